What follows belongs to an exercise in optimizing a design on an open flow for small area and a short achievable clock period; a production flow would make more cautious choices.
In this exercise RTL edits were held to simulation tests only and were not proved equivalent to the original.
Order is by start time. A run may have started before the one above it ended, and the first run may already hold edits.
Some runs may be left out. An edit can pass the tests and still lose a function that they never use.

===== flow/constraint.sdc =====
create_clock -name core_clock -period 80.0 [get_ports {clk}]
set_input_delay 16.0000 -clock core_clock [delete_from_list [all_inputs] [get_ports {clk}]]
set_output_delay 16.0000 -clock core_clock [all_outputs]
set_load 0.01 [all_outputs]

===== flow/config.mk =====
export PLATFORM = sky130hd
export DESIGN_NAME = CHIP
export DESIGN_NICKNAME = CHIP
export VERILOG_FILES = /design/flow/design.v
export SDC_FILE = /design/flow/constraint.sdc
export NUM_CORES = 4
export LEC_CHECK = 0
export CAP_MARGIN = 20
export CORE_MARGIN = 2
export CORE_UTILIZATION = 40
export SETUP_SLACK_MARGIN = 5
export SLEW_MARGIN = 20

===== flow/design.v =====
module CHIP(clk,
            rst_n,
            mem_wen_D,
            mem_addr_D,
            mem_wdata_D,
            mem_rdata_D,
            mem_addr_I,
            mem_rdata_I);
    input         clk, rst_n ;
    output        mem_wen_D  ;
    output [31:0] mem_addr_D ;
    output [31:0] mem_wdata_D;
    input  [31:0] mem_rdata_D;
    output [31:0] mem_addr_I ;
    input  [31:0] mem_rdata_I;
    reg    [31:0] PC          ;              
    wire   [31:0] PC_nxt      ;              
    wire          regWrite    ;              
    wire   [ 4:0] rs1, rs2, rd;              
    wire   [31:0] rs1_data    ;              
    wire   [31:0] rs2_data    ;              
    wire   [31:0] rd_data     ;              
    wire          branchWire  ;
    wire          memReadWriteWire;
    wire   [1:0]  memtoRegWire;
    wire   [2:0]  aluOpWire   ;
    wire          jalOpWire   ;
    wire          aluSrcWire  ;
    wire          auipcOp0Wire;
    wire          auipcOp1Wire;
    wire   [2:0]  immGenOpWire;
    wire          jalrOpWire  ;
    wire          regWriteWire;
    wire   [31:0] immGenWire  ;   
    wire          zeroWire    ;   
    wire   [31:0] aluIn1      ;   
    wire   [31:0] aluIn2      ;   
    wire   [31:0] aluOut      ;   
    assign mem_wdata_D = rs2_data;
    assign mem_addr_I = PC ;
    assign mem_addr_D = aluOut;
    assign rs1 = mem_rdata_I[19:15];
    assign rs2 = mem_rdata_I[24:20];
    assign rd = mem_rdata_I[11:7];
    Control_unit control0(
        .opcode(mem_rdata_I[6:0]),
        .funct7(mem_rdata_I[31:25]),
        .funct3(mem_rdata_I[14:12]),
        .Branch(branchWire),
        .MemReadWrite(mem_wen_D),
        .MemtoReg(memtoRegWire),
        .ALUOp(aluOpWire),
        .JALOp(jalOpWire),
        .ALUSrc(aluSrcWire),
        .AUIPCOp0(auipcOp0Wire),
        .AUIPCOp1(auipcOp1Wire),
        .ImmGenOp(immGenOpWire),
        .JALROp(jalrOpWire),
        .RegWrite(regWrite));
    Program_counter counter0(
    	.address(PC),
    	.immGen(immGenWire),
    	.aluResult(aluOut),
    	.address_nxt(PC_nxt),
    	.BranchPC(branchWire),
    	.ZeroPC(zeroWire),
    	.JALOpPC(jalOpWire),
    	.JALROpPC(jalrOpWire));
    Imm_gen imm0(
    	.instruction(mem_rdata_I),
    	.ImmGenOpIG(immGenOpWire),
    	.ImmGenOut(immGenWire));
    Middle_stage middle0(
    	.pc(PC),
    	.rd1(rs1_data),
    	.rd2(rs2_data),
    	.imm(immGenWire),
    	.asrc(aluSrcWire),
    	.auipc0(auipcOp0Wire),
    	.auipc1(auipcOp1Wire),
    	.o1(aluIn1),
    	.o2(aluIn2));
    MemtoReg_mux memtoReg0(
    	.i0(mem_rdata_D),
    	.i1(PC),
    	.i2(aluOut),
    	.memtoReg(memtoRegWire),
    	.writeData(rd_data));
    ALU alu(
        .mode(aluOpWire), 
        .in_A(aluIn1), 
        .in_B(aluIn2), 
        .out(aluOut),
        .zeroALU(zeroWire));
    reg_file reg0(                           
        .clk(clk),                           
        .rst_n(rst_n),                       
        .wen(regWrite),                      
        .a1(rs1),                            
        .a2(rs2),                            
        .aw(rd),                             
        .d(rd_data),                         
        .q1(rs1_data),                       
        .q2(rs2_data));                      
    always @(posedge clk or negedge rst_n) begin
        if (!rst_n) begin
            PC <= 32'h00010000;  
        end
        else begin
            PC <= PC_nxt;
        end
    end
endmodule
module Control_unit(opcode,
                    funct7,
                    funct3,
                    Branch,
                    MemReadWrite,
                    MemtoReg,
                    ALUOp,
                    JALOp,
                    ALUSrc,
                    AUIPCOp0,
                    AUIPCOp1,
                    ImmGenOp,
                    JALROp,
                    RegWrite);
    input [6:0] opcode;
    input [6:0] funct7;
    input [2:0] funct3;
    output reg  Branch;
    output reg  MemReadWrite;
    output reg [1:0] MemtoReg;
    output reg [2:0] ALUOp;
    output reg  JALOp;
    output reg  ALUSrc;
    output reg  AUIPCOp0;
    output reg  AUIPCOp1;
    output reg [2:0] ImmGenOp;
    output reg  JALROp;
    output reg  RegWrite;
    always @(*) begin
        if(!opcode[6]&&opcode[5]&&opcode[4]&&!opcode[3]&&!opcode[2]&&opcode[1]&&opcode[0])begin  
            if(funct7[5])begin  
                Branch <= 1'b0;
                MemReadWrite <= 1'b0;
                MemtoReg <= 2'b10;
                ALUOp <= 3'b001;
                JALOp <= 1'b0;
                ALUSrc <= 1'b0;
                AUIPCOp0 <= 1'b0;
                AUIPCOp1 <= 1'b0;
                ImmGenOp <= 3'b000;
                JALROp <= 1'b0;
                RegWrite <= 1'b1;
            end
            else begin  
                if(funct7[0])begin  
                    Branch <= 1'b0;
	                MemReadWrite <= 1'b0;
	                MemtoReg <= 2'b10;
                    ALUOp <= 3'b010;
	                JALOp <= 1'b0;
	                ALUSrc <= 1'b0;
	                AUIPCOp0 <= 1'b0;
	                AUIPCOp1 <= 1'b0;
	                ImmGenOp <= 3'b000;
	                JALROp <= 1'b0;
	                RegWrite <= 1'b1;
                end
                else begin  
                    Branch <= 1'b0;
	                MemReadWrite <= 1'b0;
	                MemtoReg <= 2'b10;
	                ALUOp <= 3'b000;
	                JALOp <= 1'b0;
	                ALUSrc <= 1'b0;
	                AUIPCOp0 <= 1'b0;
	                AUIPCOp1 <= 1'b0;
	                ImmGenOp <= 3'b000;
	                JALROp <= 1'b0;
	                RegWrite <= 1'b1;
                end
            end
        end
        else if(!opcode[6]&&!opcode[5]&&!opcode[4]&&!opcode[3]&&!opcode[2]&&opcode[1]&&opcode[0])begin  
            Branch <= 1'b0;
            MemReadWrite <= 1'b0;
            MemtoReg <= 2'b00;
            ALUOp <= 3'b000;
            JALOp <= 1'b0;
            ALUSrc <= 1'b1;
            AUIPCOp0 <= 1'b0;
            AUIPCOp1 <= 1'b0;
            ImmGenOp <= 3'b000;
            JALROp <= 1'b0;
            RegWrite <= 1'b1;
        end
        else if(!opcode[6]&&opcode[5]&&!opcode[4]&&!opcode[3]&&!opcode[2]&&opcode[1]&&opcode[0])begin  
            Branch <= 1'b0;
            MemReadWrite <= 1'b1;
            MemtoReg <= 2'b00;
            ALUOp <= 3'b000;
            JALOp <= 1'b0;
            ALUSrc <= 1'b1;
            AUIPCOp0 <= 1'b0;
            AUIPCOp1 <= 1'b0;
            ImmGenOp <= 3'b001;
            JALROp <= 1'b0;
            RegWrite <= 1'b0;
        end
        else if(opcode[6]&&opcode[5]&&!opcode[4]&&!opcode[3]&&!opcode[2]&&opcode[1]&&opcode[0])begin  
            if (!funct3[0]) begin   
                Branch <= 1'b1;
                MemReadWrite <= 1'b0;
                MemtoReg <= 2'b00;
                ALUOp <= 3'b001;
                JALOp <= 1'b0;
                ALUSrc <= 1'b0;
                AUIPCOp0 <= 1'b0;
                AUIPCOp1 <= 1'b0;
                ImmGenOp <= 3'b010;
                JALROp <= 1'b0;
                RegWrite <= 1'b0;
            end
            else begin   
                Branch <= 1'b1;
                MemReadWrite <= 1'b0;
                MemtoReg <= 2'b00;
                ALUOp <= 3'b100;
                JALOp <= 1'b0;
                ALUSrc <= 1'b0;
                AUIPCOp0 <= 1'b0;
                AUIPCOp1 <= 1'b0;
                ImmGenOp <= 3'b010;
                JALROp <= 1'b0;
                RegWrite <= 1'b0;
            end
        end
        else if(!opcode[6]&&!opcode[5]&&opcode[4]&&!opcode[3]&&opcode[2]&&opcode[1]&&opcode[0])begin  
            Branch <= 1'b0;
            MemReadWrite <= 1'b0;
            MemtoReg <= 2'b10;
            ALUOp <= 3'b000;
            JALOp <= 1'b0;
            ALUSrc <= 1'b1;
            AUIPCOp0 <= 1'b1;
            AUIPCOp1 <= 1'b1;
            ImmGenOp <= 3'b011;
            JALROp <= 1'b0;
            RegWrite <= 1'b1;
        end
        else if(opcode[6]&&opcode[5]&&!opcode[4]&&opcode[3]&&opcode[2]&&opcode[1]&&opcode[0])begin  
            Branch <= 1'b0;
            MemReadWrite <= 1'b0;
            MemtoReg <= 2'b01;
            ALUOp <= 3'b000;
            JALOp <= 1'b1;
            ALUSrc <= 1'b0;
            AUIPCOp0 <= 1'b0;
            AUIPCOp1 <= 1'b0;
            ImmGenOp <= 3'b100;
            JALROp <= 1'b0;
            RegWrite <= 1'b1;
        end
        else if(opcode[6]&&opcode[5]&&!opcode[4]&&!opcode[3]&&opcode[2]&&opcode[1]&&opcode[0])begin  
            Branch <= 1'b0;
            MemReadWrite <= 1'b0;
            MemtoReg <= 2'b00;
            ALUOp <= 3'b000;
            JALOp <= 1'b0;
            ALUSrc <= 1'b1;
            AUIPCOp0 <= 1'b0;
            AUIPCOp1 <= 1'b0;
            ImmGenOp <= 3'b000;
            JALROp <= 1'b1;
            RegWrite <= 1'b0;
        end
        else begin  
            if (funct3[2]) begin  
                Branch <= 1'b0;
                MemReadWrite <= 1'b0;
                MemtoReg <= 2'b10;
                ALUOp <= 3'b101;
                JALOp <= 1'b0;
                ALUSrc <= 1'b1;
                AUIPCOp0 <= 1'b0;
                AUIPCOp1 <= 1'b0;
                ImmGenOp <= 3'b000;
                JALROp <= 1'b0;
                RegWrite <= 1'b1;
            end
            else if(funct3[1])begin  
                Branch <= 1'b0;
	            MemReadWrite <= 1'b0;
	            MemtoReg <= 2'b10;
	            ALUOp <= 3'b011;
	            JALOp <= 1'b0;
	            ALUSrc <= 1'b1;
	            AUIPCOp0 <= 1'b0;
	            AUIPCOp1 <= 1'b0;
	            ImmGenOp <= 3'b000;
	            JALROp <= 1'b0;
	            RegWrite <= 1'b1;
            end
            else begin  
                Branch <= 1'b0;
	            MemReadWrite <= 1'b0;
	            MemtoReg <= 2'b10;
	            ALUOp <= 3'b000;
	            JALOp <= 1'b0;
	            ALUSrc <= 1'b1;
	            AUIPCOp0 <= 1'b0;
	            AUIPCOp1 <= 1'b0;
	            ImmGenOp <= 3'b000;
	            JALROp <= 1'b0;
	            RegWrite <= 1'b1;
            end
        end
    end
endmodule
module Program_counter(address, immGen, aluResult, address_nxt, BranchPC, ZeroPC, JALOpPC, JALROpPC);
    input [31:0] address;
    input [31:0] immGen;
    input [31:0] aluResult;
    input BranchPC;
    input ZeroPC;
    input JALOpPC;
    input JALROpPC;
    output reg [31:0] address_nxt;
    always @(*) begin
    	if (!JALROpPC) begin
    		if ((BranchPC && ZeroPC) || JALOpPC)begin
	            address_nxt = address + (immGen << 1);
	        end
	        else begin
	            address_nxt = address + 4;
	        end
    	end
    	else begin
    		address_nxt = aluResult;
    	end
    end
endmodule
module Imm_gen(instruction,ImmGenOpIG,ImmGenOut);
    input [31:0] instruction;
    input [2:0] ImmGenOpIG;
    output reg [31:0] ImmGenOut;
    always @(*) begin
        case(ImmGenOpIG)
            3'b000 : begin   
                if(instruction[31]==1'b0)begin
                    ImmGenOut[31:12] <= 20'b0000_0000_0000_0000_0000;
                    ImmGenOut[11:0] <= instruction[31:20];
                end
                else begin
                    ImmGenOut[31:12] <= 20'b1111_1111_1111_1111_1111;
                    ImmGenOut[11:0] <= instruction[31:20];
                end
            end
            3'b001 : begin   
                if(instruction[31]==1'b0)begin
                    ImmGenOut[31:12] <= 20'b0000_0000_0000_0000_0000;
                    ImmGenOut[11:5] <= instruction[31:25];
                    ImmGenOut[4:0] <= instruction[11:7];
                end
                else begin
                    ImmGenOut[31:12] <= 20'b1111_1111_1111_1111_1111;
                    ImmGenOut[11:5] <= instruction[31:25];
                    ImmGenOut[4:0] <= instruction[11:7];
                end
            end
            3'b010 : begin   
                if(instruction[31]==1'b0)begin
                    ImmGenOut[31:12] <= 20'b0000_0000_0000_0000_0000;
                    ImmGenOut[11] <= instruction[31];
                    ImmGenOut[10] <= instruction[7];
                    ImmGenOut[9:4] <= instruction[30:25];
                    ImmGenOut[3:0] <= instruction[11:8];
                end
                else begin
                    ImmGenOut[31:12] <= 20'b1111_1111_1111_1111_1111;
                    ImmGenOut[11] <= instruction[31];
                    ImmGenOut[10] <= instruction[7];
                    ImmGenOut[9:4] <= instruction[30:25];
                    ImmGenOut[3:0] <= instruction[11:8];
                end
            end
            3'b011 : begin   
                if(instruction[31]==1'b0)begin
                    ImmGenOut[31:20] <= 12'b0000_0000_0000;
                    ImmGenOut[19:0] <= instruction[31:12];
                end
                else begin
                    ImmGenOut[31:20] <= 12'b1111_1111_1111;
                    ImmGenOut[19:0] <= instruction[31:12];
                end
            end
            3'b100 : begin   
                if(instruction[31]==1'b0)begin
                    ImmGenOut[31:20] <= 12'b0000_0000_0000;
                    ImmGenOut[19] <= instruction[31];
                    ImmGenOut[18:11] <= instruction[19:12];
                    ImmGenOut[10] <= instruction[20];
                    ImmGenOut[9:0] <= instruction[30:21];
                end
                else begin
                    ImmGenOut[31:20] <= 12'b1111_1111_1111;
                    ImmGenOut[19] <= instruction[31];
                    ImmGenOut[18:11] <= instruction[19:12];
                    ImmGenOut[10] <= instruction[20];
                    ImmGenOut[9:0] <= instruction[30:21];
                end
            end
            default: begin
                ImmGenOut[31:0] <= 32'b00;
            end
        endcase
    end
endmodule
module Middle_stage(pc,rd1,rd2,imm,asrc,auipc0,auipc1,o1,o2);
	input [31:0] pc, rd1, rd2, imm;
	input asrc,auipc0, auipc1;
	output reg [31:0] o1, o2;
	always @(*) begin
		if (auipc0==1'b1) begin
			o1 = pc;
		end
		else begin
			o1 = rd1;
		end
		if (auipc1==1'b0) begin
			if (asrc==1'b0) begin
				o2 = rd2;
			end
			else begin
				o2 = imm;
			end
		end
		else begin
			o2 = imm << 12;
		end
	end
endmodule
module MemtoReg_mux(i0, i1, i2, memtoReg, writeData);
	input [31:0] i0;
	input [31:0] i1;
	input [31:0] i2;
	input [1:0] memtoReg;
	output reg [31:0] writeData;
	always @(*) begin
		case (memtoReg)
			2'b00 : writeData <= i0;
			2'b01 : writeData <= i1 + 4;
			2'b10 : writeData <= i2;
			default : writeData <= 31'b0;
		endcase
	end
endmodule
module reg_file(clk, rst_n, wen, a1, a2, aw, d, q1, q2);
    parameter BITS = 32;
    parameter word_depth = 32;
    parameter addr_width = 5;  
    input clk, rst_n, wen;  
    input [BITS-1:0] d;
    input [addr_width-1:0] a1, a2, aw;
    output [BITS-1:0] q1, q2;
    reg [BITS-1:0] mem [0:word_depth-1];
    reg [BITS-1:0] mem_nxt [0:word_depth-1];
    integer i;
    assign q1 = mem[a1];
    assign q2 = mem[a2];
    always @(*) begin
        for (i=0; i<word_depth; i=i+1)
            mem_nxt[i] = (wen && (aw == i)) ? d : mem[i];
    end
    always @(posedge clk or negedge rst_n) begin
        if (!rst_n) begin
            mem[0] <= 0;
            for (i=1; i<word_depth; i=i+1) begin
                case(i)
                    32'd2: mem[i] <= 32'hbffffff0;
                    32'd3: mem[i] <= 32'h10008000;
                    default: mem[i] <= 32'h0;
                endcase
            end
        end
        else begin
            mem[0] <= 0;
            for (i=1; i<word_depth; i=i+1)
                mem[i] <= mem_nxt[i];
        end       
    end
endmodule
module ALU(mode, in_A, in_B, out, zeroALU);
    input  [2:0]  mode;
    input  [31:0] in_A, in_B;
    output [31:0] out;
    output reg zeroALU;
    reg  [63:0] shreg [0:32];
    reg  [32:0] alu_out;
    parameter ADD = 3'b000;
    parameter SUB = 3'b001;
    parameter MULT = 3'b010;
    parameter COMPARE = 3'b011;
    parameter BNE = 3'b100;
    parameter SRLI = 3'b101;
    integer i;
    assign out = shreg[32][31:0]; 
    always @(*) begin
        for (i=0; i<32; i=i+1)
            shreg[i] = {64{1'b0}};
        alu_out = {33{1'b0}};
        case(mode)
            ADD:begin
                shreg[32] =  in_A + in_B;
                zeroALU = 1'b0;
            end
            SUB:begin
                shreg[32] =  in_A - in_B;
                if (shreg[32]==64'b0) begin
                    zeroALU = 1'b1;
                end
                else begin
                    zeroALU = 1'b0;
                end
            end
            COMPARE:begin
                shreg[32] =  (in_A<in_B) ? {{63{1'b0}},1'b1} : {64{1'b0}};
                zeroALU = 1'b0;
            end
            MULT:begin
                shreg[0] = in_A;
                for (i=0; i<32; i=i+1) begin
                    if (shreg[i][0]) begin
                        alu_out = shreg[i][63:32] + in_B;
                        shreg[i+1] = {alu_out, shreg[i][31:1]};
                    end
                    else
                        shreg[i+1] = {1'b0, shreg[i][63:1]};
                end
                zeroALU = 1'b0;
            end
            BNE:begin
                shreg[32] =  in_A - in_B;
                if (shreg[32]==64'b0) begin
                    zeroALU = 1'b0;
                end
                else begin
                    zeroALU = 1'b1;
                end
            end
            SRLI:begin
                shreg[32] = in_A >> in_B;
                zeroALU = 1'b0;
            end
            default:begin
            	shreg[32] = {64{1'b0}};
            	zeroALU = 1'b0;
            end
        endcase
    end
endmodule

===== flow/run.sh =====
#!/bin/bash
# synth_recipe.tcl (not shown) runs the flow's synth.tcl, then flattens the netlist and writes it again
# the make line also repeats each setting of config.mk as NAME=value (left out here)
make -C /OpenROAD-flow-scripts/flow DESIGN_CONFIG=/design/flow/config.mk WORK_HOME=/design/flow/orfs CLKGATE_MAP_FILE= SYNTH_SCRIPT=/design/flow/synth_recipe.tcl finish

==> results of run 1 <==
state kept, by name, summed over array words and instances (netlist names):
name / flops
PC: 32
reg0.mem: 992
final cells by class:
cell class	count	area, µm²
antenna	46	115.1
clock buffer	148	3012
clock inverter	50	709.4
fill	21480	117800
inverter	409	1562
multi-input combinational	8824	59560
sequential	1024	25660
tap	2854	3571
timing repair buffer	602	5370
metal layers:
| layer | vias to the layer above | GRT usage |
|---|---|---|
| li1 | 40400 | - |
| met1 | 46430 | 0.4885 |
| met2 | 7624 | 0.6138 |
| met3 | 2487 | 0.1502 |
| met4 | 34 | 0.3470 |
| met5 | - | 0.008003 |
cell families (layout without fill, tap and decap cells):
family                   after synthesis  in the layout  share of synthesized area
adder cells (fa/ha/maj)              590            590                    0.08701
AND/OR/NAND/NOR                     3705           3707                     0.1965
AO/OA/AOI/OAI                       3689           3689                     0.2756
buffers and inverters               1162           1209                    0.05295
XOR/XNOR                             436            436                    0.04501
other                                  0             46                          0
multiplexers                         402            402                    0.04999
flip-flops                          1024           1024                     0.2930
how the worst max path moves through the flow:
stage	start	end	cells after the start
CTS	mem_rdata_I[22]	mem_addr_D[31]	203
floorplan	mem_rdata_I[22]	mem_addr_D[31]	202
global route	mem_rdata_I[19]	mem_addr_D[31]	203
finish	mem_rdata_I[21]	mem_addr_D[31]	188
detailed placement	mem_rdata_I[23]	mem_addr_D[31]	191
global placement	mem_rdata_I[24]	mem_addr_D[31]	192
layout by cell type (no fill, tap or decap), types with 57 or more instances in the layout:
cell	Yosys	routed
nand2_1	1362	1341
dfrtp_1	994	994
o21ai_0	1016	984
nor2_1	854	778
a21oi_1	721	670
a22oi_1	605	598
ha_1	558	552
nand3_1	427	413
inv_1	395	394
buf_4	11	379
xnor2_1	312	309
and3_1	293	292
mux2_2	244	244
a21o_1	218	218
nand4_1	165	165
clkdlybuf4s50_1	0	150
mux2i_1	148	145
nor3_1	154	138
xor2_1	115	114
clkbuf_16	0	112
o21bai_1	96	96
o31ai_1	102	92
nor2b_1	88	84
a31oi_1	92	77
o21a_1	74	72
a22o_1	70	70
nand2b_1	67	63
o211ai_1	57	57
timing repair:
| item | in CTS | in global routing |
|---|---|---|
| resized for setup | 55 | 345 |
| setup endpoints to repair | 2 | 2 |
| cloned | 0 | 7 |
| hold buffers | 0 | 0 |
| pin swaps | 1 | 33 |
| buffers inserted | 3 | 65 |
per-stage QoR:
step / hold slack, ps / setup WS (ps) / cell area, µm² / util / cells
3_3_place_gp: 479.7 / 1512 / 93580 / 0.4305 / 13640
6_report: 502.3 / 6511 / 99570 / 0.4580 / 13960
5_1_grt: 523.4 / 4744 / 99470 / 0.4576 / 13920
3_5_place_dp: 483.9 / 1965 / 93610 / 0.4306 / 13640
2_1_floorplan: 455.3 / 8456 / 87600 / - / 11010
4_1_cts: 498.6 / 5010 / 97550 / 0.4488 / 13840
worst reg2reg max path, delay by kind of cell (launching register included):
family | cells | cell delay (ps)
compound gates | 58 | 12120
fa+ha+maj | 30 | 10110
simple gates | 42 | 7320
xor+xnor | 33 | 6330
mux | 11 | 2440
buf+inv | 15 | 2230
flops | 1 | 440
==> results by group, run 1 <==
Min path
  – Min-delay worst type: flop to flop
  – Endpoint, Worst Hold: reg0.mem[2][25]$_DFFE_PN1P_
  – Hold Path Depth: 2
  – Min-delay src: reg0.mem[2][25]$_DFFE_PN1P_

Die
  – Num rows: 171
  – Full die area: 222800 µm²
  – I/O pin count: roughly 160
  – Die height: 472.0 µm
  – Die Span X: between 400 and 500 µm
  – Core Area: 217400 µm²
  – Initial Utilization: 0.4030

Setup path
  – Startpoint Class: input pin
  – R2R depth: 189
  – Most frequent CP cell: ha_1
  – Worst reg2reg path endpoint: reg0.mem[4][31]$_DFFE_PN0P_
  – CP required: 64000 ps
  – Slowest cell on the critical path: or4b_2
  – Worst path buffer plus inverter count: 18
  – Crit path max-delay family: compound AO/OA/AOI/OAI gates
  – WP data arrival: 57490 ps
  – Crit. End Element: primary output
  – Crit Path Class: input pin to primary output
  – RR Startpoint: reg0.mem[12][10]$_DFFE_PN0P_
  – Worst R2R Setup Slack: 38830 ps
  – CP max stage delay: 630 ps
  – CP max FO: 37

Outcome
  – Run status: complete, no violations

Route
  – WL/cell: roughly 35 µm
  – DRT iter0 DRCs: approximately 16000
  – Max Used Layer: met5
  – DR pass1 iterations: 9
  – Vias per cell: 6.948
  – Met2 wire length: 202900 µm
  – Routed length on met1: 172500 µm
  – DR vias: 96970
  – Antenna-violating nets left: 0
  – Met3 wire length: 62160 µm
  – DRC viols: 0
  – Total wire length: 489200 µm

Clock network
  – CTS tree: yes
  – Total CTS buffers: 105
  – CTS max path bufs: 3
  – Clk slew on worst S/H paths: 60 ps
  – CTS H-tree depth: 3
  – Clk Tree Root Cell: clkbuf_16
  – Clk latency of the worst-skew pair: 770 ps
  – Clock sink total: approximately 1000

Synth
  – EDFF count, synth: 0
  – FFs w/ async S/R, synth: 1.000
  – Sequential area share after synthesis: 0.2930
  – Mapped Cells: 11010
  – Cell taking the most area after synthesis: dfrtp_1
  – Synth cell types: between 100 and 150
  – Ys flop type: dfrtp_1
  – Synth top area share: 0.2840
  – Most frequent cells after synthesis: nand2_1, o21ai_0, dfrtp_1
  – Cells taking the most area after synthesis: dfrtp_1, ha_1, nand2_1, o21ai_0, a22oi_1
  – Most frequent cell after synthesis: nand2_1
  – Avg Inst Size Synth: 7.958 µm²
  – Mapped Area: 87600 µm²
  – Synth Register Bits: roughly 1000
  – Syn. warnings: 11

Place
  – Detailed Place HPWL: 326800 µm
  – Gpl congestion: 1.023
  – Port Buffer Count: 162

Job
  – Max-cap viol count: 0

Timing
  – Max Slew Vio Count: 0
  – Max Fclk: 13.61 MHz
  – Crit share post-route: 0.9186
  – RSZ-0062 raised after global routing: false
  – Hold Vio Cnt, Final: 0
  – Worst-Margin Slew: 1398 ps
  – Final setup vio count: 0
  – Final TNS setup: 0 ps
  – Crit path time final: 73490 ps
  – Clk_skew: 40.71 ps
  – Relative slew slack: 0.06809

Global route
  – First-pass GRT wire length: about 680000 µm
  – Largest net degree at the start of global routing: between 100 and 150
  – Initial antenna violation count: 44
  – Total track usage: 0.4188
  – Total grt overflow: 0
  – Number of global-route vias before repair: 90190

Final layout
  – Final nets: roughly 12000
  – Area grow syn2layout: 13.66%
  – Share of layout cells above drive strength 1: 0.1245
Power of run 1 is not shown: default switching activity piles up to over one toggle a cycle in this logic, so the estimate is an artifact.
==> run 2, diff against run 1 <==
==> flow/design.v (replaced) <==
module CHIP(clk,
            rst_n,
            mem_wen_D,
            mem_addr_D,
            mem_wdata_D,
            mem_rdata_D,
            mem_addr_I,
            mem_rdata_I);
    input         clk, rst_n ;
    output        mem_wen_D  ;
    output [31:0] mem_addr_D ;
    output [31:0] mem_wdata_D;
    input  [31:0] mem_rdata_D;
    output [31:0] mem_addr_I ;
    input  [31:0] mem_rdata_I;
    wire [31:0] ins = mem_rdata_I;
    reg  [31:0] PC;
    wire b6 = ins[6], b5 = ins[5], b4 = ins[4], b3 = ins[3], b2 = ins[2];
    wire isR     = b5 & b4;
    wire isI     = b4 & ~b5 & ~b2;
    wire isAUIPC = b4 & b2;
    wire isLW    = ~b5 & ~b4;
    wire isBR    = b6 & ~b2;
    wire isJAL   = b3;
    wire isJALR  = b6 & b2 & ~b3;
    wire regWrite = b4 | ~b5 | b3;
    assign mem_wen_D = ~b6 & b5 & ~b4;
    wire isMul = isR & ins[25];
    wire isSrl = isI & ins[14];
    wire isSlt = isI & ins[13];
    wire isAdd = (isR & ~ins[25]) | (isI & ~ins[14] & ~ins[13]);
    wire [4:0] ra = ins[19:15];
    wire [4:0] rb = ins[24:20];
    wire [4:0] rd = ins[11:7];
    wire [31:0] wd;
    wire [31:0] rq [0:31];
    assign rq[0] = 32'b0;
    genvar g;
    generate
        for (g = 1; g < 32; g = g + 1) begin : R
            reg [31:0] q;
            always @(posedge clk or negedge rst_n) begin
                if (!rst_n)
                    q <= (g == 2) ? 32'hbffffff0 : (g == 3) ? 32'h10008000 : 32'h0;
                else if (regWrite && rd == g)
                    q <= wd;
            end
            assign rq[g] = q;
        end
    endgenerate
    reg [31:0] rs1, rs2;
    integer i;
    always @(*) begin
        rs1 = 32'b0;
        rs2 = 32'b0;
        for (i = 1; i < 32; i = i + 1) begin
            rs1 = rs1 | (rq[i] & {32{ra == i}});
            rs2 = rs2 | (rq[i] & {32{rb == i}});
        end
    end
    wire        selS  = b5 & ~b6;
    wire [31:0] immI  = {{20{ins[31]}}, ins[31:20]};
    wire [31:0] immIS = {{20{ins[31]}}, ins[31:25], selS ? ins[11:7] : ins[24:20]};
    wire [31:0] immB  = {{20{ins[31]}}, ins[7], ins[30:25], ins[11:8], 1'b0};
    wire [31:0] immJ  = {{12{ins[31]}}, ins[19:12], ins[20], ins[30:21], 1'b0};
    wire [31:0] immU  = {ins[31:12], 12'b0};
    wire [31:0] immT  = isJAL ? immJ : (b6 ? immB : immU);
    wire [31:0] addr  = rs1 + immIS;            
    assign mem_addr_D  = addr;
    assign mem_wdata_D = rs2;
    assign mem_addr_I  = PC;
    wire [31:0] aluB  = b5 ? rs2 : immI;
    wire        inv   = b5 ? ins[30] : ins[13];
    wire [32:0] asum  = {1'b0, rs1} + {1'b0, aluB ^ {32{inv}}} + {32'b0, inv};
    wire        lt    = ~asum[32];
    wire [31:0] prod  = rs1 * rs2;
    wire [31:0] shr   = rs1 >> rb;
    wire [31:0] tgt   = PC + immT;
    wire [31:0] pc4   = PC + 32'd4;
    assign wd = ({32{isLW}}    & mem_rdata_D)
              | ({32{isJAL}}   & pc4)
              | ({32{isAUIPC}} & tgt)
              | ({32{isMul}}   & prod)
              | ({32{isSrl}}   & shr)
              | ({32{isSlt}}   & {31'b0, lt})
              | ({32{isAdd}}   & asum[31:0]);
    wire eq    = (rs1 == rs2);
    wire taken = isJAL | (isBR & (eq ^ ins[12]));
    wire [31:0] PC_nxt = isJALR ? addr : (taken ? tgt : pc4);
    always @(posedge clk or negedge rst_n) begin
        if (!rst_n)
            PC <= 32'h00010000;
        else
            PC <= PC_nxt;
    end
endmodule
==> results by group, run 2 <==
Final layout
  – Area grow syn2layout: 12.09%
  – Largest reg by FF count: R.q
  – Most frequent cells in the layout: dfrtp_1, nand2_1, nor2_1
  – Most common cell after layout, fill and taps aside: dfrtp_1
  – Biggest regs: R.q x992, PC x32
  – Fin util: 0.4504 (-0.007648)
  – Max reg flops: 992 (unchanged)
  – Final nets: 8985 (-23%)
  – Share of layout cells above drive strength 1: 0.09999 (-0.02455)

Setup path
  – R2R depth: 31 (-84%)
  – Worst Setup SP: mem_rdata_I[18]
  – Startpoint Class: input pin
  – Crit. End Element: primary output
  – Crit Path Class: input pin to primary output
  – Worst reg2reg path endpoint: R[19].q[23]$_DFFE_PN0P_
  – Worst R2R Setup Slack: 68910 ps (+30080 ps)
  – RR Startpoint: R[15].q[11]$_DFFE_PN0P_
  – WP data arrival: 24840 ps (-32650 ps)
  – CP endpoint: mem_addr_D[24]
  – CP required: 64000 ps (about the same)
  – CP max FO: 22 (-41%)

Synth
  – Ys flop type: dfrtp_1
  – Synth top area share: 0.3342 (+0.05024)
  – Synth Register Bits: 1024 (unchanged)
  – EDFF count, synth: 0 (unchanged)
  – Mapped Area: 74430 µm² (-15%)
  – FFs w/ async S/R, synth: 1.000 (unchanged)
  – Avg Inst Size Synth: 8.817 µm² (+11%)
  – Sequential area share after synthesis: 0.3448 (+0.05183)
  – Syn. warnings: 1 (-10)
  – Most frequent cell after synthesis: dfrtp_1
  – Synth cell types: 96 (-13%)
  – Most frequent cells after synthesis: dfrtp_1, nand2_1, nor2_1
  – Cell taking the most area after synthesis: dfrtp_1
  – Cells taking the most area after synthesis: dfrtp_1, fa_1, a22oi_1, nand2_1, a21oi_1
  – Mapped Cells: 8442 (-23%)

Global route
  – First-pass GRT wire length: 543000 µm (-20%)
  – Number of global-route vias before repair: 70090 (-22%)
  – GRT Max-Usage Layer: met2
  – Total grt overflow: 0 (unchanged)
  – Total track usage: 0.4018 (-0.01702)
  – Largest net degree at the start of global routing: 91 (-20%)
  – Met1 Usage GRT: 0.4914 (+0.002860)
  – Met3 Use GR: 0.1764 (+0.02619)
  – Met2 Track Usage GR: 0.5544 (-0.05938)
  – Initial antenna violation count: 58 (+32%)

Route
  – Vias per cell: 6.870 (-1.1%)
  – WL/cell: 35.88 µm (+2.4%)
  – DRC viols: 0 (unchanged)
  – DRT iter0 DRCs: 14420 (-7.1%)
  – DR vias: 75030 (-23%)
  – Antenna-violating nets left: 0 (unchanged)
  – Total wire length: 391900 µm (-20%)
  – DR pass1 iterations: 7 (-2)

Timing
  – Final TNS setup: 0 ps (unchanged)
  – Max Fclk: 24.48 MHz (+80%)
  – Max Slew Vio Count: 0 (unchanged)
  – Final hold slack: 500.9 ps (-1.465 ps)
  – Clk_skew: 121.9 ps (+81.20 ps)
  – Relative slew slack: 0.1707 (+0.1026)
  – Final setup vio count: 0 (unchanged)
  – RSZ-0062 raised after global routing: false
  – Crit share post-route: 0.5105 (-0.4081)
  – Worst-Margin Slew: 1241 ps (-156.9 ps)
  – Hold Vio Cnt, Final: 0 (unchanged)
  – Crit path time final: 40840 ps (-32650 ps)

Clock network
  – Post-CTS setup buffer count: 0 (-3)
  – Post-cts resize count: 0 (-100%)
  – CTS max path bufs: 3 (unchanged)
  – Clk latency of the worst-skew pair: 810 ps (+40 ps)
  – Cts hold-fix bufs: 0 (unchanged)
  – CTS H-tree depth: 3 (unchanged)
  – Clk slew on worst S/H paths: 60 ps (about the same)
  – Clock sink total: 1024 (unchanged)
  – Clk Tree Root Cell: clkbuf_16
  – CTS tree: yes
  – Total CTS buffers: 111 (+5.7%)

Die
  – Num rows: 158 (-7.6%)
  – Core Area: 185200 µm² (-15%)
  – Die Span X: 435.4 µm (-7.8%)
  – Die height: 435.4 µm (-7.8%)
  – Full die area: 189500 µm² (-15%)
  – Initial Utilization: 0.4018 (-0.001159)
  – I/O pin count: 163 (unchanged)

Job
  – Max-cap viol count: 0 (unchanged)

Min path
  – Min-delay worst type: flop to flop
  – Hold Path Depth: 2 (unchanged)

Place
  – Port Buffer Count: 160 (-1.2%)
  – Detailed Place HPWL: 247800 µm (-24%)
  – Gpl congestion: 1.032 (+0.86%)

Outcome
  – Run status: complete, no violations
-- run 2: area by class of cell --
type                       count  area (µm²)
multi-input combinational   6178       44920
inverter                     522        1959
tap                         2480        3103
clock buffer                 152        3182
timing repair buffer         439        3687
clock inverter                56       738.2
sequential                  1024       25660
fill                       17970      101800
antenna                       71       177.7
-- run 2: through the flow --
step	setup WS, ps	std cells	area (µm²)
2_1_floorplan	42570	8442	74430
3_3_place_gp	39560	10640	79290
3_5_place_dp	39590	10640	79310
4_1_cts	39580	10850	83230
5_1_grt	39210	10850	83260
6_report	39160	10920	83430
-- run 2: worst min-delay path by stage --
stage,startpoint,endpoint
2_1_floorplan,R[16].q[11]$_DFFE_PN0P_,R[16].q[11]$_DFFE_PN0P_
3_3_place_gp,R[26].q[6]$_DFFE_PN0P_,R[26].q[6]$_DFFE_PN0P_
3_5_place_dp,R[26].q[6]$_DFFE_PN0P_,R[26].q[6]$_DFFE_PN0P_
4_1_cts,R[29].q[17]$_DFFE_PN0P_,R[29].q[17]$_DFFE_PN0P_
5_1_grt,R[31].q[23]$_DFFE_PN0P_,R[31].q[23]$_DFFE_PN0P_
6_report,R[31].q[15]$_DFFE_PN0P_,R[31].q[15]$_DFFE_PN0P_
-- run 2: per-layer routing --
metal	share of wire	vias up
li1	-	29360
met1	0.35	36110
met2	0.40	7211
met3	0.16	2327
met4	0.099	30
met5	0.00076	-
-- run 2: critical path: stages --
cell	delay [ps]
clkdlybuf4s50_1	460
buf_4	490
nand2b_1	760
nor2_4	810
buf_4	650
nand2_1	90
nor4b_1	190
nand4_1	150
buf_4	390
ha_1	260
inv_1	70
fa_1	500
nor2b_1	130
o21ai_0	110
a21bo_2	260
a221oi_1	500
o31ai_1	200
o21ai_0	380
a31oi_1	220
o21a_1	290
o211ai_1	350
a31o_2	210
a21o_1	120
xor2_1	470
clkdlybuf4s50_1	640
-- run 2: kinds of logic (layout without fill, tap and decap cells) --
family | Yosys count | after routing | synth area share
fa+ha+maj | 643 | 643 | 0.1495
xor+xnor | 236 | 236 | 0.02861
mux | 215 | 215 | 0.03418
other cells | 0 | 71 | 0
compound gates | 2199 | 2199 | 0.1894
flops | 1024 | 1024 | 0.3448
simple gates | 2885 | 2885 | 0.1870
buf+inv | 1240 | 1169 | 0.06645
Power of run 2 is left out for the same reason.
==> run 3, diff against run 2 <==
==> flow/design.v (replaced) <==
module CHIP(clk,
            rst_n,
            mem_wen_D,
            mem_addr_D,
            mem_wdata_D,
            mem_rdata_D,
            mem_addr_I,
            mem_rdata_I);
    input         clk, rst_n ;
    output        mem_wen_D  ;
    output [31:0] mem_addr_D ;
    output [31:0] mem_wdata_D;
    input  [31:0] mem_rdata_D;
    output [31:0] mem_addr_I ;
    input  [31:0] mem_rdata_I;
    wire [31:0] ins = mem_rdata_I;
    reg  [31:0] PC;
    genvar g;
    wire b6 = ins[6], b5 = ins[5], b4 = ins[4], b3 = ins[3], b2 = ins[2];
    wire isR     = b5 & b4;
    wire isI     = b4 & ~b5 & ~b2;
    wire isAUIPC = b4 & b2;
    wire isLW    = ~b5 & ~b4;
    wire isBR    = b6 & ~b2;
    wire isJAL   = b3;
    wire isJALR  = b6 & b2 & ~b3;
    wire regWrite = b4 | ~b5 | b3;
    assign mem_wen_D = ~b6 & b5 & ~b4;
    wire isMul = isR & ins[25];
    wire isSlt = isI & ins[13];
    wire isAdd = (isR & ~ins[25]) | (isI & ~ins[14] & ~ins[13]);
    wire isSrl, nSrl;                
    srldec dsr(.ins(ins), .srl(isSrl), .nsrl(nSrl));
    wire [4:0] ra = ins[19:15];
    wire [4:0] rb = ins[24:20];
    wire [4:0] rd = ins[11:7];
    wire [31:0] wd;
    wire [31:1] wen, hold, sel1, sel2;
    wdec  dw(.we(regWrite), .a(rd), .wen(wen), .hold(hold));
    rdec  d1(.a(ra), .sel(sel1));
    rdec  d2(.a(rb), .sel(sel2));
    wire [32*32-1:0] rq;
    assign rq[31:0] = 32'b0;
    generate
        for (g = 1; g < 32; g = g + 1) begin : R
            reg  [31:0] q;
            wire [31:0] d;
            ao22 m[31:0] (.a1(wen[g]), .a2(wd), .b1(hold[g]), .b2(q), .x(d));
            always @(posedge clk or negedge rst_n) begin
                if (!rst_n)
                    q <= (g == 2) ? 32'hbffffff0 : (g == 3) ? 32'h10008000 : 32'h0;
                else
                    q <= d;
            end
            assign rq[32*g+31:32*g] = q;
        end
    endgenerate
    wire [31:0] rs1, rs2;
    generate
        for (g = 0; g < 32; g = g + 1) begin : P
            wire [30:0] col;
            genvar k;
            for (k = 0; k < 31; k = k + 1) begin : C
                assign col[k] = rq[32*(k+1)+g];
            end
            rmux m1(.sel(sel1), .d(col), .y(rs1[g]));
            rmux m2(.sel(sel2), .d(col), .y(rs2[g]));
        end
    endgenerate
    wire        selS  = b5 & ~b6;
    wire [31:0] immI  = {{20{ins[31]}}, ins[31:20]};
    wire [31:0] immIS = {{20{ins[31]}}, ins[31:25], selS ? ins[11:7] : ins[24:20]};
    wire [31:0] immB  = {{20{ins[31]}}, ins[7], ins[30:25], ins[11:8], 1'b0};
    wire [31:0] immJ  = {{12{ins[31]}}, ins[19:12], ins[20], ins[30:21], 1'b0};
    wire [31:0] immU  = {ins[31:12], 12'b0};
    wire [31:0] immT  = isJAL ? immJ : (b6 ? immB : immU);
    wire [31:0] addr;
    addfast af(.a(rs1), .b(immIS), .s(addr));
    assign mem_addr_D  = addr;
    assign mem_wdata_D = rs2;
    assign mem_addr_I  = PC;
    wire [31:0] aluB  = b5 ? rs2 : immI;
    wire        inv   = b5 ? ins[30] : ins[13];
    wire [31:0] aluBx = aluB ^ {32{inv}};
    wire [32:0] ac;
    wire [31:0] asum;
    assign ac[0] = inv;
    generate
        for (g = 0; g < 32; g = g + 1) begin : AA
            fa u(.a(rs1[g]), .b(aluBx[g]), .c(ac[g]), .s(asum[g]), .co(ac[g+1]));
        end
    endgenerate
    wire        lt    = ~ac[32];
    wire [31:0] rs1r, man, mb, prod;
    generate
        for (g = 0; g < 32; g = g + 1) begin : M
            assign rs1r[g] = rs1[31-g];
            assign mb[g]   = (nSrl & rs2[g]) | (isSrl & (rb == g));
        end
    endgenerate
    o22ai mam[31:0] (.a1(nSrl), .a2(rs1r), .b1(isSrl), .b2(rs1), .y(man));
    mul32 mul(.an(man), .b(mb), .p(prod));
    wire [31:0] prodr;
    generate
        for (g = 0; g < 32; g = g + 1) begin : MR
            assign prodr[g] = prod[31-g];
        end
    endgenerate
    wire [31:0] tgt;
    wire [31:0] tc;
    assign tgt[0] = PC[0];
    assign tgt[1] = PC[1] ^ immT[1];
    assign tc[2]  = PC[1] & immT[1];
    generate
        for (g = 2; g < 32; g = g + 1) begin : TA
            if (g < 31) begin : F
                fa u(.a(PC[g]), .b(immT[g]), .c(tc[g]), .s(tgt[g]), .co(tc[g+1]));
            end else begin : L
                assign tgt[g] = PC[g] ^ immT[g] ^ tc[g];
            end
        end
    endgenerate
    wire [31:0] pc4   = {PC[31:2] + 30'd1, PC[1:0]};
    wire [31:0] wn0, wn1;
    aoi222 wm0[31:0] (.a1(isLW), .a2(mem_rdata_D), .b1(isJAL), .b2(pc4),
                      .c1(isAUIPC), .c2(tgt), .y(wn0));
    aoi222 wm1[31:0] (.a1(isMul), .a2(prod), .b1(isSrl), .b2(prodr),
                      .c1(isAdd), .c2(asum), .y(wn1));
    assign wd = ~(wn0 & wn1) | {31'b0, isSlt & lt};
    wire eq    = (rs1 == rs2);
    wire taken = isJAL | (isBR & (eq ^ ins[12]));
    wire [31:0] PC_nxt = isJALR ? addr : (taken ? tgt : pc4);
    always @(posedge clk or negedge rst_n) begin
        if (!rst_n)
            PC <= 32'h00010000;
        else
            PC <= PC_nxt;
    end
endmodule
module srldec(ins, srl, nsrl);
    input  [31:0] ins;
    output srl, nsrl;
    assign srl  = ins[4] & ~ins[5] & ~ins[2] & ins[14];
    assign nsrl = ~srl;
endmodule
module wdec(we, a, wen, hold);
    input        we;
    input  [4:0] a;
    output [31:1] wen, hold;
    genvar g;
    generate
        for (g = 1; g < 32; g = g + 1) begin : D
            assign wen[g]  = we & (a == g);
            assign hold[g] = ~wen[g];
        end
    endgenerate
endmodule
module rdec(a, sel);
    input  [4:0] a;
    output [31:1] sel;
    wire [3:0] lo = 4'b1 << a[1:0];
    wire [7:0] hi = 8'b1 << a[4:2];
    genvar g;
    generate
        for (g = 1; g < 32; g = g + 1) begin : D
            assign sel[g] = lo[g % 4] & hi[g / 4];
        end
    endgenerate
endmodule
module rmux(sel, d, y);
    input  [31:1] sel;
    input  [30:0] d;
    output y;
    wire [10:0] n;
    genvar k;
    generate
        for (k = 0; k < 10; k = k + 1) begin : G
            aoi222 u(.a1(sel[3*k+1]), .a2(d[3*k]), .b1(sel[3*k+2]), .b2(d[3*k+1]),
                     .c1(sel[3*k+3]), .c2(d[3*k+2]), .y(n[k]));
        end
    endgenerate
    assign n[10] = ~(sel[31] & d[30]);
    wire z0 = ~(n[0] & n[1] & n[2] & n[3]);
    wire z1 = ~(n[4] & n[5] & n[6] & n[7]);
    wire z2 = ~(n[8] & n[9] & n[10]);
    assign y = z0 | z1 | z2;
endmodule
module addfast(a, b, s);
    input  [31:0] a, b;
    output [31:0] s;
    wire [31:0] G [0:5];
    wire [31:0] P [0:5];
    assign G[0] = a & b;
    assign P[0] = a ^ b;
    genvar l, i;
    generate
        for (l = 0; l < 5; l = l + 1) begin : L
            for (i = 0; i < 32; i = i + 1) begin : B
                if ((i >> l) & 1) begin : C
                    localparam integer j = ((i >> l) << l) - 1;
                    assign G[l+1][i] = G[l][i] | (P[l][i] & G[l][j]);
                    assign P[l+1][i] = P[l][i] & P[l][j];
                end else begin : T
                    assign G[l+1][i] = G[l][i];
                    assign P[l+1][i] = P[l][i];
                end
            end
        end
    endgenerate
    assign s = P[0] ^ {G[5][30:0], 1'b0};
endmodule
module aoi222(a1, a2, b1, b2, c1, c2, y);
    input  a1, a2, b1, b2, c1, c2;
    output y;
    assign y = ~((a1 & a2) | (b1 & b2) | (c1 & c2));
endmodule
module ao22(a1, a2, b1, b2, x);
    input  a1, a2, b1, b2;
    output x;
    assign x = (a1 & a2) | (b1 & b2);
endmodule
module fa(a, b, c, s, co);
    input  a, b, c;
    output s, co;
    assign s  = a ^ b ^ c;
    assign co = (a & b) | (a & c) | (b & c);
endmodule
module mul32(an, b, p);
    input  [31:0] an, b;
    output [31:0] p;
    wire none0, ntwo0, neg0;
    benc e0(.b2(b[1]), .b1(b[0]), .b0(1'b0), .none(none0), .ntwo(ntwo0), .neg(neg0));
    wire none1, ntwo1, neg1;
    benc e1(.b2(b[3]), .b1(b[2]), .b0(b[1]), .none(none1), .ntwo(ntwo1), .neg(neg1));
    wire none2, ntwo2, neg2;
    benc e2(.b2(b[5]), .b1(b[4]), .b0(b[3]), .none(none2), .ntwo(ntwo2), .neg(neg2));
    wire none3, ntwo3, neg3;
    benc e3(.b2(b[7]), .b1(b[6]), .b0(b[5]), .none(none3), .ntwo(ntwo3), .neg(neg3));
    wire none4, ntwo4, neg4;
    benc e4(.b2(b[9]), .b1(b[8]), .b0(b[7]), .none(none4), .ntwo(ntwo4), .neg(neg4));
    wire none5, ntwo5, neg5;
    benc e5(.b2(b[11]), .b1(b[10]), .b0(b[9]), .none(none5), .ntwo(ntwo5), .neg(neg5));
    wire none6, ntwo6, neg6;
    benc e6(.b2(b[13]), .b1(b[12]), .b0(b[11]), .none(none6), .ntwo(ntwo6), .neg(neg6));
    wire none7, ntwo7, neg7;
    benc e7(.b2(b[15]), .b1(b[14]), .b0(b[13]), .none(none7), .ntwo(ntwo7), .neg(neg7));
    wire none8, ntwo8, neg8;
    benc e8(.b2(b[17]), .b1(b[16]), .b0(b[15]), .none(none8), .ntwo(ntwo8), .neg(neg8));
    wire none9, ntwo9, neg9;
    benc e9(.b2(b[19]), .b1(b[18]), .b0(b[17]), .none(none9), .ntwo(ntwo9), .neg(neg9));
    wire none10, ntwo10, neg10;
    benc e10(.b2(b[21]), .b1(b[20]), .b0(b[19]), .none(none10), .ntwo(ntwo10), .neg(neg10));
    wire none11, ntwo11, neg11;
    benc e11(.b2(b[23]), .b1(b[22]), .b0(b[21]), .none(none11), .ntwo(ntwo11), .neg(neg11));
    wire none12, ntwo12, neg12;
    benc e12(.b2(b[25]), .b1(b[24]), .b0(b[23]), .none(none12), .ntwo(ntwo12), .neg(neg12));
    wire none13, ntwo13, neg13;
    benc e13(.b2(b[27]), .b1(b[26]), .b0(b[25]), .none(none13), .ntwo(ntwo13), .neg(neg13));
    wire none14, ntwo14, neg14;
    benc e14(.b2(b[29]), .b1(b[28]), .b0(b[27]), .none(none14), .ntwo(ntwo14), .neg(neg14));
    wire none15, ntwo15, neg15;
    benc e15(.b2(b[31]), .b1(b[30]), .b0(b[29]), .none(none15), .ntwo(ntwo15), .neg(neg15));
    wire m1, m1_s;
    nor2 s0_0(.a(none0), .b(an[0]), .y(m1_s));
    xor2 x0_0(.a(m1_s), .b(neg0), .y(m1));
    wire m2, m2_s;
    o22ai s0_1(.a1(none0), .a2(an[1]), .b1(ntwo0), .b2(an[0]), .y(m2_s));
    xor2 x0_1(.a(m2_s), .b(neg0), .y(m2));
    wire m3, m3_s;
    o22ai s0_2(.a1(none0), .a2(an[2]), .b1(ntwo0), .b2(an[1]), .y(m3_s));
    xor2 x0_2(.a(m3_s), .b(neg0), .y(m3));
    wire m4, m4_s;
    o22ai s0_3(.a1(none0), .a2(an[3]), .b1(ntwo0), .b2(an[2]), .y(m4_s));
    xor2 x0_3(.a(m4_s), .b(neg0), .y(m4));
    wire m5, m5_s;
    o22ai s0_4(.a1(none0), .a2(an[4]), .b1(ntwo0), .b2(an[3]), .y(m5_s));
    xor2 x0_4(.a(m5_s), .b(neg0), .y(m5));
    wire m6, m6_s;
    o22ai s0_5(.a1(none0), .a2(an[5]), .b1(ntwo0), .b2(an[4]), .y(m6_s));
    xor2 x0_5(.a(m6_s), .b(neg0), .y(m6));
    wire m7, m7_s;
    o22ai s0_6(.a1(none0), .a2(an[6]), .b1(ntwo0), .b2(an[5]), .y(m7_s));
    xor2 x0_6(.a(m7_s), .b(neg0), .y(m7));
    wire m8, m8_s;
    o22ai s0_7(.a1(none0), .a2(an[7]), .b1(ntwo0), .b2(an[6]), .y(m8_s));
    xor2 x0_7(.a(m8_s), .b(neg0), .y(m8));
    wire m9, m9_s;
    o22ai s0_8(.a1(none0), .a2(an[8]), .b1(ntwo0), .b2(an[7]), .y(m9_s));
    xor2 x0_8(.a(m9_s), .b(neg0), .y(m9));
    wire m10, m10_s;
    o22ai s0_9(.a1(none0), .a2(an[9]), .b1(ntwo0), .b2(an[8]), .y(m10_s));
    xor2 x0_9(.a(m10_s), .b(neg0), .y(m10));
    wire m11, m11_s;
    o22ai s0_10(.a1(none0), .a2(an[10]), .b1(ntwo0), .b2(an[9]), .y(m11_s));
    xor2 x0_10(.a(m11_s), .b(neg0), .y(m11));
    wire m12, m12_s;
    o22ai s0_11(.a1(none0), .a2(an[11]), .b1(ntwo0), .b2(an[10]), .y(m12_s));
    xor2 x0_11(.a(m12_s), .b(neg0), .y(m12));
    wire m13, m13_s;
    o22ai s0_12(.a1(none0), .a2(an[12]), .b1(ntwo0), .b2(an[11]), .y(m13_s));
    xor2 x0_12(.a(m13_s), .b(neg0), .y(m13));
    wire m14, m14_s;
    o22ai s0_13(.a1(none0), .a2(an[13]), .b1(ntwo0), .b2(an[12]), .y(m14_s));
    xor2 x0_13(.a(m14_s), .b(neg0), .y(m14));
    wire m15, m15_s;
    o22ai s0_14(.a1(none0), .a2(an[14]), .b1(ntwo0), .b2(an[13]), .y(m15_s));
    xor2 x0_14(.a(m15_s), .b(neg0), .y(m15));
    wire m16, m16_s;
    o22ai s0_15(.a1(none0), .a2(an[15]), .b1(ntwo0), .b2(an[14]), .y(m16_s));
    xor2 x0_15(.a(m16_s), .b(neg0), .y(m16));
    wire m17, m17_s;
    o22ai s0_16(.a1(none0), .a2(an[16]), .b1(ntwo0), .b2(an[15]), .y(m17_s));
    xor2 x0_16(.a(m17_s), .b(neg0), .y(m17));
    wire m18, m18_s;
    o22ai s0_17(.a1(none0), .a2(an[17]), .b1(ntwo0), .b2(an[16]), .y(m18_s));
    xor2 x0_17(.a(m18_s), .b(neg0), .y(m18));
    wire m19, m19_s;
    o22ai s0_18(.a1(none0), .a2(an[18]), .b1(ntwo0), .b2(an[17]), .y(m19_s));
    xor2 x0_18(.a(m19_s), .b(neg0), .y(m19));
    wire m20, m20_s;
    o22ai s0_19(.a1(none0), .a2(an[19]), .b1(ntwo0), .b2(an[18]), .y(m20_s));
    xor2 x0_19(.a(m20_s), .b(neg0), .y(m20));
    wire m21, m21_s;
    o22ai s0_20(.a1(none0), .a2(an[20]), .b1(ntwo0), .b2(an[19]), .y(m21_s));
    xor2 x0_20(.a(m21_s), .b(neg0), .y(m21));
    wire m22, m22_s;
    o22ai s0_21(.a1(none0), .a2(an[21]), .b1(ntwo0), .b2(an[20]), .y(m22_s));
    xor2 x0_21(.a(m22_s), .b(neg0), .y(m22));
    wire m23, m23_s;
    o22ai s0_22(.a1(none0), .a2(an[22]), .b1(ntwo0), .b2(an[21]), .y(m23_s));
    xor2 x0_22(.a(m23_s), .b(neg0), .y(m23));
    wire m24, m24_s;
    o22ai s0_23(.a1(none0), .a2(an[23]), .b1(ntwo0), .b2(an[22]), .y(m24_s));
    xor2 x0_23(.a(m24_s), .b(neg0), .y(m24));
    wire m25, m25_s;
    o22ai s0_24(.a1(none0), .a2(an[24]), .b1(ntwo0), .b2(an[23]), .y(m25_s));
    xor2 x0_24(.a(m25_s), .b(neg0), .y(m25));
    wire m26, m26_s;
    o22ai s0_25(.a1(none0), .a2(an[25]), .b1(ntwo0), .b2(an[24]), .y(m26_s));
    xor2 x0_25(.a(m26_s), .b(neg0), .y(m26));
    wire m27, m27_s;
    o22ai s0_26(.a1(none0), .a2(an[26]), .b1(ntwo0), .b2(an[25]), .y(m27_s));
    xor2 x0_26(.a(m27_s), .b(neg0), .y(m27));
    wire m28, m28_s;
    o22ai s0_27(.a1(none0), .a2(an[27]), .b1(ntwo0), .b2(an[26]), .y(m28_s));
    xor2 x0_27(.a(m28_s), .b(neg0), .y(m28));
    wire m29, m29_s;
    o22ai s0_28(.a1(none0), .a2(an[28]), .b1(ntwo0), .b2(an[27]), .y(m29_s));
    xor2 x0_28(.a(m29_s), .b(neg0), .y(m29));
    wire m30, m30_s;
    o22ai s0_29(.a1(none0), .a2(an[29]), .b1(ntwo0), .b2(an[28]), .y(m30_s));
    xor2 x0_29(.a(m30_s), .b(neg0), .y(m30));
    wire m31, m31_s;
    o22ai s0_30(.a1(none0), .a2(an[30]), .b1(ntwo0), .b2(an[29]), .y(m31_s));
    xor2 x0_30(.a(m31_s), .b(neg0), .y(m31));
    wire m32, m32_s;
    o22ai s0_31(.a1(none0), .a2(an[31]), .b1(ntwo0), .b2(an[30]), .y(m32_s));
    xor2 x0_31(.a(m32_s), .b(neg0), .y(m32));
    wire m33, m33_s;
    nor2 s1_0(.a(none1), .b(an[0]), .y(m33_s));
    xor2 x1_0(.a(m33_s), .b(neg1), .y(m33));
    wire m34, m34_s;
    o22ai s1_1(.a1(none1), .a2(an[1]), .b1(ntwo1), .b2(an[0]), .y(m34_s));
    xor2 x1_1(.a(m34_s), .b(neg1), .y(m34));
    wire m35, m35_s;
    o22ai s1_2(.a1(none1), .a2(an[2]), .b1(ntwo1), .b2(an[1]), .y(m35_s));
    xor2 x1_2(.a(m35_s), .b(neg1), .y(m35));
    wire m36, m36_s;
    o22ai s1_3(.a1(none1), .a2(an[3]), .b1(ntwo1), .b2(an[2]), .y(m36_s));
    xor2 x1_3(.a(m36_s), .b(neg1), .y(m36));
    wire m37, m37_s;
    o22ai s1_4(.a1(none1), .a2(an[4]), .b1(ntwo1), .b2(an[3]), .y(m37_s));
    xor2 x1_4(.a(m37_s), .b(neg1), .y(m37));
    wire m38, m38_s;
    o22ai s1_5(.a1(none1), .a2(an[5]), .b1(ntwo1), .b2(an[4]), .y(m38_s));
    xor2 x1_5(.a(m38_s), .b(neg1), .y(m38));
    wire m39, m39_s;
    o22ai s1_6(.a1(none1), .a2(an[6]), .b1(ntwo1), .b2(an[5]), .y(m39_s));
    xor2 x1_6(.a(m39_s), .b(neg1), .y(m39));
    wire m40, m40_s;
    o22ai s1_7(.a1(none1), .a2(an[7]), .b1(ntwo1), .b2(an[6]), .y(m40_s));
    xor2 x1_7(.a(m40_s), .b(neg1), .y(m40));
    wire m41, m41_s;
    o22ai s1_8(.a1(none1), .a2(an[8]), .b1(ntwo1), .b2(an[7]), .y(m41_s));
    xor2 x1_8(.a(m41_s), .b(neg1), .y(m41));
    wire m42, m42_s;
    o22ai s1_9(.a1(none1), .a2(an[9]), .b1(ntwo1), .b2(an[8]), .y(m42_s));
    xor2 x1_9(.a(m42_s), .b(neg1), .y(m42));
    wire m43, m43_s;
    o22ai s1_10(.a1(none1), .a2(an[10]), .b1(ntwo1), .b2(an[9]), .y(m43_s));
    xor2 x1_10(.a(m43_s), .b(neg1), .y(m43));
    wire m44, m44_s;
    o22ai s1_11(.a1(none1), .a2(an[11]), .b1(ntwo1), .b2(an[10]), .y(m44_s));
    xor2 x1_11(.a(m44_s), .b(neg1), .y(m44));
    wire m45, m45_s;
    o22ai s1_12(.a1(none1), .a2(an[12]), .b1(ntwo1), .b2(an[11]), .y(m45_s));
    xor2 x1_12(.a(m45_s), .b(neg1), .y(m45));
    wire m46, m46_s;
    o22ai s1_13(.a1(none1), .a2(an[13]), .b1(ntwo1), .b2(an[12]), .y(m46_s));
    xor2 x1_13(.a(m46_s), .b(neg1), .y(m46));
    wire m47, m47_s;
    o22ai s1_14(.a1(none1), .a2(an[14]), .b1(ntwo1), .b2(an[13]), .y(m47_s));
    xor2 x1_14(.a(m47_s), .b(neg1), .y(m47));
    wire m48, m48_s;
    o22ai s1_15(.a1(none1), .a2(an[15]), .b1(ntwo1), .b2(an[14]), .y(m48_s));
    xor2 x1_15(.a(m48_s), .b(neg1), .y(m48));
    wire m49, m49_s;
    o22ai s1_16(.a1(none1), .a2(an[16]), .b1(ntwo1), .b2(an[15]), .y(m49_s));
    xor2 x1_16(.a(m49_s), .b(neg1), .y(m49));
    wire m50, m50_s;
    o22ai s1_17(.a1(none1), .a2(an[17]), .b1(ntwo1), .b2(an[16]), .y(m50_s));
    xor2 x1_17(.a(m50_s), .b(neg1), .y(m50));
    wire m51, m51_s;
    o22ai s1_18(.a1(none1), .a2(an[18]), .b1(ntwo1), .b2(an[17]), .y(m51_s));
    xor2 x1_18(.a(m51_s), .b(neg1), .y(m51));
    wire m52, m52_s;
    o22ai s1_19(.a1(none1), .a2(an[19]), .b1(ntwo1), .b2(an[18]), .y(m52_s));
    xor2 x1_19(.a(m52_s), .b(neg1), .y(m52));
    wire m53, m53_s;
    o22ai s1_20(.a1(none1), .a2(an[20]), .b1(ntwo1), .b2(an[19]), .y(m53_s));
    xor2 x1_20(.a(m53_s), .b(neg1), .y(m53));
    wire m54, m54_s;
    o22ai s1_21(.a1(none1), .a2(an[21]), .b1(ntwo1), .b2(an[20]), .y(m54_s));
    xor2 x1_21(.a(m54_s), .b(neg1), .y(m54));
    wire m55, m55_s;
    o22ai s1_22(.a1(none1), .a2(an[22]), .b1(ntwo1), .b2(an[21]), .y(m55_s));
    xor2 x1_22(.a(m55_s), .b(neg1), .y(m55));
    wire m56, m56_s;
    o22ai s1_23(.a1(none1), .a2(an[23]), .b1(ntwo1), .b2(an[22]), .y(m56_s));
    xor2 x1_23(.a(m56_s), .b(neg1), .y(m56));
    wire m57, m57_s;
    o22ai s1_24(.a1(none1), .a2(an[24]), .b1(ntwo1), .b2(an[23]), .y(m57_s));
    xor2 x1_24(.a(m57_s), .b(neg1), .y(m57));
    wire m58, m58_s;
    o22ai s1_25(.a1(none1), .a2(an[25]), .b1(ntwo1), .b2(an[24]), .y(m58_s));
    xor2 x1_25(.a(m58_s), .b(neg1), .y(m58));
    wire m59, m59_s;
    o22ai s1_26(.a1(none1), .a2(an[26]), .b1(ntwo1), .b2(an[25]), .y(m59_s));
    xor2 x1_26(.a(m59_s), .b(neg1), .y(m59));
    wire m60, m60_s;
    o22ai s1_27(.a1(none1), .a2(an[27]), .b1(ntwo1), .b2(an[26]), .y(m60_s));
    xor2 x1_27(.a(m60_s), .b(neg1), .y(m60));
    wire m61, m61_s;
    o22ai s1_28(.a1(none1), .a2(an[28]), .b1(ntwo1), .b2(an[27]), .y(m61_s));
    xor2 x1_28(.a(m61_s), .b(neg1), .y(m61));
    wire m62, m62_s;
    o22ai s1_29(.a1(none1), .a2(an[29]), .b1(ntwo1), .b2(an[28]), .y(m62_s));
    xor2 x1_29(.a(m62_s), .b(neg1), .y(m62));
    wire m63, m63_s;
    nor2 s2_0(.a(none2), .b(an[0]), .y(m63_s));
    xor2 x2_0(.a(m63_s), .b(neg2), .y(m63));
    wire m64, m64_s;
    o22ai s2_1(.a1(none2), .a2(an[1]), .b1(ntwo2), .b2(an[0]), .y(m64_s));
    xor2 x2_1(.a(m64_s), .b(neg2), .y(m64));
    wire m65, m65_s;
    o22ai s2_2(.a1(none2), .a2(an[2]), .b1(ntwo2), .b2(an[1]), .y(m65_s));
    xor2 x2_2(.a(m65_s), .b(neg2), .y(m65));
    wire m66, m66_s;
    o22ai s2_3(.a1(none2), .a2(an[3]), .b1(ntwo2), .b2(an[2]), .y(m66_s));
    xor2 x2_3(.a(m66_s), .b(neg2), .y(m66));
    wire m67, m67_s;
    o22ai s2_4(.a1(none2), .a2(an[4]), .b1(ntwo2), .b2(an[3]), .y(m67_s));
    xor2 x2_4(.a(m67_s), .b(neg2), .y(m67));
    wire m68, m68_s;
    o22ai s2_5(.a1(none2), .a2(an[5]), .b1(ntwo2), .b2(an[4]), .y(m68_s));
    xor2 x2_5(.a(m68_s), .b(neg2), .y(m68));
    wire m69, m69_s;
    o22ai s2_6(.a1(none2), .a2(an[6]), .b1(ntwo2), .b2(an[5]), .y(m69_s));
    xor2 x2_6(.a(m69_s), .b(neg2), .y(m69));
    wire m70, m70_s;
    o22ai s2_7(.a1(none2), .a2(an[7]), .b1(ntwo2), .b2(an[6]), .y(m70_s));
    xor2 x2_7(.a(m70_s), .b(neg2), .y(m70));
    wire m71, m71_s;
    o22ai s2_8(.a1(none2), .a2(an[8]), .b1(ntwo2), .b2(an[7]), .y(m71_s));
    xor2 x2_8(.a(m71_s), .b(neg2), .y(m71));
    wire m72, m72_s;
    o22ai s2_9(.a1(none2), .a2(an[9]), .b1(ntwo2), .b2(an[8]), .y(m72_s));
    xor2 x2_9(.a(m72_s), .b(neg2), .y(m72));
    wire m73, m73_s;
    o22ai s2_10(.a1(none2), .a2(an[10]), .b1(ntwo2), .b2(an[9]), .y(m73_s));
    xor2 x2_10(.a(m73_s), .b(neg2), .y(m73));
    wire m74, m74_s;
    o22ai s2_11(.a1(none2), .a2(an[11]), .b1(ntwo2), .b2(an[10]), .y(m74_s));
    xor2 x2_11(.a(m74_s), .b(neg2), .y(m74));
    wire m75, m75_s;
    o22ai s2_12(.a1(none2), .a2(an[12]), .b1(ntwo2), .b2(an[11]), .y(m75_s));
    xor2 x2_12(.a(m75_s), .b(neg2), .y(m75));
    wire m76, m76_s;
    o22ai s2_13(.a1(none2), .a2(an[13]), .b1(ntwo2), .b2(an[12]), .y(m76_s));
    xor2 x2_13(.a(m76_s), .b(neg2), .y(m76));
    wire m77, m77_s;
    o22ai s2_14(.a1(none2), .a2(an[14]), .b1(ntwo2), .b2(an[13]), .y(m77_s));
    xor2 x2_14(.a(m77_s), .b(neg2), .y(m77));
    wire m78, m78_s;
    o22ai s2_15(.a1(none2), .a2(an[15]), .b1(ntwo2), .b2(an[14]), .y(m78_s));
    xor2 x2_15(.a(m78_s), .b(neg2), .y(m78));
    wire m79, m79_s;
    o22ai s2_16(.a1(none2), .a2(an[16]), .b1(ntwo2), .b2(an[15]), .y(m79_s));
    xor2 x2_16(.a(m79_s), .b(neg2), .y(m79));
    wire m80, m80_s;
    o22ai s2_17(.a1(none2), .a2(an[17]), .b1(ntwo2), .b2(an[16]), .y(m80_s));
    xor2 x2_17(.a(m80_s), .b(neg2), .y(m80));
    wire m81, m81_s;
    o22ai s2_18(.a1(none2), .a2(an[18]), .b1(ntwo2), .b2(an[17]), .y(m81_s));
    xor2 x2_18(.a(m81_s), .b(neg2), .y(m81));
    wire m82, m82_s;
    o22ai s2_19(.a1(none2), .a2(an[19]), .b1(ntwo2), .b2(an[18]), .y(m82_s));
    xor2 x2_19(.a(m82_s), .b(neg2), .y(m82));
    wire m83, m83_s;
    o22ai s2_20(.a1(none2), .a2(an[20]), .b1(ntwo2), .b2(an[19]), .y(m83_s));
    xor2 x2_20(.a(m83_s), .b(neg2), .y(m83));
    wire m84, m84_s;
    o22ai s2_21(.a1(none2), .a2(an[21]), .b1(ntwo2), .b2(an[20]), .y(m84_s));
    xor2 x2_21(.a(m84_s), .b(neg2), .y(m84));
    wire m85, m85_s;
    o22ai s2_22(.a1(none2), .a2(an[22]), .b1(ntwo2), .b2(an[21]), .y(m85_s));
    xor2 x2_22(.a(m85_s), .b(neg2), .y(m85));
    wire m86, m86_s;
    o22ai s2_23(.a1(none2), .a2(an[23]), .b1(ntwo2), .b2(an[22]), .y(m86_s));
    xor2 x2_23(.a(m86_s), .b(neg2), .y(m86));
    wire m87, m87_s;
    o22ai s2_24(.a1(none2), .a2(an[24]), .b1(ntwo2), .b2(an[23]), .y(m87_s));
    xor2 x2_24(.a(m87_s), .b(neg2), .y(m87));
    wire m88, m88_s;
    o22ai s2_25(.a1(none2), .a2(an[25]), .b1(ntwo2), .b2(an[24]), .y(m88_s));
    xor2 x2_25(.a(m88_s), .b(neg2), .y(m88));
    wire m89, m89_s;
    o22ai s2_26(.a1(none2), .a2(an[26]), .b1(ntwo2), .b2(an[25]), .y(m89_s));
    xor2 x2_26(.a(m89_s), .b(neg2), .y(m89));
    wire m90, m90_s;
    o22ai s2_27(.a1(none2), .a2(an[27]), .b1(ntwo2), .b2(an[26]), .y(m90_s));
    xor2 x2_27(.a(m90_s), .b(neg2), .y(m90));
    wire m91, m91_s;
    nor2 s3_0(.a(none3), .b(an[0]), .y(m91_s));
    xor2 x3_0(.a(m91_s), .b(neg3), .y(m91));
    wire m92, m92_s;
    o22ai s3_1(.a1(none3), .a2(an[1]), .b1(ntwo3), .b2(an[0]), .y(m92_s));
    xor2 x3_1(.a(m92_s), .b(neg3), .y(m92));
    wire m93, m93_s;
    o22ai s3_2(.a1(none3), .a2(an[2]), .b1(ntwo3), .b2(an[1]), .y(m93_s));
    xor2 x3_2(.a(m93_s), .b(neg3), .y(m93));
    wire m94, m94_s;
    o22ai s3_3(.a1(none3), .a2(an[3]), .b1(ntwo3), .b2(an[2]), .y(m94_s));
    xor2 x3_3(.a(m94_s), .b(neg3), .y(m94));
    wire m95, m95_s;
    o22ai s3_4(.a1(none3), .a2(an[4]), .b1(ntwo3), .b2(an[3]), .y(m95_s));
    xor2 x3_4(.a(m95_s), .b(neg3), .y(m95));
    wire m96, m96_s;
    o22ai s3_5(.a1(none3), .a2(an[5]), .b1(ntwo3), .b2(an[4]), .y(m96_s));
    xor2 x3_5(.a(m96_s), .b(neg3), .y(m96));
    wire m97, m97_s;
    o22ai s3_6(.a1(none3), .a2(an[6]), .b1(ntwo3), .b2(an[5]), .y(m97_s));
    xor2 x3_6(.a(m97_s), .b(neg3), .y(m97));
    wire m98, m98_s;
    o22ai s3_7(.a1(none3), .a2(an[7]), .b1(ntwo3), .b2(an[6]), .y(m98_s));
    xor2 x3_7(.a(m98_s), .b(neg3), .y(m98));
    wire m99, m99_s;
    o22ai s3_8(.a1(none3), .a2(an[8]), .b1(ntwo3), .b2(an[7]), .y(m99_s));
    xor2 x3_8(.a(m99_s), .b(neg3), .y(m99));
    wire m100, m100_s;
    o22ai s3_9(.a1(none3), .a2(an[9]), .b1(ntwo3), .b2(an[8]), .y(m100_s));
    xor2 x3_9(.a(m100_s), .b(neg3), .y(m100));
    wire m101, m101_s;
    o22ai s3_10(.a1(none3), .a2(an[10]), .b1(ntwo3), .b2(an[9]), .y(m101_s));
    xor2 x3_10(.a(m101_s), .b(neg3), .y(m101));
    wire m102, m102_s;
    o22ai s3_11(.a1(none3), .a2(an[11]), .b1(ntwo3), .b2(an[10]), .y(m102_s));
    xor2 x3_11(.a(m102_s), .b(neg3), .y(m102));
    wire m103, m103_s;
    o22ai s3_12(.a1(none3), .a2(an[12]), .b1(ntwo3), .b2(an[11]), .y(m103_s));
    xor2 x3_12(.a(m103_s), .b(neg3), .y(m103));
    wire m104, m104_s;
    o22ai s3_13(.a1(none3), .a2(an[13]), .b1(ntwo3), .b2(an[12]), .y(m104_s));
    xor2 x3_13(.a(m104_s), .b(neg3), .y(m104));
    wire m105, m105_s;
    o22ai s3_14(.a1(none3), .a2(an[14]), .b1(ntwo3), .b2(an[13]), .y(m105_s));
    xor2 x3_14(.a(m105_s), .b(neg3), .y(m105));
    wire m106, m106_s;
    o22ai s3_15(.a1(none3), .a2(an[15]), .b1(ntwo3), .b2(an[14]), .y(m106_s));
    xor2 x3_15(.a(m106_s), .b(neg3), .y(m106));
    wire m107, m107_s;
    o22ai s3_16(.a1(none3), .a2(an[16]), .b1(ntwo3), .b2(an[15]), .y(m107_s));
    xor2 x3_16(.a(m107_s), .b(neg3), .y(m107));
    wire m108, m108_s;
    o22ai s3_17(.a1(none3), .a2(an[17]), .b1(ntwo3), .b2(an[16]), .y(m108_s));
    xor2 x3_17(.a(m108_s), .b(neg3), .y(m108));
    wire m109, m109_s;
    o22ai s3_18(.a1(none3), .a2(an[18]), .b1(ntwo3), .b2(an[17]), .y(m109_s));
    xor2 x3_18(.a(m109_s), .b(neg3), .y(m109));
    wire m110, m110_s;
    o22ai s3_19(.a1(none3), .a2(an[19]), .b1(ntwo3), .b2(an[18]), .y(m110_s));
    xor2 x3_19(.a(m110_s), .b(neg3), .y(m110));
    wire m111, m111_s;
    o22ai s3_20(.a1(none3), .a2(an[20]), .b1(ntwo3), .b2(an[19]), .y(m111_s));
    xor2 x3_20(.a(m111_s), .b(neg3), .y(m111));
    wire m112, m112_s;
    o22ai s3_21(.a1(none3), .a2(an[21]), .b1(ntwo3), .b2(an[20]), .y(m112_s));
    xor2 x3_21(.a(m112_s), .b(neg3), .y(m112));
    wire m113, m113_s;
    o22ai s3_22(.a1(none3), .a2(an[22]), .b1(ntwo3), .b2(an[21]), .y(m113_s));
    xor2 x3_22(.a(m113_s), .b(neg3), .y(m113));
    wire m114, m114_s;
    o22ai s3_23(.a1(none3), .a2(an[23]), .b1(ntwo3), .b2(an[22]), .y(m114_s));
    xor2 x3_23(.a(m114_s), .b(neg3), .y(m114));
    wire m115, m115_s;
    o22ai s3_24(.a1(none3), .a2(an[24]), .b1(ntwo3), .b2(an[23]), .y(m115_s));
    xor2 x3_24(.a(m115_s), .b(neg3), .y(m115));
    wire m116, m116_s;
    o22ai s3_25(.a1(none3), .a2(an[25]), .b1(ntwo3), .b2(an[24]), .y(m116_s));
    xor2 x3_25(.a(m116_s), .b(neg3), .y(m116));
    wire m117, m117_s;
    nor2 s4_0(.a(none4), .b(an[0]), .y(m117_s));
    xor2 x4_0(.a(m117_s), .b(neg4), .y(m117));
    wire m118, m118_s;
    o22ai s4_1(.a1(none4), .a2(an[1]), .b1(ntwo4), .b2(an[0]), .y(m118_s));
    xor2 x4_1(.a(m118_s), .b(neg4), .y(m118));
    wire m119, m119_s;
    o22ai s4_2(.a1(none4), .a2(an[2]), .b1(ntwo4), .b2(an[1]), .y(m119_s));
    xor2 x4_2(.a(m119_s), .b(neg4), .y(m119));
    wire m120, m120_s;
    o22ai s4_3(.a1(none4), .a2(an[3]), .b1(ntwo4), .b2(an[2]), .y(m120_s));
    xor2 x4_3(.a(m120_s), .b(neg4), .y(m120));
    wire m121, m121_s;
    o22ai s4_4(.a1(none4), .a2(an[4]), .b1(ntwo4), .b2(an[3]), .y(m121_s));
    xor2 x4_4(.a(m121_s), .b(neg4), .y(m121));
    wire m122, m122_s;
    o22ai s4_5(.a1(none4), .a2(an[5]), .b1(ntwo4), .b2(an[4]), .y(m122_s));
    xor2 x4_5(.a(m122_s), .b(neg4), .y(m122));
    wire m123, m123_s;
    o22ai s4_6(.a1(none4), .a2(an[6]), .b1(ntwo4), .b2(an[5]), .y(m123_s));
    xor2 x4_6(.a(m123_s), .b(neg4), .y(m123));
    wire m124, m124_s;
    o22ai s4_7(.a1(none4), .a2(an[7]), .b1(ntwo4), .b2(an[6]), .y(m124_s));
    xor2 x4_7(.a(m124_s), .b(neg4), .y(m124));
    wire m125, m125_s;
    o22ai s4_8(.a1(none4), .a2(an[8]), .b1(ntwo4), .b2(an[7]), .y(m125_s));
    xor2 x4_8(.a(m125_s), .b(neg4), .y(m125));
    wire m126, m126_s;
    o22ai s4_9(.a1(none4), .a2(an[9]), .b1(ntwo4), .b2(an[8]), .y(m126_s));
    xor2 x4_9(.a(m126_s), .b(neg4), .y(m126));
    wire m127, m127_s;
    o22ai s4_10(.a1(none4), .a2(an[10]), .b1(ntwo4), .b2(an[9]), .y(m127_s));
    xor2 x4_10(.a(m127_s), .b(neg4), .y(m127));
    wire m128, m128_s;
    o22ai s4_11(.a1(none4), .a2(an[11]), .b1(ntwo4), .b2(an[10]), .y(m128_s));
    xor2 x4_11(.a(m128_s), .b(neg4), .y(m128));
    wire m129, m129_s;
    o22ai s4_12(.a1(none4), .a2(an[12]), .b1(ntwo4), .b2(an[11]), .y(m129_s));
    xor2 x4_12(.a(m129_s), .b(neg4), .y(m129));
    wire m130, m130_s;
    o22ai s4_13(.a1(none4), .a2(an[13]), .b1(ntwo4), .b2(an[12]), .y(m130_s));
    xor2 x4_13(.a(m130_s), .b(neg4), .y(m130));
    wire m131, m131_s;
    o22ai s4_14(.a1(none4), .a2(an[14]), .b1(ntwo4), .b2(an[13]), .y(m131_s));
    xor2 x4_14(.a(m131_s), .b(neg4), .y(m131));
    wire m132, m132_s;
    o22ai s4_15(.a1(none4), .a2(an[15]), .b1(ntwo4), .b2(an[14]), .y(m132_s));
    xor2 x4_15(.a(m132_s), .b(neg4), .y(m132));
    wire m133, m133_s;
    o22ai s4_16(.a1(none4), .a2(an[16]), .b1(ntwo4), .b2(an[15]), .y(m133_s));
    xor2 x4_16(.a(m133_s), .b(neg4), .y(m133));
    wire m134, m134_s;
    o22ai s4_17(.a1(none4), .a2(an[17]), .b1(ntwo4), .b2(an[16]), .y(m134_s));
    xor2 x4_17(.a(m134_s), .b(neg4), .y(m134));
    wire m135, m135_s;
    o22ai s4_18(.a1(none4), .a2(an[18]), .b1(ntwo4), .b2(an[17]), .y(m135_s));
    xor2 x4_18(.a(m135_s), .b(neg4), .y(m135));
    wire m136, m136_s;
    o22ai s4_19(.a1(none4), .a2(an[19]), .b1(ntwo4), .b2(an[18]), .y(m136_s));
    xor2 x4_19(.a(m136_s), .b(neg4), .y(m136));
    wire m137, m137_s;
    o22ai s4_20(.a1(none4), .a2(an[20]), .b1(ntwo4), .b2(an[19]), .y(m137_s));
    xor2 x4_20(.a(m137_s), .b(neg4), .y(m137));
    wire m138, m138_s;
    o22ai s4_21(.a1(none4), .a2(an[21]), .b1(ntwo4), .b2(an[20]), .y(m138_s));
    xor2 x4_21(.a(m138_s), .b(neg4), .y(m138));
    wire m139, m139_s;
    o22ai s4_22(.a1(none4), .a2(an[22]), .b1(ntwo4), .b2(an[21]), .y(m139_s));
    xor2 x4_22(.a(m139_s), .b(neg4), .y(m139));
    wire m140, m140_s;
    o22ai s4_23(.a1(none4), .a2(an[23]), .b1(ntwo4), .b2(an[22]), .y(m140_s));
    xor2 x4_23(.a(m140_s), .b(neg4), .y(m140));
    wire m141, m141_s;
    nor2 s5_0(.a(none5), .b(an[0]), .y(m141_s));
    xor2 x5_0(.a(m141_s), .b(neg5), .y(m141));
    wire m142, m142_s;
    o22ai s5_1(.a1(none5), .a2(an[1]), .b1(ntwo5), .b2(an[0]), .y(m142_s));
    xor2 x5_1(.a(m142_s), .b(neg5), .y(m142));
    wire m143, m143_s;
    o22ai s5_2(.a1(none5), .a2(an[2]), .b1(ntwo5), .b2(an[1]), .y(m143_s));
    xor2 x5_2(.a(m143_s), .b(neg5), .y(m143));
    wire m144, m144_s;
    o22ai s5_3(.a1(none5), .a2(an[3]), .b1(ntwo5), .b2(an[2]), .y(m144_s));
    xor2 x5_3(.a(m144_s), .b(neg5), .y(m144));
    wire m145, m145_s;
    o22ai s5_4(.a1(none5), .a2(an[4]), .b1(ntwo5), .b2(an[3]), .y(m145_s));
    xor2 x5_4(.a(m145_s), .b(neg5), .y(m145));
    wire m146, m146_s;
    o22ai s5_5(.a1(none5), .a2(an[5]), .b1(ntwo5), .b2(an[4]), .y(m146_s));
    xor2 x5_5(.a(m146_s), .b(neg5), .y(m146));
    wire m147, m147_s;
    o22ai s5_6(.a1(none5), .a2(an[6]), .b1(ntwo5), .b2(an[5]), .y(m147_s));
    xor2 x5_6(.a(m147_s), .b(neg5), .y(m147));
    wire m148, m148_s;
    o22ai s5_7(.a1(none5), .a2(an[7]), .b1(ntwo5), .b2(an[6]), .y(m148_s));
    xor2 x5_7(.a(m148_s), .b(neg5), .y(m148));
    wire m149, m149_s;
    o22ai s5_8(.a1(none5), .a2(an[8]), .b1(ntwo5), .b2(an[7]), .y(m149_s));
    xor2 x5_8(.a(m149_s), .b(neg5), .y(m149));
    wire m150, m150_s;
    o22ai s5_9(.a1(none5), .a2(an[9]), .b1(ntwo5), .b2(an[8]), .y(m150_s));
    xor2 x5_9(.a(m150_s), .b(neg5), .y(m150));
    wire m151, m151_s;
    o22ai s5_10(.a1(none5), .a2(an[10]), .b1(ntwo5), .b2(an[9]), .y(m151_s));
    xor2 x5_10(.a(m151_s), .b(neg5), .y(m151));
    wire m152, m152_s;
    o22ai s5_11(.a1(none5), .a2(an[11]), .b1(ntwo5), .b2(an[10]), .y(m152_s));
    xor2 x5_11(.a(m152_s), .b(neg5), .y(m152));
    wire m153, m153_s;
    o22ai s5_12(.a1(none5), .a2(an[12]), .b1(ntwo5), .b2(an[11]), .y(m153_s));
    xor2 x5_12(.a(m153_s), .b(neg5), .y(m153));
    wire m154, m154_s;
    o22ai s5_13(.a1(none5), .a2(an[13]), .b1(ntwo5), .b2(an[12]), .y(m154_s));
    xor2 x5_13(.a(m154_s), .b(neg5), .y(m154));
    wire m155, m155_s;
    o22ai s5_14(.a1(none5), .a2(an[14]), .b1(ntwo5), .b2(an[13]), .y(m155_s));
    xor2 x5_14(.a(m155_s), .b(neg5), .y(m155));
    wire m156, m156_s;
    o22ai s5_15(.a1(none5), .a2(an[15]), .b1(ntwo5), .b2(an[14]), .y(m156_s));
    xor2 x5_15(.a(m156_s), .b(neg5), .y(m156));
    wire m157, m157_s;
    o22ai s5_16(.a1(none5), .a2(an[16]), .b1(ntwo5), .b2(an[15]), .y(m157_s));
    xor2 x5_16(.a(m157_s), .b(neg5), .y(m157));
    wire m158, m158_s;
    o22ai s5_17(.a1(none5), .a2(an[17]), .b1(ntwo5), .b2(an[16]), .y(m158_s));
    xor2 x5_17(.a(m158_s), .b(neg5), .y(m158));
    wire m159, m159_s;
    o22ai s5_18(.a1(none5), .a2(an[18]), .b1(ntwo5), .b2(an[17]), .y(m159_s));
    xor2 x5_18(.a(m159_s), .b(neg5), .y(m159));
    wire m160, m160_s;
    o22ai s5_19(.a1(none5), .a2(an[19]), .b1(ntwo5), .b2(an[18]), .y(m160_s));
    xor2 x5_19(.a(m160_s), .b(neg5), .y(m160));
    wire m161, m161_s;
    o22ai s5_20(.a1(none5), .a2(an[20]), .b1(ntwo5), .b2(an[19]), .y(m161_s));
    xor2 x5_20(.a(m161_s), .b(neg5), .y(m161));
    wire m162, m162_s;
    o22ai s5_21(.a1(none5), .a2(an[21]), .b1(ntwo5), .b2(an[20]), .y(m162_s));
    xor2 x5_21(.a(m162_s), .b(neg5), .y(m162));
    wire m163, m163_s;
    nor2 s6_0(.a(none6), .b(an[0]), .y(m163_s));
    xor2 x6_0(.a(m163_s), .b(neg6), .y(m163));
    wire m164, m164_s;
    o22ai s6_1(.a1(none6), .a2(an[1]), .b1(ntwo6), .b2(an[0]), .y(m164_s));
    xor2 x6_1(.a(m164_s), .b(neg6), .y(m164));
    wire m165, m165_s;
    o22ai s6_2(.a1(none6), .a2(an[2]), .b1(ntwo6), .b2(an[1]), .y(m165_s));
    xor2 x6_2(.a(m165_s), .b(neg6), .y(m165));
    wire m166, m166_s;
    o22ai s6_3(.a1(none6), .a2(an[3]), .b1(ntwo6), .b2(an[2]), .y(m166_s));
    xor2 x6_3(.a(m166_s), .b(neg6), .y(m166));
    wire m167, m167_s;
    o22ai s6_4(.a1(none6), .a2(an[4]), .b1(ntwo6), .b2(an[3]), .y(m167_s));
    xor2 x6_4(.a(m167_s), .b(neg6), .y(m167));
    wire m168, m168_s;
    o22ai s6_5(.a1(none6), .a2(an[5]), .b1(ntwo6), .b2(an[4]), .y(m168_s));
    xor2 x6_5(.a(m168_s), .b(neg6), .y(m168));
    wire m169, m169_s;
    o22ai s6_6(.a1(none6), .a2(an[6]), .b1(ntwo6), .b2(an[5]), .y(m169_s));
    xor2 x6_6(.a(m169_s), .b(neg6), .y(m169));
    wire m170, m170_s;
    o22ai s6_7(.a1(none6), .a2(an[7]), .b1(ntwo6), .b2(an[6]), .y(m170_s));
    xor2 x6_7(.a(m170_s), .b(neg6), .y(m170));
    wire m171, m171_s;
    o22ai s6_8(.a1(none6), .a2(an[8]), .b1(ntwo6), .b2(an[7]), .y(m171_s));
    xor2 x6_8(.a(m171_s), .b(neg6), .y(m171));
    wire m172, m172_s;
    o22ai s6_9(.a1(none6), .a2(an[9]), .b1(ntwo6), .b2(an[8]), .y(m172_s));
    xor2 x6_9(.a(m172_s), .b(neg6), .y(m172));
    wire m173, m173_s;
    o22ai s6_10(.a1(none6), .a2(an[10]), .b1(ntwo6), .b2(an[9]), .y(m173_s));
    xor2 x6_10(.a(m173_s), .b(neg6), .y(m173));
    wire m174, m174_s;
    o22ai s6_11(.a1(none6), .a2(an[11]), .b1(ntwo6), .b2(an[10]), .y(m174_s));
    xor2 x6_11(.a(m174_s), .b(neg6), .y(m174));
    wire m175, m175_s;
    o22ai s6_12(.a1(none6), .a2(an[12]), .b1(ntwo6), .b2(an[11]), .y(m175_s));
    xor2 x6_12(.a(m175_s), .b(neg6), .y(m175));
    wire m176, m176_s;
    o22ai s6_13(.a1(none6), .a2(an[13]), .b1(ntwo6), .b2(an[12]), .y(m176_s));
    xor2 x6_13(.a(m176_s), .b(neg6), .y(m176));
    wire m177, m177_s;
    o22ai s6_14(.a1(none6), .a2(an[14]), .b1(ntwo6), .b2(an[13]), .y(m177_s));
    xor2 x6_14(.a(m177_s), .b(neg6), .y(m177));
    wire m178, m178_s;
    o22ai s6_15(.a1(none6), .a2(an[15]), .b1(ntwo6), .b2(an[14]), .y(m178_s));
    xor2 x6_15(.a(m178_s), .b(neg6), .y(m178));
    wire m179, m179_s;
    o22ai s6_16(.a1(none6), .a2(an[16]), .b1(ntwo6), .b2(an[15]), .y(m179_s));
    xor2 x6_16(.a(m179_s), .b(neg6), .y(m179));
    wire m180, m180_s;
    o22ai s6_17(.a1(none6), .a2(an[17]), .b1(ntwo6), .b2(an[16]), .y(m180_s));
    xor2 x6_17(.a(m180_s), .b(neg6), .y(m180));
    wire m181, m181_s;
    o22ai s6_18(.a1(none6), .a2(an[18]), .b1(ntwo6), .b2(an[17]), .y(m181_s));
    xor2 x6_18(.a(m181_s), .b(neg6), .y(m181));
    wire m182, m182_s;
    o22ai s6_19(.a1(none6), .a2(an[19]), .b1(ntwo6), .b2(an[18]), .y(m182_s));
    xor2 x6_19(.a(m182_s), .b(neg6), .y(m182));
    wire m183, m183_s;
    nor2 s7_0(.a(none7), .b(an[0]), .y(m183_s));
    xor2 x7_0(.a(m183_s), .b(neg7), .y(m183));
    wire m184, m184_s;
    o22ai s7_1(.a1(none7), .a2(an[1]), .b1(ntwo7), .b2(an[0]), .y(m184_s));
    xor2 x7_1(.a(m184_s), .b(neg7), .y(m184));
    wire m185, m185_s;
    o22ai s7_2(.a1(none7), .a2(an[2]), .b1(ntwo7), .b2(an[1]), .y(m185_s));
    xor2 x7_2(.a(m185_s), .b(neg7), .y(m185));
    wire m186, m186_s;
    o22ai s7_3(.a1(none7), .a2(an[3]), .b1(ntwo7), .b2(an[2]), .y(m186_s));
    xor2 x7_3(.a(m186_s), .b(neg7), .y(m186));
    wire m187, m187_s;
    o22ai s7_4(.a1(none7), .a2(an[4]), .b1(ntwo7), .b2(an[3]), .y(m187_s));
    xor2 x7_4(.a(m187_s), .b(neg7), .y(m187));
    wire m188, m188_s;
    o22ai s7_5(.a1(none7), .a2(an[5]), .b1(ntwo7), .b2(an[4]), .y(m188_s));
    xor2 x7_5(.a(m188_s), .b(neg7), .y(m188));
    wire m189, m189_s;
    o22ai s7_6(.a1(none7), .a2(an[6]), .b1(ntwo7), .b2(an[5]), .y(m189_s));
    xor2 x7_6(.a(m189_s), .b(neg7), .y(m189));
    wire m190, m190_s;
    o22ai s7_7(.a1(none7), .a2(an[7]), .b1(ntwo7), .b2(an[6]), .y(m190_s));
    xor2 x7_7(.a(m190_s), .b(neg7), .y(m190));
    wire m191, m191_s;
    o22ai s7_8(.a1(none7), .a2(an[8]), .b1(ntwo7), .b2(an[7]), .y(m191_s));
    xor2 x7_8(.a(m191_s), .b(neg7), .y(m191));
    wire m192, m192_s;
    o22ai s7_9(.a1(none7), .a2(an[9]), .b1(ntwo7), .b2(an[8]), .y(m192_s));
    xor2 x7_9(.a(m192_s), .b(neg7), .y(m192));
    wire m193, m193_s;
    o22ai s7_10(.a1(none7), .a2(an[10]), .b1(ntwo7), .b2(an[9]), .y(m193_s));
    xor2 x7_10(.a(m193_s), .b(neg7), .y(m193));
    wire m194, m194_s;
    o22ai s7_11(.a1(none7), .a2(an[11]), .b1(ntwo7), .b2(an[10]), .y(m194_s));
    xor2 x7_11(.a(m194_s), .b(neg7), .y(m194));
    wire m195, m195_s;
    o22ai s7_12(.a1(none7), .a2(an[12]), .b1(ntwo7), .b2(an[11]), .y(m195_s));
    xor2 x7_12(.a(m195_s), .b(neg7), .y(m195));
    wire m196, m196_s;
    o22ai s7_13(.a1(none7), .a2(an[13]), .b1(ntwo7), .b2(an[12]), .y(m196_s));
    xor2 x7_13(.a(m196_s), .b(neg7), .y(m196));
    wire m197, m197_s;
    o22ai s7_14(.a1(none7), .a2(an[14]), .b1(ntwo7), .b2(an[13]), .y(m197_s));
    xor2 x7_14(.a(m197_s), .b(neg7), .y(m197));
    wire m198, m198_s;
    o22ai s7_15(.a1(none7), .a2(an[15]), .b1(ntwo7), .b2(an[14]), .y(m198_s));
    xor2 x7_15(.a(m198_s), .b(neg7), .y(m198));
    wire m199, m199_s;
    o22ai s7_16(.a1(none7), .a2(an[16]), .b1(ntwo7), .b2(an[15]), .y(m199_s));
    xor2 x7_16(.a(m199_s), .b(neg7), .y(m199));
    wire m200, m200_s;
    o22ai s7_17(.a1(none7), .a2(an[17]), .b1(ntwo7), .b2(an[16]), .y(m200_s));
    xor2 x7_17(.a(m200_s), .b(neg7), .y(m200));
    wire m201, m201_s;
    nor2 s8_0(.a(none8), .b(an[0]), .y(m201_s));
    xor2 x8_0(.a(m201_s), .b(neg8), .y(m201));
    wire m202, m202_s;
    o22ai s8_1(.a1(none8), .a2(an[1]), .b1(ntwo8), .b2(an[0]), .y(m202_s));
    xor2 x8_1(.a(m202_s), .b(neg8), .y(m202));
    wire m203, m203_s;
    o22ai s8_2(.a1(none8), .a2(an[2]), .b1(ntwo8), .b2(an[1]), .y(m203_s));
    xor2 x8_2(.a(m203_s), .b(neg8), .y(m203));
    wire m204, m204_s;
    o22ai s8_3(.a1(none8), .a2(an[3]), .b1(ntwo8), .b2(an[2]), .y(m204_s));
    xor2 x8_3(.a(m204_s), .b(neg8), .y(m204));
    wire m205, m205_s;
    o22ai s8_4(.a1(none8), .a2(an[4]), .b1(ntwo8), .b2(an[3]), .y(m205_s));
    xor2 x8_4(.a(m205_s), .b(neg8), .y(m205));
    wire m206, m206_s;
    o22ai s8_5(.a1(none8), .a2(an[5]), .b1(ntwo8), .b2(an[4]), .y(m206_s));
    xor2 x8_5(.a(m206_s), .b(neg8), .y(m206));
    wire m207, m207_s;
    o22ai s8_6(.a1(none8), .a2(an[6]), .b1(ntwo8), .b2(an[5]), .y(m207_s));
    xor2 x8_6(.a(m207_s), .b(neg8), .y(m207));
    wire m208, m208_s;
    o22ai s8_7(.a1(none8), .a2(an[7]), .b1(ntwo8), .b2(an[6]), .y(m208_s));
    xor2 x8_7(.a(m208_s), .b(neg8), .y(m208));
    wire m209, m209_s;
    o22ai s8_8(.a1(none8), .a2(an[8]), .b1(ntwo8), .b2(an[7]), .y(m209_s));
    xor2 x8_8(.a(m209_s), .b(neg8), .y(m209));
    wire m210, m210_s;
    o22ai s8_9(.a1(none8), .a2(an[9]), .b1(ntwo8), .b2(an[8]), .y(m210_s));
    xor2 x8_9(.a(m210_s), .b(neg8), .y(m210));
    wire m211, m211_s;
    o22ai s8_10(.a1(none8), .a2(an[10]), .b1(ntwo8), .b2(an[9]), .y(m211_s));
    xor2 x8_10(.a(m211_s), .b(neg8), .y(m211));
    wire m212, m212_s;
    o22ai s8_11(.a1(none8), .a2(an[11]), .b1(ntwo8), .b2(an[10]), .y(m212_s));
    xor2 x8_11(.a(m212_s), .b(neg8), .y(m212));
    wire m213, m213_s;
    o22ai s8_12(.a1(none8), .a2(an[12]), .b1(ntwo8), .b2(an[11]), .y(m213_s));
    xor2 x8_12(.a(m213_s), .b(neg8), .y(m213));
    wire m214, m214_s;
    o22ai s8_13(.a1(none8), .a2(an[13]), .b1(ntwo8), .b2(an[12]), .y(m214_s));
    xor2 x8_13(.a(m214_s), .b(neg8), .y(m214));
    wire m215, m215_s;
    o22ai s8_14(.a1(none8), .a2(an[14]), .b1(ntwo8), .b2(an[13]), .y(m215_s));
    xor2 x8_14(.a(m215_s), .b(neg8), .y(m215));
    wire m216, m216_s;
    o22ai s8_15(.a1(none8), .a2(an[15]), .b1(ntwo8), .b2(an[14]), .y(m216_s));
    xor2 x8_15(.a(m216_s), .b(neg8), .y(m216));
    wire m217, m217_s;
    nor2 s9_0(.a(none9), .b(an[0]), .y(m217_s));
    xor2 x9_0(.a(m217_s), .b(neg9), .y(m217));
    wire m218, m218_s;
    o22ai s9_1(.a1(none9), .a2(an[1]), .b1(ntwo9), .b2(an[0]), .y(m218_s));
    xor2 x9_1(.a(m218_s), .b(neg9), .y(m218));
    wire m219, m219_s;
    o22ai s9_2(.a1(none9), .a2(an[2]), .b1(ntwo9), .b2(an[1]), .y(m219_s));
    xor2 x9_2(.a(m219_s), .b(neg9), .y(m219));
    wire m220, m220_s;
    o22ai s9_3(.a1(none9), .a2(an[3]), .b1(ntwo9), .b2(an[2]), .y(m220_s));
    xor2 x9_3(.a(m220_s), .b(neg9), .y(m220));
    wire m221, m221_s;
    o22ai s9_4(.a1(none9), .a2(an[4]), .b1(ntwo9), .b2(an[3]), .y(m221_s));
    xor2 x9_4(.a(m221_s), .b(neg9), .y(m221));
    wire m222, m222_s;
    o22ai s9_5(.a1(none9), .a2(an[5]), .b1(ntwo9), .b2(an[4]), .y(m222_s));
    xor2 x9_5(.a(m222_s), .b(neg9), .y(m222));
    wire m223, m223_s;
    o22ai s9_6(.a1(none9), .a2(an[6]), .b1(ntwo9), .b2(an[5]), .y(m223_s));
    xor2 x9_6(.a(m223_s), .b(neg9), .y(m223));
    wire m224, m224_s;
    o22ai s9_7(.a1(none9), .a2(an[7]), .b1(ntwo9), .b2(an[6]), .y(m224_s));
    xor2 x9_7(.a(m224_s), .b(neg9), .y(m224));
    wire m225, m225_s;
    o22ai s9_8(.a1(none9), .a2(an[8]), .b1(ntwo9), .b2(an[7]), .y(m225_s));
    xor2 x9_8(.a(m225_s), .b(neg9), .y(m225));
    wire m226, m226_s;
    o22ai s9_9(.a1(none9), .a2(an[9]), .b1(ntwo9), .b2(an[8]), .y(m226_s));
    xor2 x9_9(.a(m226_s), .b(neg9), .y(m226));
    wire m227, m227_s;
    o22ai s9_10(.a1(none9), .a2(an[10]), .b1(ntwo9), .b2(an[9]), .y(m227_s));
    xor2 x9_10(.a(m227_s), .b(neg9), .y(m227));
    wire m228, m228_s;
    o22ai s9_11(.a1(none9), .a2(an[11]), .b1(ntwo9), .b2(an[10]), .y(m228_s));
    xor2 x9_11(.a(m228_s), .b(neg9), .y(m228));
    wire m229, m229_s;
    o22ai s9_12(.a1(none9), .a2(an[12]), .b1(ntwo9), .b2(an[11]), .y(m229_s));
    xor2 x9_12(.a(m229_s), .b(neg9), .y(m229));
    wire m230, m230_s;
    o22ai s9_13(.a1(none9), .a2(an[13]), .b1(ntwo9), .b2(an[12]), .y(m230_s));
    xor2 x9_13(.a(m230_s), .b(neg9), .y(m230));
    wire m231, m231_s;
    nor2 s10_0(.a(none10), .b(an[0]), .y(m231_s));
    xor2 x10_0(.a(m231_s), .b(neg10), .y(m231));
    wire m232, m232_s;
    o22ai s10_1(.a1(none10), .a2(an[1]), .b1(ntwo10), .b2(an[0]), .y(m232_s));
    xor2 x10_1(.a(m232_s), .b(neg10), .y(m232));
    wire m233, m233_s;
    o22ai s10_2(.a1(none10), .a2(an[2]), .b1(ntwo10), .b2(an[1]), .y(m233_s));
    xor2 x10_2(.a(m233_s), .b(neg10), .y(m233));
    wire m234, m234_s;
    o22ai s10_3(.a1(none10), .a2(an[3]), .b1(ntwo10), .b2(an[2]), .y(m234_s));
    xor2 x10_3(.a(m234_s), .b(neg10), .y(m234));
    wire m235, m235_s;
    o22ai s10_4(.a1(none10), .a2(an[4]), .b1(ntwo10), .b2(an[3]), .y(m235_s));
    xor2 x10_4(.a(m235_s), .b(neg10), .y(m235));
    wire m236, m236_s;
    o22ai s10_5(.a1(none10), .a2(an[5]), .b1(ntwo10), .b2(an[4]), .y(m236_s));
    xor2 x10_5(.a(m236_s), .b(neg10), .y(m236));
    wire m237, m237_s;
    o22ai s10_6(.a1(none10), .a2(an[6]), .b1(ntwo10), .b2(an[5]), .y(m237_s));
    xor2 x10_6(.a(m237_s), .b(neg10), .y(m237));
    wire m238, m238_s;
    o22ai s10_7(.a1(none10), .a2(an[7]), .b1(ntwo10), .b2(an[6]), .y(m238_s));
    xor2 x10_7(.a(m238_s), .b(neg10), .y(m238));
    wire m239, m239_s;
    o22ai s10_8(.a1(none10), .a2(an[8]), .b1(ntwo10), .b2(an[7]), .y(m239_s));
    xor2 x10_8(.a(m239_s), .b(neg10), .y(m239));
    wire m240, m240_s;
    o22ai s10_9(.a1(none10), .a2(an[9]), .b1(ntwo10), .b2(an[8]), .y(m240_s));
    xor2 x10_9(.a(m240_s), .b(neg10), .y(m240));
    wire m241, m241_s;
    o22ai s10_10(.a1(none10), .a2(an[10]), .b1(ntwo10), .b2(an[9]), .y(m241_s));
    xor2 x10_10(.a(m241_s), .b(neg10), .y(m241));
    wire m242, m242_s;
    o22ai s10_11(.a1(none10), .a2(an[11]), .b1(ntwo10), .b2(an[10]), .y(m242_s));
    xor2 x10_11(.a(m242_s), .b(neg10), .y(m242));
    wire m243, m243_s;
    nor2 s11_0(.a(none11), .b(an[0]), .y(m243_s));
    xor2 x11_0(.a(m243_s), .b(neg11), .y(m243));
    wire m244, m244_s;
    o22ai s11_1(.a1(none11), .a2(an[1]), .b1(ntwo11), .b2(an[0]), .y(m244_s));
    xor2 x11_1(.a(m244_s), .b(neg11), .y(m244));
    wire m245, m245_s;
    o22ai s11_2(.a1(none11), .a2(an[2]), .b1(ntwo11), .b2(an[1]), .y(m245_s));
    xor2 x11_2(.a(m245_s), .b(neg11), .y(m245));
    wire m246, m246_s;
    o22ai s11_3(.a1(none11), .a2(an[3]), .b1(ntwo11), .b2(an[2]), .y(m246_s));
    xor2 x11_3(.a(m246_s), .b(neg11), .y(m246));
    wire m247, m247_s;
    o22ai s11_4(.a1(none11), .a2(an[4]), .b1(ntwo11), .b2(an[3]), .y(m247_s));
    xor2 x11_4(.a(m247_s), .b(neg11), .y(m247));
    wire m248, m248_s;
    o22ai s11_5(.a1(none11), .a2(an[5]), .b1(ntwo11), .b2(an[4]), .y(m248_s));
    xor2 x11_5(.a(m248_s), .b(neg11), .y(m248));
    wire m249, m249_s;
    o22ai s11_6(.a1(none11), .a2(an[6]), .b1(ntwo11), .b2(an[5]), .y(m249_s));
    xor2 x11_6(.a(m249_s), .b(neg11), .y(m249));
    wire m250, m250_s;
    o22ai s11_7(.a1(none11), .a2(an[7]), .b1(ntwo11), .b2(an[6]), .y(m250_s));
    xor2 x11_7(.a(m250_s), .b(neg11), .y(m250));
    wire m251, m251_s;
    o22ai s11_8(.a1(none11), .a2(an[8]), .b1(ntwo11), .b2(an[7]), .y(m251_s));
    xor2 x11_8(.a(m251_s), .b(neg11), .y(m251));
    wire m252, m252_s;
    o22ai s11_9(.a1(none11), .a2(an[9]), .b1(ntwo11), .b2(an[8]), .y(m252_s));
    xor2 x11_9(.a(m252_s), .b(neg11), .y(m252));
    wire m253, m253_s;
    nor2 s12_0(.a(none12), .b(an[0]), .y(m253_s));
    xor2 x12_0(.a(m253_s), .b(neg12), .y(m253));
    wire m254, m254_s;
    o22ai s12_1(.a1(none12), .a2(an[1]), .b1(ntwo12), .b2(an[0]), .y(m254_s));
    xor2 x12_1(.a(m254_s), .b(neg12), .y(m254));
    wire m255, m255_s;
    o22ai s12_2(.a1(none12), .a2(an[2]), .b1(ntwo12), .b2(an[1]), .y(m255_s));
    xor2 x12_2(.a(m255_s), .b(neg12), .y(m255));
    wire m256, m256_s;
    o22ai s12_3(.a1(none12), .a2(an[3]), .b1(ntwo12), .b2(an[2]), .y(m256_s));
    xor2 x12_3(.a(m256_s), .b(neg12), .y(m256));
    wire m257, m257_s;
    o22ai s12_4(.a1(none12), .a2(an[4]), .b1(ntwo12), .b2(an[3]), .y(m257_s));
    xor2 x12_4(.a(m257_s), .b(neg12), .y(m257));
    wire m258, m258_s;
    o22ai s12_5(.a1(none12), .a2(an[5]), .b1(ntwo12), .b2(an[4]), .y(m258_s));
    xor2 x12_5(.a(m258_s), .b(neg12), .y(m258));
    wire m259, m259_s;
    o22ai s12_6(.a1(none12), .a2(an[6]), .b1(ntwo12), .b2(an[5]), .y(m259_s));
    xor2 x12_6(.a(m259_s), .b(neg12), .y(m259));
    wire m260, m260_s;
    o22ai s12_7(.a1(none12), .a2(an[7]), .b1(ntwo12), .b2(an[6]), .y(m260_s));
    xor2 x12_7(.a(m260_s), .b(neg12), .y(m260));
    wire m261, m261_s;
    nor2 s13_0(.a(none13), .b(an[0]), .y(m261_s));
    xor2 x13_0(.a(m261_s), .b(neg13), .y(m261));
    wire m262, m262_s;
    o22ai s13_1(.a1(none13), .a2(an[1]), .b1(ntwo13), .b2(an[0]), .y(m262_s));
    xor2 x13_1(.a(m262_s), .b(neg13), .y(m262));
    wire m263, m263_s;
    o22ai s13_2(.a1(none13), .a2(an[2]), .b1(ntwo13), .b2(an[1]), .y(m263_s));
    xor2 x13_2(.a(m263_s), .b(neg13), .y(m263));
    wire m264, m264_s;
    o22ai s13_3(.a1(none13), .a2(an[3]), .b1(ntwo13), .b2(an[2]), .y(m264_s));
    xor2 x13_3(.a(m264_s), .b(neg13), .y(m264));
    wire m265, m265_s;
    o22ai s13_4(.a1(none13), .a2(an[4]), .b1(ntwo13), .b2(an[3]), .y(m265_s));
    xor2 x13_4(.a(m265_s), .b(neg13), .y(m265));
    wire m266, m266_s;
    o22ai s13_5(.a1(none13), .a2(an[5]), .b1(ntwo13), .b2(an[4]), .y(m266_s));
    xor2 x13_5(.a(m266_s), .b(neg13), .y(m266));
    wire m267, m267_s;
    nor2 s14_0(.a(none14), .b(an[0]), .y(m267_s));
    xor2 x14_0(.a(m267_s), .b(neg14), .y(m267));
    wire m268, m268_s;
    o22ai s14_1(.a1(none14), .a2(an[1]), .b1(ntwo14), .b2(an[0]), .y(m268_s));
    xor2 x14_1(.a(m268_s), .b(neg14), .y(m268));
    wire m269, m269_s;
    o22ai s14_2(.a1(none14), .a2(an[2]), .b1(ntwo14), .b2(an[1]), .y(m269_s));
    xor2 x14_2(.a(m269_s), .b(neg14), .y(m269));
    wire m270, m270_s;
    o22ai s14_3(.a1(none14), .a2(an[3]), .b1(ntwo14), .b2(an[2]), .y(m270_s));
    xor2 x14_3(.a(m270_s), .b(neg14), .y(m270));
    wire m271, m271_s;
    nor2 s15_0(.a(none15), .b(an[0]), .y(m271_s));
    xor2 x15_0(.a(m271_s), .b(neg15), .y(m271));
    wire m272, m272_s;
    o22ai s15_1(.a1(none15), .a2(an[1]), .b1(ntwo15), .b2(an[0]), .y(m272_s));
    xor2 x15_1(.a(m272_s), .b(neg15), .y(m272));
    wire m273 = neg0 ^ m1;
    wire m274 = neg0 & m1;
    wire m275 = m2 ^ m274;
    wire m276 = m2 & m274;
    wire m277, m278;
    fa f0(.a(neg1), .b(m3), .c(m33), .s(m277), .co(m278));
    wire m279 = m276 ^ m277;
    wire m280 = m276 & m277;
    wire m281, m282;
    fa f1(.a(m34), .b(m4), .c(m278), .s(m281), .co(m282));
    wire m283 = m280 ^ m281;
    wire m284 = m280 & m281;
    wire m285, m286;
    fa f2(.a(neg2), .b(m35), .c(m5), .s(m285), .co(m286));
    wire m287, m288;
    fa f3(.a(m63), .b(m285), .c(m282), .s(m287), .co(m288));
    wire m289 = m284 ^ m287;
    wire m290 = m284 & m287;
    wire m291, m292;
    fa f4(.a(m36), .b(m6), .c(m64), .s(m291), .co(m292));
    wire m293, m294;
    fa f5(.a(m286), .b(m291), .c(m288), .s(m293), .co(m294));
    wire m295 = m290 ^ m293;
    wire m296 = m290 & m293;
    wire m297, m298;
    fa f6(.a(neg3), .b(m37), .c(m65), .s(m297), .co(m298));
    wire m299, m300;
    fa f7(.a(m7), .b(m91), .c(m292), .s(m299), .co(m300));
    wire m301, m302;
    fa f8(.a(m297), .b(m299), .c(m294), .s(m301), .co(m302));
    wire m303 = m296 ^ m301;
    wire m304 = m296 & m301;
    wire m305, m306;
    fa f9(.a(m38), .b(m66), .c(m8), .s(m305), .co(m306));
    wire m307, m308;
    fa f10(.a(m92), .b(m298), .c(m305), .s(m307), .co(m308));
    wire m309, m310;
    fa f11(.a(m300), .b(m307), .c(m302), .s(m309), .co(m310));
    wire m311 = m304 ^ m309;
    wire m312 = m304 & m309;
    wire m313, m314;
    fa f12(.a(neg4), .b(m117), .c(m39), .s(m313), .co(m314));
    wire m315, m316;
    fa f13(.a(m67), .b(m9), .c(m93), .s(m315), .co(m316));
    wire m317, m318;
    fa f14(.a(m306), .b(m313), .c(m315), .s(m317), .co(m318));
    wire m319, m320;
    fa f15(.a(m308), .b(m317), .c(m310), .s(m319), .co(m320));
    wire m321 = m312 ^ m319;
    wire m322 = m312 & m319;
    wire m323, m324;
    fa f16(.a(m10), .b(m118), .c(m40), .s(m323), .co(m324));
    wire m325, m326;
    fa f17(.a(m68), .b(m94), .c(m314), .s(m325), .co(m326));
    wire m327, m328;
    fa f18(.a(m316), .b(m323), .c(m318), .s(m327), .co(m328));
    wire m329, m330;
    fa f19(.a(m325), .b(m327), .c(m320), .s(m329), .co(m330));
    wire m331 = m322 ^ m329;
    wire m332 = m322 & m329;
    wire m333, m334;
    fa f20(.a(neg5), .b(m11), .c(m119), .s(m333), .co(m334));
    wire m335, m336;
    fa f21(.a(m141), .b(m41), .c(m69), .s(m335), .co(m336));
    wire m337, m338;
    fa f22(.a(m95), .b(m324), .c(m333), .s(m337), .co(m338));
    wire m339, m340;
    fa f23(.a(m335), .b(m326), .c(m337), .s(m339), .co(m340));
    wire m341, m342;
    fa f24(.a(m328), .b(m339), .c(m330), .s(m341), .co(m342));
    wire m343 = m332 ^ m341;
    wire m344 = m332 & m341;
    wire m345, m346;
    fa f25(.a(m12), .b(m120), .c(m142), .s(m345), .co(m346));
    wire m347, m348;
    fa f26(.a(m42), .b(m70), .c(m96), .s(m347), .co(m348));
    wire m349, m350;
    fa f27(.a(m334), .b(m336), .c(m345), .s(m349), .co(m350));
    wire m351, m352;
    fa f28(.a(m347), .b(m338), .c(m349), .s(m351), .co(m352));
    wire m353, m354;
    fa f29(.a(m340), .b(m351), .c(m342), .s(m353), .co(m354));
    wire m355 = m344 ^ m353;
    wire m356 = m344 & m353;
    wire m357, m358;
    fa f30(.a(neg6), .b(m121), .c(m13), .s(m357), .co(m358));
    wire m359, m360;
    fa f31(.a(m143), .b(m163), .c(m43), .s(m359), .co(m360));
    wire m361, m362;
    fa f32(.a(m71), .b(m97), .c(m346), .s(m361), .co(m362));
    wire m363, m364;
    fa f33(.a(m348), .b(m357), .c(m359), .s(m363), .co(m364));
    wire m365, m366;
    fa f34(.a(m350), .b(m361), .c(m363), .s(m365), .co(m366));
    wire m367, m368;
    fa f35(.a(m352), .b(m365), .c(m354), .s(m367), .co(m368));
    wire m369 = m356 ^ m367;
    wire m370 = m356 & m367;
    wire m371, m372;
    fa f36(.a(m122), .b(m14), .c(m144), .s(m371), .co(m372));
    wire m373, m374;
    fa f37(.a(m164), .b(m44), .c(m72), .s(m373), .co(m374));
    wire m375, m376;
    fa f38(.a(m98), .b(m358), .c(m360), .s(m375), .co(m376));
    wire m377, m378;
    fa f39(.a(m371), .b(m373), .c(m362), .s(m377), .co(m378));
    wire m379, m380;
    fa f40(.a(m364), .b(m375), .c(m377), .s(m379), .co(m380));
    wire m381, m382;
    fa f41(.a(m366), .b(m379), .c(m368), .s(m381), .co(m382));
    wire m383 = m370 ^ m381;
    wire m384 = m370 & m381;
    wire m385, m386;
    fa f42(.a(neg7), .b(m123), .c(m145), .s(m385), .co(m386));
    wire m387, m388;
    fa f43(.a(m15), .b(m165), .c(m183), .s(m387), .co(m388));
    wire m389, m390;
    fa f44(.a(m45), .b(m73), .c(m99), .s(m389), .co(m390));
    wire m391, m392;
    fa f45(.a(m372), .b(m374), .c(m385), .s(m391), .co(m392));
    wire m393, m394;
    fa f46(.a(m387), .b(m389), .c(m376), .s(m393), .co(m394));
    wire m395, m396;
    fa f47(.a(m391), .b(m378), .c(m393), .s(m395), .co(m396));
    wire m397, m398;
    fa f48(.a(m380), .b(m395), .c(m382), .s(m397), .co(m398));
    wire m399 = m384 ^ m397;
    wire m400 = m384 & m397;
    wire m401, m402;
    fa f49(.a(m100), .b(m124), .c(m146), .s(m401), .co(m402));
    wire m403, m404;
    fa f50(.a(m16), .b(m166), .c(m184), .s(m403), .co(m404));
    wire m405, m406;
    fa f51(.a(m46), .b(m74), .c(m386), .s(m405), .co(m406));
    wire m407, m408;
    fa f52(.a(m388), .b(m390), .c(m401), .s(m407), .co(m408));
    wire m409, m410;
    fa f53(.a(m403), .b(m392), .c(m405), .s(m409), .co(m410));
    wire m411, m412;
    fa f54(.a(m407), .b(m394), .c(m409), .s(m411), .co(m412));
    wire m413, m414;
    fa f55(.a(m396), .b(m411), .c(m398), .s(m413), .co(m414));
    wire m415 = m400 ^ m413;
    wire m416 = m400 & m413;
    wire m417, m418;
    fa f56(.a(neg8), .b(m101), .c(m125), .s(m417), .co(m418));
    wire m419, m420;
    fa f57(.a(m147), .b(m167), .c(m17), .s(m419), .co(m420));
    wire m421, m422;
    fa f58(.a(m185), .b(m201), .c(m47), .s(m421), .co(m422));
    wire m423, m424;
    fa f59(.a(m75), .b(m402), .c(m404), .s(m423), .co(m424));
    wire m425, m426;
    fa f60(.a(m417), .b(m419), .c(m421), .s(m425), .co(m426));
    wire m427, m428;
    fa f61(.a(m406), .b(m408), .c(m423), .s(m427), .co(m428));
    wire m429, m430;
    fa f62(.a(m425), .b(m410), .c(m427), .s(m429), .co(m430));
    wire m431, m432;
    fa f63(.a(m412), .b(m429), .c(m414), .s(m431), .co(m432));
    wire m433 = m416 ^ m431;
    wire m434 = m416 & m431;
    wire m435, m436;
    fa f64(.a(m102), .b(m126), .c(m148), .s(m435), .co(m436));
    wire m437, m438;
    fa f65(.a(m168), .b(m18), .c(m186), .s(m437), .co(m438));
    wire m439, m440;
    fa f66(.a(m202), .b(m48), .c(m76), .s(m439), .co(m440));
    wire m441, m442;
    fa f67(.a(m418), .b(m420), .c(m422), .s(m441), .co(m442));
    wire m443, m444;
    fa f68(.a(m435), .b(m437), .c(m439), .s(m443), .co(m444));
    wire m445, m446;
    fa f69(.a(m424), .b(m426), .c(m441), .s(m445), .co(m446));
    wire m447, m448;
    fa f70(.a(m443), .b(m428), .c(m445), .s(m447), .co(m448));
    wire m449, m450;
    fa f71(.a(m430), .b(m447), .c(m432), .s(m449), .co(m450));
    wire m451 = m434 ^ m449;
    wire m452 = m434 & m449;
    wire m453, m454;
    fa f72(.a(neg9), .b(m103), .c(m127), .s(m453), .co(m454));
    wire m455, m456;
    fa f73(.a(m149), .b(m169), .c(m187), .s(m455), .co(m456));
    wire m457, m458;
    fa f74(.a(m19), .b(m203), .c(m217), .s(m457), .co(m458));
    wire m459, m460;
    fa f75(.a(m49), .b(m77), .c(m436), .s(m459), .co(m460));
    wire m461, m462;
    fa f76(.a(m438), .b(m440), .c(m453), .s(m461), .co(m462));
    wire m463, m464;
    fa f77(.a(m455), .b(m457), .c(m442), .s(m463), .co(m464));
    wire m465, m466;
    fa f78(.a(m444), .b(m459), .c(m461), .s(m465), .co(m466));
    wire m467, m468;
    fa f79(.a(m446), .b(m463), .c(m465), .s(m467), .co(m468));
    wire m469, m470;
    fa f80(.a(m448), .b(m467), .c(m450), .s(m469), .co(m470));
    wire m471 = m452 ^ m469;
    wire m472 = m452 & m469;
    wire m473, m474;
    fa f81(.a(m104), .b(m128), .c(m150), .s(m473), .co(m474));
    wire m475, m476;
    fa f82(.a(m170), .b(m188), .c(m20), .s(m475), .co(m476));
    wire m477, m478;
    fa f83(.a(m204), .b(m218), .c(m50), .s(m477), .co(m478));
    wire m479, m480;
    fa f84(.a(m78), .b(m454), .c(m456), .s(m479), .co(m480));
    wire m481, m482;
    fa f85(.a(m458), .b(m473), .c(m475), .s(m481), .co(m482));
    wire m483, m484;
    fa f86(.a(m477), .b(m460), .c(m462), .s(m483), .co(m484));
    wire m485, m486;
    fa f87(.a(m479), .b(m481), .c(m464), .s(m485), .co(m486));
    wire m487, m488;
    fa f88(.a(m483), .b(m466), .c(m485), .s(m487), .co(m488));
    wire m489, m490;
    fa f89(.a(m468), .b(m487), .c(m470), .s(m489), .co(m490));
    wire m491 = m472 ^ m489;
    wire m492 = m472 & m489;
    wire m493, m494;
    fa f90(.a(neg10), .b(m105), .c(m129), .s(m493), .co(m494));
    wire m495, m496;
    fa f91(.a(m151), .b(m171), .c(m189), .s(m495), .co(m496));
    wire m497, m498;
    fa f92(.a(m205), .b(m21), .c(m219), .s(m497), .co(m498));
    wire m499, m500;
    fa f93(.a(m231), .b(m51), .c(m79), .s(m499), .co(m500));
    wire m501, m502;
    fa f94(.a(m474), .b(m476), .c(m478), .s(m501), .co(m502));
    wire m503, m504;
    fa f95(.a(m493), .b(m495), .c(m497), .s(m503), .co(m504));
    wire m505, m506;
    fa f96(.a(m499), .b(m480), .c(m482), .s(m505), .co(m506));
    wire m507, m508;
    fa f97(.a(m501), .b(m503), .c(m484), .s(m507), .co(m508));
    wire m509, m510;
    fa f98(.a(m505), .b(m486), .c(m507), .s(m509), .co(m510));
    wire m511, m512;
    fa f99(.a(m488), .b(m509), .c(m490), .s(m511), .co(m512));
    wire m513 = m492 ^ m511;
    wire m514 = m492 & m511;
    wire m515, m516;
    fa f100(.a(m106), .b(m130), .c(m152), .s(m515), .co(m516));
    wire m517, m518;
    fa f101(.a(m172), .b(m190), .c(m206), .s(m517), .co(m518));
    wire m519, m520;
    fa f102(.a(m22), .b(m220), .c(m232), .s(m519), .co(m520));
    wire m521, m522;
    fa f103(.a(m52), .b(m80), .c(m494), .s(m521), .co(m522));
    wire m523, m524;
    fa f104(.a(m496), .b(m498), .c(m500), .s(m523), .co(m524));
    wire m525, m526;
    fa f105(.a(m515), .b(m517), .c(m519), .s(m525), .co(m526));
    wire m527, m528;
    fa f106(.a(m502), .b(m504), .c(m521), .s(m527), .co(m528));
    wire m529, m530;
    fa f107(.a(m523), .b(m525), .c(m506), .s(m529), .co(m530));
    wire m531, m532;
    fa f108(.a(m527), .b(m508), .c(m529), .s(m531), .co(m532));
    wire m533, m534;
    fa f109(.a(m510), .b(m531), .c(m512), .s(m533), .co(m534));
    wire m535 = m514 ^ m533;
    wire m536 = m514 & m533;
    wire m537, m538;
    fa f110(.a(neg11), .b(m107), .c(m131), .s(m537), .co(m538));
    wire m539, m540;
    fa f111(.a(m153), .b(m173), .c(m191), .s(m539), .co(m540));
    wire m541, m542;
    fa f112(.a(m207), .b(m221), .c(m23), .s(m541), .co(m542));
    wire m543, m544;
    fa f113(.a(m233), .b(m243), .c(m53), .s(m543), .co(m544));
    wire m545, m546;
    fa f114(.a(m81), .b(m516), .c(m518), .s(m545), .co(m546));
    wire m547, m548;
    fa f115(.a(m520), .b(m537), .c(m539), .s(m547), .co(m548));
    wire m549, m550;
    fa f116(.a(m541), .b(m543), .c(m522), .s(m549), .co(m550));
    wire m551, m552;
    fa f117(.a(m524), .b(m526), .c(m545), .s(m551), .co(m552));
    wire m553, m554;
    fa f118(.a(m547), .b(m528), .c(m549), .s(m553), .co(m554));
    wire m555, m556;
    fa f119(.a(m551), .b(m530), .c(m553), .s(m555), .co(m556));
    wire m557, m558;
    fa f120(.a(m532), .b(m555), .c(m534), .s(m557), .co(m558));
    wire m559 = m536 ^ m557;
    wire m560 = m536 & m557;
    wire m561, m562;
    fa f121(.a(m108), .b(m132), .c(m154), .s(m561), .co(m562));
    wire m563, m564;
    fa f122(.a(m174), .b(m192), .c(m208), .s(m563), .co(m564));
    wire m565, m566;
    fa f123(.a(m222), .b(m234), .c(m24), .s(m565), .co(m566));
    wire m567, m568;
    fa f124(.a(m244), .b(m54), .c(m82), .s(m567), .co(m568));
    wire m569, m570;
    fa f125(.a(m538), .b(m540), .c(m542), .s(m569), .co(m570));
    wire m571, m572;
    fa f126(.a(m544), .b(m561), .c(m563), .s(m571), .co(m572));
    wire m573, m574;
    fa f127(.a(m565), .b(m567), .c(m546), .s(m573), .co(m574));
    wire m575, m576;
    fa f128(.a(m548), .b(m569), .c(m571), .s(m575), .co(m576));
    wire m577, m578;
    fa f129(.a(m550), .b(m552), .c(m573), .s(m577), .co(m578));
    wire m579, m580;
    fa f130(.a(m575), .b(m554), .c(m577), .s(m579), .co(m580));
    wire m581, m582;
    fa f131(.a(m556), .b(m579), .c(m558), .s(m581), .co(m582));
    wire m583 = m560 ^ m581;
    wire m584 = m560 & m581;
    wire m585, m586;
    fa f132(.a(neg12), .b(m109), .c(m133), .s(m585), .co(m586));
    wire m587, m588;
    fa f133(.a(m155), .b(m175), .c(m193), .s(m587), .co(m588));
    wire m589, m590;
    fa f134(.a(m209), .b(m223), .c(m235), .s(m589), .co(m590));
    wire m591, m592;
    fa f135(.a(m245), .b(m25), .c(m253), .s(m591), .co(m592));
    wire m593, m594;
    fa f136(.a(m55), .b(m83), .c(m562), .s(m593), .co(m594));
    wire m595, m596;
    fa f137(.a(m564), .b(m566), .c(m568), .s(m595), .co(m596));
    wire m597, m598;
    fa f138(.a(m585), .b(m587), .c(m589), .s(m597), .co(m598));
    wire m599, m600;
    fa f139(.a(m591), .b(m570), .c(m572), .s(m599), .co(m600));
    wire m601, m602;
    fa f140(.a(m593), .b(m595), .c(m597), .s(m601), .co(m602));
    wire m603, m604;
    fa f141(.a(m574), .b(m599), .c(m576), .s(m603), .co(m604));
    wire m605, m606;
    fa f142(.a(m601), .b(m578), .c(m603), .s(m605), .co(m606));
    wire m607, m608;
    fa f143(.a(m580), .b(m605), .c(m582), .s(m607), .co(m608));
    wire m609 = m584 ^ m607;
    wire m610 = m584 & m607;
    wire m611, m612;
    fa f144(.a(m110), .b(m134), .c(m156), .s(m611), .co(m612));
    wire m613, m614;
    fa f145(.a(m176), .b(m194), .c(m210), .s(m613), .co(m614));
    wire m615, m616;
    fa f146(.a(m224), .b(m236), .c(m246), .s(m615), .co(m616));
    wire m617, m618;
    fa f147(.a(m254), .b(m26), .c(m56), .s(m617), .co(m618));
    wire m619, m620;
    fa f148(.a(m84), .b(m586), .c(m588), .s(m619), .co(m620));
    wire m621, m622;
    fa f149(.a(m590), .b(m592), .c(m611), .s(m621), .co(m622));
    wire m623, m624;
    fa f150(.a(m613), .b(m615), .c(m617), .s(m623), .co(m624));
    wire m625, m626;
    fa f151(.a(m594), .b(m596), .c(m598), .s(m625), .co(m626));
    wire m627, m628;
    fa f152(.a(m619), .b(m621), .c(m623), .s(m627), .co(m628));
    wire m629, m630;
    fa f153(.a(m600), .b(m625), .c(m602), .s(m629), .co(m630));
    wire m631, m632;
    fa f154(.a(m627), .b(m604), .c(m629), .s(m631), .co(m632));
    wire m633, m634;
    fa f155(.a(m606), .b(m631), .c(m608), .s(m633), .co(m634));
    wire m635 = m610 ^ m633;
    wire m636 = m610 & m633;
    wire m637, m638;
    fa f156(.a(neg13), .b(m111), .c(m135), .s(m637), .co(m638));
    wire m639, m640;
    fa f157(.a(m157), .b(m177), .c(m195), .s(m639), .co(m640));
    wire m641, m642;
    fa f158(.a(m211), .b(m225), .c(m237), .s(m641), .co(m642));
    wire m643, m644;
    fa f159(.a(m247), .b(m255), .c(m261), .s(m643), .co(m644));
    wire m645, m646;
    fa f160(.a(m27), .b(m57), .c(m85), .s(m645), .co(m646));
    wire m647, m648;
    fa f161(.a(m612), .b(m614), .c(m616), .s(m647), .co(m648));
    wire m649, m650;
    fa f162(.a(m618), .b(m637), .c(m639), .s(m649), .co(m650));
    wire m651, m652;
    fa f163(.a(m641), .b(m643), .c(m645), .s(m651), .co(m652));
    wire m653, m654;
    fa f164(.a(m620), .b(m622), .c(m624), .s(m653), .co(m654));
    wire m655, m656;
    fa f165(.a(m647), .b(m649), .c(m651), .s(m655), .co(m656));
    wire m657, m658;
    fa f166(.a(m626), .b(m653), .c(m628), .s(m657), .co(m658));
    wire m659, m660;
    fa f167(.a(m655), .b(m630), .c(m657), .s(m659), .co(m660));
    wire m661, m662;
    fa f168(.a(m632), .b(m659), .c(m634), .s(m661), .co(m662));
    wire m663 = m636 ^ m661;
    wire m664 = m636 & m661;
    wire m665, m666;
    fa f169(.a(m112), .b(m136), .c(m158), .s(m665), .co(m666));
    wire m667, m668;
    fa f170(.a(m178), .b(m196), .c(m212), .s(m667), .co(m668));
    wire m669, m670;
    fa f171(.a(m226), .b(m238), .c(m248), .s(m669), .co(m670));
    wire m671, m672;
    fa f172(.a(m256), .b(m262), .c(m28), .s(m671), .co(m672));
    wire m673, m674;
    fa f173(.a(m58), .b(m86), .c(m638), .s(m673), .co(m674));
    wire m675, m676;
    fa f174(.a(m640), .b(m642), .c(m644), .s(m675), .co(m676));
    wire m677, m678;
    fa f175(.a(m646), .b(m665), .c(m667), .s(m677), .co(m678));
    wire m679, m680;
    fa f176(.a(m669), .b(m671), .c(m648), .s(m679), .co(m680));
    wire m681, m682;
    fa f177(.a(m650), .b(m652), .c(m673), .s(m681), .co(m682));
    wire m683, m684;
    fa f178(.a(m675), .b(m677), .c(m654), .s(m683), .co(m684));
    wire m685, m686;
    fa f179(.a(m679), .b(m681), .c(m656), .s(m685), .co(m686));
    wire m687, m688;
    fa f180(.a(m683), .b(m658), .c(m685), .s(m687), .co(m688));
    wire m689, m690;
    fa f181(.a(m660), .b(m687), .c(m662), .s(m689), .co(m690));
    wire m691 = m664 ^ m689;
    wire m692 = m664 & m689;
    wire m693, m694;
    fa f182(.a(neg14), .b(m113), .c(m137), .s(m693), .co(m694));
    wire m695, m696;
    fa f183(.a(m159), .b(m179), .c(m197), .s(m695), .co(m696));
    wire m697, m698;
    fa f184(.a(m213), .b(m227), .c(m239), .s(m697), .co(m698));
    wire m699, m700;
    fa f185(.a(m249), .b(m257), .c(m263), .s(m699), .co(m700));
    wire m701, m702;
    fa f186(.a(m267), .b(m29), .c(m59), .s(m701), .co(m702));
    wire m703, m704;
    fa f187(.a(m87), .b(m666), .c(m668), .s(m703), .co(m704));
    wire m705, m706;
    fa f188(.a(m670), .b(m672), .c(m693), .s(m705), .co(m706));
    wire m707, m708;
    fa f189(.a(m695), .b(m697), .c(m699), .s(m707), .co(m708));
    wire m709, m710;
    fa f190(.a(m701), .b(m674), .c(m676), .s(m709), .co(m710));
    wire m711, m712;
    fa f191(.a(m678), .b(m703), .c(m705), .s(m711), .co(m712));
    wire m713, m714;
    fa f192(.a(m707), .b(m680), .c(m682), .s(m713), .co(m714));
    wire m715, m716;
    fa f193(.a(m709), .b(m711), .c(m684), .s(m715), .co(m716));
    wire m717, m718;
    fa f194(.a(m713), .b(m686), .c(m715), .s(m717), .co(m718));
    wire m719, m720;
    fa f195(.a(m688), .b(m717), .c(m690), .s(m719), .co(m720));
    wire m721 = m692 ^ m719;
    wire m722 = m692 & m719;
    wire m723, m724;
    fa f196(.a(m114), .b(m138), .c(m160), .s(m723), .co(m724));
    wire m725, m726;
    fa f197(.a(m180), .b(m198), .c(m214), .s(m725), .co(m726));
    wire m727, m728;
    fa f198(.a(m228), .b(m240), .c(m250), .s(m727), .co(m728));
    wire m729, m730;
    fa f199(.a(m258), .b(m264), .c(m268), .s(m729), .co(m730));
    wire m731, m732;
    fa f200(.a(m30), .b(m60), .c(m88), .s(m731), .co(m732));
    wire m733, m734;
    fa f201(.a(m694), .b(m696), .c(m698), .s(m733), .co(m734));
    wire m735, m736;
    fa f202(.a(m700), .b(m702), .c(m723), .s(m735), .co(m736));
    wire m737, m738;
    fa f203(.a(m725), .b(m727), .c(m729), .s(m737), .co(m738));
    wire m739, m740;
    fa f204(.a(m731), .b(m704), .c(m706), .s(m739), .co(m740));
    wire m741, m742;
    fa f205(.a(m708), .b(m733), .c(m735), .s(m741), .co(m742));
    wire m743, m744;
    fa f206(.a(m737), .b(m710), .c(m739), .s(m743), .co(m744));
    wire m745, m746;
    fa f207(.a(m712), .b(m741), .c(m714), .s(m745), .co(m746));
    wire m747, m748;
    fa f208(.a(m743), .b(m716), .c(m745), .s(m747), .co(m748));
    wire m749, m750;
    fa f209(.a(m718), .b(m747), .c(m720), .s(m749), .co(m750));
    wire m751 = m722 ^ m749;
    wire m752 = m722 & m749;
    wire m753, m754;
    fa f210(.a(neg15), .b(m115), .c(m139), .s(m753), .co(m754));
    wire m755, m756;
    fa f211(.a(m161), .b(m181), .c(m199), .s(m755), .co(m756));
    wire m757, m758;
    fa f212(.a(m215), .b(m229), .c(m241), .s(m757), .co(m758));
    wire m759, m760;
    fa f213(.a(m251), .b(m259), .c(m265), .s(m759), .co(m760));
    wire m761, m762;
    fa f214(.a(m269), .b(m271), .c(m31), .s(m761), .co(m762));
    wire m763, m764;
    fa f215(.a(m61), .b(m89), .c(m724), .s(m763), .co(m764));
    wire m765, m766;
    fa f216(.a(m726), .b(m728), .c(m730), .s(m765), .co(m766));
    wire m767, m768;
    fa f217(.a(m732), .b(m753), .c(m755), .s(m767), .co(m768));
    wire m769, m770;
    fa f218(.a(m757), .b(m759), .c(m761), .s(m769), .co(m770));
    wire m771, m772;
    fa f219(.a(m734), .b(m736), .c(m738), .s(m771), .co(m772));
    wire m773, m774;
    fa f220(.a(m763), .b(m765), .c(m767), .s(m773), .co(m774));
    wire m775, m776;
    fa f221(.a(m769), .b(m740), .c(m771), .s(m775), .co(m776));
    wire m777, m778;
    fa f222(.a(m742), .b(m773), .c(m744), .s(m777), .co(m778));
    wire m779, m780;
    fa f223(.a(m775), .b(m746), .c(m777), .s(m779), .co(m780));
    wire m781, m782;
    fa f224(.a(m748), .b(m779), .c(m750), .s(m781), .co(m782));
    wire m783 = m752 ^ m781;
    wire m784 = m752 & m781;
    wire m785 = m116 ^ m140;
    wire m786 = m162 ^ m182;
    wire m787 = m200 ^ m216;
    wire m788 = m230 ^ m242;
    wire m789 = m252 ^ m260;
    wire m790 = m266 ^ m270;
    wire m791 = m272 ^ m32;
    wire m792 = m62 ^ m90;
    wire m793 = m785 ^ m786;
    wire m794 = m787 ^ m788;
    wire m795 = m789 ^ m790;
    wire m796 = m791 ^ m792;
    wire m797 = m754 ^ m756;
    wire m798 = m758 ^ m760;
    wire m799 = m762 ^ m793;
    wire m800 = m794 ^ m795;
    wire m801 = m796 ^ m797;
    wire m802 = m798 ^ m764;
    wire m803 = m766 ^ m799;
    wire m804 = m800 ^ m768;
    wire m805 = m770 ^ m801;
    wire m806 = m802 ^ m803;
    wire m807 = m804 ^ m805;
    wire m808 = m772 ^ m774;
    wire m809 = m806 ^ m807;
    wire m810 = m808 ^ m776;
    wire m811 = m809 ^ m810;
    wire m812 = m778 ^ m811;
    wire m813 = m812 ^ m780;
    wire m814 = m813 ^ m782;
    wire m815 = m784 ^ m814;
    assign p[0] = m273;
    assign p[1] = m275;
    assign p[2] = m279;
    assign p[3] = m283;
    assign p[4] = m289;
    assign p[5] = m295;
    assign p[6] = m303;
    assign p[7] = m311;
    assign p[8] = m321;
    assign p[9] = m331;
    assign p[10] = m343;
    assign p[11] = m355;
    assign p[12] = m369;
    assign p[13] = m383;
    assign p[14] = m399;
    assign p[15] = m415;
    assign p[16] = m433;
    assign p[17] = m451;
    assign p[18] = m471;
    assign p[19] = m491;
    assign p[20] = m513;
    assign p[21] = m535;
    assign p[22] = m559;
    assign p[23] = m583;
    assign p[24] = m609;
    assign p[25] = m635;
    assign p[26] = m663;
    assign p[27] = m691;
    assign p[28] = m721;
    assign p[29] = m751;
    assign p[30] = m783;
    assign p[31] = m815;
endmodule
module benc(b2, b1, b0, none, ntwo, neg);
    input  b2, b1, b0;
    output none, ntwo, neg;
    assign none = ~(b1 ^ b0);
    assign ntwo = ~((b2 & ~b1 & ~b0) | (~b2 & b1 & b0));
    assign neg  = b2;
endmodule
module o22ai(a1, a2, b1, b2, y);
    input  a1, a2, b1, b2;
    output y;
    assign y = ~((a1 | a2) & (b1 | b2));
endmodule
module nor2(a, b, y);
    input  a, b;
    output y;
    assign y = ~(a | b);
endmodule
module xor2(a, b, y);
    input  a, b;
    output y;
    assign y = a ^ b;
endmodule
--- a/flow/config.mk
+++ b/flow/config.mk
@@ -10,3 +10,4 @@
 export CORE_UTILIZATION = 40
 export SETUP_SLACK_MARGIN = 5
 export SLEW_MARGIN = 20
+export SYNTH_HIERARCHICAL = 1
==> results by group, run 3 <==
Final layout
  – FILL cells: 13410 (-25%)
  – Storage cell area: 25660 µm² (unchanged)
  – Fin util: 0.4697 (+0.01930)
  – Area grow syn2layout: 16.69%
  – Share of layout cells above drive strength 1: 0.1205 (+0.02053)
  – Largest reg by FF count: R.q
  – Most frequent cells in the layout: a22o_1, dfrtp_1, a222oi_1
  – Biggest regs: R.q x992, PC x32
  – Final nets: 5717 (-36%)
  – Area of the multi-input gates: 34650 µm² (-23%)
  – Max reg flops: 992 (unchanged)
  – Most common cell after layout, fill and taps aside: a22o_1

Route
  – Antenna-violating nets left: 0 (unchanged)
  – DRT iter0 DRCs: 12020 (-17%)
  – DRC viols: 0 (unchanged)
  – DR pass1 iterations: 17 (+10)
  – Vias per cell: 7.648 (+11%)
  – DR vias: 56610 (-25%)
  – Total wire length: 281100 µm (-28%)
  – WL/cell: 37.97 µm (+5.8%)

Setup path
  – Startpoint Class: input pin
  – CP required: 64000 ps (about the same)
  – Crit. End Element: primary output
  – WP data arrival: 22880 ps (-1960 ps)
  – CP max FO: 21 (-4.5%)
  – Crit Path Class: input pin to primary output
  – Worst Setup SP: mem_rdata_I[15]
  – RR Startpoint: R[22].q[1]$_DFF_PN0_

Synth
  – Sequential area share after synthesis: 0.4257 (+0.08090)
  – Cells taking the most area after synthesis: dfrtp_1, a22o_1, a222oi_1, fa_1, xor2_1
  – Cell taking the most area after synthesis: dfrtp_1
  – Synth cell types: 77 (-20%)
  – Avg Inst Size Synth: 12.34 µm² (+40%)
  – Synth Register Bits: 1024 (unchanged)
  – Mapped Cells: 4887 (-42%)
  – Synth top area share: 0.4126 (+0.07841)
  – Most frequent cell after synthesis: a22o_1
  – Most frequent cells after synthesis: a22o_1, dfrtp_1, a222oi_1
  – Syn. warnings: 8 (+7)
  – Mapped Area: 60290 µm² (-19%)
  – FFs w/ async S/R, synth: 1.000 (unchanged)
  – EDFF count, synth: 0 (unchanged)
  – Ys flop type: dfrtp_1

Min path
  – Min-delay worst type: flop to flop
  – Min-delay src: R[8].q[6]$_DFF_PN0_

Clock network
  – Clk Tree Root Cell: clkbuf_16
  – CTS H-tree depth: 3 (unchanged)
  – Total CTS buffers: 107 (-3.6%)
  – Cts hold-fix bufs: 0 (unchanged)
  – Clk slew on worst S/H paths: 60 ps (about the same)
  – Post-CTS setup buffer count: 0 (unchanged)
  – Post-cts resize count: 0 (unchanged)
  – Clock sink total: 1024 (unchanged)
  – CTS max path bufs: 3 (unchanged)
  – CTS tree: yes
  – Clk latency of the worst-skew pair: 790 ps (-20 ps)

Timing
  – Max Slew Vio Count: 0 (unchanged)
  – Final TNS setup: 0 ps (unchanged)
  – Hold Vio Cnt, Final: 0 (unchanged)
  – Crit path time final: 38880 ps (-1960 ps)
  – Clk_skew: 68.66 ps (-53.25 ps)
  – Crit share post-route: 0.4860 (-0.02449)
  – Final setup vio count: 0 (unchanged)
  – RSZ-0062 raised after global routing: false
  – Worst-Margin Slew: 1179 ps (-61.72 ps)
  – Relative slew slack: 0.2120 (+0.04125)
  – Max Fclk: 25.72 MHz (+5.0%)

Outcome
  – Run status: complete, no violations

Die
  – Core Area: 149800 µm² (-19%)
  – Die Span X: 392.2 µm (-9.9%)
  – Die height: 392.2 µm (-9.9%)
  – I/O pin count: 163 (unchanged)
  – Num rows: 142 (-10%)
  – Full die area: 153800 µm² (-19%)
  – Initial Utilization: 0.4025 (+0.0006885)

Global route
  – Total grt overflow: 0 (unchanged)
  – Number of global-route vias before repair: 55510 (-21%)
  – First-pass GRT wire length: 399600 µm (-26%)
  – Largest net degree at the start of global routing: 175 (+92%)
  – Initial antenna violation count: 4 (-93%)
  – Total track usage: 0.3547 (-0.04712)

Place
  – Port Buffer Count: 160 (unchanged)
  – Detailed Place HPWL: 168500 µm (-32%)
  – Gpl congestion: 0.9681 (-6.2%)

Job
  – Max-cap viol count: 0 (unchanged)
run 3: path summary, 6_finish.rpt:
path / endpoint / slack (ps) / cells past startpoint
worst min-delay path: R[8].q[6]$_DFF_PN0_ / 520 / 1
worst min register to register: R[8].q[6]$_DFF_PN0_ / 520 / 1
worst max-delay path: mem_addr_D[27] / 41120 / 17
max in group asynchronous: PC[25]$_DFF_PN0_ / 61480 / 5
min in group asynchronous: R[29].q[2]$_DFF_PN0_ / 15330 / 1
worst max register to register: R[24].q[31]$_DFF_PN0_ / 62150 / 48
run 3: final cells by class:
type                            instances  area share
Antenna cell                            1  0.00003557
Clock buffer                          164     0.04425
Sequential cell                      1024      0.3648
Multi-Input combinational cell       3712      0.4926
Tap cell                             2016     0.03586
Clock inverter                         33    0.006705
Timing Repair Buffer                  402     0.05313
Inverter                               50    0.002668
run 3: cells by family (layout without fill, tap and decap cells):
logic type,count (synthesis),count (layout),share of synthesized area
AOI/OAI and AO/OA,2236,2236,0.3268
xor gates and xnor gates,438,438,0.06363
adders and majority gates,354,354,0.1097
buffers and inverters,153,649,0.01328
DFF,1024,1024,0.4257
muxes,15,15,0.002594
other,1,4,0.00006220
and+or+nand+nor,666,666,0.05828
run 3: stage by stage:
stage / cells / cell area, µm² / worst slack [ps] / hold WS, ps
6_report: 7402 / 70350 / 41120 / 520.2
5_1_grt: 7401 / 70340 / 41070 / 533.3
4_1_cts: 7392 / 70120 / 41290 / 522.2
2_1_floorplan: 4889 / 60290 / 44190 / 483.4
3_5_place_dp: 7195 / 66540 / 41290 / 503.3
3_3_place_gp: 7187 / 66330 / 41320 / 498.6
run 3: metal layers:
layer  track usage  vias up  wire (µm)
met5      0.004147        -         65
met4        0.2292        6      21330
met3        0.1254     1093      41740
met2        0.5060     4866     117500
met1        0.4539    28660     100400
li1              -    21990          -
run 3: worst max-delay path, stage by stage:
cell and delay [ps]:
clkdlybuf4s50_1 710, nand2b_1 810, nor2_4 270, buf_4 350, a222oi_1 430, nand4_1 500
a2111o_1 810, fa_1 600, a211oi_2 230, o211ai_1 180, a32oi_1 250, o21ai_2 150
a21boi_2 270, inv_1 90, a41o_1 250, xor2_1 330, clkdlybuf4s50_1 620
run 3: per-module statistics from Yosys (local to each module, per instance), excerpt:
module	times used	cells	cell area, µm²	flops+latches
fa	286	1	20.02	0
benc	16	5	37.54	0
o22ai	288	1	6.256	0
aoi222	704	1	10.01	0
rdec	2	46	217.7	0
wdec	1	96	491.7	0
nor2	16	1	3.754	0
mul32	1	95	903.4	0
Power of run 3 is left out for the same reason.
==> run 4, diff against run 3 <==
==> flow/flow/run.sh (new file) <==
#!/bin/bash
# Standard layout, with timing repair aimed at a tighter setup slack margin
# (the clock period and constraints are unchanged).
set -euo pipefail
bash standard.sh SETUP_SLACK_MARGIN=43 finish > standard.log 2>&1
==> flow/standard.sh (new file) <==
#!/bin/bash
# synth_recipe.tcl (not shown) runs the flow's synth.tcl, then flattens the netlist and writes it again
# the make line also repeats each setting of config.mk as NAME=value (left out here)
make -C /OpenROAD-flow-scripts/flow DESIGN_CONFIG=/design/flow/config.mk WORK_HOME=/design/flow/orfs CLKGATE_MAP_FILE= SYNTH_SCRIPT=/design/flow/synth_recipe.tcl "${@:-finish}"
--- a/flow/config.mk
+++ b/flow/config.mk
@@ -8,6 +8,5 @@
 export CAP_MARGIN = 20
 export CORE_MARGIN = 2
 export CORE_UTILIZATION = 40
-export SETUP_SLACK_MARGIN = 5
 export SLEW_MARGIN = 20
 export SYNTH_HIERARCHICAL = 1
removed: flow/run.sh
==> results by group, run 4 <==
Final layout
  – Most common cell after layout, fill and taps aside: a22o_1
  – Max reg flops: 992 (unchanged)
  – Largest reg by FF count: R.q
  – Area grow syn2layout: 17.64%
  – Most frequent cells in the layout: a22o_1, dfrtp_1, a222oi_1
  – Storage cell area: 25660 µm² (unchanged)
  – Share of layout cells above drive strength 1: 0.1341 (+0.01358)
  – Final nets: 5746 (+0.51%)
  – FILL cells: 13380 (-0.23%)
  – Finished Cell Area: 70920 µm² (+0.82%)
  – Area of the multi-input gates: 34890 µm² (+0.71%)
  – Biggest regs: R.q x992, PC x32

Clock network
  – CTS max path bufs: 3 (unchanged)
  – Clk Tree Root Cell: clkbuf_16
  – Total CTS buffers: 107 (unchanged)
  – CTS H-tree depth: 3 (unchanged)
  – CTS tree: yes
  – Clock sink total: 1024 (unchanged)
  – Clk slew on worst S/H paths: 60 ps (about the same)
  – Clk latency of the worst-skew pair: 810 ps (+20 ps)

Die
  – Die Span X: 392.2 µm (unchanged)
  – Die height: 392.2 µm (unchanged)
  – Initial Utilization: 0.4025 (unchanged)
  – Core Area: 149800 µm² (unchanged)
  – Full die area: 153800 µm² (unchanged)
  – Num rows: 142 (unchanged)
  – I/O pin count: 163 (unchanged)

Synth
  – Synth top area share: 0.4126 (unchanged)
  – EDFF count, synth: 0 (unchanged)
  – Synth cell types: 77 (unchanged)
  – XOR/XNOR Fraction of Synth Area: 0.06363 (unchanged)
  – Post-synthesis mux area share: 0.002594 (unchanged)
  – Synth Register Bits: 1024 (unchanged)
  – FFs w/ async S/R, synth: 1.000 (unchanged)
  – Compound-gate portion of the synthesized area: 0.3268 (unchanged)
  – Post-Synth Simple-Gate Area: 0.05828 (unchanged)
  – Sequential area share after synthesis: 0.4257 (unchanged)
  – Syn. warnings: 8 (unchanged)
  – Post-synthesis adder-cell area fraction: 0.1097 (unchanged)
  – Cells taking the most area after synthesis: dfrtp_1, a22o_1, a222oi_1, fa_1, xor2_1
  – Avg Inst Size Synth: 12.34 µm² (unchanged)
  – Most frequent cell after synthesis: a22o_1
  – Cell taking the most area after synthesis: dfrtp_1
  – Most frequent cells after synthesis: a22o_1, dfrtp_1, a222oi_1
  – Mapped Cells: 4887 (unchanged)
  – Mapped Area: 60290 µm² (unchanged)
  – Ys flop type: dfrtp_1
  – Main combinational cell family by area after synthesis: compound AO/OA/AOI/OAI gates

Setup path
  – Crit Path Class: input pin to primary output
  – WP data arrival: 21130 ps (-1750 ps)
  – Startpoint Class: input pin
  – R2R depth: 48 (unchanged)
  – Worst reg2reg path endpoint: R[24].q[31]$_DFF_PN0_
  – Worst Setup SP: mem_rdata_I[16]
  – CP max FO: 32 (+52%)
  – Worst R2R Setup Slack: 62150 ps (about the same)
  – RR Startpoint: R[28].q[1]$_DFF_PN0_
  – CP required: 64000 ps (about the same)
  – Crit. End Element: primary output

Place
  – Detailed Place HPWL: 168500 µm (unchanged)
  – Area post-placement: 66540 µm² (unchanged)
  – Port Buffer Count: 160 (unchanged)
  – Gpl congestion: 0.9681 (unchanged)

Route
  – Antenna-violating nets left: 0 (unchanged)
  – DR vias: 56880 (+0.47%)
  – DRC viols: 0 (unchanged)
  – Vias per cell: 7.654 (about the same)
  – Total wire length: 282400 µm (+0.49%)
  – DR pass1 iterations: 15 (-2)
  – DRT iter0 DRCs: 12080 (+0.49%)
  – WL/cell: 38.01 µm (about the same)

Timing
  – Hold Vio Cnt, Final: 0 (unchanged)
  – Worst-Margin Slew: 1234 ps (+54.40 ps)
  – Crit path time final: 37130 ps (-1756 ps)
  – Max Slew Vio Count: 0 (unchanged)
  – Max Fclk: 26.93 MHz (+4.7%)
  – Final TNS setup: 0 ps (unchanged)
  – Relative slew slack: 0.1756 (-0.03635)
  – Clk_skew: 67.97 ps (-0.6873 ps)
  – Final setup vio count: 0 (unchanged)
  – RSZ-0062 raised after global routing: true
  – Crit share post-route: 0.4641 (-0.02195)

Outcome
  – Run status: complete, no violations

Min path
  – Min-delay src: R[14].q[22]$_DFF_PN0_
  – Endpoint, Worst Hold: R[14].q[22]$_DFF_PN0_
  – Hold Path Depth: 1 (unchanged)
  – Min-delay worst type: flop to flop

Global route
  – Initial antenna violation count: 9 (+5)
  – Total track usage: 0.3561 (+0.001442)
  – First-pass GRT wire length: 401000 µm (+0.35%)
  – Largest net degree at the start of global routing: 175 (unchanged)
  – Number of global-route vias before repair: 55740 (+0.41%)
  – GRT Max-Usage Layer: met2
  – Total grt overflow: 0 (unchanged)
  – Met1 Usage GRT: 0.4540 (about the same)
  – Met3 Use GR: 0.1303 (+0.004973)
  – Met2 Track Usage GR: 0.5083 (+0.002277)

Job
  – Max-cap viol count: 0 (unchanged)
-- run 4: cell counts after synthesis --
No cell type changed its count.
-- run 4: repair_timing --
| item | CTS | global route |
|---|---|---|
| gates resized for setup | 77 | 69 |
| endpoints found under the setup margin | 31 | 21 |
| pin swaps | 31 | 38 |
| gates cloned | 0 | 0 |
| endpoints found under the hold margin | 0 | 0 |
| hold buffers | 0 | 0 |
| setup buffers | 24 | 7 |
-- run 4: layer usage --
metal | vias up | share of wire
met5 | - | 0.00029
met4 | 14 | 0.076
met3 | 1103 | 0.15
met2 | 4914 | 0.42
met1 | 28810 | 0.36
li1 | 22040 | -
-- run 4: cells by family (layout without fill, tap and decap cells) --
logic type / Yosys count / after routing
AO/OA/AOI/OAI: 2236 / 2236
XOR/XNOR: 438 / 438
adder cells (fa/ha/maj): 354 / 354
buffers and inverters: 153 / 678
flip-flops: 1024 / 1024
multiplexers: 15 / 15
other: 1 / 4
AND/OR/NAND/NOR: 666 / 666
-- run 4: cell type report --
type | instances | area share
Antenna cell | 1 | 0.00003528
Clock buffer | 164 | 0.04389
Clock inverter | 33 | 0.006651
Inverter | 50 | 0.002646
Multi-Input combinational cell | 3712 | 0.4920
Sequential cell | 1024 | 0.3618
Tap cell | 2016 | 0.03557
Timing Repair Buffer | 431 | 0.05735
-- run 4: how the worst max path moves through the flow --
| stage | endpoint | depth (start not counted) |
|---|---|---|
| 4_1_cts | mem_addr_D[27] | 19 |
| 5_1_grt | mem_addr_D[31] | 20 |
| 3_5_place_dp | mem_addr_D[27] | 17 |
| 3_3_place_gp | mem_addr_D[27] | 17 |
| 6_report | mem_addr_D[31] | 19 |
| 2_1_floorplan | mem_addr_D[27] | 15 |
-- run 4: per-stage QoR --
| step | instances | util | setup slack, ps | hold slack, ps |
|---|---|---|---|---|
| after global routing | 7430 | 0.4735 | 42830 | 533.3 |
| final | 7431 | 0.4735 | 42870 | 519.9 |
| after global placement | 7187 | 0.4429 | 41320 | 498.6 |
| after floorplan | 4889 | - | 44190 | 483.4 |
| after CTS | 7416 | 0.4703 | 42880 | 522.2 |
| after detailed placement | 7195 | 0.4442 | 41290 | 503.3 |
-- run 4: per-module statistics from Yosys (local to each module, per instance), a selection --
module | times used | flip-flops and latches
fa | 286 | 0
xor2 | 272 | 0
CHIP | 1 | 1024
nor2 | 16 | 0
o22ai | 288 | 0
addfast | 1 | 0
rmux | 64 | 0
ao22 | 992 | 0
srldec | 1 | 0
rdec | 2 | 0
-- run 4: critical path, stage by stage --
cell and delay [ps]:
buf_4 190, nand2b_4 230, buf_4 140, nor2_4 40, buf_8 220, a222oi_1 410
nand4_1 550, a2111o_2 710, fa_2 460, a211oi_2 250, o211ai_1 240, a32oi_2 320
o21ai_4 130, a21boi_2 190, buf_4 150, o21ai_4 70, a211oi_1 260, xnor2_1 210
dlygate4sd2_1 320
Power of run 4 is left out for the same reason.
==> run 5, diff against run 4 <==
--- a/flow/design.v
+++ b/flow/design.v
@@ -34,7 +34,9 @@
     wire [4:0] ra = ins[19:15];
     wire [4:0] rb = ins[24:20];
     wire [4:0] rd = ins[11:7];
+    reg         ph;
     wire [31:0] wd;
+    wire [31:0] wdx = wd ^ {32{ph}};          
     wire [31:1] wen, hold, sel1, sel2;
     wdec  dw(.we(regWrite), .a(rd), .wen(wen), .hold(hold));
     rdec  d1(.a(ra), .sel(sel1));
@@ -45,7 +47,7 @@
         for (g = 1; g < 32; g = g + 1) begin : R
             reg  [31:0] q;
             wire [31:0] d;
-            ao22 m[31:0] (.a1(wen[g]), .a2(wd), .b1(hold[g]), .b2(q), .x(d));
+            o22ai m[31:0] (.a1(hold[g]), .a2(wdx), .b1(wen[g]), .b2(q), .y(d));
             always @(posedge clk or negedge rst_n) begin
                 if (!rst_n)
                     q <= (g == 2) ? 32'hbffffff0 : (g == 3) ? 32'h10008000 : 32'h0;
@@ -55,7 +57,13 @@
             assign rq[32*g+31:32*g] = q;
         end
     endgenerate
-    wire [31:0] rs1, rs2;
+    always @(posedge clk or negedge rst_n) begin
+        if (!rst_n)
+            ph <= 1'b0;
+        else
+            ph <= ~ph;
+    end
+    wire [31:0] yn1, yn2;                     
     generate
         for (g = 0; g < 32; g = g + 1) begin : P
             wire [30:0] col;
@@ -63,10 +71,14 @@
             for (k = 0; k < 31; k = k + 1) begin : C
                 assign col[k] = rq[32*(k+1)+g];
             end
-            rmux m1(.sel(sel1), .d(col), .y(rs1[g]));
-            rmux m2(.sel(sel2), .d(col), .y(rs2[g]));
+            rmux m1(.sel(sel1), .d(col), .yn(yn1[g]));
+            rmux m2(.sel(sel2), .d(col), .yn(yn2[g]));
         end
     endgenerate
+    wire ph1 = ph & (ra != 5'd0);
+    wire ph2 = ph & (rb != 5'd0);
+    wire [31:0] rs1 = ~(yn1 ^ {32{ph1}});
+    wire [31:0] rs2 = ~(yn2 ^ {32{ph2}});
     wire        selS  = b5 & ~b6;
     wire [31:0] immI  = {{20{ins[31]}}, ins[31:20]};
     wire [31:0] immIS = {{20{ins[31]}}, ins[31:25], selS ? ins[11:7] : ins[24:20]};
@@ -75,7 +87,7 @@
     wire [31:0] immU  = {ins[31:12], 12'b0};
     wire [31:0] immT  = isJAL ? immJ : (b6 ? immB : immU);
     wire [31:0] addr;
-    addfast af(.a(rs1), .b(immIS), .s(addr));
+    addx af(.yn(yn1), .bl(immIS[11:0]), .bs(ins[31]), .phi(ph1), .s(addr));
     assign mem_addr_D  = addr;
     assign mem_wdata_D = rs2;
     assign mem_addr_I  = PC;
@@ -167,11 +179,12 @@
         end
     endgenerate
 endmodule
-module rmux(sel, d, y);
+module rmux(sel, d, yn);
     input  [31:1] sel;
     input  [30:0] d;
-    output y;
+    output yn;
     wire [10:0] n;
+    wire [2:0] z;
     genvar k;
     generate
         for (k = 0; k < 10; k = k + 1) begin : G
@@ -179,35 +192,26 @@
                      .c1(sel[3*k+3]), .c2(d[3*k+2]), .y(n[k]));
         end
     endgenerate
-    assign n[10] = ~(sel[31] & d[30]);
-    wire z0 = ~(n[0] & n[1] & n[2] & n[3]);
-    wire z1 = ~(n[4] & n[5] & n[6] & n[7]);
-    wire z2 = ~(n[8] & n[9] & n[10]);
-    assign y = z0 | z1 | z2;
+    c_nand2 u10(.a(sel[31]), .b(d[30]), .y(n[10]));
+    c_nand4 z0(.a(n[0]), .b(n[1]), .c(n[2]), .d(n[3]), .y(z[0]));
+    c_nand4 z1(.a(n[4]), .b(n[5]), .c(n[6]), .d(n[7]), .y(z[1]));
+    c_nand3 z2(.a(n[8]), .b(n[9]), .c(n[10]), .y(z[2]));
+    c_nor3  o(.a(z[0]), .b(z[1]), .c(z[2]), .y(yn));
 endmodule
-module addfast(a, b, s);
-    input  [31:0] a, b;
-    output [31:0] s;
-    wire [31:0] G [0:5];
-    wire [31:0] P [0:5];
-    assign G[0] = a & b;
-    assign P[0] = a ^ b;
-    genvar l, i;
-    generate
-        for (l = 0; l < 5; l = l + 1) begin : L
-            for (i = 0; i < 32; i = i + 1) begin : B
-                if ((i >> l) & 1) begin : C
-                    localparam integer j = ((i >> l) << l) - 1;
-                    assign G[l+1][i] = G[l][i] | (P[l][i] & G[l][j]);
-                    assign P[l+1][i] = P[l][i] & P[l][j];
-                end else begin : T
-                    assign G[l+1][i] = G[l][i];
-                    assign P[l+1][i] = P[l][i];
-                end
-            end
-        end
-    endgenerate
-    assign s = P[0] ^ {G[5][30:0], 1'b0};
+module c_nand4(a, b, c, d, y);
+    input  a, b, c, d;
+    output y;
+    assign y = ~(a & b & c & d);
+endmodule
+module c_nand3(a, b, c, y);
+    input  a, b, c;
+    output y;
+    assign y = ~(a & b & c);
+endmodule
+module c_nor3(a, b, c, y);
+    input  a, b, c;
+    output y;
+    assign y = ~(a | b | c);
 endmodule
 module aoi222(a1, a2, b1, b2, c1, c2, y);
     input  a1, a2, b1, b2, c1, c2;
@@ -1674,3 +1678,625 @@
     output y;
     assign y = a ^ b;
 endmodule
+module addx(yn, bl, bs, phi, s);
+    input  [31:0] yn;
+    input  [11:0] bl;
+    input         bs, phi;
+    output [31:0] s;
+    wire [11:0] bxn = ~(bl ^ {12{phi}});
+    wire        sxn = ~(bs ^ phi);
+    wire        ne0 = ~(phi | ~bxn[0]);
+    wire        ne1 = ~(phi & ~bxn[0]);
+    wire w1;
+    c_nor2 uw1(.a(yn[1]), .b(bxn[1]), .y(w1));
+    wire w2;
+    c_nand2 uw2(.a(yn[1]), .b(bxn[1]), .y(w2));
+    wire w3;
+    c_nor2 uw3(.a(yn[2]), .b(bxn[2]), .y(w3));
+    wire w4;
+    c_nand2 uw4(.a(yn[2]), .b(bxn[2]), .y(w4));
+    wire w5;
+    c_nor2 uw5(.a(yn[3]), .b(bxn[3]), .y(w5));
+    wire w6;
+    c_nand2 uw6(.a(yn[3]), .b(bxn[3]), .y(w6));
+    wire w7;
+    c_nor2 uw7(.a(yn[4]), .b(bxn[4]), .y(w7));
+    wire w8;
+    c_nand2 uw8(.a(yn[4]), .b(bxn[4]), .y(w8));
+    wire w9;
+    c_nor2 uw9(.a(yn[5]), .b(bxn[5]), .y(w9));
+    wire w10;
+    c_nand2 uw10(.a(yn[5]), .b(bxn[5]), .y(w10));
+    wire w11;
+    c_nor2 uw11(.a(yn[6]), .b(bxn[6]), .y(w11));
+    wire w12;
+    c_nand2 uw12(.a(yn[6]), .b(bxn[6]), .y(w12));
+    wire w13;
+    c_nor2 uw13(.a(yn[7]), .b(bxn[7]), .y(w13));
+    wire w14;
+    c_nand2 uw14(.a(yn[7]), .b(bxn[7]), .y(w14));
+    wire w15;
+    c_nor2 uw15(.a(yn[8]), .b(bxn[8]), .y(w15));
+    wire w16;
+    c_nand2 uw16(.a(yn[8]), .b(bxn[8]), .y(w16));
+    wire w17;
+    c_nor2 uw17(.a(yn[9]), .b(bxn[9]), .y(w17));
+    wire w18;
+    c_nand2 uw18(.a(yn[9]), .b(bxn[9]), .y(w18));
+    wire w19;
+    c_nor2 uw19(.a(yn[10]), .b(bxn[10]), .y(w19));
+    wire w20;
+    c_nand2 uw20(.a(yn[10]), .b(bxn[10]), .y(w20));
+    wire w21;
+    c_nor2 uw21(.a(yn[11]), .b(bxn[11]), .y(w21));
+    wire w22;
+    c_nand2 uw22(.a(yn[11]), .b(bxn[11]), .y(w22));
+    wire w23;
+    c_nor2 uw23(.a(yn[12]), .b(sxn), .y(w23));
+    wire w24;
+    c_nand2 uw24(.a(yn[12]), .b(sxn), .y(w24));
+    wire w25;
+    c_nor2 uw25(.a(yn[13]), .b(sxn), .y(w25));
+    wire w26;
+    c_nand2 uw26(.a(yn[13]), .b(sxn), .y(w26));
+    wire w27;
+    c_nor2 uw27(.a(yn[14]), .b(sxn), .y(w27));
+    wire w28;
+    c_nand2 uw28(.a(yn[14]), .b(sxn), .y(w28));
+    wire w29;
+    c_nor2 uw29(.a(yn[15]), .b(sxn), .y(w29));
+    wire w30;
+    c_nand2 uw30(.a(yn[15]), .b(sxn), .y(w30));
+    wire w31;
+    c_nor2 uw31(.a(yn[16]), .b(sxn), .y(w31));
+    wire w32;
+    c_nand2 uw32(.a(yn[16]), .b(sxn), .y(w32));
+    wire w33;
+    c_nor2 uw33(.a(yn[17]), .b(sxn), .y(w33));
+    wire w34;
+    c_nand2 uw34(.a(yn[17]), .b(sxn), .y(w34));
+    wire w35;
+    c_nor2 uw35(.a(yn[18]), .b(sxn), .y(w35));
+    wire w36;
+    c_nand2 uw36(.a(yn[18]), .b(sxn), .y(w36));
+    wire w37;
+    c_nor2 uw37(.a(yn[19]), .b(sxn), .y(w37));
+    wire w38;
+    c_nand2 uw38(.a(yn[19]), .b(sxn), .y(w38));
+    wire w39;
+    c_nor2 uw39(.a(yn[20]), .b(sxn), .y(w39));
+    wire w40;
+    c_nand2 uw40(.a(yn[20]), .b(sxn), .y(w40));
+    wire w41;
+    c_nor2 uw41(.a(yn[21]), .b(sxn), .y(w41));
+    wire w42;
+    c_nand2 uw42(.a(yn[21]), .b(sxn), .y(w42));
+    wire w43;
+    c_nor2 uw43(.a(yn[22]), .b(sxn), .y(w43));
+    wire w44;
+    c_nand2 uw44(.a(yn[22]), .b(sxn), .y(w44));
+    wire w45;
+    c_nor2 uw45(.a(yn[23]), .b(sxn), .y(w45));
+    wire w46;
+    c_nand2 uw46(.a(yn[23]), .b(sxn), .y(w46));
+    wire w47;
+    c_nor2 uw47(.a(yn[24]), .b(sxn), .y(w47));
+    wire w48;
+    c_nand2 uw48(.a(yn[24]), .b(sxn), .y(w48));
+    wire w49;
+    c_nor2 uw49(.a(yn[25]), .b(sxn), .y(w49));
+    wire w50;
+    c_nand2 uw50(.a(yn[25]), .b(sxn), .y(w50));
+    wire w51;
+    c_nor2 uw51(.a(yn[26]), .b(sxn), .y(w51));
+    wire w52;
+    c_nand2 uw52(.a(yn[26]), .b(sxn), .y(w52));
+    wire w53;
+    c_nor2 uw53(.a(yn[27]), .b(sxn), .y(w53));
+    wire w54;
+    c_nand2 uw54(.a(yn[27]), .b(sxn), .y(w54));
+    wire w55;
+    c_nor2 uw55(.a(yn[28]), .b(sxn), .y(w55));
+    wire w56;
+    c_nand2 uw56(.a(yn[28]), .b(sxn), .y(w56));
+    wire w57;
+    c_nor2 uw57(.a(yn[29]), .b(sxn), .y(w57));
+    wire w58;
+    c_nand2 uw58(.a(yn[29]), .b(sxn), .y(w58));
+    wire w59;
+    c_nor2 uw59(.a(yn[30]), .b(sxn), .y(w59));
+    wire w60;
+    c_nand2 uw60(.a(yn[30]), .b(sxn), .y(w60));
+    wire w63;
+    c_mux2i uw63(.a0(ne0), .a1(ne1), .s(yn[0]), .y(w63));
+    wire w64;
+    c_aoi21 uw64(.a1(w2), .a2(w63), .b1(w1), .y(w64));
+    wire w65;
+    c_aoi21 uw65(.a1(w6), .a2(w3), .b1(w5), .y(w65));
+    wire w66;
+    c_nand2 uw66(.a(w6), .b(w4), .y(w66));
+    wire w67;
+    c_aoi21 uw67(.a1(w10), .a2(w7), .b1(w9), .y(w67));
+    wire w68;
+    c_nand2 uw68(.a(w10), .b(w8), .y(w68));
+    wire w69;
+    c_aoi21 uw69(.a1(w14), .a2(w11), .b1(w13), .y(w69));
+    wire w70;
+    c_nand2 uw70(.a(w14), .b(w12), .y(w70));
+    wire w71;
+    c_aoi21 uw71(.a1(w18), .a2(w15), .b1(w17), .y(w71));
+    wire w72;
+    c_nand2 uw72(.a(w18), .b(w16), .y(w72));
+    wire w73;
+    c_aoi21 uw73(.a1(w22), .a2(w19), .b1(w21), .y(w73));
+    wire w74;
+    c_nand2 uw74(.a(w22), .b(w20), .y(w74));
+    wire w75;
+    c_aoi21 uw75(.a1(w26), .a2(w23), .b1(w25), .y(w75));
+    wire w76;
+    c_nand2 uw76(.a(w26), .b(w24), .y(w76));
+    wire w77;
+    c_aoi21 uw77(.a1(w30), .a2(w27), .b1(w29), .y(w77));
+    wire w78;
+    c_nand2 uw78(.a(w30), .b(w28), .y(w78));
+    wire w79;
+    c_aoi21 uw79(.a1(w34), .a2(w31), .b1(w33), .y(w79));
+    wire w80;
+    c_nand2 uw80(.a(w34), .b(w32), .y(w80));
+    wire w81;
+    c_aoi21 uw81(.a1(w38), .a2(w35), .b1(w37), .y(w81));
+    wire w82;
+    c_nand2 uw82(.a(w38), .b(w36), .y(w82));
+    wire w83;
+    c_aoi21 uw83(.a1(w42), .a2(w39), .b1(w41), .y(w83));
+    wire w84;
+    c_nand2 uw84(.a(w42), .b(w40), .y(w84));
+    wire w85;
+    c_aoi21 uw85(.a1(w46), .a2(w43), .b1(w45), .y(w85));
+    wire w86;
+    c_nand2 uw86(.a(w46), .b(w44), .y(w86));
+    wire w87;
+    c_aoi21 uw87(.a1(w50), .a2(w47), .b1(w49), .y(w87));
+    wire w88;
+    c_nand2 uw88(.a(w50), .b(w48), .y(w88));
+    wire w89;
+    c_aoi21 uw89(.a1(w54), .a2(w51), .b1(w53), .y(w89));
+    wire w90;
+    c_nand2 uw90(.a(w54), .b(w52), .y(w90));
+    wire w91;
+    c_aoi21 uw91(.a1(w58), .a2(w55), .b1(w57), .y(w91));
+    wire w92;
+    c_nand2 uw92(.a(w58), .b(w56), .y(w92));
+    wire w95;
+    c_inv uw95(.a(w64), .y(w95));
+    wire w96;
+    c_aoi21 uw96(.a1(w4), .a2(w95), .b1(w3), .y(w96));
+    wire w97;
+    c_oai21 uw97(.a1(w66), .a2(w64), .b1(w65), .y(w97));
+    wire w98;
+    c_inv uw98(.a(w67), .y(w98));
+    wire w99;
+    c_aoi21 uw99(.a1(w12), .a2(w98), .b1(w11), .y(w99));
+    wire w100;
+    c_inv uw100(.a(w68), .y(w100));
+    wire w101;
+    c_nand2 uw101(.a(w12), .b(w100), .y(w101));
+    wire w102;
+    c_oai21 uw102(.a1(w70), .a2(w67), .b1(w69), .y(w102));
+    wire w103;
+    c_nor2 uw103(.a(w70), .b(w68), .y(w103));
+    wire w104;
+    c_inv uw104(.a(w71), .y(w104));
+    wire w105;
+    c_aoi21 uw105(.a1(w20), .a2(w104), .b1(w19), .y(w105));
+    wire w106;
+    c_inv uw106(.a(w72), .y(w106));
+    wire w107;
+    c_nand2 uw107(.a(w20), .b(w106), .y(w107));
+    wire w108;
+    c_oai21 uw108(.a1(w74), .a2(w71), .b1(w73), .y(w108));
+    wire w109;
+    c_nor2 uw109(.a(w74), .b(w72), .y(w109));
+    wire w110;
+    c_inv uw110(.a(w75), .y(w110));
+    wire w111;
+    c_aoi21 uw111(.a1(w28), .a2(w110), .b1(w27), .y(w111));
+    wire w112;
+    c_inv uw112(.a(w76), .y(w112));
+    wire w113;
+    c_nand2 uw113(.a(w28), .b(w112), .y(w113));
+    wire w114;
+    c_oai21 uw114(.a1(w78), .a2(w75), .b1(w77), .y(w114));
+    wire w115;
+    c_nor2 uw115(.a(w78), .b(w76), .y(w115));
+    wire w116;
+    c_inv uw116(.a(w79), .y(w116));
+    wire w117;
+    c_aoi21 uw117(.a1(w36), .a2(w116), .b1(w35), .y(w117));
+    wire w118;
+    c_inv uw118(.a(w80), .y(w118));
+    wire w119;
+    c_nand2 uw119(.a(w36), .b(w118), .y(w119));
+    wire w120;
+    c_oai21 uw120(.a1(w82), .a2(w79), .b1(w81), .y(w120));
+    wire w121;
+    c_nor2 uw121(.a(w82), .b(w80), .y(w121));
+    wire w122;
+    c_inv uw122(.a(w83), .y(w122));
+    wire w123;
+    c_aoi21 uw123(.a1(w44), .a2(w122), .b1(w43), .y(w123));
+    wire w124;
+    c_inv uw124(.a(w84), .y(w124));
+    wire w125;
+    c_nand2 uw125(.a(w44), .b(w124), .y(w125));
+    wire w126;
+    c_oai21 uw126(.a1(w86), .a2(w83), .b1(w85), .y(w126));
+    wire w127;
+    c_nor2 uw127(.a(w86), .b(w84), .y(w127));
+    wire w128;
+    c_inv uw128(.a(w87), .y(w128));
+    wire w129;
+    c_aoi21 uw129(.a1(w52), .a2(w128), .b1(w51), .y(w129));
+    wire w130;
+    c_inv uw130(.a(w88), .y(w130));
+    wire w131;
+    c_nand2 uw131(.a(w52), .b(w130), .y(w131));
+    wire w132;
+    c_oai21 uw132(.a1(w90), .a2(w87), .b1(w89), .y(w132));
+    wire w133;
+    c_nor2 uw133(.a(w90), .b(w88), .y(w133));
+    wire w134;
+    c_inv uw134(.a(w91), .y(w134));
+    wire w135;
+    c_aoi21 uw135(.a1(w60), .a2(w134), .b1(w59), .y(w135));
+    wire w136;
+    c_inv uw136(.a(w92), .y(w136));
+    wire w137;
+    c_nand2 uw137(.a(w60), .b(w136), .y(w137));
+    wire w140;
+    c_aoi21 uw140(.a1(w8), .a2(w97), .b1(w7), .y(w140));
+    wire w141;
+    c_inv uw141(.a(w97), .y(w141));
+    wire w142;
+    c_oai21 uw142(.a1(w68), .a2(w141), .b1(w67), .y(w142));
+    wire w143;
+    c_oai21 uw143(.a1(w101), .a2(w141), .b1(w99), .y(w143));
+    wire w144;
+    c_aoi21 uw144(.a1(w103), .a2(w97), .b1(w102), .y(w144));
+    wire w145;
+    c_aoi21 uw145(.a1(w24), .a2(w108), .b1(w23), .y(w145));
+    wire w146;
+    c_nand2 uw146(.a(w24), .b(w109), .y(w146));
+    wire w147;
+    c_inv uw147(.a(w108), .y(w147));
+    wire w148;
+    c_oai21 uw148(.a1(w76), .a2(w147), .b1(w75), .y(w148));
+    wire w149;
+    c_inv uw149(.a(w109), .y(w149));
+    wire w150;
+    c_nor2 uw150(.a(w76), .b(w149), .y(w150));
+    wire w151;
+    c_oai21 uw151(.a1(w113), .a2(w147), .b1(w111), .y(w151));
+    wire w152;
+    c_nor2 uw152(.a(w113), .b(w149), .y(w152));
+    wire w153;
+    c_aoi21 uw153(.a1(w115), .a2(w108), .b1(w114), .y(w153));
+    wire w154;
+    c_nand2 uw154(.a(w115), .b(w109), .y(w154));
+    wire w155;
+    c_aoi21 uw155(.a1(w40), .a2(w120), .b1(w39), .y(w155));
+    wire w156;
+    c_nand2 uw156(.a(w40), .b(w121), .y(w156));
+    wire w157;
+    c_inv uw157(.a(w120), .y(w157));
+    wire w158;
+    c_oai21 uw158(.a1(w84), .a2(w157), .b1(w83), .y(w158));
+    wire w159;
+    c_inv uw159(.a(w121), .y(w159));
+    wire w160;
+    c_nor2 uw160(.a(w84), .b(w159), .y(w160));
+    wire w161;
+    c_oai21 uw161(.a1(w125), .a2(w157), .b1(w123), .y(w161));
+    wire w162;
+    c_nor2 uw162(.a(w125), .b(w159), .y(w162));
+    wire w163;
+    c_aoi21 uw163(.a1(w127), .a2(w120), .b1(w126), .y(w163));
+    wire w164;
+    c_nand2 uw164(.a(w127), .b(w121), .y(w164));
+    wire w165;
+    c_aoi21 uw165(.a1(w56), .a2(w132), .b1(w55), .y(w165));
+    wire w166;
+    c_nand2 uw166(.a(w56), .b(w133), .y(w166));
+    wire w167;
+    c_inv uw167(.a(w132), .y(w167));
+    wire w168;
+    c_oai21 uw168(.a1(w92), .a2(w167), .b1(w91), .y(w168));
+    wire w169;
+    c_inv uw169(.a(w133), .y(w169));
+    wire w170;
+    c_nor2 uw170(.a(w92), .b(w169), .y(w170));
+    wire w171;
+    c_oai21 uw171(.a1(w137), .a2(w167), .b1(w135), .y(w171));
+    wire w172;
+    c_nor2 uw172(.a(w137), .b(w169), .y(w172));
+    wire w175;
+    c_inv uw175(.a(w144), .y(w175));
+    wire w176;
+    c_aoi21 uw176(.a1(w16), .a2(w175), .b1(w15), .y(w176));
+    wire w177;
+    c_oai21 uw177(.a1(w72), .a2(w144), .b1(w71), .y(w177));
+    wire w178;
+    c_oai21 uw178(.a1(w107), .a2(w144), .b1(w105), .y(w178));
+    wire w179;
+    c_aoi21 uw179(.a1(w109), .a2(w175), .b1(w108), .y(w179));
+    wire w180;
+    c_oai21 uw180(.a1(w146), .a2(w144), .b1(w145), .y(w180));
+    wire w181;
+    c_aoi21 uw181(.a1(w150), .a2(w175), .b1(w148), .y(w181));
+    wire w182;
+    c_aoi21 uw182(.a1(w152), .a2(w175), .b1(w151), .y(w182));
+    wire w183;
+    c_oai21 uw183(.a1(w154), .a2(w144), .b1(w153), .y(w183));
+    wire w184;
+    c_inv uw184(.a(w163), .y(w184));
+    wire w185;
+    c_aoi21 uw185(.a1(w48), .a2(w184), .b1(w47), .y(w185));
+    wire w186;
+    c_inv uw186(.a(w164), .y(w186));
+    wire w187;
+    c_nand2 uw187(.a(w48), .b(w186), .y(w187));
+    wire w188;
+    c_oai21 uw188(.a1(w88), .a2(w163), .b1(w87), .y(w188));
+    wire w189;
+    c_nor2 uw189(.a(w88), .b(w164), .y(w189));
+    wire w190;
+    c_oai21 uw190(.a1(w131), .a2(w163), .b1(w129), .y(w190));
+    wire w191;
+    c_nor2 uw191(.a(w131), .b(w164), .y(w191));
+    wire w192;
+    c_aoi21 uw192(.a1(w133), .a2(w184), .b1(w132), .y(w192));
+    wire w193;
+    c_nand2 uw193(.a(w133), .b(w186), .y(w193));
+    wire w194;
+    c_oai21 uw194(.a1(w166), .a2(w163), .b1(w165), .y(w194));
+    wire w195;
+    c_nor2 uw195(.a(w166), .b(w164), .y(w195));
+    wire w196;
+    c_aoi21 uw196(.a1(w170), .a2(w184), .b1(w168), .y(w196));
+    wire w197;
+    c_nand2 uw197(.a(w170), .b(w186), .y(w197));
+    wire w198;
+    c_aoi21 uw198(.a1(w172), .a2(w184), .b1(w171), .y(w198));
+    wire w199;
+    c_nand2 uw199(.a(w172), .b(w186), .y(w199));
+    wire w202;
+    c_aoi21 uw202(.a1(w32), .a2(w183), .b1(w31), .y(w202));
+    wire w203;
+    c_inv uw203(.a(w183), .y(w203));
+    wire w204;
+    c_oai21 uw204(.a1(w80), .a2(w203), .b1(w79), .y(w204));
+    wire w205;
+    c_oai21 uw205(.a1(w119), .a2(w203), .b1(w117), .y(w205));
+    wire w206;
+    c_aoi21 uw206(.a1(w121), .a2(w183), .b1(w120), .y(w206));
+    wire w207;
+    c_oai21 uw207(.a1(w156), .a2(w203), .b1(w155), .y(w207));
+    wire w208;
+    c_aoi21 uw208(.a1(w160), .a2(w183), .b1(w158), .y(w208));
+    wire w209;
+    c_aoi21 uw209(.a1(w162), .a2(w183), .b1(w161), .y(w209));
+    wire w210;
+    c_oai21 uw210(.a1(w164), .a2(w203), .b1(w163), .y(w210));
+    wire w211;
+    c_oai21 uw211(.a1(w187), .a2(w203), .b1(w185), .y(w211));
+    wire w212;
+    c_aoi21 uw212(.a1(w189), .a2(w183), .b1(w188), .y(w212));
+    wire w213;
+    c_aoi21 uw213(.a1(w191), .a2(w183), .b1(w190), .y(w213));
+    wire w214;
+    c_oai21 uw214(.a1(w193), .a2(w203), .b1(w192), .y(w214));
+    wire w215;
+    c_aoi21 uw215(.a1(w195), .a2(w183), .b1(w194), .y(w215));
+    wire w216;
+    c_oai21 uw216(.a1(w197), .a2(w203), .b1(w196), .y(w216));
+    wire w217;
+    c_oai21 uw217(.a1(w199), .a2(w203), .b1(w198), .y(w217));
+    wire w219;
+    c_xnor2 uw219(.a(yn[0]), .b(bl[0]), .y(w219));
+    wire w220;
+    c_xnor2 uw220(.a(yn[1]), .b(bl[1]), .y(w220));
+    wire w221;
+    c_xor2 uw221(.a(w220), .b(w63), .y(w221));
+    wire w222;
+    c_xnor2 uw222(.a(yn[2]), .b(bl[2]), .y(w222));
+    wire w223;
+    c_xnor2 uw223(.a(w222), .b(w64), .y(w223));
+    wire w224;
+    c_xnor2 uw224(.a(yn[3]), .b(bl[3]), .y(w224));
+    wire w225;
+    c_xnor2 uw225(.a(w224), .b(w96), .y(w225));
+    wire w226;
+    c_xnor2 uw226(.a(yn[4]), .b(bl[4]), .y(w226));
+    wire w227;
+    c_xor2 uw227(.a(w226), .b(w97), .y(w227));
+    wire w228;
+    c_xnor2 uw228(.a(yn[5]), .b(bl[5]), .y(w228));
+    wire w229;
+    c_xnor2 uw229(.a(w228), .b(w140), .y(w229));
+    wire w230;
+    c_xnor2 uw230(.a(yn[6]), .b(bl[6]), .y(w230));
+    wire w231;
+    c_xor2 uw231(.a(w230), .b(w142), .y(w231));
+    wire w232;
+    c_xnor2 uw232(.a(yn[7]), .b(bl[7]), .y(w232));
+    wire w233;
+    c_xor2 uw233(.a(w232), .b(w143), .y(w233));
+    wire w234;
+    c_xnor2 uw234(.a(yn[8]), .b(bl[8]), .y(w234));
+    wire w235;
+    c_xnor2 uw235(.a(w234), .b(w144), .y(w235));
+    wire w236;
+    c_xnor2 uw236(.a(yn[9]), .b(bl[9]), .y(w236));
+    wire w237;
+    c_xnor2 uw237(.a(w236), .b(w176), .y(w237));
+    wire w238;
+    c_xnor2 uw238(.a(yn[10]), .b(bl[10]), .y(w238));
+    wire w239;
+    c_xor2 uw239(.a(w238), .b(w177), .y(w239));
+    wire w240;
+    c_xnor2 uw240(.a(yn[11]), .b(bl[11]), .y(w240));
+    wire w241;
+    c_xor2 uw241(.a(w240), .b(w178), .y(w241));
+    wire w242;
+    c_xnor2 uw242(.a(yn[12]), .b(bs), .y(w242));
+    wire w243;
+    c_xnor2 uw243(.a(w242), .b(w179), .y(w243));
+    wire w244;
+    c_xnor2 uw244(.a(yn[13]), .b(bs), .y(w244));
+    wire w245;
+    c_xor2 uw245(.a(w244), .b(w180), .y(w245));
+    wire w246;
+    c_xnor2 uw246(.a(yn[14]), .b(bs), .y(w246));
+    wire w247;
+    c_xnor2 uw247(.a(w246), .b(w181), .y(w247));
+    wire w248;
+    c_xnor2 uw248(.a(yn[15]), .b(bs), .y(w248));
+    wire w249;
+    c_xnor2 uw249(.a(w248), .b(w182), .y(w249));
+    wire w250;
+    c_xnor2 uw250(.a(yn[16]), .b(bs), .y(w250));
+    wire w251;
+    c_xor2 uw251(.a(w250), .b(w183), .y(w251));
+    wire w252;
+    c_xnor2 uw252(.a(yn[17]), .b(bs), .y(w252));
+    wire w253;
+    c_xnor2 uw253(.a(w252), .b(w202), .y(w253));
+    wire w254;
+    c_xnor2 uw254(.a(yn[18]), .b(bs), .y(w254));
+    wire w255;
+    c_xor2 uw255(.a(w254), .b(w204), .y(w255));
+    wire w256;
+    c_xnor2 uw256(.a(yn[19]), .b(bs), .y(w256));
+    wire w257;
+    c_xor2 uw257(.a(w256), .b(w205), .y(w257));
+    wire w258;
+    c_xnor2 uw258(.a(yn[20]), .b(bs), .y(w258));
+    wire w259;
+    c_xnor2 uw259(.a(w258), .b(w206), .y(w259));
+    wire w260;
+    c_xnor2 uw260(.a(yn[21]), .b(bs), .y(w260));
+    wire w261;
+    c_xor2 uw261(.a(w260), .b(w207), .y(w261));
+    wire w262;
+    c_xnor2 uw262(.a(yn[22]), .b(bs), .y(w262));
+    wire w263;
+    c_xnor2 uw263(.a(w262), .b(w208), .y(w263));
+    wire w264;
+    c_xnor2 uw264(.a(yn[23]), .b(bs), .y(w264));
+    wire w265;
+    c_xnor2 uw265(.a(w264), .b(w209), .y(w265));
+    wire w266;
+    c_xnor2 uw266(.a(yn[24]), .b(bs), .y(w266));
+    wire w267;
+    c_xor2 uw267(.a(w266), .b(w210), .y(w267));
+    wire w268;
+    c_xnor2 uw268(.a(yn[25]), .b(bs), .y(w268));
+    wire w269;
+    c_xor2 uw269(.a(w268), .b(w211), .y(w269));
+    wire w270;
+    c_xnor2 uw270(.a(yn[26]), .b(bs), .y(w270));
+    wire w271;
+    c_xnor2 uw271(.a(w270), .b(w212), .y(w271));
+    wire w272;
+    c_xnor2 uw272(.a(yn[27]), .b(bs), .y(w272));
+    wire w273;
+    c_xnor2 uw273(.a(w272), .b(w213), .y(w273));
+    wire w274;
+    c_xnor2 uw274(.a(yn[28]), .b(bs), .y(w274));
+    wire w275;
+    c_xor2 uw275(.a(w274), .b(w214), .y(w275));
+    wire w276;
+    c_xnor2 uw276(.a(yn[29]), .b(bs), .y(w276));
+    wire w277;
+    c_xnor2 uw277(.a(w276), .b(w215), .y(w277));
+    wire w278;
+    c_xnor2 uw278(.a(yn[30]), .b(bs), .y(w278));
+    wire w279;
+    c_xor2 uw279(.a(w278), .b(w216), .y(w279));
+    wire w280;
+    c_xnor2 uw280(.a(yn[31]), .b(bs), .y(w280));
+    wire w281;
+    c_xor2 uw281(.a(w280), .b(w217), .y(w281));
+    assign s[0] = w219 ^ phi;
+    assign s[1] = w221;
+    assign s[2] = w223;
+    assign s[3] = w225;
+    assign s[4] = w227;
+    assign s[5] = w229;
+    assign s[6] = w231;
+    assign s[7] = w233;
+    assign s[8] = w235;
+    assign s[9] = w237;
+    assign s[10] = w239;
+    assign s[11] = w241;
+    assign s[12] = w243;
+    assign s[13] = w245;
+    assign s[14] = w247;
+    assign s[15] = w249;
+    assign s[16] = w251;
+    assign s[17] = w253;
+    assign s[18] = w255;
+    assign s[19] = w257;
+    assign s[20] = w259;
+    assign s[21] = w261;
+    assign s[22] = w263;
+    assign s[23] = w265;
+    assign s[24] = w267;
+    assign s[25] = w269;
+    assign s[26] = w271;
+    assign s[27] = w273;
+    assign s[28] = w275;
+    assign s[29] = w277;
+    assign s[30] = w279;
+    assign s[31] = w281;
+endmodule
+module c_inv(a, y);
+    input  a;
+    output y;
+    assign y = ~a;
+endmodule
+module c_nand2(a, b, y);
+    input  a, b;
+    output y;
+    assign y = ~(a & b);
+endmodule
+module c_nor2(a, b, y);
+    input  a, b;
+    output y;
+    assign y = ~(a | b);
+endmodule
+module c_aoi21(a1, a2, b1, y);
+    input  a1, a2, b1;
+    output y;
+    assign y = ~((a1 & a2) | b1);
+endmodule
+module c_oai21(a1, a2, b1, y);
+    input  a1, a2, b1;
+    output y;
+    assign y = ~((a1 | a2) & b1);
+endmodule
+module c_mux2i(a0, a1, s, y);
+    input  a0, a1, s;
+    output y;
+    assign y = ~(s ? a1 : a0);
+endmodule
+module c_xor2(a, b, y);
+    input  a, b;
+    output y;
+    assign y = a ^ b;
+endmodule
+module c_xnor2(a, b, y);
+    input  a, b;
+    output y;
+    assign y = ~(a ^ b);
+endmodule
==> flow/flow/run.sh (replaced) <==
#!/bin/bash
# Standard layout (standard.sh), with timing repair aimed at a larger
# setup slack margin, free gate sizing, and buf_4 port buffers.  The clock
# period and constraints are unchanged.
set -euo pipefail
bash standard.sh SETUP_SLACK_MARGIN=45 MATCH_CELL_FOOTPRINT=0 \
    "BUFFER_PORTS_ARGS=-buffer_cell sky130_fd_sc_hd__buf_4" finish > standard.log 2>&1
==> results by group, run 5 <==
Synth
  – Most frequent cells after synthesis: o22ai_1, dfrtp_1, a222oi_1
  – Avg Inst Size Synth: 11.47 µm² (-7.0%)
  – Cells taking the most area after synthesis: dfrtp_1, o22ai_1, a222oi_1, fa_1, xor2_1
  – Cell taking the most area after synthesis: dfrtp_1
  – Most frequent cell after synthesis: o22ai_1
  – Ys flop type: dfrtp_1
  – Synth Register Bits: 1025 (+0.098%)
  – Synth cell types: 63 (-18%)
  – Sequential area share after synthesis: 0.4319 (+0.006242)
  – Synth top area share: 0.4187 (+0.006063)
  – Syn. warnings: 7 (-1)
  – Mapped Cells: 5184 (+6.1%)
  – FFs w/ async S/R, synth: 1.000 (unchanged)
  – EDFF count, synth: 0 (unchanged)
  – Mapped Area: 59470 µm² (-1.3%)

Route
  – WL/cell: 37.51 µm (-1.3%)
  – Vias per cell: 7.634 (-0.26%)
  – DR pass1 iterations: 14 (-1)
  – DRT iter0 DRCs: 11840 (-2.0%)
  – Total wire length: 293300 µm (+3.8%)
  – DR vias: 59690 (+4.9%)
  – Antenna-violating nets left: 0 (unchanged)
  – DRC viols: 0 (unchanged)

Clock network
  – Clk slew on worst S/H paths: 60 ps (about the same)
  – Clk Tree Root Cell: clkbuf_16
  – CTS H-tree depth: 3 (unchanged)
  – Total CTS buffers: 106 (-0.93%)
  – Clock sink total: 1025 (+0.098%)
  – Cts hold-fix bufs: 0 (unchanged)
  – Clk latency of the worst-skew pair: 770 ps (-40 ps)
  – CTS tree: yes
  – CTS max path bufs: 3 (unchanged)

Timing
  – Clk_skew: 62.77 ps (-5.201 ps)
  – Hold Vio Cnt, Final: 0 (unchanged)
  – Final TNS setup: 0 ps (unchanged)
  – Worst-Margin Slew: 1265 ps (+31.31 ps)
  – Max Fclk: 27.88 MHz (+3.5%)
  – Relative slew slack: 0.1547 (-0.02092)
  – Max Slew Vio Count: 0 (unchanged)
  – Final setup vio count: 0 (unchanged)
  – Crit path time final: 35860 ps (-1263 ps)
  – Crit share post-route: 0.4483 (-0.01579)
  – RSZ-0062 raised after global routing: true

Die
  – Initial Utilization: 0.4028 (about the same)
  – Full die area: 151800 µm² (-1.3%)
  – Num rows: 141 (-0.70%)
  – I/O pin count: 163 (unchanged)
  – Die height: 389.6 µm (-0.67%)
  – Core Area: 147700 µm² (-1.4%)
  – Die Span X: 389.6 µm (-0.67%)

Place
  – Gpl congestion: 1.007 (+4.0%)
  – Port Buffer Count: 160 (unchanged)
  – Detailed Place HPWL: 172000 µm (+2.1%)

Setup path
  – Worst path buffer plus inverter count: 7 (+2)
  – Crit path max-delay family: simple AND/OR/NAND/NOR gates
  – RR Startpoint: R[10].q[3]$_DFF_PN0_
  – Startpoint Class: input pin
  – Crit. End Element: primary output
  – Worst Setup SP: mem_rdata_I[15]
  – WP data arrival: 19860 ps (-1270 ps)
  – Sequence of cells on the critical path: buf_16 -> nand2b_4 -> buf_12 -> nor2_4 -> buf_12 -> a222oi_1 -> nand4_1 -> nor3_4 -> buf_6 -> mux2i_4 -> a21oi_2 -> o21ai_2 -> a21oi_4 -> o21ai_4 -> buf_6 -> buf_8 -> a21oi_4 -> xnor2_2 -> buf_4
  – CP max stage delay: 590 ps (-120 ps)
  – Crit Path Class: input pin to primary output
  – Slowest cell on the critical path: nand4_1
  – CP required: 64000 ps (about the same)
  – CP max FO: 16 (-50%)

Global route
  – First-pass GRT wire length: 414400 µm (+3.3%)
  – Initial antenna violation count: 4 (-5)
  – Number of global-route vias before repair: 57990 (+4.0%)
  – Largest net degree at the start of global routing: 167 (-4.6%)
  – Total grt overflow: 0 (unchanged)
  – Total track usage: 0.3724 (+0.01633)

Final layout
  – Most frequent cells in the layout: o22ai_1, dfrtp_1, a222oi_1
  – Largest reg by FF count: R.q
  – FILL cells: 13000 (-2.8%)
  – Share of layout cells above drive strength 1: 0.2108 (+0.07674)
  – Max reg flops: 992 (unchanged)
  – Most common cell after layout, fill and taps aside: o22ai_1
  – Final nets: 6185 (+7.6%)
  – Biggest regs: R.q x992, PC x32, ph x1
  – Area grow syn2layout: 22.64%

Min path
  – Min-delay worst type: flop to flop
  – Min-delay src: R[24].q[21]$_DFF_PN0_

Outcome
  – Run status: complete, no violations

Job
  – Max-cap viol count: 0 (unchanged)
run 5: changes by cell type after synthesis, moves of 30 or more:
cell and delta:
a21oi_2 +42, nand2_1 +42, nand3_1 +64, nor3_2 +63, a2111o_1 -64, xnor2_1 +90
a22o_1 -992, xor2_1 +58, ha_1 -30, o22ai_1 +994
run 5: final timing paths:
kind                       slack, ps               endpoint  cells after the start
setup / recovery               44140         mem_addr_D[26]                     19
hold reg to reg                  490  R[24].q[21]$_DFF_PN0_                      1
setup reg to reg               61430   R[5].q[31]$_DFF_PN0_                     52
min in group asynchronous      15290  R[24].q[15]$_DFF_PN0_                      1
hold / removal                   490  R[24].q[21]$_DFF_PN0_                      1
max in group asynchronous      61550   R[25].q[2]$_DFF_PN0_                      4
run 5: timing repair:
action,CTS,global route
endpoints found under the setup margin,64,61
gates resized for setup,245,61
cloned,15,3
pin swaps,138,71
setup buffers,168,47
run 5: per-module statistics from Yosys, one instance, submodules excluded, excerpt:
module / cell area [µm²] / times used / flip-flops and latches
c_aoi21: 8.758 / 45 / 0
c_nor3: 10.01 / 64 / 0
fa: 20.02 / 286 / 0
mul32: 903.4 / 1 / 0
c_inv: 3.754 / 26 / 0
CHIP: 29810 / 1 / 1025
c_nor2: 3.754 / 45 / 0
addx: 387.9 / 1 / 0
xor2: 8.758 / 272 / 0
run 5: metal layers:
layer,GRT usage,wire (µm)
met1,0.4752,103100
met4,0.2507,23740
met2,0.5025,116400
met5,0.01053,189
met3,0.1664,49830
run 5: layout make-up:
| type | count | area, µm² | share of cell area |
|---|---|---|---|
| Multi-Input combinational cell | 3988 | 35000 | 0.4798 |
| Tap cell | 1930 | 2415 | 0.03311 |
| Sequential cell | 1025 | 25690 | 0.3522 |
| Clock buffer | 163 | 3189 | 0.04373 |
| Antenna cell | 2 | 5.005 | 0.00006862 |
| Inverter | 37 | 147.6 | 0.002024 |
| Timing Repair Buffer | 642 | 6082 | 0.08339 |
| Clock inverter | 31 | 411.6 | 0.005644 |
run 5: kinds of logic after synthesis:
| kind of cell | synth area share |
|---|---|
| other cells | 0.00006305 |
| compound gates | 0.2794 |
| flops | 0.4319 |
| buf+inv | 0.01734 |
| xor+xnor | 0.08630 |
| simple gates | 0.07883 |
| fa+ha+maj | 0.1032 |
| mux | 0.002966 |
run 5: stage by stage:
step | util | instance area, µm² | setup WS [ps] | cells | hold slack [ps]
after floorplan | - | 59810 | 44940 | 5186 | 459.1
after global placement | 0.4417 | 65220 | 42760 | 7376 | 472.1
after detailed placement | 0.4427 | 65370 | 42700 | 7382 | 478.8
after CTS | 0.4878 | 72030 | 44480 | 7759 | 489.0
after global routing | 0.4939 | 72930 | 44170 | 7817 | 500.2
final | 0.4939 | 72940 | 44140 | 7818 | 489.9
Power of run 5 is left out for the same reason.
==> run 6, diff against run 5 <==
--- a/flow/config.mk
+++ b/flow/config.mk
@@ -8,5 +8,7 @@
 export CAP_MARGIN = 20
 export CORE_MARGIN = 2
 export CORE_UTILIZATION = 40
+export CTS_CLUSTER_DIAMETER = 100
+export CTS_CLUSTER_SIZE = 25
 export SLEW_MARGIN = 20
 export SYNTH_HIERARCHICAL = 1
==> results by group, run 6 <==
Global route
  – First-pass GRT wire length: 408400 µm (-1.4%)
  – Initial antenna violation count: 2 (-2)
  – Largest net degree at the start of global routing: 167 (unchanged)
  – Total track usage: 0.3659 (-0.006553)
  – Number of global-route vias before repair: 57060 (-1.6%)
  – Total grt overflow: 0 (unchanged)

Clock network
  – Clk Tree Root Cell: clkbuf_16
  – Clk latency of the worst-skew pair: 730 ps (-40 ps)
  – CTS H-tree depth: 2 (-1)
  – Clock sink total: 1025 (unchanged)
  – Total CTS buffers: 50 (-53%)
  – CTS max path bufs: 3 (unchanged)
  – Clk slew on worst S/H paths: 100 ps (+40 ps)
  – CTS tree: yes

Synth
  – Synth Register Bits: 1025 (unchanged)
  – Sequential area share after synthesis: 0.4319 (unchanged)
  – FFs w/ async S/R, synth: 1.000 (unchanged)
  – Avg Inst Size Synth: 11.47 µm² (unchanged)
  – Mapped Area: 59470 µm² (unchanged)
  – Syn. warnings: 7 (unchanged)
  – Most frequent cells after synthesis: o22ai_1, dfrtp_1, a222oi_1
  – Ys flop type: dfrtp_1
  – EDFF count, synth: 0 (unchanged)
  – Synth cell types: 63 (unchanged)
  – Most frequent cell after synthesis: o22ai_1
  – Cells taking the most area after synthesis: dfrtp_1, o22ai_1, a222oi_1, fa_1, xor2_1
  – Synth top area share: 0.4187 (unchanged)
  – Cell taking the most area after synthesis: dfrtp_1
  – Mapped Cells: 5184 (unchanged)

Die
  – Initial Utilization: 0.4028 (unchanged)
  – I/O pin count: 163 (unchanged)
  – Num rows: 141 (unchanged)
  – Core Area: 147700 µm² (unchanged)
  – Die Span X: 389.6 µm (unchanged)
  – Full die area: 151800 µm² (unchanged)
  – Die height: 389.6 µm (unchanged)

Final layout
  – Share of layout cells above drive strength 1: 0.1969 (-0.01392)
  – Final nets: 6133 (-0.84%)
  – Most common cell after layout, fill and taps aside: o22ai_1
  – Most frequent cells in the layout: o22ai_1, dfrtp_1, a222oi_1
  – Area grow syn2layout: 19.37%
  – Biggest regs: R.q x992, PC x32, ph x1
  – Final std cells w/o fill: 7710 (-1.4%)
  – Max reg flops: 992 (unchanged)
  – Finished Cell Area: 70990 µm² (-2.7%)
  – Largest reg by FF count: R.q

Timing
  – Clk_skew: 66.46 ps (+3.689 ps)
  – Final setup vio count: 0 (unchanged)
  – RSZ-0062 raised after global routing: true
  – Hold Vio Cnt, Final: 0 (unchanged)
  – Crit path time final: 35760 ps (-109.2 ps)
  – Worst-Margin Slew: 1267 ps (+1.939 ps)
  – Max Fclk: 27.97 MHz (+0.31%)
  – Final hold slack: 494.6 ps (+4.709 ps)
  – Crit share post-route: 0.4469 (-0.001365)
  – Final TNS setup: 0 ps (unchanged)
  – Relative slew slack: 0.1534 (-0.001296)
  – Max Slew Vio Count: 0 (unchanged)

Setup path
  – Worst reg2reg path endpoint: R[6].q[31]$_DFF_PN0_
  – Worst R2R Setup Slack: 61320 ps (-110 ps)
  – Crit Path Class: input pin to primary output
  – CP max FO: 6 (-10)
  – RR Startpoint: R[4].q[3]$_DFF_PN0_
  – CP max stage delay: 640 ps (+50 ps)
  – WP data arrival: 19760 ps (-100 ps)
  – Sequence of cells on the critical path: buf_12 -> nand2b_4 -> buf_12 -> nor2_4 -> buf_12 -> buf_12 -> a222oi_1 -> nand4_1 -> nor3_4 -> buf_6 -> nor2_2 -> a21oi_2 -> o21ai_4 -> a21oi_4 -> o21ai_4 -> buf_4 -> a21oi_2 -> xnor2_2 -> buf_4
  – Crit. End Element: primary output
  – Stages on worst setup path: 19 (unchanged)
  – R2R depth: 52 (unchanged)
  – Crit path max-delay family: simple AND/OR/NAND/NOR gates
  – Most frequent CP cell: buf_12
  – Slowest cell on the critical path: nand4_1
  – Startpoint Class: input pin
  – Worst path buffer plus inverter count: 7 (unchanged)
  – Worst Setup SP: mem_rdata_I[16]
  – CP required: 64000 ps (about the same)

Place
  – Port Buffer Count: 160 (unchanged)
  – Area post-placement: 65370 µm² (unchanged)
  – Gpl congestion: 1.007 (unchanged)
  – Detailed Place HPWL: 172000 µm (unchanged)
  – DP Cell Count: 7382 (unchanged)

Min path
  – Min-delay src: R[22].q[5]$_DFF_PN0_
  – Min-delay worst type: flop to flop
  – Hold Path Depth: 1 (unchanged)
  – Endpoint, Worst Hold: R[22].q[5]$_DFF_PN0_

Route
  – DRC viols: 0 (unchanged)
  – Vias per cell: 7.685 (+0.66%)
  – Total wire length: 290500 µm (-0.95%)
  – DRT iter0 DRCs: 11980 (+1.2%)
  – Antenna-violating nets left: 0 (unchanged)
  – DR pass1 iterations: 14 (unchanged)
  – WL/cell: 37.67 µm (+0.43%)
  – DR vias: 59250 (-0.73%)

Outcome
  – Run status: complete, no violations

Job
  – Max-cap viol count: 0 (unchanged)
[run 6: cell count changes in the layout (fill, tap and decap cells not counted), moves of 4 or more]
cell / previous run / this run
clkinv_2: 17 / 1
buf_4: 515 / 508
bufinv_16: 6 / 0
clkbuf_8: 28 / 0
buf_6: 47 / 52
a21oi_2: 53 / 49
clkbuf_1: 27 / 23
a21oi_4: 8 / 12
clkbuf_16: 122 / 65
[run 6: worst register-to-register path: cells and delay by family, from the launching register on]
| family | cells | cell delay, ps |
|---|---|---|
| compound gates | 6 | 1630 |
| xor+xnor | 8 | 1570 |
| fa+ha+maj | 29 | 11870 |
| buf+inv | 4 | 1610 |
| flops | 1 | 420 |
| simple gates | 5 | 1410 |
[run 6: layout make-up]
type | instances | area (µm²)
Tap cell | 1930 | 2415
Timing Repair Buffer | 645 | 6213
Multi-Input combinational cell | 3989 | 35010
Sequential cell | 1025 | 25690
Fill cell | 13170 | 76670
Antenna cell | 1 | 2.502
Inverter | 37 | 150.1
Clock buffer | 73 | 1338
Clock inverter | 10 | 175.2
[run 6: cells by family after synthesis]
| family | after synthesis | share of synthesized area |
|---|---|---|
| AND/OR/NAND/NOR | 871 | 0.07883 |
| flip-flops | 1025 | 0.4319 |
| AO/OA/AOI/OAI | 2188 | 0.2794 |
| multiplexers | 17 | 0.002966 |
| buffers and inverters | 177 | 0.01734 |
| adder cells (fa/ha/maj) | 319 | 0.1032 |
| XOR/XNOR | 586 | 0.08630 |
| other | 1 | 0.00006305 |
[run 6: worst max path at each step]
stage,endpoint,slack [ps]
after floorplan,mem_addr_D[25],44940
after global placement,mem_addr_D[31],42760
after detailed placement,mem_addr_D[21],42700
after CTS,mem_addr_D[21],44460
after global routing,mem_addr_D[28],44250
final,mem_addr_D[20],44240
[run 6: timing repair]
action	4_1_cts	5_1_grt
gates cloned	13	7
endpoints found under the setup margin	64	100
pin swaps	116	77
setup buffers	156	59
gates resized for setup	236	85
hold buffers	0	0
[run 6: metal layers]
layer  routed length, µm  share of wire  track usage
met5                 673         0.0023      0.02456
met4               23200          0.080       0.2352
met3               48980           0.17       0.1503
met2              115300           0.40       0.4985
met1              102300           0.35       0.4744
[run 6: per-module statistics from Yosys, one instance, submodules excluded, a selection]
module	flops+latches	cells inside
CHIP	1025	1623
mul32	0	95
wdec	0	96
addx	0	48
rdec	0	46
srldec	0	2
fa	0	1
c_mux2i	0	1
c_nor3	0	1
c_xor2	0	1
c_xnor2	0	1
c_nand4	0	1
c_nand3	0	1
c_oai21	0	1
c_nand2	0	1
c_inv	0	1
[run 6: stage by stage]
| stage | setup slack (ps) | util |
|---|---|---|
| finish | 44240 | 0.4808 |
| global route | 44250 | 0.4808 |
| CTS | 44460 | 0.4723 |
| detailed placement | 42700 | 0.4427 |
| global placement | 42760 | 0.4417 |
| floorplan | 44940 | - |
Power of run 6 is left out for the same reason.
==> run 7, diff against run 6 <==
==> flow/flow/run.sh (replaced) <==
#!/bin/bash
# Standard layout (standard.sh), with timing repair aimed at a larger
# setup slack margin, free gate sizing, and buf_4 port buffers.  The clock
# period and constraints are unchanged.
set -euo pipefail
bash standard.sh SETUP_SLACK_MARGIN=44.2 MATCH_CELL_FOOTPRINT=0 \
    "BUFFER_PORTS_ARGS=-buffer_cell sky130_fd_sc_hd__buf_4" finish > standard.log 2>&1
--- a/flow/config.mk
+++ b/flow/config.mk
@@ -8,7 +8,5 @@
 export CAP_MARGIN = 20
 export CORE_MARGIN = 2
 export CORE_UTILIZATION = 40
-export CTS_CLUSTER_DIAMETER = 100
-export CTS_CLUSTER_SIZE = 25
 export SLEW_MARGIN = 20
 export SYNTH_HIERARCHICAL = 1
==> results by group, run 7 <==
Die
  – Die height: 389.6 µm (unchanged)
  – Die Span X: 389.6 µm (unchanged)
  – Initial Utilization: 0.4028 (unchanged)
  – Num rows: 141 (unchanged)
  – I/O pin count: 163 (unchanged)
  – Full die area: 151800 µm² (unchanged)
  – Core Area: 147700 µm² (unchanged)

Global route
  – First-pass GRT wire length: 402800 µm (-1.4%)
  – Initial antenna violation count: 9 (+7)
  – Total track usage: 0.3603 (-0.005561)
  – Met3 Use GR: 0.1639 (+0.01354)
  – Total grt overflow: 0 (unchanged)
  – Met1 Usage GRT: 0.4568 (-0.01764)
  – Met2 Track Usage GR: 0.4960 (-0.002523)
  – Number of global-route vias before repair: 57130 (+0.12%)
  – GRT Max-Usage Layer: met2
  – Largest net degree at the start of global routing: 191 (+14%)

Setup path
  – Slowest cell on the critical path: xor2_1
  – Crit. End Element: primary output
  – Startpoint Class: input pin
  – CP required: 64000 ps (about the same)
  – Worst path buffer plus inverter count: 3 (-4)
  – Crit Path Class: input pin to primary output
  – WP data arrival: 19910 ps (+150 ps)
  – Most frequent CP cell: buf_4
  – Sequence of cells on the critical path: buf_4 -> nand2b_2 -> nor2_4 -> buf_4 -> a222oi_1 -> nand4_1 -> nor3_2 -> xor2_1 -> buf_4
  – Crit path max-delay family: simple AND/OR/NAND/NOR gates
  – CP max stage delay: 770 ps (+130 ps)
  – CP max FO: 32 (+26)

Final layout
  – Biggest regs: R.q x992, PC x32, ph x1
  – Most frequent cells in the layout: o22ai_1, dfrtp_1, a222oi_1
  – Largest reg by FF count: R.q
  – Max reg flops: 992 (unchanged)
  – Area grow syn2layout: 19.06%
  – Most common cell after layout, fill and taps aside: o22ai_1
  – Share of layout cells above drive strength 1: 0.1860 (-0.01092)
  – Final nets: 6062 (-1.2%)

Clock network
  – Clk Tree Root Cell: clkbuf_16
  – CTS max path bufs: 3 (unchanged)
  – CTS H-tree depth: 3 (+1)
  – Total CTS buffers: 104 (+110%)
  – Clock sink total: 1025 (unchanged)
  – Clk latency of the worst-skew pair: 760 ps (+30 ps)
  – Clk slew on worst S/H paths: 60 ps (-40 ps)
  – CTS tree: yes

Place
  – Detailed Place HPWL: 170400 µm (-0.91%)
  – Gpl congestion: 0.9848 (-2.2%)
  – Port Buffer Count: 160 (unchanged)
  – Pre-CTS WS: 42460 ps (-235.9 ps)

Timing
  – Max Slew Vio Count: 0 (unchanged)
  – Relative slew slack: 0.04604 (-0.1073)
  – Hold Vio Cnt, Final: 0 (unchanged)
  – Crit path time final: 35910 ps (+157.0 ps)
  – Final setup vio count: 0 (unchanged)
  – Crit share post-route: 0.4489 (+0.001963)
  – Final hold slack: 488.2 ps (-6.404 ps)
  – Final TNS setup: 0 ps (unchanged)
  – Clk_skew: 40.32 ps (-26.14 ps)
  – Final setup margin: 44090 ps (-157.0 ps)
  – Worst-Margin Slew: 1429 ps (+162.5 ps)
  – Max Fclk: 27.85 MHz (-0.44%)
  – RSZ-0062 raised after global routing: true

Synth
  – Ys flop type: dfrtp_1
  – FFs w/ async S/R, synth: 1.000 (unchanged)
  – EDFF count, synth: 0 (unchanged)
  – Most frequent cells after synthesis: o22ai_1, dfrtp_1, a222oi_1
  – Syn. warnings: 7 (unchanged)
  – Avg Inst Size Synth: 11.47 µm² (unchanged)
  – Most frequent cell after synthesis: o22ai_1
  – Sequential area share after synthesis: 0.4319 (unchanged)
  – Cells taking the most area after synthesis: dfrtp_1, o22ai_1, a222oi_1, fa_1, xor2_1
  – Mapped Cells: 5184 (unchanged)
  – Cell taking the most area after synthesis: dfrtp_1
  – Mapped Area: 59470 µm² (unchanged)
  – Synth top area share: 0.4187 (unchanged)
  – Synth Register Bits: 1025 (unchanged)
  – Synth cell types: 63 (unchanged)

Route
  – Total wire length: 286000 µm (-1.5%)
  – Antenna-violating nets left: 0 (unchanged)
  – DRT iter0 DRCs: 12130 (+1.3%)
  – DR pass1 iterations: 14 (unchanged)
  – DRC viols: 0 (unchanged)
  – WL/cell: 37.17 µm (-1.3%)
  – DR vias: 58720 (-0.90%)
  – Vias per cell: 7.633 (-0.68%)

Min path
  – Min-delay worst type: flop to flop

Outcome
  – Run status: complete, no violations

Job
  – Max-cap viol count: 0 (unchanged)
-- run 7: cell types whose count changed in the layout (fill, tap and decap cells not counted), sizes merged --
| cell | change |
|---|---|
| clkinvlp | +5 |
| clkinv | +15 |
| diode | +4 |
| clkbuf | +76 |
| inv | -3 |
| bufinv | +5 |
| nor2 | -3 |
| buf | -116 |
-- run 7: worst paths after layout --
kind / startpoint / to / slack, ps / cells past startpoint
min in group asynchronous: rst_n / R[9].q[18]$_DFF_PN0_ / 15300 / 1
worst max register to register: R[7].q[3]$_DFF_PN0_ / R[27].q[0]$_DFF_PN0_ / 61320 / 50
worst max-delay path: mem_rdata_I[21] / mem_wdata_D[14] / 44090 / 9
max in group asynchronous: rst_n / PC[29]$_DFF_PN0_ / 61480 / 4
worst min register to register: R[17].q[3]$_DFF_PN0_ / R[17].q[3]$_DFF_PN0_ / 490 / 1
worst min-delay path: R[17].q[3]$_DFF_PN0_ / R[17].q[3]$_DFF_PN0_ / 490 / 1
-- run 7: metrics by stage --
step / cells / util / instance area (µm²)
floorplan: 5186 / - / 59560
global placement: 7378 / 0.4412 / 65150
detailed placement: 7381 / 0.4416 / 65210
CTS: 7630 / 0.4722 / 69730
global route: 7690 / 0.4795 / 70800
finish: 7693 / 0.4795 / 70810
-- run 7: layout make-up --
type	instances	area, µm²
tap	1930	2415
sequential	1025	25690
antenna	5	12.51
multi-input combinational	3986	34360
clock buffer	155	3075
fill	13320	76850
clock inverter	32	401.6
timing repair buffer	523	4712
inverter	37	147.6
-- run 7: Yosys stat by module, one instance, submodules excluded, excerpt --
| module | times used | cell area, µm² | cells |
|---|---|---|---|
| c_inv | 26 | 3.754 | 1 |
| c_nand3 | 64 | 5.005 | 1 |
| c_nand4 | 128 | 6.256 | 1 |
| mul32 | 1 | 903.4 | 95 |
| nor2 | 16 | 3.754 | 1 |
| o22ai | 1280 | 6.256 | 1 |
-- run 7: routing by layer --
metal / vias to the layer above / routed length, µm
li1: 22990 / -
met1: 29200 / 100800
met2: 5398 / 115600
met3: 1119 / 47940
met4: 12 / 21480
met5: - / 226
-- run 7: kinds of logic (layout without fill, tap and decap cells) --
logic type      count (synthesis)  count (layout)  share of synthesized area
mux                            17              17                   0.002966
compound gates               2188            2188                     0.2794
flops                        1025            1025                     0.4319
xor+xnor                      586             587                    0.08630
fa+ha+maj                     319             319                     0.1032
other cells                     1               8                 0.00006305
buf+inv                       177             747                    0.01734
simple gates                  871             872                    0.07883
-- run 7: timing repair --
item,4_1_cts,5_1_grt
cloned,3,8
pin swaps,45,62
buffers inserted,59,44
hold buffers,0,0
gates resized for setup,101,75
endpoints found under the setup margin,36,25
Power of run 7 is left out for the same reason.
==> run 8, diff against run 7 <==
--- a/flow/config.mk
+++ b/flow/config.mk
@@ -8,5 +8,7 @@
 export CAP_MARGIN = 20
 export CORE_MARGIN = 2
 export CORE_UTILIZATION = 40
+export CTS_CLUSTER_DIAMETER = 80
+export CTS_CLUSTER_SIZE = 18
 export SLEW_MARGIN = 20
 export SYNTH_HIERARCHICAL = 1
==> results by group, run 8 <==
Outcome
  – Run status: complete, no violations

Synth
  – Avg Inst Size Synth: 11.47 µm² (unchanged)
  – Synth cell types: 63 (unchanged)
  – Sequential area share after synthesis: 0.4319 (unchanged)
  – FFs w/ async S/R, synth: 1.000 (unchanged)
  – Ys flop type: dfrtp_1
  – EDFF count, synth: 0 (unchanged)
  – Most frequent cells after synthesis: o22ai_1, dfrtp_1, a222oi_1
  – Mapped Cells: 5184 (unchanged)
  – Mapped Area: 59470 µm² (unchanged)
  – Cell taking the most area after synthesis: dfrtp_1
  – Synth top area share: 0.4187 (unchanged)
  – Most frequent cell after synthesis: o22ai_1
  – Syn. warnings: 7 (unchanged)
  – Synth Register Bits: 1025 (unchanged)
  – Cells taking the most area after synthesis: dfrtp_1, o22ai_1, a222oi_1, fa_1, xor2_1

Final layout
  – FILL cells: 13430 (+0.84%)
  – Most common cell after layout, fill and taps aside: o22ai_1
  – Most frequent cells in the layout: o22ai_1, dfrtp_1, a222oi_1
  – Largest reg by FF count: R.q
  – Share of layout cells above drive strength 1: 0.1754 (-0.01061)
  – Biggest regs: R.q x992, PC x32, ph x1
  – Max reg flops: 992 (unchanged)
  – Area grow syn2layout: 16.70%
  – Final nets: 6026 (-0.59%)

Global route
  – Total track usage: 0.3599 (-0.0003767)
  – Met1 Usage GRT: 0.4581 (+0.001290)
  – Number of global-route vias before repair: 56700 (-0.75%)
  – Met3 Use GR: 0.1581 (-0.005772)
  – Met2 Track Usage GR: 0.5003 (+0.004303)
  – Total grt overflow: 0 (unchanged)
  – Initial antenna violation count: 7 (-2)
  – Largest net degree at the start of global routing: 191 (unchanged)
  – First-pass GRT wire length: 401800 µm (-0.26%)
  – GRT Max-Usage Layer: met2

Route
  – Vias per cell: 7.660 (+0.35%)
  – DR pass1 iterations: 12 (-2)
  – DRC viols: 0 (unchanged)
  – WL/cell: 37.32 µm (+0.40%)
  – Total wire length: 283900 µm (-0.72%)
  – DRT iter0 DRCs: 12000 (-1.1%)
  – Antenna-violating nets left: 0 (unchanged)
  – DR vias: 58270 (-0.77%)

Timing
  – Final setup margin: 44030 ps (-61.90 ps)
  – Worst-Margin Slew: 1261 ps (-168.5 ps)
  – Crit path time final: 35970 ps (+61.90 ps)
  – Final setup vio count: 0 (unchanged)
  – Max Slew Vio Count: 0 (unchanged)
  – Hold Vio Cnt, Final: 0 (unchanged)
  – Final TNS setup: 0 ps (unchanged)
  – Clk_skew: 32.85 ps (-7.475 ps)
  – Crit share post-route: 0.4497 (+0.0007737)
  – RSZ-0062 raised after global routing: true
  – Relative slew slack: 0.1574 (+0.1113)
  – Max Fclk: 27.80 MHz (-0.17%)

Place
  – Port Buffer Count: 160 (unchanged)
  – Detailed Place HPWL: 170400 µm (unchanged)
  – Gpl congestion: 0.9848 (unchanged)
  – Pre-CTS WS: 42460 ps (unchanged)

Clock network
  – Clk latency of the worst-skew pair: 730 ps (-30 ps)
  – Clock sink total: 1025 (unchanged)
  – CTS H-tree depth: 3 (unchanged)
  – Cts hold-fix bufs: 0 (unchanged)
  – Clk slew on worst S/H paths: 80 ps (+20 ps)
  – Total CTS buffers: 69 (-34%)
  – CTS tree: yes
  – Clk Tree Root Cell: clkbuf_16
  – CTS max path bufs: 3 (unchanged)

Setup path
  – CP required: 64000 ps (about the same)
  – Startpoint Class: input pin
  – Crit. End Element: primary output
  – CP max FO: 32 (unchanged)
  – WP data arrival: 19970 ps (+60 ps)
  – Crit Path Class: input pin to primary output

Die
  – Die height: 389.6 µm (unchanged)
  – Num rows: 141 (unchanged)
  – I/O pin count: 163 (unchanged)
  – Full die area: 151800 µm² (unchanged)
  – Die Span X: 389.6 µm (unchanged)
  – Initial Utilization: 0.4028 (unchanged)
  – Core Area: 147700 µm² (unchanged)

Min path
  – Min-delay worst type: flop to flop

Job
  – Max-cap viol count: 0 (unchanged)
## run 8: area by class of cell
class	count	area, µm²	share of cell area
multi-input cells	3985	34350	0.4949
flip-flops and latches	1025	25690	0.3701
repair buffers	523	4716	0.06795
well taps	1930	2415	0.03479
clock buffers	90	1868	0.02692
clock inverters	13	211.5	0.003047
inverters	37	147.6	0.002127
diodes	4	10.01	0.0001442
## run 8: cells by family (layout without fill, tap and decap cells)
kind of cell	count (synthesis)	in the layout	synth area share
simple gates	871	871	0.07883
mux	17	17	0.002966
fa+ha+maj	319	319	0.1032
compound gates	2188	2188	0.2794
flops	1025	1025	0.4319
buf+inv	177	663	0.01734
xor+xnor	586	587	0.08630
other cells	1	7	0.00006305
## run 8: critical path, cell delays in order
cell      delay (ps)
buf_4            220
nand2_1          670
nor2_4            60
buf_4            340
a222oi_1         470
nand4_1          500
nor3_2           550
xor2_1           860
buf_4            270
## run 8: path summary, 6_finish.rpt
kind / start / endpoint / slack (ps) / cells after the start
worst max-delay path: mem_rdata_I[21] / mem_wdata_D[14] / 44030 / 9
worst min register to register: R[17].q[3]$_DFF_PN0_ / R[17].q[3]$_DFF_PN0_ / 490 / 1
worst max register to register: R[4].q[3]$_DFF_PN0_ / R[4].q[0]$_DFF_PN0_ / 61210 / 50
max in group asynchronous: rst_n / R[27].q[9]$_DFF_PN0_ / 61480 / 4
worst min-delay path: R[17].q[3]$_DFF_PN0_ / R[17].q[3]$_DFF_PN0_ / 490 / 1
min in group asynchronous: rst_n / R[9].q[18]$_DFF_PN0_ / 15330 / 1
## run 8: through the flow
stage	std cells	cell area (µm²)	utilization	hold WS (ps)
2_1_floorplan	5186	59560	-	459.1
3_3_place_gp	7378	65150	0.4412	472.0
3_5_place_dp	7381	65210	0.4416	478.8
4_1_cts	7542	68290	0.4625	491.8
5_1_grt	7605	69400	0.4700	502.4
6_report	7607	69400	0.4700	490.1
## run 8: layer usage
metal / vias to the layer above / wire length, µm
met5: - / 370
met4: 18 / 21650
met3: 1123 / 46110
met2: 5217 / 114300
met1: 29060 / 101500
li1: 22840 / -
## run 8: Yosys stat by module, one instance, submodules excluded, a selection
module,copies in the design,cells,area [µm²],flip-flops and latches
nor2,16,1,3.754,0
addx,1,48,387.9,0
xor2,272,1,8.758,0
srldec,1,2,23.77,0
c_nor3,64,1,10.01,0
c_nand4,128,1,6.256,0
aoi222,704,1,10.01,0
c_inv,26,1,3.754,0
rdec,2,46,217.7,0
benc,16,5,37.54,0
c_nor2,45,1,3.754,0
c_mux2i,1,1,10.01,0
mul32,1,95,903.4,0
c_aoi21,45,1,8.758,0
wdec,1,96,491.7,0
c_nand2,124,1,3.754,0
## run 8: repair_timing
action,4_1_cts,5_1_grt
pin swaps,44,51
setup endpoints to repair,36,25
buffers inserted,56,46
resized for setup,96,66
gates cloned,2,6
Power of run 8 is left out for the same reason.
==> run 9, diff against run 8 <==
==> flow/flow/run.sh (replaced) <==
#!/bin/bash
# Standard layout (standard.sh), with timing repair aimed at a larger
# setup slack margin, free gate sizing, and buf_2 port buffers.  The clock
# period and constraints are unchanged.
set -euo pipefail
bash standard.sh SETUP_SLACK_MARGIN=44.2 MATCH_CELL_FOOTPRINT=0 \
    "BUFFER_PORTS_ARGS=-buffer_cell sky130_fd_sc_hd__buf_2" finish > standard.log 2>&1
--- a/flow/config.mk
+++ b/flow/config.mk
@@ -7,7 +7,7 @@
 export LEC_CHECK = 0
 export CAP_MARGIN = 20
 export CORE_MARGIN = 2
-export CORE_UTILIZATION = 40
+export CORE_UTILIZATION = 50
 export CTS_CLUSTER_DIAMETER = 80
 export CTS_CLUSTER_SIZE = 18
 export SLEW_MARGIN = 20
==> results by group, run 9 <==
Clock network
  – CTS max path bufs: 3 (unchanged)
  – Clock sink total: 1025 (unchanged)
  – Clk latency of the worst-skew pair: 710 ps (-20 ps)
  – Total CTS buffers: 71 (+2.9%)
  – CTS H-tree depth: 3 (unchanged)
  – CTS tree: yes
  – Clk Tree Root Cell: clkbuf_16
  – Cts hold-fix bufs: 0 (unchanged)
  – Clk slew on worst S/H paths: 80 ps (about the same)

Route
  – Antenna-violating nets left: 0 (unchanged)
  – DR vias: 58590 (+0.55%)
  – DRT iter0 DRCs: 12210 (+1.7%)
  – Total wire length: 286300 µm (+0.83%)
  – DRC viols: 0 (unchanged)
  – WL/cell: 39.41 µm (+5.6%)
  – Vias per cell: 8.066 (+5.3%)
  – DR pass1 iterations: 13 (+1)

Final layout
  – Most frequent cells in the layout: o22ai_1, dfrtp_1, a222oi_1
  – Most common cell after layout, fill and taps aside: o22ai_1
  – Final nets: 6081 (+0.91%)
  – Biggest regs: R.q x992, PC x32, ph x1
  – Area grow syn2layout: 16.73% (about the same)
  – Share of layout cells above drive strength 1: 0.1876 (+0.01224)
  – Final std cells w/o fill: 7264 (-4.5%)
  – Area of the multi-input gates: 34660 µm² (+0.90%)
  – FILL cells: 9903 (-26%)
  – Storage cell area: 25690 µm² (unchanged)
  – Max reg flops: 992 (unchanged)
  – Largest reg by FF count: R.q
  – Finished Cell Area: 69420 µm² (about the same)

Global route
  – Initial antenna violation count: 5 (-2)
  – Largest net degree at the start of global routing: 164 (-14%)
  – Number of global-route vias before repair: 56470 (-0.41%)
  – Total track usage: 0.4563 (+0.09639)
  – Total grt overflow: 0 (unchanged)
  – First-pass GRT wire length: 404100 µm (+0.58%)

Setup path
  – CP max stage delay: 620 ps (-240 ps)
  – CP max FO: 10 (-69%)
  – WP data arrival: 20070 ps (+100 ps)
  – R2R depth: 51 (+2.0%)
  – CP required: 64000 ps (about the same)
  – Crit path max-delay family: simple AND/OR/NAND/NOR gates
  – Sequence of cells on the critical path: buf_12 -> or3b_4 -> nor2_4 -> clkbuf_16 -> a222oi_1 -> nand4_1 -> nor3_4 -> buf_12 -> nand2_4 -> a21oi_4 -> o21ai_4 -> a21oi_4 -> o21ai_4 -> buf_4 -> buf_12 -> a21oi_4 -> xnor2_4 -> buf_2
  – Crit. End Element: primary output
  – Worst path buffer plus inverter count: 6 (+3)
  – Stages on worst setup path: 18 (+9)
  – Crit Path Class: input pin to primary output
  – Startpoint Class: input pin
  – Slowest cell on the critical path: nand4_1

Synth
  – Avg Inst Size Synth: 11.47 µm² (unchanged)
  – Synth top area share: 0.4187 (unchanged)
  – Mapped Cells: 5184 (unchanged)
  – Synth Register Bits: 1025 (unchanged)
  – Mapped Area: 59470 µm² (unchanged)
  – EDFF count, synth: 0 (unchanged)
  – Ys flop type: dfrtp_1
  – FFs w/ async S/R, synth: 1.000 (unchanged)
  – Most frequent cells after synthesis: o22ai_1, dfrtp_1, a222oi_1
  – Cells taking the most area after synthesis: dfrtp_1, o22ai_1, a222oi_1, fa_1, xor2_1
  – Most frequent cell after synthesis: o22ai_1
  – Syn. warnings: 7 (unchanged)
  – Sequential area share after synthesis: 0.4319 (unchanged)
  – Synth cell types: 63 (unchanged)
  – Cell taking the most area after synthesis: dfrtp_1

Place
  – Gpl congestion: 1.017 (+3.3%)
  – DP Cell Count: 7006 (-5.1%)
  – Pre-CTS WS: 42170 ps (-293.5 ps)
  – Detailed Place HPWL: 173500 µm (+1.8%)
  – Port Buffer Count: 160 (unchanged)
  – Area post-placement: 64500 µm² (-1.1%)

Min path
  – Min-delay worst type: flop to flop
  – Hold Path Depth: 1 (unchanged)

Timing
  – Clk_skew: 49.78 ps (+16.93 ps)
  – Hold Vio Cnt, Final: 0 (unchanged)
  – Relative slew slack: 0.2038 (+0.04640)
  – Max Slew Vio Count: 0 (unchanged)
  – Final TNS setup: 0 ps (unchanged)
  – Worst-Margin Slew: 1191 ps (-69.43 ps)
  – RSZ-0062 raised after global routing: true
  – Crit path time final: 36070 ps (+96.10 ps)
  – Final setup margin: 43930 ps (-96.10 ps)
  – Crit share post-route: 0.4509 (+0.001201)
  – Final setup vio count: 0 (unchanged)
  – Max Fclk: 27.72 MHz (-0.27%)

Die
  – Core Area: 118100 µm² (-20%)
  – Die height: 348.9 µm (-10%)
  – I/O pin count: 163 (unchanged)
  – Full die area: 121700 µm² (-20%)
  – Num rows: 126 (-11%)
  – Initial Utilization: 0.5037 (+0.1009)
  – Die Span X: 348.9 µm (-10%)

Outcome
  – Run status: complete, no violations

Job
  – Max-cap viol count: 0 (unchanged)
## run 9: cell counts after synthesis
No cell type changed its count.
## run 9: worst paths after layout
| path | from | end | slack, ps |
|---|---|---|---|
| worst max-delay path | mem_rdata_I[17] | mem_addr_D[29] | 43930 |
| worst min-delay path | R[19].q[4]$_DFF_PN0_ | R[19].q[4]$_DFF_PN0_ | 490 |
| worst max register to register | R[7].q[3]$_DFF_PN0_ | R[10].q[0]$_DFF_PN0_ | 60750 |
| worst min register to register | R[19].q[4]$_DFF_PN0_ | R[19].q[4]$_DFF_PN0_ | 490 |
| max in group asynchronous | rst_n | R[17].q[5]$_DFF_PN0_ | 60220 |
| min in group asynchronous | rst_n | R[6].q[8]$_DFF_PN0_ | 15390 |
## run 9: stage by stage
stage / util / hold slack [ps]
after global routing: 0.5879 / 500.0
after CTS: 0.5753 / 491.1
after global placement: 0.5456 / 472.0
after floorplan: - / 459.1
after detailed placement: 0.5462 / 478.8
final: 0.5879 / 487.6
## run 9: metal layers
metal	vias to the layer above	track usage	wire, µm
met5	-	0.003201	27
li1	22980	-	-
met2	5349	0.6299	116400
met3	1186	0.1805	46220
met1	29070	0.5919	101000
met4	4	0.2986	22610
## run 9: cells by family (layout without fill, tap and decap cells)
family | Yosys count | count (layout) | share of synthesized area
adders and majority gates | 319 | 319 | 0.1032
xor gates and xnor gates | 586 | 587 | 0.08630
DFF | 1025 | 1025 | 0.4319
buffers and inverters | 177 | 714 | 0.01734
and+or+nand+nor | 871 | 871 | 0.07883
muxes | 17 | 17 | 0.002966
AOI/OAI and AO/OA | 2188 | 2188 | 0.2794
other | 1 | 7 | 0.00006305
## run 9: worst reg2reg max path: cells and delay by family (launching register included)
kind,cells,cell delay [ps]
AOI/OAI and AO/OA,6,1710
xor gates and xnor gates,8,1790
adders and majority gates,29,11880
buffers and inverters,3,1360
DFF,1,400
and+or+nand+nor,5,1910
## run 9: timing repair
action / 4_1_cts / 5_1_grt
pin swaps: 53 / 85
gates cloned: 7 / 5
endpoints found under the setup margin: 51 / 97
buffers inserted: 58 / 71
gates resized for setup: 144 / 96
## run 9: area by class of cell
class,count,share of cell area
Inverter,37,0.002181
Timing Repair Buffer,576,0.07115
Clock inverter,16,0.002956
Antenna cell,4,0.0001442
Tap cell,1536,0.02768
Multi-Input combinational cell,3985,0.4992
Sequential cell,1025,0.3700
Clock buffer,85,0.02666
## run 9: Yosys stat by module, one instance, submodules excluded, a selection
module | times used | cells
c_xnor2 | 47 | 1
c_nor2 | 45 | 1
c_oai21 | 30 | 1
o22ai | 1280 | 1
c_nand2 | 124 | 1
c_mux2i | 1 | 1
rdec | 2 | 46
srldec | 1 | 2
mul32 | 1 | 95
c_xor2 | 16 | 1
nor2 | 16 | 1
c_aoi21 | 45 | 1
wdec | 1 | 96
Power of run 9 is left out for the same reason.
==> run 10, diff against run 9 <==
--- a/flow/config.mk
+++ b/flow/config.mk
@@ -7,8 +7,8 @@
 export LEC_CHECK = 0
 export CAP_MARGIN = 20
 export CORE_MARGIN = 2
-export CORE_UTILIZATION = 50
-export CTS_CLUSTER_DIAMETER = 80
-export CTS_CLUSTER_SIZE = 18
+export CORE_UTILIZATION = 40
+export CTS_CLUSTER_DIAMETER = 100
+export CTS_CLUSTER_SIZE = 25
 export SLEW_MARGIN = 20
 export SYNTH_HIERARCHICAL = 1
==> results by group, run 10 <==
Setup path
  – Sequence of cells on the critical path: buf_12 -> or3b_4 -> nor2_4 -> buf_12 -> clkbuf_16 -> a222oi_1 -> nand4_1 -> nor3_4 -> nand2_1 -> a21oi_2 -> inv_1 -> a21oi_2 -> o21ai_1 -> a21oi_2 -> o21ai_4 -> xor2_2 -> buf_6
  – Most frequent CP cell: a21oi_2
  – Crit. End Element: primary output
  – Crit Path Class: input pin to primary output
  – CP max FO: 5 (-5)
  – Slowest cell on the critical path: nor3_4
  – Worst path buffer plus inverter count: 5 (-1)
  – CP required: 64000 ps (about the same)
  – CP max stage delay: 690 ps (+70 ps)
  – Crit path max-delay family: simple AND/OR/NAND/NOR gates
  – WP data arrival: 19920 ps (-150 ps)
  – Startpoint Class: input pin

Timing
  – Relative slew slack: 0.1928 (-0.01103)
  – Crit path time final: 35920 ps (-147.9 ps)
  – Final setup vio count: 0 (unchanged)
  – Hold Vio Cnt, Final: 0 (unchanged)
  – Crit share post-route: 0.4490 (-0.001849)
  – Clk_skew: 56.57 ps (+6.790 ps)
  – Final TNS setup: 0 ps (unchanged)
  – Max Slew Vio Count: 0 (unchanged)
  – RSZ-0062 raised after global routing: true
  – Worst-Margin Slew: 1208 ps (+16.51 ps)
  – Max Fclk: 27.84 MHz (+0.41%)

Synth
  – Synth Register Bits: 1025 (unchanged)
  – Synth top area share: 0.4187 (unchanged)
  – EDFF count, synth: 0 (unchanged)
  – Mapped Area: 59470 µm² (unchanged)
  – Cells taking the most area after synthesis: dfrtp_1, o22ai_1, a222oi_1, fa_1, xor2_1
  – Syn. warnings: 7 (unchanged)
  – Avg Inst Size Synth: 11.47 µm² (unchanged)
  – Most frequent cells after synthesis: o22ai_1, dfrtp_1, a222oi_1
  – Cell taking the most area after synthesis: dfrtp_1
  – Mapped Cells: 5184 (unchanged)
  – FFs w/ async S/R, synth: 1.000 (unchanged)
  – Ys flop type: dfrtp_1
  – Sequential area share after synthesis: 0.4319 (unchanged)
  – Synth cell types: 63 (unchanged)
  – Most frequent cell after synthesis: o22ai_1

Route
  – Vias per cell: 7.651 (-5.1%)
  – Total wire length: 284500 µm (-0.60%)
  – Antenna-violating nets left: 0 (unchanged)
  – DRC viols: 0 (unchanged)
  – DR pass1 iterations: 13 (unchanged)
  – DR vias: 58220 (-0.63%)
  – DRT iter0 DRCs: 12690 (+3.9%)
  – WL/cell: 37.40 µm (-5.1%)

Final layout
  – Biggest regs: R.q x992, PC x32, ph x1
  – Storage cell area: 25690 µm² (unchanged)
  – Share of layout cells above drive strength 1: 0.1762 (-0.01145)
  – Largest reg by FF count: R.q
  – Most common cell after layout, fill and taps aside: o22ai_1
  – Area grow syn2layout: 15.91%
  – Most frequent cells in the layout: o22ai_1, dfrtp_1, a222oi_1
  – Finished Cell Area: 68930 µm² (-0.71%)
  – Final nets: 6033 (-0.79%)
  – Area of the multi-input gates: 34330 µm² (-0.94%)
  – Max reg flops: 992 (unchanged)
  – FILL cells: 13370 (+35%)

Place
  – Port Buffer Count: 160 (unchanged)
  – Gpl congestion: 1.024 (+0.67%)
  – Area post-placement: 64980 µm² (+0.75%)
  – Detailed Place HPWL: 170800 µm (-1.6%)

Clock network
  – Clk Tree Root Cell: clkbuf_16
  – Clk latency of the worst-skew pair: 710 ps (about the same)
  – Total CTS buffers: 49 (-31%)
  – Clock sink total: 1025 (unchanged)
  – CTS max path bufs: 3 (unchanged)
  – CTS tree: yes
  – CTS H-tree depth: 2 (-1)
  – Clk slew on worst S/H paths: 80 ps (about the same)

Die
  – Core Area: 147700 µm² (+25%)
  – Die height: 389.6 µm (+12%)
  – Initial Utilization: 0.4028 (-0.1009)
  – Full die area: 151800 µm² (+25%)
  – Num rows: 141 (+12%)
  – I/O pin count: 163 (unchanged)
  – Die Span X: 389.6 µm (+12%)

Global route
  – Largest net degree at the start of global routing: 197 (+20%)
  – Number of global-route vias before repair: 56290 (-0.32%)
  – Initial antenna violation count: 6 (+1)
  – Total grt overflow: 0 (unchanged)
  – Total track usage: 0.3547 (-0.1016)
  – First-pass GRT wire length: 397700 µm (-1.6%)

Outcome
  – Run status: complete, no violations

Min path
  – Min-delay worst type: flop to flop

Job
  – Max-cap viol count: 0 (unchanged)
## run 10: routing by layer
| layer | vias up | GRT usage | wire length, µm |
|---|---|---|---|
| met3 | 1120 | 0.1445 | 47300 |
| li1 | 22880 | - | - |
| met1 | 28850 | 0.4524 | 99520 |
| met5 | - | 0.001914 | 386 |
| met4 | 11 | 0.2132 | 21500 |
| met2 | 5357 | 0.5019 | 115800 |
## run 10: kinds of logic (layout without fill, tap and decap cells)
family	count (synthesis)	count (layout)	synth area share
DFF	1025	1025	0.4319
other	1	6	0.00006305
adders and majority gates	319	319	0.1032
muxes	17	17	0.002966
buffers and inverters	177	666	0.01734
xor gates and xnor gates	586	587	0.08630
AOI/OAI and AO/OA	2188	2188	0.2794
and+or+nand+nor	871	871	0.07883
## run 10: repair_timing
| action | in CTS | in global routing |
|---|---|---|
| endpoints found under the setup margin | 39 | 34 |
| gates resized for setup | 121 | 74 |
| pin swaps | 45 | 59 |
| setup buffers | 55 | 53 |
| gates cloned | 2 | 14 |
| hold buffers | 0 | 0 |
## run 10: cell type report
type | count | share of cell area
Antenna cell | 3 | 0.0001089
Clock inverter | 11 | 0.002323
Tap cell | 1930 | 0.03503
Multi-Input combinational cell | 3985 | 0.4980
Timing Repair Buffer | 550 | 0.07059
Sequential cell | 1025 | 0.3726
Clock buffer | 68 | 0.01913
Inverter | 37 | 0.002142
## run 10: per-stage QoR
stage,hold WS (ps),cells,utilization,setup WS [ps]
after floorplan,459.1,5186,-,44300
after global placement,471.7,7383,0.4388,42460
after detailed placement,479.2,7391,0.4401,42350
after CTS,494.7,7527,0.4570,44200
after global routing,505.9,7607,0.4668,44120
final,492.4,7609,0.4668,44080
## run 10: path summary, 6_finish.rpt
path,from,endpoint,slack [ps],cells after the start
setup / recovery,mem_rdata_I[17],mem_addr_D[31],44080,17
hold / removal,R[14].q[22]$_DFF_PN0_,R[14].q[22]$_DFF_PN0_,490,1
setup reg to reg,R[7].q[3]$_DFF_PN0_,R[7].q[31]$_DFF_PN0_,61350,51
hold reg to reg,R[14].q[22]$_DFF_PN0_,R[14].q[22]$_DFF_PN0_,490,1
max in group asynchronous,rst_n,R[27].q[10]$_DFF_PN0_,61910,4
min in group asynchronous,rst_n,R[10].q[26]$_DFF_PN0_,15320,1
## run 10: Yosys stat by module (local to each module, per instance), excerpt
module / times used / cell area [µm²] / flip-flops and latches
c_nand3: 64 / 5.005 / 0
c_inv: 26 / 3.754 / 0
benc: 16 / 37.54 / 0
aoi222: 704 / 10.01 / 0
o22ai: 1280 / 6.256 / 0
c_nand2: 124 / 3.754 / 0
Power of run 10 is left out for the same reason.

## static timing again, ports no longer ideal
Ports are ideal in the flow. The routed layouts listed here were re-timed in OpenROAD. Step 1 (the two cells are an assumption about what drives the block):
set clk [get_ports {clk}]
set_driving_cell -lib_cell sky130_fd_sc_hd__clkbuf_16 $clk
set_driving_cell -lib_cell sky130_fd_sc_hd__buf_2 [delete_from_list [all_inputs] $clk]
Step 2, shift: input delay + t, output delay - t, t = (earliest + latest rising clock arrival at the registers) / 2. This alone moves slack from input paths to output paths. a / b / c = ideal ports / drivers / drivers and shift; a / b = the first two.
run	t, ns	slack for setup (ns)	worst setup path at the end
run 1	0.835	6.511 / 6.342 / 6.342	input to output
run 2	0.825	39.157 / 39.133 / 39.133	input to output
run 3	0.838	41.116 / 41.088 / 41.088	input to output
run 4	0.855	42.873 / 42.847 / 42.847	input to output
run 5	0.816	44.136 / 43.906 / 43.906	input to output
run 6	0.766	44.245 / 44.056 / 44.056	input to output
run 7	0.819	44.088 / 43.904 / 43.904	input to output
run 8	0.788	44.026 / 43.826 / 43.826	input to output
run 9	0.767	43.930 / 43.738 / 43.738	input to output
run 10	0.752	44.078 / 43.896 / 43.896	input to output
After both steps setup and hold are still met in every run listed. For run 5, which loses most, drivers alone change the setup slack by -0.230 ns; drivers and shift together by -0.230 ns.
